This is an optimization exercise on Yosys and OpenROAD, whose aim is small area, not a production implementation.
RTL that was checked went through simulation tests only; none was proved equivalent to the original.
The runs stand in the order in which they began. Some may have run side by side, so a run need not build on the results above it, and the first need not be the original design.
Not every run is shown, and edits may drop behaviour that the tests do not exercise.
Function not checked in runs 1 to 5, 8 and 14: the RTL went through the layout flow alone.
No activity file was given, so power comes from the tool's default toggle rates.

<file path="design/flow/design.v">
`timescale 1ns / 1ps
module execute(EXE_NPC, EXE_CSRFD, EXE_ALU1, EXE_ALU2, EXE_IR,
               EXE_V, EXE_RFD, MEM_NPC, MEM_ALU_RESULT, MEM_IR,
               MEM_SR2, MEM_SR1, MEM_V, MEM_CSRFD, MEM_RFD,clk, V_MEM_STALL, MEM_ECALL, EXE_ECALL, RESET,
               V_AGEX_BR_STALL, EXE_IR_OLD, V_AGEX_TRAP_STALL);
input clk;
input EXE_V;
input V_MEM_STALL;
input RESET;
input EXE_ECALL;
input [31:0] EXE_IR;
input [63:0] EXE_NPC, EXE_CSRFD, EXE_ALU1, EXE_ALU2;
input [63:0] EXE_RFD;
output reg MEM_ECALL;
output reg[31:0] MEM_IR;
output [31:0] EXE_IR_OLD;
output reg [63:0] MEM_NPC, MEM_ALU_RESULT, MEM_SR2, MEM_SR1,
              MEM_CSRFD, MEM_RFD;
output reg MEM_V;
output V_AGEX_BR_STALL;
output V_AGEX_TRAP_STALL;
wire [63:0] csrresult;
wire [63:0] alu_A, alu_B, EXE_PC, temp_div;
wire [63:0] tempsum, tempshiftright, tempshiftleft, tempsubab, tempblah;
assign tempsum = alu_A + alu_B;
assign tempshiftright = alu_A >> alu_B[4:0];
assign tempshiftleft = alu_A << alu_B[4:0];
assign tempsubab = alu_A - alu_B;
assign tempblah = ((alu_A[31]) ? {32'hFFFFFFFF, alu_A[31:0]} : {32'd0, alu_A[31:0]}) >>> alu_B[4:0];
wire [127:0] temp_mul_uu, temp_mul_ss, temp_mul_su;
assign EXE_PC = EXE_NPC - 'd4;
assign temp_mul_uu = $unsigned(alu_A) * $unsigned(alu_B);
assign temp_mul_ss = $signed(alu_A) * $signed(alu_B);
assign temp_mul_su = $signed(alu_A) * $unsigned(alu_B);
assign alu_A = ((EXE_IR[6:0] == 7'b0000011) || (EXE_IR[6:0] == 0010111) ||
                (EXE_IR[6:0] == 7'b0100011) || (EXE_IR[6:0] == 7'b1101111) ||
                (EXE_IR[6:0] == 7'b1100111))? EXE_PC : EXE_ALU1;
assign alu_B = EXE_ALU2;
assign V_AGEX_BR_STALL = (EXE_IR[6:0] == 7'b1100011 || EXE_IR[6:0] == 7'b1101111 || EXE_IR[6:0] == 7'b1100111) ? 1'd1 : 1'd0;
assign V_AGEX_TRAP_STALL = (EXE_IR[27:0] == 28'h0000073) ? 1'd1 : 1'd0;
assign EXE_IR_OLD = EXE_IR;
always @(posedge clk) begin
    if(RESET)begin
        MEM_NPC <= 0;
        MEM_ECALL <= 0;
        MEM_IR <= 0;
        MEM_SR1 <= 0;
        MEM_SR2 <= 0;
        MEM_CSRFD <= 0;
        MEM_RFD <= 0;
        MEM_V <= 0;
        MEM_ALU_RESULT <= 0;
    end
    else if(EXE_V && !V_MEM_STALL) begin
        MEM_NPC <= EXE_NPC;
        MEM_ECALL <= EXE_ECALL;
        MEM_IR <= EXE_IR;
        MEM_SR1 <= EXE_ALU1;
        MEM_SR2 <= EXE_ALU2;
        MEM_CSRFD <= EXE_CSRFD;
        MEM_RFD <= csrresult;
        MEM_V <= EXE_V;
    if (EXE_IR[6:0] == 7'b0110111) begin
        MEM_ALU_RESULT <= alu_B;
    end else if ((EXE_IR[6:0] == 7'b0010111) || (EXE_IR[6:0] == 7'b1101111) || (EXE_IR[6:0] == 7'b1100111) || (EXE_IR[6:0] == 7'b0000011) || (EXE_IR[6:0] == 7'b0100011)) begin
        MEM_ALU_RESULT <= alu_A + alu_B;
    end else if (EXE_IR[6:0] == 7'b0010011) begin
        case (EXE_IR[14:12])
            3'd0:begin
                MEM_ALU_RESULT <= alu_A + alu_B;
            end
            3'd1: begin
                MEM_ALU_RESULT <= alu_A << alu_B[5:0];
            end
            3'd2:begin
                MEM_ALU_RESULT <= ($signed(alu_A) < $signed(alu_B)) ? (1'd1) : 1'd0;
            end
            3'd3:begin
                MEM_ALU_RESULT <= ($unsigned(alu_A) < $unsigned(alu_B)) ? (1'd1) : 1'd0;
            end
            3'd4: begin
                MEM_ALU_RESULT <= alu_A ^ alu_B;
            end
            3'd5: begin
                if (EXE_IR[30]) begin
                    MEM_ALU_RESULT <= alu_A >>> alu_B[5:0]; 
                end else begin
                    MEM_ALU_RESULT <= alu_A >> alu_B[5:0]; 
                end
            end
            3'd6: begin
                MEM_ALU_RESULT <= alu_A | alu_B;
            end
            3'd7: begin
                MEM_ALU_RESULT <= alu_A & alu_B;
            end
        endcase
    end else if (EXE_IR[6:0] == 7'b0110011) begin
        case (EXE_IR[14:12])
            3'd0:begin
                if (EXE_IR[30] == 1'b1) begin
                    MEM_ALU_RESULT <= alu_A - alu_B;
                end else begin
                    MEM_ALU_RESULT <= alu_A + alu_B;
                end
            end
            3'd1: begin
                MEM_ALU_RESULT <= alu_A << alu_B[5:0];
            end
            3'd2:begin
                MEM_ALU_RESULT <= ($signed(alu_A) < $signed(alu_B)) ? (1'd1) : 1'd0;
            end
            3'd3:begin
                MEM_ALU_RESULT <= ($unsigned(alu_A) < $unsigned(alu_B)) ? (1'd1) : 1'd0;
            end
            3'd4: begin
                MEM_ALU_RESULT <= alu_A ^ alu_B;
            end
            3'd5: begin
                if (EXE_IR[30]) begin
                    MEM_ALU_RESULT <= alu_A >>> alu_B[5:0]; 
                end else begin
                    MEM_ALU_RESULT <= alu_A >> alu_B[5:0]; 
                end
            end
            3'd6: begin
                MEM_ALU_RESULT <= alu_A | alu_B;
            end
            3'd7: begin
                MEM_ALU_RESULT <= alu_A & alu_B;
            end
        endcase
    end else if (EXE_IR[6:0] == 7'b0011011) begin
        case (EXE_IR[14:12])
            3'd0: begin
                MEM_ALU_RESULT <= (tempsum[31]) ? {32'hFFFFFFFF, tempsum[31:0]} : {32'd0, tempsum[31:0]};
            end
            3'd1: begin
                MEM_ALU_RESULT <= {32'd0, tempshiftleft[31:0]};
            end
            3'd5: begin
                if (EXE_IR[30]) begin
                    MEM_ALU_RESULT <= {32'd0, tempblah[31:0]};
                end else begin
                    MEM_ALU_RESULT <= {32'd0, tempshiftright[31:0]};
                end
            end
        endcase
    end else if (EXE_IR[6:0] == 7'b0111011) begin
        case (EXE_IR[14:12])
            3'd0: begin
                if (EXE_IR[30] == 1'b1) begin
                MEM_ALU_RESULT <= (tempsubab[31]) ? {32'hFFFFFFFF, tempsubab[31:0]} : {32'd0, tempsubab[31:0]};    
                end else 
                MEM_ALU_RESULT <= (tempsum[31]) ? {32'hFFFFFFFF, tempsum[31:0]} : {32'd0, tempsum[31:0]};
            end
            3'd1: begin
               MEM_ALU_RESULT <= {32'd0, tempshiftleft[31:0]};
            end
            3'd5: begin
                if (EXE_IR[30]) begin
                    MEM_ALU_RESULT <= {32'd0, tempshiftleft[31:0]};
                end else begin
                    MEM_ALU_RESULT <= {32'd0, tempshiftright[31:0]};
                end
            end
        endcase
    end else if (EXE_IR[6:0] == 7'b0110011) begin
        case (EXE_IR[14:12])
            3'd0: begin
                MEM_ALU_RESULT <= temp_mul_uu[63:0];
            end
            3'd1: begin
                MEM_ALU_RESULT <= temp_mul_ss[127:64];
            end
            3'd2: begin
                MEM_ALU_RESULT <= temp_mul_su[127:64];
            end
            3'd3: begin
                MEM_ALU_RESULT <= temp_mul_uu[127:64];
            end
            3'd4: begin
                MEM_ALU_RESULT <= $signed(alu_A) / $signed(alu_B);
            end
            3'd5: begin
                MEM_ALU_RESULT <= $unsigned(alu_A) / $unsigned(alu_B);
            end
            3'd6: begin
                MEM_ALU_RESULT <= $signed(alu_A) % $signed(alu_B);
            end
            3'd6: begin
                MEM_ALU_RESULT <= $unsigned(alu_A) % $unsigned(alu_B);
            end
        endcase
    end else if (EXE_IR[6:0] == 7'b0111011) begin
        case(EXE_IR[14:12])
            3'd0: begin
                if (temp_div[63]) begin
                    MEM_ALU_RESULT <= {32'hFFFFFFFF, temp_mul_uu[31:0]};
                end else begin
                    MEM_ALU_RESULT <= {32'd0, temp_mul_uu[31:0]};
                end
            end
            3'd4: begin
                if (temp_div[63]) begin
                    MEM_ALU_RESULT <= {32'hFFFFFFFF, temp_mul_ss[31:0]};
                end else begin
                    MEM_ALU_RESULT <= {32'd0, temp_mul_ss[31:0]};
                end
            end
            3'd5: begin
                MEM_ALU_RESULT <= {32'd0, temp_mul_uu[31:0]};
            end
            3'd6: begin
                if (temp_div[31]) begin
                    MEM_ALU_RESULT <= {32'hFFFFFFFF, temp_mul_ss[31:0]};
                end else begin
                    MEM_ALU_RESULT <= {32'd0, temp_mul_ss[31:0]};
                end
            end
            3'd7: begin
                MEM_ALU_RESULT <= {32'd0, temp_mul_uu[31:0]};
            end
        endcase
    end
end
else begin
    MEM_NPC <= 0;
    MEM_ECALL <= 0;
    MEM_IR <= 0;
    MEM_SR1 <= 0;
    MEM_SR2 <= 0;
    MEM_CSRFD <= 0;
    MEM_RFD <= 0;
    MEM_V <= 0;
    MEM_ALU_RESULT <= 0;
end
end
assign csrresult = (EXE_IR[13:12] == 2'b01) ? EXE_RFD : (EXE_IR[13:12] == 2'b10) ? (EXE_ALU1 | EXE_RFD) : (EXE_IR[13:12] == 2'b10) ? (EXE_ALU1 & EXE_RFD) : 'd0;
endmodule
</file>
<file path="design/flow/run.sh">
#!/bin/bash
# synth_recipe.tcl (not shown) runs the flow's synth.tcl, then flattens the netlist and writes it again
# the make line also repeats each setting of config.mk as NAME=value (left out here)
make -C /OpenROAD-flow-scripts/flow DESIGN_CONFIG=/design/flow/config.mk WORK_HOME=/design/flow/orfs CLKGATE_MAP_FILE= SYNTH_SCRIPT=/design/flow/synth_recipe.tcl finish
</file>
<file path="design/flow/config.mk">
export PLATFORM = sky130hd
export DESIGN_NAME = execute
export DESIGN_NICKNAME = execute
export VERILOG_FILES = /design/flow/design.v
export SDC_FILE = /design/flow/constraint.sdc
export NUM_CORES = 4
export LEC_CHECK = 0
export CAP_MARGIN = 20
export CORE_MARGIN = 2
export CORE_UTILIZATION = 40
export SLEW_MARGIN = 20
</file>
<file path="design/flow/constraint.sdc">
create_clock -name core_clock -period 8.5 [get_ports {clk}]
set_input_delay 1.7000 -clock core_clock [delete_from_list [all_inputs] [get_ports {clk}]]
set_output_delay 1.7000 -clock core_clock [all_outputs]
set_load 0.01 [all_outputs]
</file>
==> results of run 1 <==
[critical path, stage by stage]
cell	delay, ns
clkdlybuf4s50_1	0.51
inv_1	0.17
ha_1	0.20
or4b_2	0.66
or4_1	0.62
nor3_1	0.29
xor2_1	0.22
a21bo_2	0.41
ha_1	0.38
a21oi_1	0.50
nand2_1	0.14
or4_1	0.55
a2bb2oi_1	0.48
xnor2_1	0.20
nand3_1	0.16
a21oi_1	0.12
buf_12	0.19
a21oi_1	0.13
o21ai_0	0.11
a2111oi_0	0.65
buf_4	0.22
a221oi_1	0.06
[cell type report]
class / count / area, sq um
clock inverter: 30 / 403
inverter: 209 / 797
fill: 9472 / 46300
clock buffer: 59 / 1310
multi-input combinational: 4304 / 28500
sequential: 418 / 8370
antenna: 18 / 45.0
timing repair buffer: 1147 / 10700
tap: 1287 / 1610
[where the power goes]
part	switching [uW]	total, uW	internal (uW)
clock network	1010	2360	1350
registers	18.4	2020	2000
logic	2060	3090	1030
[path summary, 6_finish.rpt]
kind | start | endpoint | slack [ns] | cells past startpoint
worst max register to register | MEM_ALU_RESULT[17] | MEM_ALU_RESULT[17] | 6.72 | 7
worst max-delay path | EXE_NPC[2] | MEM_ALU_RESULT[46] | 0.35 | 22
worst min-delay path | MEM_ALU_RESULT[59] | MEM_ALU_RESULT[59] | 0.57 | 2
worst min register to register | MEM_ALU_RESULT[59] | MEM_ALU_RESULT[59] | 0.57 | 2
[cells in the final DEF (no fill, tap or decap), types with 110 or more instances in the layout]
| master | n |
|---|---|
| and2_1 | 234 |
| xnor2_1 | 110 |
| clkdlybuf4s50_1 | 799 |
| inv_1 | 198 |
| nor3_1 | 127 |
| buf_4 | 336 |
| a21oi_1 | 477 |
| ha_1 | 208 |
| nand2_1 | 468 |
| dfxtp_1 | 418 |
| o21ai_0 | 377 |
| nor2_1 | 611 |
| mux2i_1 | 164 |
[synthesized netlist by cell type (all sizes together) (66+ instances only)]
library cell	count
nor2	622
ha	208
mux4	75
nand2	468
o211ai	82
mux2i	164
o21ai	382
and2	234
a31oi	66
clkbuf	359
a211oi	80
inv	204
dfxtp	418
xnor2	110
buf	94
nand3	95
nor3	129
a21oi	479
[metal layers]
layer	vias to the layer above	GRT usage, %	share of wire, %	wire, um
li1	21214	-	-	-
met1	25013	66.2	37	106000
met2	4859	72.7	38	110000
met3	1130	27.3	17	47000
met4	32	32.2	7.6	21600
met5	-	3.55	0.24	681
[state kept, by name (all words and copies together), names as in the netlist]
signal          cells
MEM_ALU_RESULT     64
MEM_CSRFD          64
MEM_NPC            64
MEM_RFD            64
MEM_SR1            64
MEM_SR2            64
MEM_IR             32
MEM_ECALL           1
MEM_V               1
[through the flow]
stage | cell area, sq um | setup TNS [ns] | instances | utilization (%) | power, uW
2_1_floorplan | 39400 | 0 | 5384 | - | 3540
3_3_place_gp | 49900 | 0 | 7364 | 51.0 | 4930
3_5_place_dp | 49900 | -0.0414 | 7364 | 51.0 | 4920
4_1_cts | 51700 | 0 | 7453 | 52.7 | 7250
5_1_grt | 51700 | 0 | 7459 | 52.8 | 7560
6_report | 51700 | 0 | 7472 | 52.8 | 7480
[cell families (layout without fill, tap and decap cells)]
| kind of cell | Yosys count | count (layout) | synth area share [%] |
|---|---|---|---|
| and+or+nand+nor | 1896 | 1896 | 22.9 |
| adders and majority gates | 210 | 210 | 6.71 |
| DFF | 418 | 418 | 21.3 |
| other | 0 | 18 | 0 |
| AOI/OAI and AO/OA | 1773 | 1773 | 29.5 |
| buffers and inverters | 662 | 1445 | 6.65 |
| xor gates and xnor gates | 130 | 130 | 2.89 |
| muxes | 295 | 295 | 10.1 |
==> run notes, run 1 <==
Status: complete, no violations
Core Area: 98000 sq um
Setup Buffers After CTS: 0
Cell taking the most area after synthesis: dfxtp_1
Die Wd: 318 um
Number of iterations in the first detailed-routing pass: 14
Avg Cell Area, Syn: 7.31 sq um
Sequential cell area fraction in the yosys report: 21.3%
Synth warn: 3
Synth Cell Area: 39400 sq um
Max-Cap Viols: 0
DR DRC count: 0
DPL Wire Length: 224000 um
Worst slack, placed: -0.0414 ns
Max Fclk: 0.123 GHz
WL/cell: 38.1 um
CP endpoint kind: register
Clk buf depth: 3
Max_slew headroom: 14.2%
RSZ-0062 raised after global routing: no
Drt initial violations: 10.3k
Worst-Margin Slew: 1.28 ns
Static Leak: 0.0203 uW
Row count: 115
CP Data Arrival Time: 8.68 ns
Post-route ant nets: 0
Final Hold Vio Count: 0
Setup-failing EPs final: 0
Antenna violations before repair: 31
Routability Congestion: 1.19
Post-cts sizing count: 0
Primary FF master, synth: dfxtp_1
Final net count: 6695
Pins Over Slew Limit: 0
Total track usage: 53.4%
Crit-path max FO: 19
CTS tree: built
Setup WS post-layout: 0.352 ns
Peak VDD IR: 0.000164 V
Port Buffers: 808
Worst hold slack: 0.571 ns
WS Path Type: in -> reg
Reg clk slew, reported paths: 0.07 ns
Fin Clk Skew: 0 ns
DR vias/cell: 6.99
Top-area cell type share of the netlist area: 21.3%
Syn Inst Count: 5384
Vias in the first global route: 47.5k
Initial Utilization: 40.2%
#FFs+latches synth: 418
CTS buffer count: 48
Clk sinks: 418
Vias post-DR: 52.2k
Power per Cell Area: 145 nW/um^2
Htree depth: 2
Hold Crit Class: reg -> reg
Ports: 809
EDFF count, synth: 0
Die area: 101000 sq um
Synth area leaders: dfxtp_1 21%, ha_1 6.6%, a21oi_1 6.1%, nor2_1 5.9%, o21ai_0 4.8%
P&R area growth vs syn: 31.4%
Async SR Flop Fraction: 0%
Layout cells sized above 1: 10.5%
Drt total wl: 285000 um
Die H: 318 um
Clock Tree Root: clkbuf_16
Final worst-path cycle share: 95.9%
WP data required: 9.04 ns
Clock latency (worst-skew pair): 0.69 ns
Gr ovfl total: 0
Hold Buf Count CTS: 0
First-pass GRT wire length: 385000 um
Min cycle time layout: 8.15 ns
Critical Path Start Type: input pin
Largest net degree at the start of global routing: 150
Post-synthesis cell type count: 87
==> run 2: changes to the inputs <==
==> design/flow/design.v (replaced) <==
module execute(EXE_NPC, EXE_CSRFD, EXE_ALU1, EXE_ALU2, EXE_IR,
               EXE_V, EXE_RFD, MEM_NPC, MEM_ALU_RESULT, MEM_IR,
               MEM_SR2, MEM_SR1, MEM_V, MEM_CSRFD, MEM_RFD, clk, V_MEM_STALL, MEM_ECALL, EXE_ECALL, RESET,
               V_AGEX_BR_STALL, EXE_IR_OLD, V_AGEX_TRAP_STALL);
input clk;
input EXE_V;
input V_MEM_STALL;
input RESET;
input EXE_ECALL;
input [31:0] EXE_IR;
input [63:0] EXE_NPC, EXE_CSRFD, EXE_ALU1, EXE_ALU2;
input [63:0] EXE_RFD;
output reg MEM_ECALL;
output reg [31:0] MEM_IR;
output [31:0] EXE_IR_OLD;
output reg [63:0] MEM_NPC, MEM_ALU_RESULT, MEM_SR2, MEM_SR1,
                  MEM_CSRFD, MEM_RFD;
output reg MEM_V;
output V_AGEX_BR_STALL;
output V_AGEX_TRAP_STALL;
wire [6:0] op = EXE_IR[6:0];
wire [2:0] f3 = EXE_IR[14:12];
wire b30 = EXE_IR[30];
assign V_AGEX_BR_STALL = (op == 7'b1100011) | (op == 7'b1101111) | (op == 7'b1100111);
assign V_AGEX_TRAP_STALL = (EXE_IR[27:0] == 28'h0000073);
assign EXE_IR_OLD = EXE_IR;
wire load = EXE_V & ~V_MEM_STALL & ~RESET;
wire isLUI  = (op == 7'b0110111);
wire isAUI  = (op == 7'b0010111);
wire isPC   = (op == 7'b0000011) | (op == 7'b0100011) | (op == 7'b1101111) | (op == 7'b1100111);
wire isOPI  = (op == 7'b0010011);
wire isOP   = (op == 7'b0110011);
wire isOPIW = (op == 7'b0011011);
wire isOPW  = (op == 7'b0111011);
wire rr = isOPI | isOP;
wire ww = isOPIW | isOPW;
wire f0 = (f3 == 3'd0);
wire f1 = (f3 == 3'd1);
wire f5 = (f3 == 3'd5);
wire selAdd64 = isLUI | isAUI | isPC | (rr & f0);
wire selAddW  = ww & f0;
wire selLt    = rr & (f3[2:1] == 2'b01);
wire selXorOr = rr & ((f3 == 3'd4) | (f3 == 3'd6));
wire selAndOr = rr & ((f3 == 3'd7) | (f3 == 3'd6));
wire selR64   = rr & f5;
wire selL64   = rr & f1;
wire selRW    = ww & f5 & ~(isOPW & b30);
wire selLW    = ww & (f1 | (isOPW & f5 & b30));
wire upd      = selAdd64 | selAddW | selLt | selXorOr | selAndOr |
                selR64 | selL64 | selRW | selLW;
wire sub    = ((isOP | isOPW) & f0 & b30) | selLt;
wire ltSign = ~f3[0];
wire left   = selL64 | selLW;
wire arith  = isOPIW & f5 & b30;
wire word   = ww;
reg [63:0] orp;
integer i, l;
always @* begin
    orp = EXE_NPC;
    for (l = 1; l <= 6; l = l + 1)
        for (i = 2 + (1 << l) - 1; i < 64; i = i + (1 << l))
            orp[i] = orp[i] | orp[i - (1 << (l - 1))];
    for (l = 5; l >= 1; l = l - 1)
        for (i = 2 + 3 * (1 << (l - 1)) - 1; i < 64; i = i + (1 << l))
            orp[i] = orp[i] | orp[i - (1 << (l - 1))];
end
wire [63:0] npcm4;
assign npcm4[1:0] = EXE_NPC[1:0];
assign npcm4[2] = ~EXE_NPC[2];
genvar k;
generate for (k = 3; k < 64; k = k + 1) begin : g_dec
    assign npcm4[k] = ~(EXE_NPC[k] ^ orp[k-1]);
end endgenerate
wire useA1 = ~isPC & ~isLUI;
wire [63:0] A = ({64{isPC}} & npcm4) | ({64{useA1}} & EXE_ALU1);
wire [63:0] B = EXE_ALU2;
wire [63:0] Bx = B ^ {64{sub}};
wire [63:0] p0 = A ^ Bx;
wire [63:0] g0 = A & Bx;
reg [63:0] G, P;
always @* begin
    G = g0;
    P = p0;
    G[0] = g0[0] | (p0[0] & sub);
    for (l = 1; l <= 6; l = l + 1)
        for (i = (1 << l) - 1; i < 64; i = i + (1 << l)) begin
            G[i] = G[i] | (P[i] & G[i - (1 << (l - 1))]);
            P[i] = P[i] & P[i - (1 << (l - 1))];
        end
    for (l = 5; l >= 1; l = l - 1)
        for (i = 3 * (1 << (l - 1)) - 1; i < 64; i = i + (1 << l)) begin
            G[i] = G[i] | (P[i] & G[i - (1 << (l - 1))]);
            P[i] = P[i] & P[i - (1 << (l - 1))];
        end
end
wire [63:0] carry = {G[62:0], sub};
wire [63:0] sum = p0 ^ carry;
wire cout = G[63];
wire ltu = ~cout;
wire lt = ltSign ? ((A[63] ^ B[63]) ? A[63] : ltu) : ltu;
wire [5:0] sh = {EXE_ALU2[5] & ~word, EXE_ALU2[4:0]};
wire [63:0] x;
generate for (k = 0; k < 64; k = k + 1) begin : g_sx
    if (k < 32) begin : lo
        assign x[k] = left ? A[63-k] : A[k];
    end else begin : hi
        assign x[k] = left ? A[63-k] : (arith ? A[31] : A[k]);
    end
end endgenerate
wire [63:0] r1 = sh[0] ? {1'b0,  x[63:1]}  : x;
wire [63:0] r2 = sh[1] ? {2'b0,  r1[63:2]} : r1;
wire [63:0] r3 = sh[2] ? {4'b0,  r2[63:4]} : r2;
wire [63:0] r4 = sh[3] ? {8'b0,  r3[63:8]} : r3;
wire [63:0] r5 = sh[4] ? {16'b0, r4[63:16]} : r4;
wire [63:0] R  = sh[5] ? {32'b0, r5[63:32]} : r5;
wire [63:0] Rrev;
generate for (k = 0; k < 64; k = k + 1) begin : g_rv
    assign Rrev[k] = R[63-k];
end endgenerate
wire gAdd64 = load & selAdd64;
wire gAddW  = load & selAddW;
wire gAddLo = gAdd64 | gAddW;
wire gLt    = load & selLt;
wire gXO    = load & selXorOr;
wire gAO    = load & selAndOr;
wire gR64   = load & selR64;
wire gL64   = load & selL64;
wire gRlo   = gR64 | (load & selRW);
wire gLlo   = gL64 | (load & selLW);
wire [63:0] res;
assign res[31:0] = ({32{gAddLo}} & sum[31:0]) | ({32{gXO}} & p0[31:0]) |
                   ({32{gAO}} & g0[31:0]) | ({32{gRlo}} & R[31:0]) |
                   ({32{gLlo}} & Rrev[31:0]) | {31'd0, gLt & lt};
assign res[63:32] = ({32{gAdd64}} & sum[63:32]) | ({32{gAddW & sum[31]}}) |
                    ({32{gXO}} & p0[63:32]) | ({32{gAO}} & g0[63:32]) |
                    ({32{gR64}} & R[63:32]) | ({32{gL64}} & Rrev[63:32]);
wire weAlu = ~load | upd;
wire c1 = load & (EXE_IR[13:12] == 2'b01);
wire c2 = load & (EXE_IR[13:12] == 2'b10);
wire [63:0] csr = ({64{c1 | c2}} & EXE_RFD) | ({64{c2}} & EXE_ALU1);
always @(posedge clk) begin
    MEM_NPC   <= {64{load}} & EXE_NPC;
    MEM_ECALL <= load & EXE_ECALL;
    MEM_IR    <= {32{load}} & EXE_IR;
    MEM_SR1   <= {64{load}} & EXE_ALU1;
    MEM_SR2   <= {64{load}} & EXE_ALU2;
    MEM_CSRFD <= {64{load}} & EXE_CSRFD;
    MEM_RFD   <= csr;
    MEM_V     <= load;
    if (weAlu)
        MEM_ALU_RESULT <= res;
end
endmodule
--- a/design/flow/config.mk
+++ b/design/flow/config.mk
@@ -5,7 +5,9 @@
 export SDC_FILE = /design/flow/constraint.sdc
 export NUM_CORES = 4
 export LEC_CHECK = 0
+export ABC_AREA = 1
 export CAP_MARGIN = 20
 export CORE_MARGIN = 2
-export CORE_UTILIZATION = 40
+export CORE_UTILIZATION = 60
+export CTS_BUF_LIST = sky130_fd_sc_hd__clkbuf_4
 export SLEW_MARGIN = 20
==> run 2 against run 1 <==
  * The run now fails in I/O pin placement (3_2_place_iop)
  * Area after synthesis decreased by 36%
  * Synthesized cell count is 34% lower
==> run notes, run 2 <==
#FFs+latches synth: 418
Top-area cell type share of the netlist area: 28.3%
Row count: 74
Post-synthesis cell type count: 55
Avg Cell Area, Syn: 7.10 sq um
Die H: 208 um
Die Wd: 208 um
Most common cell in the synthesized netlist: nand3_1
EDFF count, synth: 64
Post-synth top cells: 666 x nand3_1, 582 x nand2_1, 479 x inv_1
Primary FF master, synth: dfxtp_1
Synth Cell Area: 25000 sq um
Synth area leaders: dfxtp_1 28%, nand3_1 13%, nand2_1 8.7%, edfxtp_1 7.7%, inv_1 7.2%
Synth warn: 1
Exit stage: I/O pin placement (3_2_place_iop)
Status: did not finish
Async SR Flop Fraction: 0%
Sequential cell area fraction in the yosys report: 36.0%
Log Error: [ERROR PPL-0024] Number of IO pins (809) exceeds maximum number of available positions (748). Increase the die perimeter from 833.00um to 1100.24um.
Initial Utilization: 61.0%
Cell taking the most area after synthesis: dfxtp_1
Syn Inst Count: 3528
## run 2: changes by cell type after synthesis, sizes merged, moves of 75 or more
| cell | change |
|---|---|
| nor2 | -182 |
| nand3 | +577 |
| xnor2 | -85 |
| nand2 | +128 |
| a21oi | -412 |
| mux4 | -75 |
| inv | +287 |
| clkbuf | -246 |
| ha | -113 |
| and2 | -232 |
| o21ai | -251 |
| a211oi | -80 |
| nor3 | -108 |
| mux2i | -164 |
## run 2: logic make-up after synthesis
kind of cell	count (synthesis)	share of synthesized area [%]
adder cells (fa/ha/maj)	126	7.23
buffers and inverters	723	11.8
XOR/XNOR	118	4.13
flip-flops	418	36.0
AND/OR/NAND/NOR	1818	32.4
AO/OA/AOI/OAI	325	8.48
==> run 3: changes to the inputs <==
--- a/design/flow/config.mk
+++ b/design/flow/config.mk
@@ -7,7 +7,7 @@
 export LEC_CHECK = 0
 export ABC_AREA = 1
 export CAP_MARGIN = 20
-export CORE_MARGIN = 2
-export CORE_UTILIZATION = 60
+export CORE_AREA = 3 3 277 277
 export CTS_BUF_LIST = sky130_fd_sc_hd__clkbuf_4
+export DIE_AREA = 0 0 280 280
 export SLEW_MARGIN = 20
==> run 3 against run 2 <==
  * Now fails the layout checks on slew limit
  * Area after synthesis unchanged
  * Synthesized cell count stayed put
==> run notes, run 3 <==
RSZ-0062 raised after global routing: no
Critical Path Start Type: input pin
Row count: 99
P&R area growth vs syn: 40.8%
Async SR Flop Fraction: 0%
Final net count: 4762
Clk buf depth: 3
Power share of the sequential group: 39.6%
Failed Checks: slew limit
CP Data Arrival Time: 7.75 ns
Die Wd: 280 um
Pins Over Slew Limit: 42
Synth warn: 1
Cell taking the most area after synthesis: dfxtp_1
CP endpoint kind: register
Final Hold Vio Count: 0
Synth Cell Area: 25000 sq um
Peak VDD IR: 0.000103 V
Total track usage: 38.1%
Syn Inst Count: 3528
Antenna violations before repair: 23
Clock Tree Root: clkbuf_4
DR vias/cell: 5.33
Sw Share: 33.3%
Largest net degree at the start of global routing: 208
Post-cts sizing count: 0
Port Buffers: 808
Layout cells sized above 1: 7.63%
Sw power: 1750 uW
Clock power share: 36.5%
Most frequent cells in the layout: 804 x clkdlybuf4s50_1, 665 x nand3_1, 581 x nand2_1
Post-route ant nets: 0
Die area: 78400 sq um
Avg Cell Area, Syn: 7.10 sq um
Min cycle time layout: 7.09 ns
Max_slew headroom: -1.56%
Hold Buf Count CTS: 0
Worst-Margin Slew: 1.52 ns
Drt initial violations: 3416
Primary FF master, synth: dfxtp_1
Final worst-path cycle share: 83.4%
Htree depth: 3
FILL cells: 7600
Commonest non-fill, non-tap cell in the layout: clkdlybuf4s50_1
CTS buffer count: 118
Core Area: 73700 sq um
Die H: 280 um
Setup TNS: 0 ns
EDFF count, synth: 64
Hold Crit Class: in -> reg
CTS tree: built
Drt total wl: 154000 um
Internal power: 3520 uW
Synth area leaders: dfxtp_1 28%, nand3_1 13%, nand2_1 8.7%, edfxtp_1 7.7%, inv_1 7.2%
First-pass GRT wire length: 212000 um
WL/cell: 28.8 um
Power per Cell Area: 150 nW/um^2
Vias post-DR: 28.5k
Top-area cell type share of the netlist area: 28.3%
Gr ovfl total: 0
#FFs+latches synth: 418
Setup Buffers After CTS: 0
Clk sinks: 418
Slowest CP cell: o22ai_1
WP data required: 9.16 ns
Reg clk slew, reported paths: 0.07 ns
Max Fclk: 0.141 GHz
Placed cells: 5118
Setup-failing EPs final: 0
DPL Wire Length: 125000 um
Crit-path max FO: 4
Post-synthesis cell type count: 55
Max incr delay on CP: 0.58 ns
Most common cell in the synthesized netlist: nand3_1
Number of iterations in the first detailed-routing pass: 6
Post-synth top cells: 666 x nand3_1, 582 x nand2_1, 479 x inv_1
Combinational power share: 23.9%
Non-Filler Instances: 5352
WS Path Type: in -> reg
Initial Utilization: 34.0%
Max-Cap Viols: 0
Vias in the first global route: 27.9k
Status: complete, but fails checks
Ports: 809
DR DRC count: 0
Routability Congestion: 1.05
Static Leak: 0.0165 uW
Most common cell on crit path: nand2_1
Sequential cell area fraction in the yosys report: 36.0%
## run 3: final timing paths
path	start	to	slack [ns]	cells after the start
setup / recovery	EXE_NPC[2]	MEM_ALU_RESULT[58]	1.41	31
hold / removal	EXE_CSRFD[48]	MEM_CSRFD[48]	1.23	3
## run 3: final cells by class
class                   instances  area, sq um  area share (%)
diodes                         16         40.0           0.114
clock buffers                 168         1260            3.58
clock inverters                50          268           0.760
inverters                     496         1870            5.31
multi-input cells            2387        13100            37.2
flip-flops and latches        418         9010            25.6
well taps                     959         1200            3.40
repair buffers                858         8470            24.0
## run 3: power groups by stage
| stage | sequential, uW | clock [uW] | combinational, uW |
|---|---|---|---|
| final | 2090 | 1920 | 1260 |
| after global routing | 2090 | 2080 | 1340 |
| after CTS | 2090 | 1970 | 1230 |
| after detailed placement | 2130 | 0 | 1230 |
| after global placement | 2130 | 0 | 1230 |
| after floorplan | 2160 | 0 | 578 |
## run 3: worst max-delay path, delay by kind of cell
kind,cells,cell delay (ns)
adder cells (fa/ha/maj),4,1.25
buffers and inverters,3,0.61
AND/OR/NAND/NOR,17,2.42
XOR/XNOR,1,0.06
AO/OA/AOI/OAI,6,1.70
## run 3: through the flow
| step | util, % | total power [uW] | hold slack (ns) | instance area [sq um] | setup slack, ns |
|---|---|---|---|---|---|
| finish | 47.8 | 5270 | 1.23 | 35200 | 1.41 |
| floorplan | - | 2730 | 1.81 | 25000 | 2.05 |
| global route | 47.8 | 5510 | 1.20 | 35200 | 1.01 |
| CTS | 47.8 | 5290 | 1.16 | 35200 | 1.57 |
| global placement | 45.7 | 3360 | 2.22 | 33700 | 0.662 |
| detailed placement | 45.7 | 3360 | 2.23 | 33700 | 0.612 |
## run 3: cells by family (layout without fill, tap and decap cells)
kind of cell             after synthesis  in the layout  share of synthesized area, %
AND/OR/NAND/NOR                     1818           1818                          32.4
XOR/XNOR                             118            118                          4.13
other                                  0             16                             0
AO/OA/AOI/OAI                        325            325                          8.48
flip-flops                           418            418                          36.0
adder cells (fa/ha/maj)              126            126                          7.23
buffers and inverters                723           1572                          11.8
## run 3: metal layers
layer	track usage [%]	share of wire, %	vias up
met5	0	0.033	-
met4	27.8	8.7	6
met2	61.5	45	1778
met1	43.1	36	13316
li1	-	-	13045
met3	11.0	10	363
==> run 4: changes to the inputs <==
==> design/flow/flow/run.sh (new file) <==
#!/bin/bash
# The standard layout with three changes:
#  - synthesis maps with an area-oriented ABC script (flow/abc_area.script);
#    everything else in ORFS's scripts folder is used unchanged (copied);
#  - buffers that ABC inserted are removed at floorplan (REMOVE_ABC_BUFFERS);
#  - port buffers use sky130_fd_sc_hd__buf_1 instead of clkdlybuf4s50_1.
set -euo pipefail
cd "$(dirname "${BASH_SOURCE[0]}")/.."
rm -rf scripts_local
cp -r "$FLOW_HOME/scripts" scripts_local
cp flow/abc_area.script scripts_local/abc_area.script
cat >> config.mk <<'EOC'
export BUFFER_PORTS_ARGS = -buffer_cell sky130_fd_sc_hd__buf_1
export REMOVE_ABC_BUFFERS = 1
EOC
bash standard.sh SCRIPTS_DIR="$PWD/scripts_local" finish > standard_make.log 2>&1
==> design/flow/flow/abc_area.script (new file) <==
strash
&get -n
&st
&syn2
&dch
&nf -R 1000 -p
&st
&syn2
&dch
&nf -R 1000 -p
&st
&syn2
&dch
&nf -R 1000 -p
&st
&dch
&nf -R 1000 -p
&put
==> design/flow/standard.sh (new file) <==
#!/bin/bash
# synth_recipe.tcl (not shown) runs the flow's synth.tcl, then flattens the netlist and writes it again
# the make line also repeats each setting of config.mk as NAME=value (left out here)
make -C /OpenROAD-flow-scripts/flow DESIGN_CONFIG=/design/flow/config.mk WORK_HOME=/design/flow/orfs CLKGATE_MAP_FILE= SYNTH_SCRIPT=/design/flow/synth_recipe.tcl "${@:-finish}"
--- a/design/flow/config.mk
+++ b/design/flow/config.mk
@@ -8,6 +8,11 @@
 export ABC_AREA = 1
 export CAP_MARGIN = 20
 export CORE_AREA = 3 3 277 277
-export CTS_BUF_LIST = sky130_fd_sc_hd__clkbuf_4
+export CTS_BUF_LIST = sky130_fd_sc_hd__clkbuf_8
+export CTS_CLUSTER_DIAMETER = 60
+export CTS_CLUSTER_SIZE = 16
 export DIE_AREA = 0 0 280 280
+export GPL_TIMING_DRIVEN = 0
 export SLEW_MARGIN = 20
+export BUFFER_PORTS_ARGS = -buffer_cell sky130_fd_sc_hd__buf_1
+export REMOVE_ABC_BUFFERS = 1
removed: design/flow/run.sh
==> run 4 against run 3 <==
  * Non-clock buffer count grew 43
  * Largest cell class unchanged
  * Area after synthesis shrank 13%
  * Sequential power barely moved
  * The layout fails its checks (setup timing)
  * Synthesized cell count is 31% lower
  * Utilization is 8.3 points lower
==> run notes, run 4 <==
Clk buf depth: 3
Vias post-DR: 22.0k
Post-synthesis cell type count: 56
Final net count: 3822
Worst-case hold path end point: MEM_CSRFD[33]
Power per Cell Area: 157 nW/um^2
Top-area cell type share of the netlist area: 32.4%
Cell taking the most area after synthesis: dfxtp_1
WP data required: 8.87 ns
Worst slack, placed: -8.74 ns
CP endpoint kind: register
Hold Startpoint: EXE_CSRFD[33]
Primary FF master, synth: dfxtp_1
Antenna violations before repair: 12
Max Fclk: 0.0756 GHz
Ports: 809
DR vias/cell: 5.07
Status: complete, but fails checks
Row count: 99
Synth area leaders: dfxtp_1 32%, edfxtp_1 8.8%, and2_0 7.4%, ha_1 5.4%, o21ai_0 5.0%
Reg clk slew, reported paths: 0.10 ns
Most common cell on crit path: or3_4
Slowest CP cell: or3_4
Core Area: 73700 sq um
EDFF count, synth: 64
Setup-failing EPs final: 64
Die H: 280 um
Commonest non-fill, non-tap cell in the layout: buf_1
Crit-path max FO: 3
CTS buffer count: 45
DPL Wire Length: 82300 um
First-pass GRT wire length: 143000 um
Synth warn: 1
Initial Utilization: 29.7%
Min cycle time layout: 13.22 ns
Layout cells sized above 1: 9.91%
Setup TNS: -293.82 ns
CP Data Arrival Time: 13.59 ns
Final Hold Vio Count: 0
Number of iterations in the first detailed-routing pass: 6
Final worst-path cycle share: 156%
Post-route ant nets: 0
Failed Checks: setup timing
Syn Inst Count: 2423
Final non-filler cell area: 29100 sq um
Die area: 78400 sq um
Vias in the first global route: 21.4k
Gr ovfl total: 0
Setup WS post-layout: -4.72 ns
Async SR Flop Fraction: 0%
#FFs+latches synth: 418
Worst-Margin Slew: 1.07 ns
WHS Path Cells: 2
WL/cell: 23.5 um
Sequential cell area fraction in the yosys report: 41.2%
Most frequent cells in the layout: 802 x buf_1, 354 x dfxtp_1, 255 x and2_0
Critical Path Start Type: input pin
DR DRC count: 0
Post-synth top cells: 354 x dfxtp_1, 257 x and2_0, 246 x nor2_1
Routability Congestion: 0.938
Total power draw: 4580 uW
Total track usage: 24.6%
WS Path Type: in -> reg
Htree depth: 2
Placed Area: 26800 sq um
Clk sinks: 418
Drt initial violations: 1523
Most common cell in the synthesized netlist: dfxtp_1
Max-Cap Viols: 0
Pins Over Slew Limit: 0
Port Buffers: 808
Clock Tree Root: clkbuf_8
Avg Cell Area, Syn: 9.02 sq um
Die Wd: 280 um
Hold Crit Class: in -> reg
Peak VDD IR: 0.000123 V
Max incr delay on CP: 0.38 ns
CTS tree: built
Static Leak: 0.0112 uW
Largest net degree at the start of global routing: 107
Synth Cell Area: 21900 sq um
Drt total wl: 102000 um
RSZ-0062 raised after global routing: yes
P&R area growth vs syn: 33.1%
Max_slew headroom: 27.6%
## run 4: through the flow
step | cells | hold WS [ns] | util [%]
floorplan | 2391 | 1.82 | -
global placement | 4158 | 1.89 | 35.1
detailed placement | 4202 | 1.89 | 36.4
CTS | 4315 | 1.15 | 39.0
global route | 4331 | 1.17 | 39.5
finish | 4336 | 1.20 | 39.5
## run 4: final cells by class
type | instances | area (sq um)
Clock inverter | 30 | 329
Multi-Input combinational cell | 1834 | 13100
Inverter | 139 | 533
Tap cell | 959 | 1200
Timing Repair Buffer | 901 | 4300
Sequential cell | 418 | 9010
Clock buffer | 48 | 661
Fill cell | 7588 | 44600
Antenna cell | 7 | 17.5
## run 4: report_power, final
group	internal, uW	switching (uW)	leakage [uW]
combinational	358	650	0.00707
sequential	2060	15.8	0.00363
clock	614	877	0.000515
total	3030	1540	0.0112
## run 4: logic make-up (layout without fill, tap and decap cells)
kind of cell | after synthesis | in the layout | synth area share, %
AOI/OAI and AO/OA | 708 | 708 | 20.3
xor gates and xnor gates | 97 | 97 | 3.89
adders and majority gates | 126 | 126 | 8.27
buffers and inverters | 171 | 1118 | 3.48
DFF | 418 | 418 | 41.2
muxes | 107 | 107 | 5.00
other | 0 | 7 | 0
and+or+nand+nor | 796 | 796 | 17.8
## run 4: how the worst max path moves through the flow
stage          startpoint                  to  slack (ns)  cells after the start
5_1_grt        EXE_NPC[2]  MEM_ALU_RESULT[62]       -5.02                     50
6_report       EXE_NPC[2]  MEM_ALU_RESULT[62]       -4.72                     50
3_5_place_dp   EXE_NPC[2]  MEM_ALU_RESULT[63]       -8.74                     46
4_1_cts        EXE_NPC[2]   MEM_ALU_RESULT[1]       -4.81                     50
3_3_place_gp    EXE_IR[5]  MEM_ALU_RESULT[36]      -16.09                     27
2_1_floorplan  EXE_NPC[2]  MEM_ALU_RESULT[47]       -4.37                     43
## run 4: routing by layer
layer | wire length, um | vias up | global-route usage, %
li1 | - | 10480 | -
met1 | 40600 | 10474 | 29.7
met2 | 50400 | 876 | 43.6
met3 | 6980 | 161 | 4.83
met4 | 3840 | 6 | 8.70
met5 | 35 | - | 0
## run 4: what timing repair did
action | 4_1_cts | 5_1_grt
buffers inserted | 35 | 14
hold buffers | 0 | 0
pin swaps | 38 | 32
endpoints found under the setup margin | 64 | 64
resized for setup | 170 | 71
## run 4: critical path, delay by kind of cell
| kind | cells | cell delay (ns) |
|---|---|---|
| AO/OA/AOI/OAI | 7 | 1.12 |
| adder cells (fa/ha/maj) | 2 | 0.35 |
| AND/OR/NAND/NOR | 33 | 9.27 |
| multiplexers | 1 | 0.31 |
| buffers and inverters | 6 | 0.69 |
| XOR/XNOR | 1 | 0.08 |
==> run 5: changes to the inputs <==
--- a/design/flow/config.mk
+++ b/design/flow/config.mk
@@ -8,9 +8,9 @@
 export ABC_AREA = 1
 export CAP_MARGIN = 20
 export CORE_AREA = 3 3 277 277
-export CTS_BUF_LIST = sky130_fd_sc_hd__clkbuf_8
+export CTS_BUF_LIST = sky130_fd_sc_hd__clkbuf_4 sky130_fd_sc_hd__clkbuf_8
 export CTS_CLUSTER_DIAMETER = 60
-export CTS_CLUSTER_SIZE = 16
+export CTS_CLUSTER_SIZE = 12
 export DIE_AREA = 0 0 280 280
 export GPL_TIMING_DRIVEN = 0
 export SLEW_MARGIN = 20
==> run 5 against run 4 <==
  * Utilization increased by 0.54 points
  * Total power increased by 2.0%
  * Count of clock-buffer cells in the layout increased by 13
  * Final cell count increased by 0.32%
  * Still fails the layout checks on setup timing
  * Routed wire length increased by 0.53%
  * Critical endpoint is now MEM_ALU_RESULT[61]
  * Final area increased by 1.4%
  * Clock power increased by 4%
  * Worst setup slack got worse by 0.031 ns
  * Synthesized cell count unchanged
  * Critical path depth decreased by 2
==> run notes, run 5 <==
Max-Cap Viols: 0
Internal power: 3170 uW
Most common cell in the synthesized netlist: dfxtp_1
Combinational power share: 22.3%
Clock Tree Root: clkbuf_8
Vias post-DR: 22.2k
Max incr delay on CP: 0.38 ns
Most common cell on crit path: or3_4
WL/cell: 23.5 um
FF/Latch Area: 9010 sq um
Sw Share: 32.2%
Post-synthesis cell type count: 56
Syn Inst Count: 2423
WS Path Type: in -> reg
Clk sinks: 418
WP data required: 8.83 ns
FILL cells: 7539
Drt total wl: 102000 um
Critical Path Start Type: input pin
Setup WS post-layout: -4.76 ns
Primary FF master, synth: dfxtp_1
Setup-failing EPs final: 64
Clk buf depth: 3
DR DRC count: 0
Commonest non-fill, non-tap cell in the layout: buf_1
Total track usage: 24.8%
CTS tree: built
Synth warn: 1
Max_slew headroom: 27.4%
Slowest CP cell: or3_4
Final net count: 3841
Async SR Flop Fraction: 0%
Synth area leaders: dfxtp_1 32%, edfxtp_1 8.8%, and2_0 7.4%, ha_1 5.4%, o21ai_0 5.0%
Initial Utilization: 29.7%
CP endpoint kind: register
Max Fclk: 0.0754 GHz
Power share of the sequential group: 44.5%
Placed cells: 4202
Clock power share: 33.2%
Most frequent cells in the layout: 802 x buf_1, 354 x dfxtp_1, 255 x and2_0
Worst slack, placed: -8.74 ns
Antenna violations before repair: 12
Routability Congestion: 0.938
Crit-path max FO: 3
Sw power: 1500 uW
Power per Cell Area: 158 nW/um^2
Die area: 78400 sq um
Number of iterations in the first detailed-routing pass: 6
Placed Area: 26800 sq um
Pins Over Slew Limit: 0
Hold Startpoint: EXE_CSRFD[33]
Worst hold slack: 1.19 ns
Post-synth top cells: 354 x dfxtp_1, 257 x and2_0, 246 x nor2_1
Min cycle time layout: 13.26 ns
Sequential cell area fraction in the yosys report: 41.2%
Gr ovfl total: 0
Final non-filler cell area: 29500 sq um
Area of the multi-input gates: 13300 sq um
Drt initial violations: 1618
Status: complete, but fails checks
Port Buffers: 808
CP Data Arrival Time: 13.59 ns
Reg clk slew, reported paths: 0.08 ns
Hold Crit Class: in -> reg
Fin util: 40.0%
Post-route ant nets: 0
DR vias/cell: 5.11
Layout cells sized above 1: 11.2%
Peak VDD IR: 0.000117 V
Die H: 280 um
CTS buffer count: 50
Worst-case hold path end point: MEM_CSRFD[33]
EDFF count, synth: 64
Vias in the first global route: 21.6k
Largest net degree at the start of global routing: 107
Final worst-path cycle share: 156%
Die Wd: 280 um
Synth Cell Area: 21900 sq um
WHS Path Cells: 2
Htree depth: 2
P&R area growth vs syn: 34.9%
Static Leak: 0.0113 uW
Ports: 809
#FFs+latches synth: 418
Non-Filler Instances: 4350
Failed Checks: setup timing
RSZ-0062 raised after global routing: yes
Row count: 99
Top-area cell type share of the netlist area: 32.4%
Core Area: 73700 sq um
Final Hold Vio Count: 0
DPL Wire Length: 82300 um
Cell taking the most area after synthesis: dfxtp_1
First-pass GRT wire length: 144000 um
Avg Cell Area, Syn: 9.02 sq um
Worst-Margin Slew: 1.07 ns
-- run 5: final cells by class --
cell class | count | share of cell area (%)
Tap cell | 959 | 4.07
Inverter | 139 | 1.83
Multi-Input combinational cell | 1834 | 45.0
Antenna cell | 4 | 0.0339
Clock buffer | 61 | 2.70
Clock inverter | 20 | 0.814
Sequential cell | 418 | 30.5
Timing Repair Buffer | 915 | 15.1
-- run 5: per-layer routing --
layer | share of wire (%) | track usage (%)
met1 | 40 | 29.9
met2 | 49 | 43.5
met3 | 7.1 | 5.14
met4 | 3.8 | 9.02
met5 | 0.037 | 0
-- run 5: worst max-delay path by stage --
stage | cells after the start | startpoint | to | slack, ns
2_1_floorplan | 43 | EXE_NPC[2] | MEM_ALU_RESULT[47] | -4.37
3_3_place_gp | 27 | EXE_IR[5] | MEM_ALU_RESULT[36] | -16.09
3_5_place_dp | 46 | EXE_NPC[2] | MEM_ALU_RESULT[63] | -8.74
4_1_cts | 49 | EXE_NPC[2] | MEM_ALU_RESULT[40] | -4.85
5_1_grt | 49 | EXE_NPC[3] | MEM_ALU_RESULT[40] | -5.02
6_report | 48 | EXE_NPC[2] | MEM_ALU_RESULT[61] | -4.76
-- run 5: kinds of logic after synthesis --
family | after synthesis | synth area share [%]
mux | 107 | 5.00
flops | 418 | 41.2
xor+xnor | 97 | 3.89
buf+inv | 171 | 3.48
simple gates | 796 | 17.8
fa+ha+maj | 126 | 8.27
compound gates | 708 | 20.3
-- run 5: critical path, delay by kind of cell --
family | cells | cell delay (ns)
buf+inv | 6 | 0.75
xor+xnor | 1 | 0.08
simple gates | 31 | 9.16
mux | 1 | 0.12
compound gates | 7 | 1.35
fa+ha+maj | 2 | 0.35
-- run 5: power groups by stage --
stage	Sequential [uW]	Combinational (uW)	Clock [uW]
final	2080	1040	1550
after global routing	2080	1140	1670
after CTS	2080	1000	1590
after detailed placement	2120	902	0
after global placement	2120	890	0
after floorplan	2160	450	0
-- run 5: what timing repair did --
item | 4_1_cts | 5_1_grt
resized for setup | 232 | 61
hold buffers | 0 | 0
pin swaps | 59 | 47
setup buffers | 47 | 17
gates cloned | 0 | 0
endpoints found under the setup margin | 64 | 64
-- run 5: per-stage QoR --
stage	TNS [ns]	total power, uW
floorplan	-258.86	2610
global placement	-2451.91	3010
detailed placement	-521.09	3030
CTS	-302.64	4680
global route	-314.08	4890
finish	-296.66	4670
==> run 6: changes to the inputs <==
--- a/design/flow/design.v
+++ b/design/flow/design.v
@@ -57,12 +57,10 @@
 integer i, l;
 always @* begin
     orp = EXE_NPC;
-    for (l = 1; l <= 6; l = l + 1)
-        for (i = 2 + (1 << l) - 1; i < 64; i = i + (1 << l))
-            orp[i] = orp[i] | orp[i - (1 << (l - 1))];
-    for (l = 5; l >= 1; l = l - 1)
-        for (i = 2 + 3 * (1 << (l - 1)) - 1; i < 64; i = i + (1 << l))
-            orp[i] = orp[i] | orp[i - (1 << (l - 1))];
+    for (l = 0; l < 6; l = l + 1)
+        for (i = 2; i < 64; i = i + 1)
+            if (((i - 2) >> l) & 1)
+                orp[i] = orp[i] | orp[((((i - 2) >> l) << l) - 1) + 2];
 end
 wire [63:0] npcm4;
 assign npcm4[1:0] = EXE_NPC[1:0];
@@ -82,16 +80,12 @@
     G = g0;
     P = p0;
     G[0] = g0[0] | (p0[0] & sub);
-    for (l = 1; l <= 6; l = l + 1)
-        for (i = (1 << l) - 1; i < 64; i = i + (1 << l)) begin
-            G[i] = G[i] | (P[i] & G[i - (1 << (l - 1))]);
-            P[i] = P[i] & P[i - (1 << (l - 1))];
-        end
-    for (l = 5; l >= 1; l = l - 1)
-        for (i = 3 * (1 << (l - 1)) - 1; i < 64; i = i + (1 << l)) begin
-            G[i] = G[i] | (P[i] & G[i - (1 << (l - 1))]);
-            P[i] = P[i] & P[i - (1 << (l - 1))];
-        end
+    for (l = 0; l < 6; l = l + 1)
+        for (i = 0; i < 64; i = i + 1)
+            if ((i >> l) & 1) begin
+                G[i] = G[i] | (P[i] & G[((i >> l) << l) - 1]);
+                P[i] = P[i] & P[((i >> l) << l) - 1];
+            end
 end
 wire [63:0] carry = {G[62:0], sub};
 wire [63:0] sum = p0 ^ carry;
@@ -134,7 +128,7 @@
 assign res[63:32] = ({32{gAdd64}} & sum[63:32]) | ({32{gAddW & sum[31]}}) |
                     ({32{gXO}} & p0[63:32]) | ({32{gAO}} & g0[63:32]) |
                     ({32{gR64}} & R[63:32]) | ({32{gL64}} & Rrev[63:32]);
-wire weAlu = ~load | upd;
+wire hold = load & ~upd;
 wire c1 = load & (EXE_IR[13:12] == 2'b01);
 wire c2 = load & (EXE_IR[13:12] == 2'b10);
 wire [63:0] csr = ({64{c1 | c2}} & EXE_RFD) | ({64{c2}} & EXE_ALU1);
@@ -147,7 +141,6 @@
     MEM_CSRFD <= {64{load}} & EXE_CSRFD;
     MEM_RFD   <= csr;
     MEM_V     <= load;
-    if (weAlu)
-        MEM_ALU_RESULT <= res;
+    MEM_ALU_RESULT <= res | ({64{hold}} & MEM_ALU_RESULT);
 end
 endmodule
==> design/flow/flow/abc_area.script (replaced) <==
strash
&get -n
&st
&syn2
&dch
&nf -R 20 -p
&st
&syn2
&dch
&nf -R 20 -p
&st
&dch
&nf -R 20 -p
&put
--- a/design/flow/config.mk
+++ b/design/flow/config.mk
@@ -8,9 +8,9 @@
 export ABC_AREA = 1
 export CAP_MARGIN = 20
 export CORE_AREA = 3 3 277 277
-export CTS_BUF_LIST = sky130_fd_sc_hd__clkbuf_4 sky130_fd_sc_hd__clkbuf_8
+export CTS_BUF_LIST = sky130_fd_sc_hd__clkbuf_8
 export CTS_CLUSTER_DIAMETER = 60
-export CTS_CLUSTER_SIZE = 12
+export CTS_CLUSTER_SIZE = 16
 export DIE_AREA = 0 0 280 280
 export GPL_TIMING_DRIVEN = 0
 export SLEW_MARGIN = 20
==> run 6 against run 5 <==
  * Now clean on timing, DRC and antenna
  * Worst setup slack improved by 5.0 ns
  * Non-clock buffer count decreased by 37
  * Critical path type unchanged
  * Clock power increased by 7%
  * First-iteration DRC count increased by 71%
  * Sequential share of layout area decreased by 0.49 points
  * Largest cell class unchanged
  * Routed wire length increased by 15%
==> run notes, run 6 <==
Routability Congestion: 1.00
Commonest non-fill, non-tap cell in the layout: buf_1
Synth Cell Area: 21400 sq um
Fin Clk Skew: 0 ns
Reg2Reg Setup Slack: 7.17 ns
Die area: 78400 sq um
Most frequent cells in the layout: 801 x buf_1, 418 x dfxtp_1, 287 x and2_0
Final worst-path cycle share: 97.4%
WS Path Type: in -> reg
Max incr delay on CP: 0.60 ns
Final Hold Vio Count: 0
Slowest CP cell: o21ai_1
P&R area growth vs syn: 30.0%
Post-synth top cells: 418 x dfxtp_1, 290 x and2_0, 266 x nand2_1
Htree depth: 2
CP endpoint kind: register
Crit-path max FO: 4
Max-Cap Viols: 0
Total track usage: 28.1%
Synth area leaders: dfxtp_1 39%, and2_0 8.5%, o21ai_0 5.8%, a21oi_1 5.4%, nand2_1 4.7%
Largest net degree at the start of global routing: 120
Primary FF master, synth: dfxtp_1
Worst-case hold path end point: MEM_ALU_RESULT[28]
Final net count: 3864
Fin util: 37.8%
DPL Wire Length: 94000 um
Layout cells sized above 1: 6.32%
Clock latency (worst-skew pair): 0.66 ns
Max_slew headroom: 24.4%
Antenna violations before repair: 30
Top-area cell type share of the netlist area: 39.1%
Drt initial violations: 2763
FF-to-FF Start: MEM_ALU_RESULT[44]
Number of iterations in the first detailed-routing pass: 8
Worst-Margin Slew: 1.12 ns
WHS Path Cells: 2
Placed Area: 26300 sq um
Vias post-DR: 24.1k
Initial Utilization: 29.1%
Power per Cell Area: 167 nW/um^2
CP Data Arrival Time: 8.78 ns
CTS buffer count: 47
Setup-failing EPs final: 0
Critical Path Start: EXE_NPC[2]
Min cycle time layout: 8.28 ns
Drt total wl: 117000 um
Non-Filler Instances: 4436
Placed cells: 4319
Vias in the first global route: 22.2k
Avg Cell Area, Syn: 8.45 sq um
Final non-filler cell area: 27900 sq um
Die H: 280 um
Syn Inst Count: 2535
Synth warn: 1
Hold Crit Class: reg -> reg
Post-route ant nets: 0
Reg clk slew, reported paths: 0.10 ns
CTS tree: built
Setup TNS: 0 ns
Total power draw: 4660 uW
Clock Tree Root: clkbuf_8
DR vias/cell: 5.43
WP data required: 9.00 ns
Row count: 99
Most common cell in the synthesized netlist: dfxtp_1
Pins Over Slew Limit: 0
Post-synthesis cell type count: 61
Status: complete, no violations
Static Leak: 0.0104 uW
Clk buf depth: 3
Async SR Flop Fraction: 0%
EDFF count, synth: 0
WL/cell: 26.4 um
Ports: 809
Peak VDD IR: 0.000130 V
Gr ovfl total: 0
R2r worst-path depth: 4
Clk sinks: 418
Sequential cell area fraction in the yosys report: 39.1%
DR DRC count: 0
Critical Path Start Type: input pin
Max Fclk: 0.121 GHz
Capturing point of the worst reg2reg path: MEM_ALU_RESULT[44]
First-pass GRT wire length: 161000 um
Die Wd: 280 um
Core Area: 73700 sq um
#FFs+latches synth: 418
Hold Startpoint: MEM_ALU_RESULT[28]
Port Buffers: 808
Cell taking the most area after synthesis: dfxtp_1
[run 6: cell types whose count changed after synthesis, moves of 26 or more]
cell      previous run  this run
a222oi_1             1        30
and2_0             257       290
clkinv_1           139        54
dfxtp_1            354       418
edfxtp_1            64         0
fa_1                31         5
mux2i_1             89        62
nand2_1            176       266
nor2_1             246       220
nor3_1              24        51
o21ai_0            217       247
[run 6: logic make-up after synthesis]
group                      after synthesis  share of synthesized area, %
AOI/OAI and AO/OA                      792                          23.5
xor gates and xnor gates               110                          4.50
adders and majority gates               75                          4.56
buffers and inverters                   86                          2.07
and+or+nand+nor                        977                          22.7
muxes                                   77                          3.69
DFF                                    418                          39.1
[run 6: routing by layer]
| layer | vias up | routed length (um) | GRT usage [%] |
|---|---|---|---|
| met5 | - | 79 | 0 |
| met2 | 1446 | 50500 | 42.5 |
| li1 | 10993 | - | - |
| met4 | 14 | 4250 | 10.2 |
| met3 | 205 | 13500 | 8.13 |
| met1 | 11446 | 48900 | 38.1 |
[run 6: critical path: cells and delay by family]
| family | cells | cell delay [ns] |
|---|---|---|
| simple gates | 13 | 2.80 |
| compound gates | 11 | 2.99 |
| fa+ha+maj | 2 | 0.60 |
| buf+inv | 4 | 0.54 |
| xor+xnor | 1 | 0.16 |
[run 6: final cells by class]
cell class,instances,area (sq um)
Clock inverter,31,444
Sequential cell,418,8370
Clock buffer,50,688
Antenna cell,13,32.5
Multi-Input combinational cell,2033,13000
Inverter,54,208
Fill cell,7761,45900
Timing Repair Buffer,878,3940
Tap cell,959,1200
[run 6: repair_timing]
item / 4_1_cts / 5_1_grt
setup buffers: 8 / 13
cloned: 2 / 0
setup endpoints to repair: 64 / 38
pin swaps: 7 / 10
resized for setup: 29 / 35
hold buffers: 0 / 0
[run 6: how the worst max path moves through the flow]
stage | end | cells after the start | slack (ns)
final | MEM_ALU_RESULT[55] | 31 | 0.22
after global routing | MEM_ALU_RESULT[55] | 35 | -0.04
after CTS | MEM_ALU_RESULT[55] | 32 | 0.09
after detailed placement | MEM_ALU_RESULT[18] | 27 | -2.25
after global placement | MEM_ALU_RESULT[44] | 9 | -9.80
after floorplan | MEM_ALU_RESULT[0] | 26 | -2.01
[run 6: where the power goes]
part | internal [uW] | switching [uW] | total (uW)
clock network | 761 | 902 | 1660
logic | 307 | 666 | 974
registers | 2000 | 14.6 | 2020
total | 3070 | 1580 | 4660
[run 6: through the flow]
step	worst slack, ns	hold slack (ns)
detailed placement	-2.25	0.467
global route	-0.0405	0.555
CTS	0.0868	0.490
finish	0.222	0.492
global placement	-9.80	0.465
floorplan	-2.01	0.516
==> run 7: changes to the inputs <==
==> design/flow/flow/run.sh (replaced) <==
#!/bin/bash
# The standard layout with these changes:
#  - synthesis maps with an area-oriented ABC script (flow/abc_area.script);
#    everything else in ORFS's scripts folder is used unchanged (copied);
#  - buffers that ABC inserted are removed at floorplan (REMOVE_ABC_BUFFERS);
#  - port buffers use sky130_fd_sc_hd__buf_1 instead of clkdlybuf4s50_1;
set -euo pipefail
cd "$(dirname "${BASH_SOURCE[0]}")/.."
rm -rf scripts_local
cp -r "$FLOW_HOME/scripts" scripts_local
cp flow/abc_area.script scripts_local/abc_area.script
cat >> config.mk <<'EOC'
export BUFFER_PORTS_ARGS = -buffer_cell sky130_fd_sc_hd__buf_1
export REMOVE_ABC_BUFFERS = 1
export CTS_ARGS = -sink_clustering_enable -repair_clock_nets -dont_use_dummy_load -sink_clustering_size 16 -sink_clustering_max_diameter 60 -buf_list sky130_fd_sc_hd__clkbuf_8
EOC
bash standard.sh SCRIPTS_DIR="$PWD/scripts_local" finish > standard_make.log 2>&1
==> design/flow/flow/abc_area.script (replaced) <==
strash
&get -n
&st
&syn2
&dch
&nf -R 5 -p
&st
&syn2
&dch
&nf -R 5 -p
&st
&dch
&nf -R 5 -p
&put
--- a/design/flow/config.mk
+++ b/design/flow/config.mk
@@ -16,3 +16,4 @@
 export SLEW_MARGIN = 20
 export BUFFER_PORTS_ARGS = -buffer_cell sky130_fd_sc_hd__buf_1
 export REMOVE_ABC_BUFFERS = 1
+export CTS_ARGS = -sink_clustering_enable -repair_clock_nets -dont_use_dummy_load -sink_clustering_size 16 -sink_clustering_max_diameter 60 -buf_list sky130_fd_sc_hd__clkbuf_8
==> run 7 against run 6 <==
  * Total power is 8.9% lower
  * Critical endpoint is now MEM_ALU_RESULT[1]
  * Critical path type unchanged
  * Still clean on timing, DRC and antenna
  * Combinational power is 4% higher
  * Maximum frequency is 0.34% higher
  * Clock skew stayed put
  * First-iteration DRC count is 6.7% higher
  * Synthesized cell count is 0.55% lower
  * Utilization is 0.26 points lower
  * Via count is 0.66% lower
  * Highest routed layer unchanged
  * Global-route usage is 1.3 points higher
  * Worst setup slack better by 0.028 ns
  * Non-clock buffer count is 9 lower
  * Area after synthesis is 1.3% higher
==> run notes, run 7 <==
Status: complete, no violations
Synth warn: 1
Capturing point of the worst reg2reg path: MEM_ALU_RESULT[52]
Critical path endpoint: MEM_ALU_RESULT[1]
FF-to-FF Start: MEM_ALU_RESULT[52]
WL/cell: 28.0 um
Area of the multi-input gates: 13300 sq um
Fin Clk Skew: 0 ns
Min cycle time layout: 8.25 ns
Power per Cell Area: 153 nW/um^2
Combinational power share: 23.7%
Fin util: 37.5%
Peak VDD IR: 0.000106 V
Sequential cell area fraction in the yosys report: 38.6%
Largest net degree at the start of global routing: 108
Worst-Margin Slew: 1.22 ns
Max incr delay on CP: 0.56 ns
Sw power: 1430 uW
Antenna violations before repair: 18
Core Area: 73700 sq um
#FFs+latches synth: 418
Clock latency (worst-skew pair): 0.65 ns
DR vias/cell: 5.48
Die area: 78400 sq um
Met1 Use GR: 37.8%
Layout cells sized above 1: 5.05%
Avg Cell Area, Syn: 8.60 sq um
Setup TNS: 0 ns
Worst slack, placed: -2.39 ns
Clock Tree Root: clkbuf_8
Gr ovfl total: 0
P&R area growth vs syn: 27.5%
Primary FF master, synth: dfxtp_1
Slowest CP cell: or4b_1
Pins Over Slew Limit: 0
Reg clk slew, reported paths: 0.10 ns
Static Leak: 0.0103 uW
CTS buffer count: 47
Die H: 280 um
Final Hold Vio Count: 0
FF/Latch Area: 8370 sq um
FILL cells: 7809
First-pass GRT wire length: 166000 um
CTS tree: built
Max-Cap Viols: 0
Setup-failing EPs final: 0
DR DRC count: 0
Async SR Flop Fraction: 0%
Number of iterations in the first detailed-routing pass: 8
Cell taking the most area after synthesis: dfxtp_1
Critical Path Start: EXE_NPC[2]
Max_slew headroom: 18.7%
Final net count: 3840
Most common cell in the synthesized netlist: dfxtp_1
EDFF count, synth: 0
Clk buf depth: 3
Drt total wl: 123000 um
Hold Crit Class: reg -> reg
Syn Inst Count: 2521
Most common cell on crit path: o21ai_0
Ports: 809
Critical path depth: 30
Total track usage: 29.5%
GR Util met2: 47.3%
Power share of the sequential group: 47.6%
CP endpoint kind: register
Clock power share: 28.7%
Reg2Reg Setup Slack: 7.24 ns
Grt peak-use layer: met2
Synth area leaders: dfxtp_1 39%, and2_0 8.4%, a21oi_1 4.9%, o21ai_0 4.8%, nand2_1 4.3%
Top-area cell type share of the netlist area: 38.6%
Crit-path max FO: 7
Port Buffers: 808
Clk sinks: 418
WP data required: 9.08 ns
Row count: 99
CP top delay family: simple AND/OR/NAND/NOR gates
CP Data Arrival Time: 8.83 ns
Die Wd: 280 um
Setup WS post-layout: 0.250 ns
Post-synthesis cell type count: 65
Max Fclk: 0.121 GHz
Most frequent cells in the layout: 799 x buf_1, 418 x dfxtp_1, 290 x and2_0
R2r worst-path depth: 3
DPL Wire Length: 99500 um
Htree depth: 2
Sw Share: 33.7%
Synth Cell Area: 21700 sq um
Post-route ant nets: 0
Final worst-path cycle share: 97.1%
Critical Path Start Type: input pin
Crit path buffers/inverters: 8
Vias in the first global route: 22.2k
Vias post-DR: 23.9k
Drt initial violations: 2947
Fraction of met3 tracks used by global routing: 7.45%
Internal power: 2810 uW
Post-synth top cells: 418 x dfxtp_1, 291 x and2_0, 251 x nand2_1
Commonest non-fill, non-tap cell in the layout: buf_1
RSZ-0062 raised after global routing: yes
Routability Congestion: 1.00
WS Path Type: in -> reg
Initial Utilization: 29.4%
run 7: changes by cell type in the layout (fill, tap and decap cells not counted), sizes merged, moves of 11 or more:
cell,change
mux2,+11
inv,-17
mux2i,+18
nor2,-25
a21oi,-17
o21ai,-41
o211ai,+18
nand2,-15
run 7: cells by family (layout without fill, tap and decap cells):
logic type | Yosys count | count (layout) | synth area share (%)
other | 0 | 6 | 0
muxes | 106 | 106 | 5.04
DFF | 418 | 418 | 38.6
and+or+nand+nor | 939 | 940 | 21.8
buffers and inverters | 92 | 976 | 2.15
adders and majority gates | 75 | 75 | 4.50
xor gates and xnor gates | 106 | 106 | 4.28
AOI/OAI and AO/OA | 785 | 785 | 23.6
run 7: through the flow:
step / area (sq um) / total power (uW) / hold slack [ns] / instances
global route: 27700 / 4410 / 0.530 / 4367
CTS: 27400 / 4230 / 0.498 / 4353
floorplan: 21400 / 2550 / 0.521 / 2489
global placement: 25700 / 3000 / 0.468 / 4256
finish: 27700 / 4240 / 0.491 / 4371
detailed placement: 26600 / 3010 / 0.482 / 4299
run 7: worst min-delay path by stage:
stage,slack [ns],endpoint,start,cells past startpoint
6_report,0.49,MEM_ALU_RESULT[18],MEM_ALU_RESULT[18],2
5_1_grt,0.53,MEM_ALU_RESULT[18],MEM_ALU_RESULT[18],2
4_1_cts,0.50,MEM_ALU_RESULT[18],MEM_ALU_RESULT[18],2
3_5_place_dp,0.48,MEM_ALU_RESULT[18],MEM_ALU_RESULT[18],2
3_3_place_gp,0.47,MEM_ALU_RESULT[18],MEM_ALU_RESULT[18],2
2_1_floorplan,0.52,MEM_ALU_RESULT[15],MEM_ALU_RESULT[15],2
run 7: worst min-delay path, stage by stage (launching register included):
cell       delay, ns
dfxtp_1         0.32
a2111oi_0       0.08
o21ai_0         0.06
run 7: what timing repair did:
item	CTS	global route
gates resized for setup	30	27
hold buffers	0	0
setup endpoints to repair	64	42
setup buffers	6	11
gates cloned	1	0
pin swaps	3	7
run 7: per-layer routing:
layer  part of all wire (%)  vias to the layer above  routed length [um]
met4                    4.8                       14                5830
met1                     40                    11426               49500
li1                       -                    10931                   -
met3                    9.9                      238               12100
met2                     45                     1337               55100
met5                  0.061                        -                  75
run 7: final cells by class:
| class | instances | share of cell area, % |
|---|---|---|
| well taps | 959 | 4.34 |
| flip-flops and latches | 418 | 30.3 |
| clock buffers | 47 | 2.34 |
| multi-input cells | 2012 | 47.9 |
| diodes | 6 | 0.0543 |
| repair buffers | 869 | 14.3 |
| inverters | 60 | 0.841 |
run 7: power by group through the flow:
stage	combinational (uW)	sequential (uW)	clock, uW
after floorplan	464	2090	0
after detailed placement	945	2060	0
final	1010	2020	1220
after global placement	941	2060	0
after CTS	960	2020	1250
after global routing	1070	2020	1320
==> run 8: changes to the inputs <==
--- a/design/flow/design.v
+++ b/design/flow/design.v
@@ -96,9 +96,9 @@
 wire [63:0] x;
 generate for (k = 0; k < 64; k = k + 1) begin : g_sx
     if (k < 32) begin : lo
-        assign x[k] = left ? A[63-k] : A[k];
+        assign x[k] = left ? EXE_ALU1[63-k] : EXE_ALU1[k];
     end else begin : hi
-        assign x[k] = left ? A[63-k] : (arith ? A[31] : A[k]);
+        assign x[k] = left ? EXE_ALU1[63-k] : (arith ? EXE_ALU1[31] : EXE_ALU1[k]);
     end
 end endgenerate
 wire [63:0] r1 = sh[0] ? {1'b0,  x[63:1]}  : x;
==> design/flow/flow/abc_area.script (replaced) <==
strash
&get -n
&st
&syn2
&dch
&nf -R 20 -p
&st
&syn2
&dch
&nf -R 20 -p
&st
&dch
&nf -R 20 -p
&put
==> run 8 against run 7 <==
  * Now fails the layout checks on setup timing
  * Count of clock-buffer cells in the layout is 1 lower
  * Synthesized cell count is 0.87% lower
  * Sequential power hardly changed
  * Global-route usage is 4.3 points lower
  * Clock power hardly changed
  * Worst hold slack worse by 0.0078 ns
  * Non-clock buffer count is 37 higher
  * Clock skew stayed put
  * Total power is 2.5% lower
  * Maximum frequency is 3.8% lower
==> run notes, run 8 <==
Drt initial violations: 2200
Max_slew headroom: 22.0%
Slowest CP cell: or4_4
Fin util: 37.8%
Clk buf depth: 3
Max Fclk: 0.117 GHz
Vias post-DR: 22.9k
Gr ovfl total: 0
Final Hold Vio Count: 0
Number of iterations in the first detailed-routing pass: 9
Failed Checks: setup timing
Die Wd: 280 um
WHS Path Cells: 2
CP endpoint kind: register
Largest net degree at the start of global routing: 106
Synth area leaders: dfxtp_1 39%, and2_0 8.3%, nand2_1 5.9%, o21ai_0 4.9%, a21oi_1 4.4%
Reg clk slew, reported paths: 0.08 ns
Hold Crit Class: reg -> reg
Avg Cell Area, Syn: 8.55 sq um
Static Leak: 0.0108 uW
Final net count: 3854
Synth Cell Area: 21400 sq um
Clk sinks: 418
CP Data Arrival Time: 9.10 ns
Port Buffers: 808
Clock Tree Root: clkbuf_8
Vias in the first global route: 21.7k
Primary FF master, synth: dfxtp_1
Routability Congestion: 0.998
Synth warn: 1
Layout cells sized above 1: 6.90%
Die area: 78400 sq um
Ports: 809
EDFF count, synth: 0
Most common cell in the synthesized netlist: dfxtp_1
FILL cells: 7756
Commonest non-fill, non-tap cell in the layout: buf_1
Fin Clk Skew: 0 ns
Core Area: 73700 sq um
Post-route ant nets: 0
#FFs+latches synth: 418
R2r worst-path depth: 4
Setup-failing EPs final: 2
DR DRC count: 0
Hold Buf Count CTS: 0
Antenna violations before repair: 11
Max incr delay on CP: 0.54 ns
CTS tree: built
Initial Utilization: 29.0%
Max-Cap Viols: 0
Min cycle time layout: 8.57 ns
DPL Wire Length: 82900 um
Most common cell on crit path: or4_4
Crit-path max FO: 5
Die H: 280 um
Sequential cell area fraction in the yosys report: 39.1%
Status: complete, but fails checks
Worst slack, placed: -3.93 ns
Cell taking the most area after synthesis: dfxtp_1
Post-synth top cells: 418 x dfxtp_1, 335 x nand2_1, 284 x and2_0
Top-area cell type share of the netlist area: 39.1%
RSZ-0062 raised after global routing: yes
WS Path Type: in -> reg
Setup WS post-layout: -0.0722 ns
Critical Path Start Type: input pin
Syn Inst Count: 2499
Power per Cell Area: 148 nW/um^2
Htree depth: 2
Row count: 99
DR vias/cell: 5.23
Total track usage: 25.1%
P&R area growth vs syn: 30.3%
Async SR Flop Fraction: 0%
CTS buffer count: 46
Peak VDD IR: 0.000109 V
Pins Over Slew Limit: 0
WL/cell: 23.8 um
Post-synthesis cell type count: 62
WP data required: 9.03 ns
Drt total wl: 104000 um
Most frequent cells in the layout: 799 x buf_1, 418 x dfxtp_1, 331 x nand2_1
Clock latency (worst-skew pair): 0.63 ns
Worst-Margin Slew: 1.17 ns
Final worst-path cycle share: 101%
First-pass GRT wire length: 147000 um
## run 8: changes by cell type in the layout (fill, tap and decap cells not counted), sizes merged, moves of 18 or more
cell,before,now
a21oi,213,190
buf,868,905
clkinv,59,40
nand2,251,335
nand2b,10,28
o21a,33,15
## run 8: cell families after synthesis
kind of cell               after synthesis  share of synthesized area [%]
and+or+nand+nor                        999                           22.9
AOI/OAI and AO/OA                      714                           21.6
DFF                                    418                           39.1
muxes                                  112                           5.50
xor gates and xnor gates               105                           4.30
adders and majority gates               76                           4.66
buffers and inverters                   75                           1.88
## run 8: routing by layer
layer / vias to the layer above / wire, um / track usage (%)
li1: 10820 / - / -
met4: 6 / 3800 / 9.43
met3: 184 / 8110 / 5.28
met1: 10902 / 43200 / 31.6
met2: 1031 / 49300 / 42.3
met5: - / 29 / 0
## run 8: worst max-delay path, delay by kind of cell
kind,cells,cell delay [ns]
AND/OR/NAND/NOR,23,5.53
AO/OA/AOI/OAI,6,1.18
adder cells (fa/ha/maj),2,0.34
buffers and inverters,3,0.32
## run 8: worst paths after layout
check | startpoint | to | slack, ns
worst min-delay path | MEM_ALU_RESULT[57] | MEM_ALU_RESULT[57] | 0.48
worst min register to register | MEM_ALU_RESULT[57] | MEM_ALU_RESULT[57] | 0.48
worst max-delay path | EXE_NPC[2] | MEM_ALU_RESULT[62] | -0.07
worst max register to register | MEM_ALU_RESULT[20] | MEM_ALU_RESULT[20] | 7.13
## run 8: through the flow
| step | hold slack (ns) | area (sq um) | instances | power [uW] | TNS (ns) |
|---|---|---|---|---|---|
| finish | 0.483 | 27800 | 4386 | 4130 | -0.134 |
| global route | 0.505 | 27800 | 4383 | 4340 | -0.758 |
| CTS | 0.478 | 27600 | 4365 | 4150 | -1.65 |
| detailed placement | 0.463 | 26300 | 4267 | 2920 | -52.56 |
| global placement | 0.447 | 25400 | 4234 | 2910 | -1565.65 |
| floorplan | 0.503 | 21100 | 2467 | 2510 | -82.78 |
## run 8: cell type report
cell class	count	area (sq um)	area share (%)
antenna	8	20.0	0.0719
clock buffer	46	633	2.27
inverter	43	180	0.647
multi-input combinational	2006	13100	47.1
sequential	418	8370	30.1
tap	959	1200	4.31
timing repair buffer	906	4320	15.5
## run 8: where the power goes
group / switching (uW) / internal (uW) / leakage, uW
Sequential: 12.7 / 2010 / 0.00340
Combinational: 609 / 321 / 0.00706
Clock: 708 / 478 / 0.000331
## run 8: timing repair
action                     in CTS  in global routing
setup endpoints to repair      21                 17
resized for setup              72                 41
buffers inserted               57                 19
pin swaps                      54                 46
cloned                          0                  0
==> run 9: changes to the inputs <==
--- a/design/flow/design.v
+++ b/design/flow/design.v
@@ -96,9 +96,9 @@
 wire [63:0] x;
 generate for (k = 0; k < 64; k = k + 1) begin : g_sx
     if (k < 32) begin : lo
-        assign x[k] = left ? EXE_ALU1[63-k] : EXE_ALU1[k];
+        assign x[k] = left ? A[63-k] : A[k];
     end else begin : hi
-        assign x[k] = left ? EXE_ALU1[63-k] : (arith ? EXE_ALU1[31] : EXE_ALU1[k]);
+        assign x[k] = left ? A[63-k] : (arith ? A[31] : A[k]);
     end
 end endgenerate
 wire [63:0] r1 = sh[0] ? {1'b0,  x[63:1]}  : x;
--- a/design/flow/config.mk
+++ b/design/flow/config.mk
@@ -13,6 +13,7 @@
 export CTS_CLUSTER_SIZE = 16
 export DIE_AREA = 0 0 280 280
 export GPL_TIMING_DRIVEN = 0
+export SETUP_SLACK_MARGIN = 0.1
 export SLEW_MARGIN = 20
 export BUFFER_PORTS_ARGS = -buffer_cell sky130_fd_sc_hd__buf_1
 export REMOVE_ABC_BUFFERS = 1
==> run 9 against run 8 <==
  * Now clean on timing, DRC and antenna
  * Sequential share of layout area grew 0.51 points
  * Clock skew is the same
  * Total power grew 1.6%
  * Maximum frequency grew 3.7%
  * Non-clock buffer count shrank 27
  * Routed wire length grew 12%
==> run notes, run 9 <==
Hold Startpoint: MEM_ALU_RESULT[28]
WS Path Type: in -> reg
CTS tree: built
Placed Area: 26300 sq um
WL/cell: 26.6 um
CTS buffer count: 47
RSZ-0062 raised after global routing: yes
Synth Area in Adders: 4.56%
Synth area leaders: dfxtp_1 39%, and2_0 8.5%, o21ai_0 5.8%, a21oi_1 5.4%, nand2_1 4.7%
Post-synthesis cell type count: 61
Top-area cell type share of the netlist area: 39.1%
FF-to-FF Start: MEM_ALU_RESULT[52]
Clk sinks: 418
Primary FF master, synth: dfxtp_1
Final worst-path cycle share: 97.2%
CP Data Arrival Time: 8.73 ns
Static Leak: 0.0102 uW
DR DRC count: 0
CP endpoint kind: register
Sw power: 1400 uW
Capturing point of the worst reg2reg path: MEM_ALU_RESULT[52]
Combinational power share: 23.2%
Avg Cell Area, Syn: 8.45 sq um
EDFF count, synth: 0
Peak VDD IR: 0.000115 V
Most common cell in the synthesized netlist: dfxtp_1
Max-Cap Viols: 0
Clk buf depth: 3
Critical path depth: 32
Cell taking the most area after synthesis: dfxtp_1
R2r worst-path depth: 3
Critical Path Start Type: input pin
Post-synth top cells: 418 x dfxtp_1, 290 x and2_0, 266 x nand2_1
Setup TNS: 0 ns
Internal power: 2800 uW
Initial Utilization: 29.1%
Routability Congestion: 1.00
Die H: 280 um
Power share of the sequential group: 48.1%
Hold Buf Count CTS: 0
Htree depth: 2
Setup WS post-layout: 0.236 ns
Die Wd: 280 um
Max Fclk: 0.121 GHz
Reg clk slew, reported paths: 0.09 ns
Crit-path max FO: 5
Clock power share: 28.7%
Largest net degree at the start of global routing: 120
Commonest non-fill, non-tap cell in the layout: buf_1
Vias post-DR: 24.0k
Critical Path Start: EXE_NPC[2]
CP top delay family: simple AND/OR/NAND/NOR gates
Power per Cell Area: 153 nW/um^2
Slowest CP cell: or4b_4
#FFs+latches synth: 418
Async SR Flop Fraction: 0%
Max_slew headroom: 20.0%
Vias in the first global route: 22.2k
Worst slack, placed: -2.25 ns
Final non-filler cell area: 27400 sq um
Antenna violations before repair: 29
Final net count: 3865
Post-synthesis xor/xnor area fraction: 4.50%
Max incr delay on CP: 0.55 ns
Core Area: 73700 sq um
Multiplexer share of the synthesized area: 3.69%
Worst-Margin Slew: 1.19 ns
Post-route ant nets: 0
Most frequent cells in the layout: 801 x buf_1, 418 x dfxtp_1, 287 x and2_0
Min cycle time layout: 8.26 ns
Ports: 809
Gr ovfl total: 0
Largest family of logic cells by synthesized area: compound AO/OA/AOI/OAI gates
Status: complete, no violations
Drt total wl: 117000 um
Crit path buffers/inverters: 5
Number of iterations in the first detailed-routing pass: 7
Clock Tree Root: clkbuf_8
Die area: 78400 sq um
First-pass GRT wire length: 161000 um
Row count: 99
Critical path endpoint: MEM_ALU_RESULT[0]
Sequential cell area fraction in the yosys report: 39.1%
Hold Crit Class: reg -> reg
Total track usage: 28.1%
Reg2Reg Setup Slack: 7.17 ns
Port Buffers: 808
DR vias/cell: 5.44
Synth warn: 1
Sw Share: 33.3%
Drt initial violations: 2857
Compound-Gate Fraction of Synth Area: 23.5%
Setup-failing EPs final: 0
Pins Over Slew Limit: 0
Syn Inst Count: 2535
DPL Wire Length: 94000 um
Fin Clk Skew: 0 ns
Clock latency (worst-skew pair): 0.62 ns
Synth Area in Simple Gates: 22.7%
Final Hold Vio Count: 0
P&R area growth vs syn: 27.8%
WP data required: 8.96 ns
Synth Cell Area: 21400 sq um
Layout cells sized above 1: 5.60%
[run 9: worst min path at each step]
stage                          to  slack, ns  depth (start not counted)
2_1_floorplan  MEM_ALU_RESULT[28]       0.52                          2
3_3_place_gp   MEM_ALU_RESULT[28]       0.46                          2
3_5_place_dp   MEM_ALU_RESULT[28]       0.47                          2
4_1_cts        MEM_ALU_RESULT[28]       0.49                          2
5_1_grt        MEM_ALU_RESULT[29]       0.55                          2
6_report       MEM_ALU_RESULT[28]       0.49                          2
[run 9: worst reg2reg max path, delay by kind of cell, from the launching register on]
kind / cells / cell delay, ns
flip-flops: 1 / 0.37
AO/OA/AOI/OAI: 3 / 0.85
[run 9: kinds of logic after synthesis]
kind of cell	after synthesis
flops	418
buf+inv	86
simple gates	977
fa+ha+maj	75
xor+xnor	110
compound gates	792
mux	77
[run 9: through the flow]
step                      instances  power, uW  hold WS (ns)  utilization, %
after floorplan                2503       2540         0.516               -
after global placement         4270       2980         0.465            34.5
after detailed placement       4319       2980         0.467            35.7
after CTS                      4376       4200         0.487            36.8
after global routing           4393       4370         0.552            37.1
final                          4403       4200         0.490            37.1
[run 9: repair_timing]
action	in CTS	in global routing
setup buffers	8	14
cloned	2	0
setup endpoints to repair	64	49
resized for setup	31	38
pin swaps	7	11
endpoints found under the hold margin	0	0
[run 9: cell type report]
cell class | instances | area, sq um
inverters | 54 | 208
fillers | 7811 | 46300
repair buffers | 879 | 3950
diodes | 13 | 32.5
multi-input cells | 2033 | 13000
well taps | 959 | 1200
clock buffers | 47 | 647
flip-flops and latches | 418 | 8370
[run 9: routing by layer]
layer | track usage (%) | part of all wire, %
met1 | 38.2 | 42
met3 | 7.86 | 11
met5 | 0 | 0.068
met4 | 9.50 | 3.4
met2 | 42.9 | 43
[run 9: power by group through the flow]
stage | logic [uW] | clock network, uW | registers, uW
after floorplan | 451 | 0 | 2090
after global placement | 916 | 0 | 2060
after detailed placement | 920 | 0 | 2060
after CTS | 937 | 1240 | 2020
after global routing | 1040 | 1310 | 2020
final | 976 | 1210 | 2020
==> run 10: changes to the inputs <==
--- a/design/flow/flow/run.sh
+++ b/design/flow/flow/run.sh
@@ -12,6 +12,6 @@
 cat >> config.mk <<'EOC'
 export BUFFER_PORTS_ARGS = -buffer_cell sky130_fd_sc_hd__buf_1
 export REMOVE_ABC_BUFFERS = 1
-export CTS_ARGS = -sink_clustering_enable -repair_clock_nets -dont_use_dummy_load -sink_clustering_size 16 -sink_clustering_max_diameter 60 -buf_list sky130_fd_sc_hd__clkbuf_8
+export CTS_ARGS = -sink_clustering_enable -repair_clock_nets -dont_use_dummy_load -sink_clustering_size 16 -sink_clustering_max_diameter 100 -buf_list sky130_fd_sc_hd__clkbuf_8
 EOC
 bash standard.sh SCRIPTS_DIR="$PWD/scripts_local" finish > standard_make.log 2>&1
==> design/flow/config.mk (replaced) <==
export PLATFORM = sky130hd
export DESIGN_NAME = execute
export DESIGN_NICKNAME = execute
export VERILOG_FILES = /design/flow/design.v
export SDC_FILE = /design/flow/constraint.sdc
export NUM_CORES = 4
export LEC_CHECK = 0
export ABC_AREA = 1
export CAP_MARGIN = 20
export CORE_AREA = 3 3 277 277
export CTS_BUF_LIST = sky130_fd_sc_hd__clkbuf_8
export CTS_CLUSTER_DIAMETER = 100
export CTS_CLUSTER_SIZE = 16
export DIE_AREA = 0 0 280 280
export GPL_TIMING_DRIVEN = 0
export SETUP_SLACK_MARGIN = 0.25
export SLEW_MARGIN = 20
export BUFFER_PORTS_ARGS = -buffer_cell sky130_fd_sc_hd__buf_1
export REMOVE_ABC_BUFFERS = 1
export CTS_ARGS = -sink_clustering_enable -repair_clock_nets -dont_use_dummy_load -sink_clustering_size 16 -sink_clustering_max_diameter 100 -buf_list sky130_fd_sc_hd__clkbuf_8
==> run 10 against run 9 <==
  * Still clean on timing, DRC and antenna
  * Die area stayed put
  * Sequential power hardly changed
  * Total power is 2.9% lower
  * Worst setup slack better by 0.19 ns
  * Synthesized cell count stayed put
  * Highest routed layer unchanged
==> run notes, run 10 <==
Synth Cell Area: 21400 sq um
WP data required: 9.03 ns
DR DRC count: 0
Synth Area in Adders: 4.56%
Total track usage: 28.2%
CTS tree: built
Slowest CP cell: or4b_4
Core Area: 73700 sq um
Critical Path Start Type: input pin
Compound-Gate Fraction of Synth Area: 23.5%
Die area: 78400 sq um
Htree depth: 2
RSZ-0062 raised after global routing: yes
Final net count: 3854
Multiplexer share of the synthesized area: 3.69%
Top-area cell type share of the netlist area: 39.1%
CP endpoint kind: register
P&R area growth vs syn: 28.0%
Synth Area in Simple Gates: 22.7%
Final Hold Vio Count: 0
Status: complete, no violations
Min cycle time layout: 8.07 ns
Routability Congestion: 1.00
Power share of the sequential group: 49.5%
Die H: 280 um
EDFF count, synth: 0
Peak VDD IR: 0.000101 V
Post-synth top cells: 418 x dfxtp_1, 290 x and2_0, 266 x nand2_1
Max incr delay on CP: 0.54 ns
Pins Over Slew Limit: 0
Power per Cell Area: 149 nW/um^2
Clock Tree Root: clkbuf_8
Drt total wl: 118000 um
Internal power: 2690 uW
Primary FF master, synth: dfxtp_1
Fin util: 37.2%
Final worst-path cycle share: 95.0%
Drt initial violations: 2751
#FFs+latches synth: 418
WS Path Type: in -> reg
Crit-path max FO: 6
Layout cells sized above 1: 6.46%
Synth warn: 1
Most frequent cells in the layout: 801 x buf_1, 418 x dfxtp_1, 286 x and2_0
Max Fclk: 0.124 GHz
DPL Wire Length: 94000 um
Antenna violations before repair: 28
Combinational power share: 24.3%
Row count: 99
Die Wd: 280 um
Worst-Margin Slew: 1.16 ns
Initial Utilization: 29.1%
Clk buf depth: 3
First-pass GRT wire length: 161000 um
Largest net degree at the start of global routing: 120
Post-synthesis cell type count: 61
Sequential cell area fraction in the yosys report: 39.1%
Setup TNS: 0 ns
DR vias/cell: 5.43
Gr ovfl total: 0
Vias post-DR: 23.9k
Number of iterations in the first detailed-routing pass: 6
Reg clk slew, reported paths: 0.11 ns
Worst hold slack: 0.506 ns
Setup-failing EPs final: 0
Commonest non-fill, non-tap cell in the layout: buf_1
Largest family of logic cells by synthesized area: compound AO/OA/AOI/OAI gates
Async SR Flop Fraction: 0%
Avg Cell Area, Syn: 8.45 sq um
Clock latency (worst-skew pair): 0.61 ns
Sw Share: 34.1%
Synth area leaders: dfxtp_1 39%, and2_0 8.5%, o21ai_0 5.8%, a21oi_1 5.4%, nand2_1 4.7%
Max-Cap Viols: 0
Hold Crit Class: reg -> reg
CP Data Arrival Time: 8.60 ns
Clk sinks: 418
Syn Inst Count: 2535
Cell taking the most area after synthesis: dfxtp_1
WL/cell: 26.8 um
Max_slew headroom: 21.7%
Ports: 809
Port Buffers: 808
CTS buffer count: 35
Fin Clk Skew: 0 ns
Sw power: 1390 uW
Clock power share: 26.2%
Vias in the first global route: 22.0k
Most common cell in the synthesized netlist: dfxtp_1
Post-synthesis xor/xnor area fraction: 4.50%
Post-route ant nets: 0
Static Leak: 0.0101 uW
[run 10: cell counts after synthesis]
Identical to the previous run, type by type.
[run 10: routing by layer]
metal / vias up / track usage [%] / share of wire (%)
li1: 10942 / - / -
met5: - / 0 / 0.059
met1: 11307 / 37.8 / 41
met3: 198 / 8.81 / 12
met4: 12 / 8.94 / 3.4
met2: 1404 / 43.0 / 43
[run 10: cells by family (layout without fill, tap and decap cells)]
group | count (synthesis) | count (layout)
fa+ha+maj | 75 | 75
mux | 77 | 77
other cells | 0 | 13
simple gates | 977 | 979
flops | 418 | 418
buf+inv | 86 | 969
xor+xnor | 110 | 110
compound gates | 792 | 792
[run 10: worst paths after layout]
kind	slack [ns]	depth (start not counted)	startpoint	to
min	0.51	2	MEM_ALU_RESULT[28]	MEM_ALU_RESULT[28]
max reg2reg	7.15	4	MEM_ALU_RESULT[44]	MEM_ALU_RESULT[44]
max	0.43	33	EXE_NPC[2]	MEM_ALU_RESULT[0]
min reg2reg	0.51	2	MEM_ALU_RESULT[28]	MEM_ALU_RESULT[28]
[run 10: worst max-delay path: cells and delay by family]
family,cells,cell delay (ns)
fa+ha+maj,2,0.60
buf+inv,5,0.71
compound gates,13,3.09
simple gates,12,2.39
xor+xnor,1,0.08
[run 10: cell type report]
cell class                      instances  area (sq um)
Inverter                               54           208
Antenna cell                           13          32.5
Timing Repair Buffer                  880          3960
Clock buffer                           35           482
Fill cell                            7809         46300
Multi-Input combinational cell       2033         13200
Sequential cell                       418          8370
Tap cell                              959          1200
[run 10: timing repair]
item                       in CTS  in global routing
resized for setup              35                 91
setup buffers                  12                 11
hold buffers                    0                  0
gates cloned                    2                  0
hold endpoints to repair        0                  0
pin swaps                      11                 19
setup endpoints to repair      64                 53
[run 10: through the flow]
step	power (uW)	cells	cell area [sq um]	setup WS (ns)
final	4080	4392	27400	0.428
after global routing	4250	4382	27400	0.206
after CTS	4060	4368	27000	0.257
after detailed placement	2980	4319	26300	-2.25
after global placement	2980	4270	25400	-9.80
after floorplan	2540	2503	21200	-2.01
[run 10: power by group through the flow]
stage / Sequential, uW / Combinational (uW) / Clock, uW
finish: 2020 / 991 / 1070
global route: 2020 / 1060 / 1170
CTS: 2020 / 939 / 1110
detailed placement: 2060 / 920 / 0
global placement: 2060 / 916 / 0
floorplan: 2090 / 451 / 0
==> run 11: changes to the inputs <==
--- a/design/flow/flow/run.sh
+++ b/design/flow/flow/run.sh
@@ -12,6 +12,6 @@
 cat >> config.mk <<'EOC'
 export BUFFER_PORTS_ARGS = -buffer_cell sky130_fd_sc_hd__buf_1
 export REMOVE_ABC_BUFFERS = 1
-export CTS_ARGS = -sink_clustering_enable -repair_clock_nets -dont_use_dummy_load -sink_clustering_size 16 -sink_clustering_max_diameter 100 -buf_list sky130_fd_sc_hd__clkbuf_8
+export CTS_ARGS = -sink_clustering_enable -repair_clock_nets -dont_use_dummy_load -sink_clustering_size 16 -sink_clustering_max_diameter 60 -buf_list sky130_fd_sc_hd__clkbuf_8
 EOC
 bash standard.sh SCRIPTS_DIR="$PWD/scripts_local" finish > standard_make.log 2>&1
==> design/flow/config.mk (replaced) <==
export PLATFORM = sky130hd
export DESIGN_NAME = execute
export DESIGN_NICKNAME = execute
export VERILOG_FILES = /design/flow/design.v
export SDC_FILE = /design/flow/constraint.sdc
export NUM_CORES = 4
export LEC_CHECK = 0
export ABC_AREA = 1
export CAP_MARGIN = 20
export CORE_AREA = 3 3 277 277
export CTS_BUF_LIST = sky130_fd_sc_hd__clkbuf_8
export CTS_CLUSTER_DIAMETER = 60
export CTS_CLUSTER_SIZE = 16
export DIE_AREA = 0 0 280 280
export GPL_TIMING_DRIVEN = 0
export SETUP_SLACK_MARGIN = 0.25
export SLEW_MARGIN = 20
export BUFFER_PORTS_ARGS = -buffer_cell sky130_fd_sc_hd__buf_1
export REMOVE_ABC_BUFFERS = 1
export CTS_ARGS = -sink_clustering_enable -repair_clock_nets -dont_use_dummy_load -sink_clustering_size 16 -sink_clustering_max_diameter 60 -buf_list sky130_fd_sc_hd__clkbuf_8
==> run 11 against run 10 <==
  * Still clean on timing, DRC and antenna
  * Count of clock-buffer cells in the layout is 12 higher
  * Clock power is 12% higher
  * Sequential share of layout area hardly changed
  * Highest routed layer unchanged
==> run notes, run 11 <==
Most common cell in the synthesized netlist: dfxtp_1
Crit-path max FO: 4
Avg Cell Area, Syn: 8.45 sq um
Power share of the sequential group: 48.1%
#FFs+latches synth: 418
WHS Path Cells: 2
Sw Share: 33.3%
Max_slew headroom: 20.5%
Routability Congestion: 1.00
Peak VDD IR: 0.000114 V
First-pass GRT wire length: 161000 um
Reg2Reg Setup Slack: 7.17 ns
Vias in the first global route: 22.2k
Worst-Margin Slew: 1.18 ns
Gr ovfl total: 0
Ports: 809
Clk sinks: 418
CP top delay family: compound AO/OA/AOI/OAI gates
Layout cells sized above 1: 5.77%
Critical Path Start: EXE_NPC[2]
Status: complete, no violations
Core Area: 73700 sq um
Clock Tree Root: clkbuf_8
FF-to-FF Start: MEM_ALU_RESULT[44]
Antenna violations before repair: 29
Clock power share: 28.6%
Total track usage: 28.1%
Htree depth: 2
Total power draw: 4200 uW
Final non-filler cell area: 27400 sq um
Min cycle time layout: 8.13 ns
CTS tree: built
WL/cell: 26.6 um
Placed Area: 26300 sq um
WP data required: 9.04 ns
FILL cells: 7815
Most common cell on crit path: buf_4
P&R area growth vs syn: 28.0%
Syn Inst Count: 2535
CP Data Arrival Time: 8.67 ns
DR vias/cell: 5.44
Drt initial violations: 2840
Initial Utilization: 29.1%
Reg clk slew, reported paths: 0.09 ns
RSZ-0062 raised after global routing: yes
Post-synthesis cell type count: 61
Final worst-path cycle share: 95.6%
Static Leak: 0.0102 uW
Port Buffers: 808
Hold Crit Class: reg -> reg
Synth area leaders: dfxtp_1 39%, and2_0 8.5%, o21ai_0 5.8%, a21oi_1 5.4%, nand2_1 4.7%
Pins Over Slew Limit: 0
Max Fclk: 0.123 GHz
Synth Cell Area: 21400 sq um
CP endpoint kind: register
Setup-failing EPs final: 0
Crit path buffers/inverters: 5
Worst-case hold path end point: MEM_ALU_RESULT[28]
Die Wd: 280 um
Capturing point of the worst reg2reg path: MEM_ALU_RESULT[44]
Max-Cap Viols: 0
Primary FF master, synth: dfxtp_1
Async SR Flop Fraction: 0%
Most frequent cells in the layout: 801 x buf_1, 418 x dfxtp_1, 286 x and2_0
WS Path Type: in -> reg
Hold Startpoint: MEM_ALU_RESULT[28]
Combinational power share: 23.3%
Die area: 78400 sq um
EDFF count, synth: 0
Number of iterations in the first detailed-routing pass: 6
Fin Clk Skew: 0 ns
DR DRC count: 0
Synth warn: 1
Top-area cell type share of the netlist area: 39.1%
Drt total wl: 117000 um
Sw power: 1400 uW
Max incr delay on CP: 0.55 ns
Die H: 280 um
Critical Path Start Type: input pin
R2r worst-path depth: 4
Vias post-DR: 24.0k
CTS buffer count: 47
Clock latency (worst-skew pair): 0.62 ns
Sequential cell area fraction in the yosys report: 39.1%
Row count: 99
Largest net degree at the start of global routing: 120
Slowest CP cell: or4b_4
Clk buf depth: 3
Final Hold Vio Count: 0
Cell taking the most area after synthesis: dfxtp_1
DPL Wire Length: 94000 um
Commonest non-fill, non-tap cell in the layout: buf_1
Post-route ant nets: 0
Final net count: 3866
Power per Cell Area: 153 nW/um^2
Post-synth top cells: 418 x dfxtp_1, 290 x and2_0, 266 x nand2_1
Internal power: 2800 uW
## run 11: cell count changes in the layout (fill, tap and decap cells not counted), moves of 3 or more
| cell | previous run | this run |
|---|---|---|
| a21oi_2 | 15 | 9 |
| nor3_1 | 43 | 46 |
| o21ai_0 | 214 | 220 |
| a21oi_1 | 212 | 220 |
| o21ai_2 | 15 | 9 |
| ha_1 | 65 | 68 |
| nor3_2 | 8 | 5 |
| diode_2 | 13 | 17 |
| clkbuf_8 | 35 | 47 |
## run 11: worst register-to-register path: stages, from the launching register on
cell and delay [ns]:
dfxtp_1 0.31, a222oi_1 0.29, o311ai_0 0.24, a21oi_1 0.18
o21ai_0 0.14
## run 11: worst max path at each step
stage	endpoint	slack [ns]	depth (start not counted)
4_1_cts	MEM_ALU_RESULT[0]	0.17	31
6_report	MEM_ALU_RESULT[63]	0.37	32
2_1_floorplan	MEM_ALU_RESULT[0]	-2.01	26
3_3_place_gp	MEM_ALU_RESULT[44]	-9.80	9
3_5_place_dp	MEM_ALU_RESULT[18]	-2.25	27
5_1_grt	MEM_ALU_RESULT[63]	0.13	35
## run 11: layer usage
layer | vias up | part of all wire, % | global-route usage (%)
li1 | 10966 | - | -
met1 | 11381 | 41 | 38.1
met2 | 1416 | 43 | 42.7
met3 | 197 | 12 | 8.18
met4 | 14 | 3.7 | 9.78
met5 | - | 0.068 | 0
## run 11: repair_timing
item                       4_1_cts  5_1_grt
pin swaps                        8       13
setup endpoints to repair       64       48
gates resized for setup         34       47
setup buffers                   12       11
cloned                           2        0
hold buffers                     0        0
## run 11: cell families after synthesis
| logic type | share of synthesized area (%) |
|---|---|
| and+or+nand+nor | 22.7 |
| AOI/OAI and AO/OA | 23.5 |
| DFF | 39.1 |
| xor gates and xnor gates | 4.50 |
| buffers and inverters | 2.07 |
| muxes | 3.69 |
| adders and majority gates | 4.56 |
## run 11: cell type report
cell class | count | area [sq um] | share of cell area [%]
diodes | 17 | 42.5 | 0.155
clock buffers | 47 | 647 | 2.36
inverters | 54 | 208 | 0.757
multi-input cells | 2033 | 13000 | 47.4
flip-flops and latches | 418 | 8370 | 30.5
well taps | 959 | 1200 | 4.37
repair buffers | 880 | 3960 | 14.4
## run 11: through the flow
stage	hold slack (ns)	setup slack [ns]	instances	util, %	TNS, ns
finish	0.494	0.370	4408	37.2	0
global route	0.552	0.129	4394	37.2	0
CTS	0.487	0.166	4380	36.9	0
detailed placement	0.467	-2.25	4319	35.7	-106.47
global placement	0.465	-9.80	4270	34.5	-1741.28
floorplan	0.516	-2.01	2503	-	-85.90
## run 11: power groups by stage
stage	combinational [uW]	sequential (uW)	clock, uW
final	981	2020	1200
after floorplan	451	2090	0
after detailed placement	920	2060	0
after global placement	916	2060	0
after CTS	939	2020	1240
after global routing	1040	2020	1310
==> run 12: changes to the inputs <==
--- a/design/flow/flow/run.sh
+++ b/design/flow/flow/run.sh
@@ -12,6 +12,6 @@
 cat >> config.mk <<'EOC'
 export BUFFER_PORTS_ARGS = -buffer_cell sky130_fd_sc_hd__buf_1
 export REMOVE_ABC_BUFFERS = 1
-export CTS_ARGS = -sink_clustering_enable -repair_clock_nets -dont_use_dummy_load -sink_clustering_size 16 -sink_clustering_max_diameter 60 -buf_list sky130_fd_sc_hd__clkbuf_8
+export CTS_ARGS = -sink_clustering_enable -repair_clock_nets -dont_use_dummy_load -sink_clustering_size 16 -sink_clustering_max_diameter 100 -buf_list sky130_fd_sc_hd__clkbuf_8
 EOC
 bash standard.sh SCRIPTS_DIR="$PWD/scripts_local" finish > standard_make.log 2>&1
==> design/flow/config.mk (replaced) <==
export PLATFORM = sky130hd
export DESIGN_NAME = execute
export DESIGN_NICKNAME = execute
export VERILOG_FILES = /design/flow/design.v
export SDC_FILE = /design/flow/constraint.sdc
export NUM_CORES = 4
export LEC_CHECK = 0
export ABC_AREA = 1
export CAP_MARGIN = 20
export CORE_AREA = 3 3 277 277
export CTS_BUF_LIST = sky130_fd_sc_hd__clkbuf_8
export CTS_CLUSTER_DIAMETER = 100
export CTS_CLUSTER_SIZE = 16
export DIE_AREA = 0 0 280 280
export GPL_TIMING_DRIVEN = 0
export SETUP_SLACK_MARGIN = 0.12
export SLEW_MARGIN = 20
export BUFFER_PORTS_ARGS = -buffer_cell sky130_fd_sc_hd__buf_1
export REMOVE_ABC_BUFFERS = 1
export CTS_ARGS = -sink_clustering_enable -repair_clock_nets -dont_use_dummy_load -sink_clustering_size 16 -sink_clustering_max_diameter 100 -buf_list sky130_fd_sc_hd__clkbuf_8
==> run 12 against run 11 <==
  * Global-route usage is essentially flat
  * Synthesized cell count is the same
  * Sequential power is essentially flat
  * Total power shrank 3.3%
  * Still clean
==> run notes, run 12 <==
DR vias/cell: 5.43
Worst-Margin Slew: 1.11 ns
Clk buf depth: 3
Placed Area: 26300 sq um
EDFF count, synth: 0
Most frequent cells in the layout: 801 x buf_1, 418 x dfxtp_1, 287 x and2_0
Max incr delay on CP: 0.55 ns
Hold Crit Class: reg -> reg
Max_slew headroom: 25.1%
Drt initial violations: 2605
Die H: 280 um
Antenna violations before repair: 28
CTS tree: built
Htree depth: 2
Non-Filler Instances: 4390
Initial Utilization: 29.1%
P&R area growth vs syn: 27.1%
Compound-Gate Fraction of Synth Area: 23.5%
Row count: 99
Avg Cell Area, Syn: 8.45 sq um
Synth Area in Simple Gates: 22.7%
Slowest CP cell: or4b_4
Final worst-path cycle share: 96.6%
Pins Over Slew Limit: 0
Port Buffers: 808
Most common cell in the synthesized netlist: dfxtp_1
Layout cells sized above 1: 5.44%
Largest family of logic cells by synthesized area: compound AO/OA/AOI/OAI gates
Commonest non-fill, non-tap cell in the layout: buf_1
RSZ-0062 raised after global routing: yes
Clock latency (worst-skew pair): 0.61 ns
Cell taking the most area after synthesis: dfxtp_1
Final non-filler cell area: 27200 sq um
Post-synth top cells: 418 x dfxtp_1, 290 x and2_0, 266 x nand2_1
Primary FF master, synth: dfxtp_1
Synth area leaders: dfxtp_1 39%, and2_0 8.5%, o21ai_0 5.8%, a21oi_1 5.4%, nand2_1 4.7%
CTS buffer count: 35
Static Leak: 0.0101 uW
Synth warn: 1
WL/cell: 26.7 um
Syn Inst Count: 2535
Hold Buf Count CTS: 0
Critical Path Start Type: input pin
CP endpoint kind: register
Vias in the first global route: 22.0k
Status: complete, no violations
Sequential cell area fraction in the yosys report: 39.1%
Top-area cell type share of the netlist area: 39.1%
Setup WS post-layout: 0.286 ns
Final Hold Vio Count: 0
Die Wd: 280 um
Setup-failing EPs final: 0
Clock Tree Root: clkbuf_8
Gr ovfl total: 0
First-pass GRT wire length: 161000 um
WS Path Type: in -> reg
Die area: 78400 sq um
DR DRC count: 0
Clk sinks: 418
Drt total wl: 117000 um
Number of iterations in the first detailed-routing pass: 8
Total track usage: 28.1%
Ports: 809
Power per Cell Area: 149 nW/um^2
CP Data Arrival Time: 8.73 ns
Fin Clk Skew: 0 ns
DPL Wire Length: 94000 um
Post-route ant nets: 0
Vias post-DR: 23.8k
Async SR Flop Fraction: 0%
Final net count: 3853
Reg clk slew, reported paths: 0.11 ns
Largest net degree at the start of global routing: 120
WP data required: 9.02 ns
Core Area: 73700 sq um
Max-Cap Viols: 0
Synth Cell Area: 21400 sq um
Multiplexer share of the synthesized area: 3.69%
Peak VDD IR: 0.000101 V
Crit-path max FO: 6
Routability Congestion: 1.00
Post-synthesis cell type count: 61
Post-synthesis xor/xnor area fraction: 4.50%
Synth Area in Adders: 4.56%
Worst slack, placed: -2.25 ns
Max Fclk: 0.122 GHz
Min cycle time layout: 8.21 ns
Placed cells: 4319
#FFs+latches synth: 418
==> run 12: cell counts after synthesis <==
No cell type changed its count.
==> run 12: per-layer routing <==
metal | wire length [um] | global-route usage (%) | vias to the layer above
met1 | 49100 | 37.8 | 11298
li1 | - | - | 10930
met2 | 50900 | 42.9 | 1398
met3 | 13100 | 8.70 | 193
met5 | 69 | 0 | -
met4 | 4010 | 9.11 | 12
==> run 12: where the power goes <==
part	switching, uW	internal, uW	total [uW]
Clock	697	371	1070
Combinational	668	310	978
Sequential	14.7	2000	2020
Total	1380	2690	4070
==> run 12: through the flow <==
stage                     power, uW  hold WS [ns]  util [%]  setup TNS, ns
after floorplan                2540         0.516         -         -85.90
after global placement         2980         0.465      34.5       -1741.28
after detailed placement       2980         0.467      35.7        -106.47
after CTS                      4060         0.493      36.6              0
after global routing           4240         0.558      36.9              0
final                          4070         0.500      37.0              0
==> run 12: timing repair <==
item	4_1_cts	5_1_grt
buffers inserted	8	14
resized for setup	33	44
pin swaps	8	11
cloned	2	0
setup endpoints to repair	64	39
==> run 12: worst paths after layout <==
| path | to | cells past startpoint | slack (ns) | from |
|---|---|---|---|---|
| min | MEM_ALU_RESULT[28] | 2 | 0.50 | MEM_ALU_RESULT[28] |
| min reg2reg | MEM_ALU_RESULT[28] | 2 | 0.50 | MEM_ALU_RESULT[28] |
| max reg2reg | MEM_ALU_RESULT[44] | 4 | 7.18 | MEM_ALU_RESULT[44] |
| max | MEM_ALU_RESULT[62] | 29 | 0.29 | EXE_NPC[2] |
==> run 12: layout make-up <==
class,count,area [sq um]
antenna,12,30.0
timing repair buffer,879,3950
inverter,54,208
clock buffer,35,482
tap,959,1200
fill,7824,46500
multi-input combinational,2033,13000
sequential,418,8370
==> run 12: worst max-delay path: cells and delay by family <==
family / cells / cell delay (ns)
buffers and inverters: 6 / 0.98
adder cells (fa/ha/maj): 1 / 0.20
multiplexers: 2 / 0.73
AND/OR/NAND/NOR: 10 / 2.69
AO/OA/AOI/OAI: 10 / 2.40
==> run 12: logic make-up (layout without fill, tap and decap cells) <==
| family | count (synthesis) | after routing |
|---|---|---|
| buffers and inverters | 86 | 968 |
| multiplexers | 77 | 77 |
| flip-flops | 418 | 418 |
| AND/OR/NAND/NOR | 977 | 979 |
| adder cells (fa/ha/maj) | 75 | 75 |
| AO/OA/AOI/OAI | 792 | 792 |
| other | 0 | 12 |
| XOR/XNOR | 110 | 110 |
==> run 13: changes to the inputs <==
--- a/design/flow/config.mk
+++ b/design/flow/config.mk
@@ -6,7 +6,7 @@
 export NUM_CORES = 4
 export LEC_CHECK = 0
 export ABC_AREA = 1
-export CAP_MARGIN = 20
+export CAP_MARGIN = 10
 export CORE_AREA = 3 3 277 277
 export CTS_BUF_LIST = sky130_fd_sc_hd__clkbuf_8
 export CTS_CLUSTER_DIAMETER = 100
@@ -14,7 +14,7 @@
 export DIE_AREA = 0 0 280 280
 export GPL_TIMING_DRIVEN = 0
 export SETUP_SLACK_MARGIN = 0.12
-export SLEW_MARGIN = 20
+export SLEW_MARGIN = 10
 export BUFFER_PORTS_ARGS = -buffer_cell sky130_fd_sc_hd__buf_1
 export REMOVE_ABC_BUFFERS = 1
 export CTS_ARGS = -sink_clustering_enable -repair_clock_nets -dont_use_dummy_load -sink_clustering_size 16 -sink_clustering_max_diameter 100 -buf_list sky130_fd_sc_hd__clkbuf_8
==> run 13 against run 12 <==
  * Total power is 0.43% higher
  * Sequential cell count unchanged
  * Global-route usage decreased by 0.37 points
  * First-iteration DRC count up 9.6%
  * Area after synthesis is the same
  * Maximum frequency shrank 1.2%
  * Utilization decreased by 0.12 points
  * Still clean on timing, DRC and antenna
  * Clock power about the same
==> run notes, run 13 <==
WL/cell: 26.6 um
Worst-Margin Slew: 1.32 ns
Avg Cell Area, Syn: 8.45 sq um
#FFs+latches synth: 418
Primary FF master, synth: dfxtp_1
CP Data Arrival Time: 8.85 ns
Routability Congestion: 1.00
Static Leak: 0.0101 uW
Top-area cell type share of the netlist area: 39.1%
Final worst-path cycle share: 97.8%
DR DRC count: 0
Placed cells: 4315
Synth Cell Area: 21400 sq um
Power per Cell Area: 150 nW/um^2
Initial Utilization: 29.1%
WHS Path Cells: 2
Row count: 99
Htree depth: 2
Cell taking the most area after synthesis: dfxtp_1
Synth Area in Simple Gates: 22.7%
Post-synthesis xor/xnor area fraction: 4.50%
Ports: 809
Most common cell in the synthesized netlist: dfxtp_1
Max_slew headroom: 12.0%
Die Wd: 280 um
Clk sinks: 418
Synth area leaders: dfxtp_1 39%, and2_0 8.5%, o21ai_0 5.8%, a21oi_1 5.4%, nand2_1 4.7%
RSZ-0062 raised after global routing: no
Multiplexer share of the synthesized area: 3.69%
Post-synth top cells: 418 x dfxtp_1, 290 x and2_0, 266 x nand2_1
Drt total wl: 117000 um
Post-synthesis cell type count: 61
Clock Tree Root: clkbuf_8
Gr ovfl total: 0
P&R area growth vs syn: 26.7%
CTS buffer count: 36
Antenna violations before repair: 26
Reg2Reg Setup Slack: 7.19 ns
Reg clk slew, reported paths: 0.12 ns
Syn Inst Count: 2535
Hold Crit Class: reg -> reg
Final non-filler cell area: 27100 sq um
CP endpoint kind: register
WP data required: 9.03 ns
Non-Filler Instances: 4381
Max Fclk: 0.120 GHz
DPL Wire Length: 93800 um
Largest net degree at the start of global routing: 120
Die H: 280 um
Largest family of logic cells by synthesized area: compound AO/OA/AOI/OAI gates
Vias in the first global route: 21.6k
Compound-Gate Fraction of Synth Area: 23.5%
Hold Buf Count CTS: 0
Critical Path Start Type: input pin
Synth Area in Adders: 4.56%
FILL cells: 7799
Clock latency (worst-skew pair): 0.65 ns
Final Hold Vio Count: 0
Pins Over Slew Limit: 0
Port Buffers: 808
Final net count: 3846
FF-to-FF Start: MEM_ALU_RESULT[15]
Total power draw: 4080 uW
Layout cells sized above 1: 4.89%
Status: complete, no violations
Setup WS post-layout: 0.186 ns
Hold Startpoint: MEM_ALU_RESULT[28]
Number of iterations in the first detailed-routing pass: 8
Placed Area: 26200 sq um
Async SR Flop Fraction: 0%
DR vias/cell: 5.42
Setup-failing EPs final: 0
Vias post-DR: 23.8k
Setup TNS: 0 ns
Core Area: 73700 sq um
WS Path Type: in -> reg
Die area: 78400 sq um
CTS tree: built
Max-Cap Viols: 0
Peak VDD IR: 0.000113 V
First-pass GRT wire length: 158000 um
Worst slack, placed: -2.65 ns
Clk buf depth: 3
Fin Clk Skew: 0 ns
Crit-path max FO: 6
Sequential cell area fraction in the yosys report: 39.1%
EDFF count, synth: 0
R2r worst-path depth: 2
Synth warn: 1
Commonest non-fill, non-tap cell in the layout: buf_1
Total track usage: 27.8%
Most frequent cells in the layout: 801 x buf_1, 418 x dfxtp_1, 288 x and2_0
Min cycle time layout: 8.31 ns
Critical Path Start: EXE_NPC[2]
Drt initial violations: 2854
Post-route ant nets: 0
-- run 13: cell types whose count changed in the layout (fill, tap and decap cells not counted), moves of 3 or more --
cell	delta
buf_16	-3
o21ai_0	+3
a21oi_1	+3
buf_2	-7
buf_8	+3
a21oi_2	-3
o21ai_2	-3
-- run 13: where the power goes --
part	leakage [uW]	switching (uW)	internal, uW
logic	0.00641	667	308
clock network	0.000259	708	380
registers	0.00340	14.5	2000
-- run 13: final timing paths --
path / to
max: MEM_ALU_RESULT[44]
min: MEM_ALU_RESULT[28]
max reg2reg: MEM_ALU_RESULT[15]
min reg2reg: MEM_ALU_RESULT[28]
-- run 13: routing by layer --
metal | track usage (%) | vias to the layer above | routed length [um] | share of wire, %
met4 | 9.20 | 12 | 4090 | 3.5
met5 | 0 | - | 78 | 0.067
met3 | 7.90 | 185 | 12500 | 11
met1 | 37.9 | 11317 | 49700 | 43
met2 | 42.1 | 1344 | 50200 | 43
li1 | - | 10903 | - | -
-- run 13: layout make-up --
type                    count  area, sq um  area share [%]
repair buffers            873         3890            14.3
diodes                     10         25.0          0.0922
well taps                 959         1200            4.42
flip-flops and latches    418         8370            30.8
inverters                  54          208           0.765
multi-input cells        2031        13000            47.7
clock buffers              36          495            1.83
-- run 13: cells by family (layout without fill, tap and decap cells) --
group	Yosys count	in the layout
and+or+nand+nor	977	977
AOI/OAI and AO/OA	792	792
DFF	418	418
xor gates and xnor gates	110	110
buffers and inverters	86	963
muxes	77	77
adders and majority gates	75	75
other	0	10
-- run 13: stage by stage --
step	hold slack, ns	utilization, %
5_1_grt	0.558	36.8
3_5_place_dp	0.469	35.6
3_3_place_gp	0.465	34.5
2_1_floorplan	0.516	-
4_1_cts	0.495	36.5
6_report	0.493	36.8
-- run 13: critical path, stage by stage --
cell	delay (ns)
buf_1	0.11
clkinv_1	0.07
ha_1	0.20
or3b_4	0.40
or4b_4	0.55
nor4b_4	0.26
buf_4	0.18
nor4b_4	0.34
nand4_1	0.15
buf_4	0.21
buf_4	0.13
nor4_4	0.13
buf_4	0.20
nand3_1	0.20
or4_1	0.51
xor2_1	0.17
o21ai_1	0.55
nor2_1	0.11
nor2_1	0.11
a21oi_1	0.05
o21ai_0	0.39
mux2i_1	0.28
o21ai_0	0.45
mux2i_1	0.25
o311ai_0	0.87
a21oi_1	0.14
o21ai_0	0.15
-- run 13: repair_timing --
item / in CTS / in global routing
pin swaps: 7 / 9
endpoints found under the setup margin: 64 / 40
setup buffers: 11 / 8
resized for setup: 36 / 32
hold endpoints to repair: 0 / 0
==> run 14: changes to the inputs <==
--- a/design/flow/design.v
+++ b/design/flow/design.v
@@ -101,12 +101,24 @@
         assign x[k] = left ? A[63-k] : (arith ? A[31] : A[k]);
     end
 end endgenerate
-wire [63:0] r1 = sh[0] ? {1'b0,  x[63:1]}  : x;
-wire [63:0] r2 = sh[1] ? {2'b0,  r1[63:2]} : r1;
-wire [63:0] r3 = sh[2] ? {4'b0,  r2[63:4]} : r2;
-wire [63:0] r4 = sh[3] ? {8'b0,  r3[63:8]} : r3;
-wire [63:0] r5 = sh[4] ? {16'b0, r4[63:16]} : r4;
-wire [63:0] R  = sh[5] ? {32'b0, r5[63:32]} : r5;
+wire [3:0] d0 = 4'b0001 << sh[1:0];
+wire [3:0] d1 = 4'b0001 << sh[3:2];
+wire [3:0] d2 = 4'b0001 << sh[5:4];
+wire [66:0] xe = {3'b0, x};
+wire [63:0] q1;
+generate for (k = 0; k < 64; k = k + 1) begin : g_q1
+    assign q1[k] = (d0[0] & xe[k]) | (d0[1] & xe[k+1]) | (d0[2] & xe[k+2]) | (d0[3] & xe[k+3]);
+end endgenerate
+wire [111:0] q1e = {48'b0, q1};
+wire [63:0] q2;
+generate for (k = 0; k < 64; k = k + 1) begin : g_q2
+    assign q2[k] = (d1[0] & q1e[k]) | (d1[1] & q1e[k+4]) | (d1[2] & q1e[k+8]) | (d1[3] & q1e[k+12]);
+end endgenerate
+wire [111:0] q2e = {48'b0, q2};
+wire [63:0] R;
+generate for (k = 0; k < 64; k = k + 1) begin : g_q3
+    assign R[k] = (d2[0] & q2e[k]) | (d2[1] & q2e[k+16]) | (d2[2] & q2e[k+32]) | (d2[3] & q2e[k+48]);
+end endgenerate
 wire [63:0] Rrev;
 generate for (k = 0; k < 64; k = k + 1) begin : g_rv
     assign Rrev[k] = R[63-k];
==> run 14 against run 13 <==
  * Sequential power is essentially flat
  * Worst hold slack gained 0.014 ns
  * Routed wire length shrank 1.0%
  * Register-to-register slack gained 0.16 ns
  * Worst setup slack gained 0.085 ns
  * Clock power is essentially flat
  * Utilization grew 0.25 points
  * Sequential cell count is the same
  * Area after synthesis shrank 1.0%
  * Largest cell class unchanged
==> run notes, run 14 <==
Status: complete, no violations
Power share of the sequential group: 49.8%
Critical Path Start Type: input pin
Clk sinks: 418
Power per Cell Area: 148 nW/um^2
Setup-failing EPs final: 0
Clock power share: 26.2%
Total track usage: 27.6%
Worst hold slack: 0.507 ns
Vias post-DR: 23.3k
Post-synth top cells: 418 x dfxtp_1, 297 x and2_0, 252 x o21ai_0
CP endpoint kind: register
Crit path buffers/inverters: 4
Worst-Margin Slew: 1.38 ns
Gr ovfl total: 0
Fin Clk Skew: 0 ns
Vias in the first global route: 22.0k
Post-synthesis cell type count: 62
Port Buffers: 808
Placed cells: 4288
Avg Cell Area, Syn: 8.44 sq um
Max-Cap Viols: 0
Setup WS post-layout: 0.271 ns
Post-route ant nets: 0
Max incr delay on CP: 1.06 ns
Final worst-path cycle share: 96.8%
Ports: 809
WS Path Type: in -> reg
WL/cell: 26.4 um
DR vias/cell: 5.33
Most frequent cells in the layout: 796 x buf_1, 418 x dfxtp_1, 294 x and2_0
Drt initial violations: 2135
Synth Cell Area: 21200 sq um
Async SR Flop Fraction: 0%
Reg clk slew, reported paths: 0.11 ns
Sequential cell area fraction in the yosys report: 39.5%
RSZ-0062 raised after global routing: yes
Pins Over Slew Limit: 0
CTS tree: built
Synth area leaders: dfxtp_1 39%, and2_0 8.8%, o21ai_0 5.9%, a21oi_1 5.9%, ha_1 4.1%
CP top delay family: compound AO/OA/AOI/OAI gates
CTS buffer count: 35
Final Hold Vio Count: 0
P&R area growth vs syn: 28.9%
Setup TNS: 0 ns
Layout cells sized above 1: 6.51%
Row count: 99
Drt total wl: 115000 um
Commonest non-fill, non-tap cell in the layout: buf_1
Worst slack, placed: -3.36 ns
Combinational power share: 24.0%
Hold Crit Class: reg -> reg
Top-area cell type share of the netlist area: 39.5%
Hold Buf Count CTS: 0
Clock latency (worst-skew pair): 0.55 ns
Most common cell in the synthesized netlist: dfxtp_1
Max Fclk: 0.122 GHz
Peak VDD IR: 0.0000989 V
Primary FF master, synth: dfxtp_1
EDFF count, synth: 0
Max_slew headroom: 6.92%
Largest net degree at the start of global routing: 133
Die area: 78400 sq um
WP data required: 8.96 ns
DR DRC count: 0
Antenna violations before repair: 17
Routability Congestion: 1.03
Internal power: 2690 uW
Die Wd: 280 um
#FFs+latches synth: 418
Syn Inst Count: 2511
Crit-path max FO: 5
First-pass GRT wire length: 158000 um
Initial Utilization: 28.8%
Core Area: 73700 sq um
Htree depth: 2
DPL Wire Length: 92400 um
Slowest CP cell: o21ai_0
Non-Filler Instances: 4366
Cell taking the most area after synthesis: dfxtp_1
Final net count: 3831
CP Data Arrival Time: 8.69 ns
Synth warn: 1
Clock Tree Root: clkbuf_8
Die H: 280 um
Sw Share: 33.7%
Min cycle time layout: 8.23 ns
Static Leak: 0.0103 uW
Clk buf depth: 3
Number of iterations in the first detailed-routing pass: 5
Sw power: 1360 uW
Total power draw: 4050 uW
[run 14: metal layers]
metal | global-route usage, % | vias up | routed length (um)
li1 | - | 10824 | -
met2 | 43.1 | 1082 | 51600
met3 | 6.23 | 186 | 9260
met4 | 10.9 | 8 | 4870
met1 | 36.8 | 11163 | 49600
met5 | 0 | - | 54
[run 14: path summary, 6_finish.rpt]
| path | startpoint | endpoint | slack (ns) | cells after the start |
|---|---|---|---|---|
| setup reg to reg | MEM_ALU_RESULT[3] | MEM_ALU_RESULT[3] | 7.35 | 4 |
| hold reg to reg | MEM_ALU_RESULT[4] | MEM_ALU_RESULT[4] | 0.51 | 2 |
| setup / recovery | EXE_NPC[2] | MEM_ALU_RESULT[63] | 0.27 | 32 |
| hold / removal | MEM_ALU_RESULT[4] | MEM_ALU_RESULT[4] | 0.51 | 2 |
[run 14: layout make-up]
type | count | area (sq um)
Antenna cell | 11 | 27.5
Clock buffer | 35 | 482
Fill cell | 7878 | 46400
Inverter | 55 | 213
Multi-Input combinational cell | 2007 | 13100
Sequential cell | 418 | 8370
Tap cell | 959 | 1200
Timing Repair Buffer | 881 | 3970
[run 14: tightest hold or removal path, delay by kind of cell, from the launching register on]
kind | cells | cell delay, ns
flops | 1 | 0.35
compound gates | 2 | 0.14
[run 14: stage by stage]
stage	cell area, sq um	utilization [%]
global route	27300	37.1
detailed placement	26000	35.3
floorplan	21000	-
finish	27300	37.1
CTS	26900	36.5
global placement	25200	34.2
[run 14: power by group through the flow]
| stage | combinational [uW] | sequential [uW] | clock, uW |
|---|---|---|---|
| floorplan | 437 | 2090 | 0 |
| finish | 972 | 2020 | 1060 |
| detailed placement | 898 | 2060 | 0 |
| CTS | 922 | 2020 | 1100 |
| global route | 1040 | 2020 | 1160 |
| global placement | 896 | 2060 | 0 |
[run 14: kinds of logic (layout without fill, tap and decap cells)]
| group | Yosys count | count (layout) | synth area share, % |
|---|---|---|---|
| AO/OA/AOI/OAI | 824 | 824 | 24.2 |
| XOR/XNOR | 101 | 101 | 4.17 |
| flip-flops | 418 | 418 | 39.5 |
| buffers and inverters | 87 | 971 | 2.11 |
| AND/OR/NAND/NOR | 931 | 932 | 21.8 |
| other | 0 | 11 | 0 |
| multiplexers | 74 | 74 | 3.56 |
| adder cells (fa/ha/maj) | 76 | 76 | 4.70 |
[run 14: what timing repair did]
action,CTS,global route
hold endpoints to repair,0,0
gates cloned,0,1
setup endpoints to repair,64,58
buffers inserted,19,12
pin swaps,12,25
resized for setup,67,78
==> run 15: changes to the inputs <==
--- a/design/flow/design.v
+++ b/design/flow/design.v
@@ -101,24 +101,12 @@
         assign x[k] = left ? A[63-k] : (arith ? A[31] : A[k]);
     end
 end endgenerate
-wire [3:0] d0 = 4'b0001 << sh[1:0];
-wire [3:0] d1 = 4'b0001 << sh[3:2];
-wire [3:0] d2 = 4'b0001 << sh[5:4];
-wire [66:0] xe = {3'b0, x};
-wire [63:0] q1;
-generate for (k = 0; k < 64; k = k + 1) begin : g_q1
-    assign q1[k] = (d0[0] & xe[k]) | (d0[1] & xe[k+1]) | (d0[2] & xe[k+2]) | (d0[3] & xe[k+3]);
-end endgenerate
-wire [111:0] q1e = {48'b0, q1};
-wire [63:0] q2;
-generate for (k = 0; k < 64; k = k + 1) begin : g_q2
-    assign q2[k] = (d1[0] & q1e[k]) | (d1[1] & q1e[k+4]) | (d1[2] & q1e[k+8]) | (d1[3] & q1e[k+12]);
-end endgenerate
-wire [111:0] q2e = {48'b0, q2};
-wire [63:0] R;
-generate for (k = 0; k < 64; k = k + 1) begin : g_q3
-    assign R[k] = (d2[0] & q2e[k]) | (d2[1] & q2e[k+16]) | (d2[2] & q2e[k+32]) | (d2[3] & q2e[k+48]);
-end endgenerate
+wire [63:0] r1 = sh[0] ? {1'b0,  x[63:1]}  : x;
+wire [63:0] r2 = sh[1] ? {2'b0,  r1[63:2]} : r1;
+wire [63:0] r3 = sh[2] ? {4'b0,  r2[63:4]} : r2;
+wire [63:0] r4 = sh[3] ? {8'b0,  r3[63:8]} : r3;
+wire [63:0] r5 = sh[4] ? {16'b0, r4[63:16]} : r4;
+wire [63:0] R  = sh[5] ? {32'b0, r5[63:32]} : r5;
 wire [63:0] Rrev;
 generate for (k = 0; k < 64; k = k + 1) begin : g_rv
     assign Rrev[k] = R[63-k];
--- a/design/flow/config.mk
+++ b/design/flow/config.mk
@@ -12,7 +12,7 @@
 export CTS_CLUSTER_DIAMETER = 100
 export CTS_CLUSTER_SIZE = 16
 export DIE_AREA = 0 0 280 280
-export GPL_TIMING_DRIVEN = 0
+export GPL_TIMING_DRIVEN = 1
 export SETUP_SLACK_MARGIN = 0.12
 export SLEW_MARGIN = 10
 export BUFFER_PORTS_ARGS = -buffer_cell sky130_fd_sc_hd__buf_1
==> run 15 against run 14 <==
  * Via count rose by 5.4%
  * Clock power barely moved
  * Worst setup slack improved by 0.30 ns
  * Routed wire length rose by 3.1%
  * Critical path depth did not move
==> run notes, run 15 <==
CTS buffer count: 35
Die H: 280 um
Ports: 809
Worst slack, placed: -0.417 ns
Post-synth top cells: 418 x dfxtp_1, 290 x and2_0, 266 x nand2_1
CTS tree: built
Final net count: 4051
DR DRC count: 0
Top-area cell type share of the netlist area: 39.1%
Final Hold Vio Count: 0
Vias in the first global route: 22.9k
Final worst-path cycle share: 93.3%
Min cycle time layout: 7.93 ns
Post-route ant nets: 0
Most frequent cells in the layout: 803 x buf_1, 418 x dfxtp_1, 289 x and2_0
Clk buf depth: 3
Peak VDD IR: 0.000110 V
Max-Cap Viols: 0
Most common cell in the synthesized netlist: dfxtp_1
Max incr delay on CP: 0.53 ns
Htree depth: 2
Routability Congestion: 1.06
WL/cell: 25.9 um
WP data required: 9.03 ns
Status: complete, no violations
Layout cells sized above 1: 9.29%
Core Area: 73700 sq um
Commonest non-fill, non-tap cell in the layout: buf_1
WS Path Type: in -> reg
Reg clk slew, reported paths: 0.11 ns
Slowest CP cell: or4b_4
Worst-Margin Slew: 1.10 ns
Row count: 99
Post-synthesis cell type count: 61
RSZ-0062 raised after global routing: no
First-pass GRT wire length: 164000 um
Largest net degree at the start of global routing: 200
EDFF count, synth: 0
Sequential cell area fraction in the yosys report: 39.1%
Drt initial violations: 2962
Port Buffers: 808
Setup WS post-layout: 0.568 ns
Power per Cell Area: 149 nW/um^2
Most common cell on crit path: buf_4
Gr ovfl total: 0
DPL Wire Length: 95100 um
CP endpoint kind: register
Synth Cell Area: 21400 sq um
Fin Clk Skew: 0 ns
Pins Over Slew Limit: 0
Critical Path Start Type: input pin
Synth warn: 1
Static Leak: 0.0108 uW
Async SR Flop Fraction: 0%
Clk sinks: 418
Initial Utilization: 29.1%
Clock Tree Root: clkbuf_8
Die area: 78400 sq um
Max_slew headroom: 26.3%
Total power draw: 4190 uW
Hold Crit Class: reg -> reg
CP Data Arrival Time: 8.47 ns
Total track usage: 28.5%
Number of iterations in the first detailed-routing pass: 6
FILL cells: 7860
P&R area growth vs syn: 31.2%
Syn Inst Count: 2535
Die Wd: 280 um
Avg Cell Area, Syn: 8.45 sq um
Vias post-DR: 24.5k
Cell taking the most area after synthesis: dfxtp_1
DR vias/cell: 5.35
Crit-path max FO: 4
Primary FF master, synth: dfxtp_1
Drt total wl: 119000 um
Synth area leaders: dfxtp_1 39%, and2_0 8.5%, o21ai_0 5.8%, a21oi_1 5.4%, nand2_1 4.7%
#FFs+latches synth: 418
Max Fclk: 0.126 GHz
Clock latency (worst-skew pair): 0.62 ns
Setup-failing EPs final: 0
Antenna violations before repair: 21
==> run 15: changes by cell type after synthesis, sizes merged, moves of 8 or more <==
| cell | delta |
|---|---|
| nand4 | -8 |
| o22ai | -17 |
| a21oi | -19 |
| o22a | -9 |
| nand2 | +38 |
| nand2b | -8 |
| xnor2 | +67 |
| nor2b | +14 |
| a22oi | -36 |
| a222oi | +29 |
| o21a | +18 |
| nor3 | +13 |
| nor2 | -11 |
| xor2 | -58 |
==> run 15: path summary, 6_finish.rpt <==
check                startpoint            endpoint  slack [ns]  depth (start not counted)
min          MEM_ALU_RESULT[28]  MEM_ALU_RESULT[28]        0.50                          2
max                  EXE_NPC[2]  MEM_ALU_RESULT[63]        0.57                         32
max reg2reg  MEM_ALU_RESULT[58]  MEM_ALU_RESULT[58]        7.21                          4
min reg2reg  MEM_ALU_RESULT[28]  MEM_ALU_RESULT[28]        0.50                          2
==> run 15: critical path: cells and delay by family <==
family | cells | cell delay (ns)
buffers and inverters | 5 | 0.65
xor gates and xnor gates | 1 | 0.17
AOI/OAI and AO/OA | 13 | 2.92
adders and majority gates | 2 | 0.49
and+or+nand+nor | 11 | 2.54
==> run 15: routing by layer <==
| metal | vias to the layer above | wire length [um] | global-route usage (%) |
|---|---|---|---|
| met5 | - | 51 | 0 |
| met4 | 8 | 3880 | 8.88 |
| met3 | 199 | 14200 | 9.04 |
| met2 | 1416 | 50500 | 42.6 |
| met1 | 11594 | 50300 | 39.1 |
| li1 | 11306 | - | - |
==> run 15: cells by family after synthesis <==
kind of cell             Yosys count  share of synthesized area, %
adder cells (fa/ha/maj)           75                          4.56
AND/OR/NAND/NOR                  977                          22.7
multiplexers                      77                          3.69
flip-flops                       418                          39.1
buffers and inverters             86                          2.07
XOR/XNOR                         110                          4.50
AO/OA/AOI/OAI                    792                          23.5
==> run 15: report_power, final <==
part	switching, uW	total [uW]	internal [uW]
combinational	692	1090	399
sequential	14.6	2020	2000
clock	705	1080	371
total	1410	4190	2780
==> run 15: layout make-up <==
type / instances / area [sq um] / share of cell area (%)
Antenna cell: 9 / 22.5 / 0.0802
Tap cell: 959 / 1200 / 4.27
Inverter: 54 / 210 / 0.748
Multi-Input combinational cell: 2031 / 12700 / 45.3
Clock buffer: 35 / 482 / 1.71
Timing Repair Buffer: 1079 / 5080 / 18.1
Sequential cell: 418 / 8370 / 29.8
==> run 15: timing repair <==
action,4_1_cts,5_1_grt
gates resized for setup,0,14
setup endpoints to repair,0,19
endpoints found under the hold margin,0,0
hold buffers,0,0
buffers inserted,0,1
==> run 15: per-stage QoR <==
| step | instance area, sq um | hold slack, ns | cells | utilization [%] | setup TNS, ns |
|---|---|---|---|---|---|
| 2_1_floorplan | 21200 | 0.516 | 2503 | - | -85.90 |
| 3_3_place_gp | 27500 | 0.468 | 4540 | 37.3 | -1.07 |
| 3_5_place_dp | 27500 | 0.477 | 4540 | 37.3 | -2.71 |
| 4_1_cts | 28000 | 0.502 | 4575 | 38.0 | 0 |
| 5_1_grt | 28100 | 0.518 | 4577 | 38.1 | 0 |
| 6_report | 28100 | 0.498 | 4585 | 38.1 | 0 |
==> run 16: changes to the inputs <==
--- a/design/flow/flow/run.sh
+++ b/design/flow/flow/run.sh
@@ -12,6 +12,6 @@
 cat >> config.mk <<'EOC'
 export BUFFER_PORTS_ARGS = -buffer_cell sky130_fd_sc_hd__buf_1
 export REMOVE_ABC_BUFFERS = 1
-export CTS_ARGS = -sink_clustering_enable -repair_clock_nets -dont_use_dummy_load -sink_clustering_size 16 -sink_clustering_max_diameter 100 -buf_list sky130_fd_sc_hd__clkbuf_8
+export CTS_ARGS = -sink_clustering_enable -repair_clock_nets -dont_use_dummy_load -sink_clustering_size 12 -sink_clustering_max_diameter 100 -buf_list sky130_fd_sc_hd__clkbuf_4 sky130_fd_sc_hd__clkbuf_8
 EOC
 bash standard.sh SCRIPTS_DIR="$PWD/scripts_local" finish > standard_make.log 2>&1
==> design/flow/config.mk (replaced) <==
export PLATFORM = sky130hd
export DESIGN_NAME = execute
export DESIGN_NICKNAME = execute
export VERILOG_FILES = /design/flow/design.v
export SDC_FILE = /design/flow/constraint.sdc
export NUM_CORES = 4
export LEC_CHECK = 0
export ABC_AREA = 1
export CAP_MARGIN = 10
export CORE_AREA = 3 3 277 277
export CTS_BUF_LIST = sky130_fd_sc_hd__clkbuf_4 sky130_fd_sc_hd__clkbuf_8
export CTS_CLUSTER_DIAMETER = 100
export CTS_CLUSTER_SIZE = 12
export DIE_AREA = 0 0 280 280
export GPL_TIMING_DRIVEN = 0
export SETUP_SLACK_MARGIN = 0.12
export SLEW_MARGIN = 10
export BUFFER_PORTS_ARGS = -buffer_cell sky130_fd_sc_hd__buf_1
export REMOVE_ABC_BUFFERS = 1
export CTS_ARGS = -sink_clustering_enable -repair_clock_nets -dont_use_dummy_load -sink_clustering_size 12 -sink_clustering_max_diameter 100 -buf_list sky130_fd_sc_hd__clkbuf_4 sky130_fd_sc_hd__clkbuf_8
==> run 16 against run 15 <==
  * The run now fails in clock tree synthesis (4_1_cts)
  * Synthesized cell count unchanged
  * Area after synthesis unchanged
==> run notes, run 16 <==
Avg Cell Area, Syn: 8.45 sq um
Post-synthesis cell type count: 61
Log Error: [ERROR STA-0564] clock_tree_synthesis positional arguments not supported.
Primary FF master, synth: dfxtp_1
Post-synth top cells: 418 x dfxtp_1, 290 x and2_0, 266 x nand2_1
Status: did not finish
Exit stage: clock tree synthesis (4_1_cts)
Synth Cell Area: 21400 sq um
Top-area cell type share of the netlist area: 39.1%
Sequential cell area fraction in the yosys report: 39.1%
Most common cell in the synthesized netlist: dfxtp_1
Async SR Flop Fraction: 0%
Die Wd: 280 um
Row count: 99
Synth area leaders: dfxtp_1 39%, and2_0 8.5%, o21ai_0 5.8%, a21oi_1 5.4%, nand2_1 4.7%
Placed cells: 4315
#FFs+latches synth: 418
Ports: 809
Port Buffers: 808
Initial Utilization: 29.1%
EDFF count, synth: 0
Routability Congestion: 1.00
Die H: 280 um
Syn Inst Count: 2535
Synth warn: 1
Cell taking the most area after synthesis: dfxtp_1
DPL Wire Length: 93800 um
[run 16: cell counts after synthesis]
Identical to the previous run, type by type.
[run 16: power groups by stage]
stage | combinational, uW | clock, uW | sequential (uW)
3_5_place_dp | 917 | 0 | 2060
3_3_place_gp | 916 | 0 | 2060
2_1_floorplan | 451 | 0 | 2090
[run 16: worst min-delay path by stage]
stage | start | endpoint | slack [ns] | cells after the start
floorplan | MEM_ALU_RESULT[28] | MEM_ALU_RESULT[28] | 0.52 | 2
global placement | MEM_ALU_RESULT[28] | MEM_ALU_RESULT[28] | 0.46 | 2
detailed placement | MEM_ALU_RESULT[28] | MEM_ALU_RESULT[28] | 0.47 | 2
[run 16: cells by family after synthesis]
| kind of cell | after synthesis | synth area share [%] |
|---|---|---|
| AOI/OAI and AO/OA | 792 | 23.5 |
| xor gates and xnor gates | 110 | 4.50 |
| adders and majority gates | 75 | 4.56 |
| buffers and inverters | 86 | 2.07 |
| DFF | 418 | 39.1 |
| muxes | 77 | 3.69 |
| and+or+nand+nor | 977 | 22.7 |
[run 16: per-stage QoR]
step | setup WS (ns) | cell area, sq um
3_5_place_dp | -2.65 | 26200
2_1_floorplan | -2.01 | 21200
3_3_place_gp | -9.80 | 25400
==> run 17: changes to the inputs <==
--- a/design/flow/flow/run.sh
+++ b/design/flow/flow/run.sh
@@ -12,6 +12,6 @@
 cat >> config.mk <<'EOC'
 export BUFFER_PORTS_ARGS = -buffer_cell sky130_fd_sc_hd__buf_1
 export REMOVE_ABC_BUFFERS = 1
-export CTS_ARGS = -sink_clustering_enable -repair_clock_nets -dont_use_dummy_load -sink_clustering_size 12 -sink_clustering_max_diameter 100 -buf_list sky130_fd_sc_hd__clkbuf_4 sky130_fd_sc_hd__clkbuf_8
+export CTS_ARGS = -sink_clustering_enable -repair_clock_nets -dont_use_dummy_load -sink_clustering_size 12 -sink_clustering_max_diameter 100 -buf_list {sky130_fd_sc_hd__clkbuf_4 sky130_fd_sc_hd__clkbuf_8}
 EOC
 bash standard.sh SCRIPTS_DIR="$PWD/scripts_local" finish > standard_make.log 2>&1
--- a/design/flow/config.mk
+++ b/design/flow/config.mk
@@ -17,4 +17,4 @@
 export SLEW_MARGIN = 10
 export BUFFER_PORTS_ARGS = -buffer_cell sky130_fd_sc_hd__buf_1
 export REMOVE_ABC_BUFFERS = 1
-export CTS_ARGS = -sink_clustering_enable -repair_clock_nets -dont_use_dummy_load -sink_clustering_size 12 -sink_clustering_max_diameter 100 -buf_list sky130_fd_sc_hd__clkbuf_4 sky130_fd_sc_hd__clkbuf_8
+export CTS_ARGS = -sink_clustering_enable -repair_clock_nets -dont_use_dummy_load -sink_clustering_size 12 -sink_clustering_max_diameter 100 -buf_list {sky130_fd_sc_hd__clkbuf_4 sky130_fd_sc_hd__clkbuf_8}
==> run 17 against run 16 <==
  * The run now finishes clean
  * Synthesized cell count stayed put
  * Area after synthesis stayed put
==> run notes, run 17 <==
Crit-path max FO: 6
Final non-filler cell area: 27200 sq um
Placed Area: 26200 sq um
CTS buffer count: 43
Most common cell in the synthesized netlist: dfxtp_1
Slowest CP cell: or4b_4
Synth area leaders: dfxtp_1 39%, and2_0 8.5%, o21ai_0 5.8%, a21oi_1 5.4%, nand2_1 4.7%
WL/cell: 26.5 um
Sequential cell area fraction in the yosys report: 39.1%
CP endpoint kind: register
Hold Startpoint: MEM_ALU_RESULT[28]
Top-area cell type share of the netlist area: 39.1%
Largest net degree at the start of global routing: 120
RSZ-0062 raised after global routing: no
Cell taking the most area after synthesis: dfxtp_1
Final worst-path cycle share: 97.1%
Clk sinks: 418
Routability Congestion: 1.00
Setup TNS: 0 ns
Worst hold slack: 0.491 ns
Max incr delay on CP: 0.55 ns
EDFF count, synth: 0
Final Hold Vio Count: 0
Port Buffers: 808
Fin util: 37.0%
Antenna violations before repair: 27
Peak VDD IR: 0.000102 V
Clock Tree Root: clkbuf_8
Static Leak: 0.0101 uW
FF/Latch Area: 8370 sq um
Max-Cap Viols: 0
#FFs+latches synth: 418
Ports: 809
Area of the multi-input gates: 13000 sq um
Layout cells sized above 1: 5.15%
DR vias/cell: 5.42
Total track usage: 27.8%
Die H: 280 um
Vias in the first global route: 21.8k
WP data required: 9.06 ns
Drt total wl: 116000 um
Final net count: 3853
Avg Cell Area, Syn: 8.45 sq um
CP Data Arrival Time: 8.81 ns
Post-route ant nets: 0
Die area: 78400 sq um
Drt initial violations: 2652
DPL Wire Length: 93800 um
Pins Over Slew Limit: 0
Core Area: 73700 sq um
Setup-failing EPs final: 0
Syn Inst Count: 2535
Fin Clk Skew: 0 ns
Status: complete, no violations
WS Path Type: in -> reg
Row count: 99
Clk buf depth: 3
Synth Cell Area: 21400 sq um
Min cycle time layout: 8.25 ns
Reg clk slew, reported paths: 0.10 ns
Die Wd: 280 um
Most common cell on crit path: buf_4
Commonest non-fill, non-tap cell in the layout: buf_1
Vias post-DR: 23.8k
Post-synthesis cell type count: 61
Number of iterations in the first detailed-routing pass: 8
Hold Crit Class: reg -> reg
Primary FF master, synth: dfxtp_1
Htree depth: 2
First-pass GRT wire length: 158000 um
Critical Path Start Type: input pin
DR DRC count: 0
Most frequent cells in the layout: 799 x buf_1, 418 x dfxtp_1, 288 x and2_0
CTS tree: built
P&R area growth vs syn: 27.2%
Critical Path Start: EXE_NPC[2]
FILL cells: 7802
Clock latency (worst-skew pair): 0.64 ns
Post-synth top cells: 418 x dfxtp_1, 290 x and2_0, 266 x nand2_1
FF-to-FF Start: MEM_ALU_RESULT[52]
Async SR Flop Fraction: 0%
Synth warn: 1
Max Fclk: 0.121 GHz
Worst-Margin Slew: 1.32 ns
Initial Utilization: 29.1%
Max_slew headroom: 12.0%
Power per Cell Area: 153 nW/um^2
Gr ovfl total: 0
-- run 17: cell counts after synthesis --
Identical to the previous run, type by type.
-- run 17: area by class of cell --
class	count	share of cell area, %
Multi-Input combinational cell	2031	47.5
Tap cell	959	4.40
Antenna cell	14	0.129
Clock buffer	43	2.17
Timing Repair Buffer	873	14.3
Inverter	54	0.762
Sequential cell	418	30.7
-- run 17: what timing repair did --
item / in CTS / in global routing
resized for setup: 35 / 33
endpoints found under the setup margin: 64 / 40
pin swaps: 7 / 11
buffers inserted: 11 / 8
hold buffers: 0 / 0
-- run 17: logic make-up (layout without fill, tap and decap cells) --
kind of cell,Yosys count,after routing,synth area share (%)
and+or+nand+nor,977,977,22.7
buffers and inverters,86,970,2.07
muxes,77,77,3.69
other,0,14,0
xor gates and xnor gates,110,110,4.50
AOI/OAI and AO/OA,792,792,23.5
adders and majority gates,75,75,4.56
DFF,418,418,39.1
-- run 17: critical path: cells and delay by family --
| family | cells | cell delay (ns) |
|---|---|---|
| compound gates | 13 | 2.95 |
| xor+xnor | 1 | 0.17 |
| fa+ha+maj | 2 | 0.46 |
| buf+inv | 6 | 0.89 |
| simple gates | 12 | 2.64 |
-- run 17: through the flow --
stage / instances / power, uW / worst slack (ns)
3_5_place_dp: 4315 / 2980 / -2.65
5_1_grt: 4381 / 4320 / 0.0908
6_report: 4392 / 4170 / 0.250
2_1_floorplan: 2503 / 2540 / -2.01
4_1_cts: 4369 / 4160 / 0.149
3_3_place_gp: 4270 / 2980 / -9.80
-- run 17: final timing paths --
path / endpoint / slack (ns) / cells after the start
setup / recovery: MEM_ALU_RESULT[0] / 0.25 / 34
hold / removal: MEM_ALU_RESULT[28] / 0.49 / 2
setup reg to reg: MEM_ALU_RESULT[52] / 7.19 / 3
hold reg to reg: MEM_ALU_RESULT[28] / 0.49 / 2
-- run 17: layer usage --
| layer | track usage (%) | wire length (um) | part of all wire [%] | vias to the layer above |
|---|---|---|---|---|
| li1 | - | - | - | 10917 |
| met3 | 8.28 | 12900 | 11 | 208 |
| met2 | 42.1 | 49900 | 43 | 1377 |
| met5 | 0 | 78 | 0.067 | - |
| met4 | 9.45 | 4300 | 3.7 | 12 |
| met1 | 37.6 | 49300 | 42 | 11276 |
-- run 17: report_power, final --
group	internal (uW)	switching, uW
sequential	2000	14.4
combinational	308	667
clock	451	724
total	2760	1410
==> run 18: changes to the inputs <==
--- a/design/flow/flow/run.sh
+++ b/design/flow/flow/run.sh
@@ -12,6 +12,6 @@
 cat >> config.mk <<'EOC'
 export BUFFER_PORTS_ARGS = -buffer_cell sky130_fd_sc_hd__buf_1
 export REMOVE_ABC_BUFFERS = 1
-export CTS_ARGS = -sink_clustering_enable -repair_clock_nets -dont_use_dummy_load -sink_clustering_size 12 -sink_clustering_max_diameter 100 -buf_list {sky130_fd_sc_hd__clkbuf_4 sky130_fd_sc_hd__clkbuf_8}
+export CTS_ARGS = -sink_clustering_enable -repair_clock_nets -dont_use_dummy_load -sink_clustering_size 9 -sink_clustering_max_diameter 70 -buf_list sky130_fd_sc_hd__clkbuf_8 -root_buf sky130_fd_sc_hd__clkbuf_8 -sink_clustering_buffer sky130_fd_sc_hd__clkbuf_4
 EOC
 bash standard.sh SCRIPTS_DIR="$PWD/scripts_local" finish > standard_make.log 2>&1
==> design/flow/config.mk (replaced) <==
export PLATFORM = sky130hd
export DESIGN_NAME = execute
export DESIGN_NICKNAME = execute
export VERILOG_FILES = /design/flow/design.v
export SDC_FILE = /design/flow/constraint.sdc
export NUM_CORES = 4
export LEC_CHECK = 0
export ABC_AREA = 1
export CAP_MARGIN = 10
export CORE_AREA = 3 3 277 277
export CTS_BUF_LIST = sky130_fd_sc_hd__clkbuf_4 sky130_fd_sc_hd__clkbuf_8
export CTS_CLUSTER_DIAMETER = 70
export CTS_CLUSTER_SIZE = 9
export DIE_AREA = 0 0 280 280
export GPL_TIMING_DRIVEN = 0
export SETUP_SLACK_MARGIN = 0.12
export SLEW_MARGIN = 10
export BUFFER_PORTS_ARGS = -buffer_cell sky130_fd_sc_hd__buf_1
export REMOVE_ABC_BUFFERS = 1
export CTS_ARGS = -sink_clustering_enable -repair_clock_nets -dont_use_dummy_load -sink_clustering_size 9 -sink_clustering_max_diameter 70 -buf_list sky130_fd_sc_hd__clkbuf_8 -root_buf sky130_fd_sc_hd__clkbuf_8 -sink_clustering_buffer sky130_fd_sc_hd__clkbuf_4
==> run 18 against run 17 <==
  * Combinational power hardly changed
  * Sequential share of layout area grew 0.15 points
  * Final cell count grew 0.32%
  * Routed wire length decreased by 0.12%
  * Register-to-register slack worse by 0.02 ns
  * Worst setup slack got worse by 0.034 ns
  * Synthesized cell count stayed put
  * Worst hold slack improved by 0.0031 ns
  * Largest power group unchanged
==> run notes, run 18 <==
Status: complete, no violations
Max Fclk: 0.121 GHz
Clk sinks: 418
CTS tree: built
Compound-Gate Fraction of Synth Area: 23.5%
Reg clk slew, reported paths: 0.12 ns
Drt total wl: 116000 um
Min cycle time layout: 8.28 ns
Die area: 78400 sq um
Largest family of logic cells by synthesized area: compound AO/OA/AOI/OAI gates
WS Path Type: in -> reg
Final non-filler cell area: 27100 sq um
Max_slew headroom: 12.6%
Final Hold Vio Count: 0
Gr ovfl total: 0
FILL cells: 7826
Post-synthesis xor/xnor area fraction: 4.50%
Slowest CP cell: or4b_4
Initial Utilization: 29.1%
Final worst-path cycle share: 97.5%
Post-synth top cells: 418 x dfxtp_1, 290 x and2_0, 266 x nand2_1
Fin util: 36.8%
Synth area leaders: dfxtp_1 39%, and2_0 8.5%, o21ai_0 5.8%, a21oi_1 5.4%, nand2_1 4.7%
Placed cells: 4315
Critical Path Start: EXE_NPC[2]
Syn Inst Count: 2535
Synth Area in Adders: 4.56%
Critical Path Start Type: input pin
WHS Path Cells: 2
Top-area cell type share of the netlist area: 39.1%
P&R area growth vs syn: 26.6%
Power per Cell Area: 149 nW/um^2
Synth Area in Simple Gates: 22.7%
Crit-path max FO: 4
DPL Wire Length: 93800 um
Static Leak: 0.0101 uW
DR vias/cell: 5.40
Most frequent cells in the layout: 799 x buf_1, 418 x dfxtp_1, 288 x and2_0
First-pass GRT wire length: 158000 um
Post-route ant nets: 0
WL/cell: 26.4 um
Synth Cell Area: 21400 sq um
Fin Clk Skew: 0 ns
Area of the multi-input gates: 13000 sq um
Reg2Reg Setup Slack: 7.17 ns
Cell taking the most area after synthesis: dfxtp_1
Primary FF master, synth: dfxtp_1
Total track usage: 27.8%
Port Buffers: 808
Vias in the first global route: 21.8k
R2r worst-path depth: 3
Placed Area: 26200 sq um
Number of iterations in the first detailed-routing pass: 8
CP Data Arrival Time: 8.81 ns
CP endpoint kind: register
WP data required: 9.02 ns
RSZ-0062 raised after global routing: no
Hold Buf Count CTS: 0
Worst-case hold path end point: MEM_ALU_RESULT[28]
Hold Startpoint: MEM_ALU_RESULT[28]
Peak VDD IR: 0.000102 V
Most common cell in the synthesized netlist: dfxtp_1
Largest net degree at the start of global routing: 120
Synth warn: 1
FF/Latch Area: 8370 sq um
Capturing point of the worst reg2reg path: MEM_ALU_RESULT[52]
EDFF count, synth: 0
Avg Cell Area, Syn: 8.45 sq um
CTS buffer count: 58
Multiplexer share of the synthesized area: 3.69%
Htree depth: 2
Clk buf depth: 3
Row count: 99
Ports: 809
Clock latency (worst-skew pair): 0.61 ns
Die Wd: 280 um
Non-Filler Instances: 4406
Pins Over Slew Limit: 0
Max incr delay on CP: 0.55 ns
Worst-Margin Slew: 1.31 ns
DR DRC count: 0
Core Area: 73700 sq um
Routability Congestion: 1.00
Clock Tree Root: clkbuf_8
Final net count: 3866
Max-Cap Viols: 0
Post-synthesis cell type count: 61
Die H: 280 um
Commonest non-fill, non-tap cell in the layout: buf_1
Most common cell on crit path: buf_4
Setup-failing EPs final: 0
Hold Crit Class: reg -> reg
Layout cells sized above 1: 5.51%
#FFs+latches synth: 418
Sequential cell area fraction in the yosys report: 39.1%
FF-to-FF Start: MEM_ALU_RESULT[52]
Vias post-DR: 23.8k
Async SR Flop Fraction: 0%
Antenna violations before repair: 28
Drt initial violations: 2767
run 18: how the worst max path moves through the flow:
stage	endpoint	cells after the start	slack, ns
after floorplan	MEM_ALU_RESULT[0]	26	-2.01
after global placement	MEM_ALU_RESULT[44]	9	-9.80
after detailed placement	MEM_ALU_RESULT[18]	27	-2.65
after CTS	MEM_ALU_RESULT[0]	30	0.16
after global routing	MEM_ALU_RESULT[18]	31	0.08
final	MEM_ALU_RESULT[0]	34	0.22
run 18: timing repair:
action                     in CTS  in global routing
setup endpoints to repair      64                 40
pin swaps                       7                 11
resized for setup              35                 32
cloned                          0                  0
setup buffers                  11                  6
run 18: metrics by stage:
step | worst slack (ns) | power (uW) | setup TNS [ns] | hold WS (ns)
after floorplan | -2.01 | 2540 | -85.90 | 0.516
after global placement | -9.80 | 2980 | -1741.28 | 0.465
after detailed placement | -2.65 | 2980 | -133.98 | 0.469
after CTS | 0.161 | 4040 | 0 | 0.497
after global routing | 0.0822 | 4210 | 0 | 0.560
final | 0.216 | 4040 | 0 | 0.494
run 18: area by class of cell:
cell class                 count  share of cell area, %
multi-input combinational   2031                   47.8
sequential                   418                   30.9
timing repair buffer         871                   14.3
tap                          959                   4.43
clock buffer                  58                   1.72
inverter                      54                  0.766
antenna                       15                  0.138
run 18: logic make-up (layout without fill, tap and decap cells):
logic type | count (synthesis) | count (layout)
buf+inv | 86 | 983
fa+ha+maj | 75 | 75
mux | 77 | 77
simple gates | 977 | 977
xor+xnor | 110 | 110
other cells | 0 | 15
compound gates | 792 | 792
flops | 418 | 418
run 18: critical path, delay by kind of cell:
kind	cells	cell delay (ns)
buffers and inverters	6	0.89
AO/OA/AOI/OAI	12	2.77
XOR/XNOR	1	0.09
AND/OR/NAND/NOR	13	2.82
adder cells (fa/ha/maj)	2	0.50
run 18: where the power goes:
| part | internal (uW) | switching (uW) |
|---|---|---|
| combinational | 306 | 665 |
| sequential | 2010 | 14.3 |
| clock | 340 | 706 |
run 18: layer usage:
metal  GRT usage, %  part of all wire, %  vias to the layer above  wire (um)
met3           8.06                   12                      201      13500
met1           37.6                   42                    11174      48600
met5              0                0.052                        -         60
met4           9.83                  3.7                       10       4360
met2           42.0                   43                     1444      49800
li1               -                    -                    10951          -
==> run 19: changes to the inputs <==
--- a/design/flow/flow/run.sh
+++ b/design/flow/flow/run.sh
@@ -12,6 +12,6 @@
 cat >> config.mk <<'EOC'
 export BUFFER_PORTS_ARGS = -buffer_cell sky130_fd_sc_hd__buf_1
 export REMOVE_ABC_BUFFERS = 1
-export CTS_ARGS = -sink_clustering_enable -repair_clock_nets -dont_use_dummy_load -sink_clustering_size 9 -sink_clustering_max_diameter 70 -buf_list sky130_fd_sc_hd__clkbuf_8 -root_buf sky130_fd_sc_hd__clkbuf_8 -sink_clustering_buffer sky130_fd_sc_hd__clkbuf_4
+export CTS_ARGS = -sink_clustering_enable -repair_clock_nets -dont_use_dummy_load -sink_clustering_size 8 -sink_clustering_max_diameter 60 -buf_list sky130_fd_sc_hd__clkbuf_4
 EOC
 bash standard.sh SCRIPTS_DIR="$PWD/scripts_local" finish > standard_make.log 2>&1
==> design/flow/config.mk (replaced) <==
export PLATFORM = sky130hd
export DESIGN_NAME = execute
export DESIGN_NICKNAME = execute
export VERILOG_FILES = /design/flow/design.v
export SDC_FILE = /design/flow/constraint.sdc
export NUM_CORES = 4
export LEC_CHECK = 0
export ABC_AREA = 1
export CAP_MARGIN = 10
export CORE_AREA = 3 3 277 277
export CTS_BUF_LIST = sky130_fd_sc_hd__clkbuf_4
export CTS_CLUSTER_DIAMETER = 60
export CTS_CLUSTER_SIZE = 8
export DIE_AREA = 0 0 280 280
export GPL_TIMING_DRIVEN = 0
export SETUP_SLACK_MARGIN = 0.2
export SLEW_MARGIN = 10
export BUFFER_PORTS_ARGS = -buffer_cell sky130_fd_sc_hd__buf_1
export REMOVE_ABC_BUFFERS = 1
export CTS_ARGS = -sink_clustering_enable -repair_clock_nets -dont_use_dummy_load -sink_clustering_size 8 -sink_clustering_max_diameter 60 -buf_list sky130_fd_sc_hd__clkbuf_4
==> run 19 against run 18 <==
  * Routed wire length up 0.47%
  * Via count is 0.88% higher
  * Non-clock buffer count rose by 5
  * Count of clock-buffer cells in the layout is 11 higher
  * Die area is the same
  * Critical path depth down 8
  * Combinational power about the same
  * Worst setup slack better by 0.15 ns
  * Register-to-register slack about the same
  * Highest routed layer unchanged
==> run notes, run 19 <==
Status: complete, no violations
Fin util: 36.9%
Clk sinks: 418
Primary FF master, synth: dfxtp_1
Port Buffers: 808
P&R area growth vs syn: 26.9%
Max-Cap Viols: 0
DR DRC count: 0
Fin Clk Skew: 0 ns
Synth warn: 1
Top-area cell type share of the netlist area: 39.1%
Min cycle time layout: 8.14 ns
EDFF count, synth: 0
Die area: 78400 sq um
Drt total wl: 117000 um
Critical path depth: 26
Die H: 280 um
Vias post-DR: 24.0k
Htree depth: 3
Crit path buffers/inverters: 5
Vias in the first global route: 21.9k
WL/cell: 26.4 um
Drt initial violations: 2845
Syn Inst Count: 2535
WHS Path Cells: 2
Largest net degree at the start of global routing: 120
Peak VDD IR: 0.0000815 V
Post-synthesis cell type count: 61
Async SR Flop Fraction: 0%
WS Path Type: in -> reg
Antenna violations before repair: 28
Max Fclk: 0.123 GHz
CTS buffer count: 69
Total track usage: 28.0%
Final net count: 3882
Commonest non-fill, non-tap cell in the layout: buf_1
Pins Over Slew Limit: 0
#FFs+latches synth: 418
Final worst-path cycle share: 95.7%
CP Data Arrival Time: 8.84 ns
Clk buf depth: 3
CP endpoint kind: register
DPL Wire Length: 93800 um
Post-synth top cells: 418 x dfxtp_1, 290 x and2_0, 266 x nand2_1
Most common cell in the synthesized netlist: dfxtp_1
Setup-failing EPs final: 0
DR vias/cell: 5.42
Core Area: 73700 sq um
Slowest CP cell: o311ai_0
Initial Utilization: 29.1%
CP top delay family: simple AND/OR/NAND/NOR gates
Clock Tree Root: clkbuf_4
R2r worst-path depth: 4
WP data required: 9.20 ns
Critical Path Start Type: input pin
Max incr delay on CP: 0.81 ns
Hold Crit Class: reg -> reg
Synth Cell Area: 21400 sq um
Worst-Margin Slew: 1.32 ns
FILL cells: 7823
Layout cells sized above 1: 5.68%
Crit-path max FO: 6
Gr ovfl total: 0
Clock latency (worst-skew pair): 0.81 ns
Ports: 809
Total power draw: 4100 uW
Post-route ant nets: 0
RSZ-0062 raised after global routing: yes
Sequential cell area fraction in the yosys report: 39.1%
Synth area leaders: dfxtp_1 39%, and2_0 8.5%, o21ai_0 5.8%, a21oi_1 5.4%, nand2_1 4.7%
Row count: 99
Power per Cell Area: 151 nW/um^2
Static Leak: 0.0101 uW
Most frequent cells in the layout: 799 x buf_1, 418 x dfxtp_1, 288 x and2_0
Avg Cell Area, Syn: 8.45 sq um
Routability Congestion: 1.00
Number of iterations in the first detailed-routing pass: 8
Die Wd: 280 um
Final Hold Vio Count: 0
CTS tree: built
Reg clk slew, reported paths: 0.11 ns
Cell taking the most area after synthesis: dfxtp_1
Max_slew headroom: 11.6%
First-pass GRT wire length: 159000 um
Worst hold slack: 0.495 ns
==> run 19: cell counts after synthesis <==
No cell type changed its count.
==> run 19: cell families after synthesis <==
family,share of synthesized area [%]
DFF,39.1
and+or+nand+nor,22.7
AOI/OAI and AO/OA,23.5
adders and majority gates,4.56
buffers and inverters,2.07
xor gates and xnor gates,4.50
muxes,3.69
==> run 19: final cells by class <==
class | count | area, sq um | share of cell area (%)
antenna | 15 | 37.5 | 0.138
multi-input combinational | 2031 | 12900 | 47.5
inverter | 54 | 208 | 0.764
tap | 959 | 1200 | 4.41
timing repair buffer | 876 | 3930 | 14.4
clock buffer | 69 | 518 | 1.91
sequential | 418 | 8370 | 30.8
==> run 19: worst reg2reg max path: stages, from the launching register on <==
cell      delay, ns
dfxtp_1        0.32
a222oi_1       0.31
o311ai_0       0.23
a21oi_1        0.16
o21ai_0        0.14
==> run 19: routing by layer <==
metal  up-vias  wire [um]  track usage [%]  part of all wire (%)
li1      10998          -                -                     -
met1     11347      49900             38.0                    43
met2      1393      49900             42.1                    43
met3       237      12300             8.18                    11
met4        14       4650             10.0                   4.0
met5         -        101                0                 0.086
==> run 19: worst paths after layout <==
kind	from	end	slack, ns
max	EXE_NPC[2]	MEM_ALU_RESULT[44]	0.36
min	MEM_ALU_RESULT[28]	MEM_ALU_RESULT[28]	0.50
max reg2reg	MEM_ALU_RESULT[44]	MEM_ALU_RESULT[44]	7.18
min reg2reg	MEM_ALU_RESULT[28]	MEM_ALU_RESULT[28]	0.50
==> run 19: power by group <==
group          leakage [uW]  switching, uW  total, uW  internal (uW)
combinational       0.00643            666        975            309
clock              0.000318            738       1110            371
sequential          0.00340           14.5       2020           2000
total                0.0101           1420       4100           2690
==> run 19: repair_timing <==
item | CTS | global route
resized for setup | 33 | 28
endpoints found under the setup margin | 64 | 49
hold buffers | 0 | 0
setup buffers | 8 | 14
pin swaps | 5 | 8
==> run 19: stage by stage <==
stage / setup WS [ns] / TNS (ns) / instance area, sq um / cells
after floorplan: -2.01 / -85.90 / 21200 / 2503
after global placement: -9.80 / -1741.28 / 25400 / 4270
after detailed placement: -2.65 / -133.98 / 26200 / 4315
after CTS: 0.194 / 0 / 26900 / 4392
after global routing: 0.160 / 0 / 27200 / 4411
final: 0.362 / 0 / 27200 / 4422
==> run 20: changes to the inputs <==
--- a/design/flow/flow/run.sh
+++ b/design/flow/flow/run.sh
@@ -12,6 +12,6 @@
 cat >> config.mk <<'EOC'
 export BUFFER_PORTS_ARGS = -buffer_cell sky130_fd_sc_hd__buf_1
 export REMOVE_ABC_BUFFERS = 1
-export CTS_ARGS = -sink_clustering_enable -repair_clock_nets -dont_use_dummy_load -sink_clustering_size 8 -sink_clustering_max_diameter 60 -buf_list sky130_fd_sc_hd__clkbuf_4
+export CTS_ARGS = -sink_clustering_enable -repair_clock_nets -dont_use_dummy_load -sink_clustering_size 16 -sink_clustering_max_diameter 100 -buf_list sky130_fd_sc_hd__clkbuf_8
 EOC
 bash standard.sh SCRIPTS_DIR="$PWD/scripts_local" finish > standard_make.log 2>&1
==> design/flow/flow/abc_area.script (replaced) <==
strash
&get -n
&st
&syn2
&dch
&nf -R 20 -p -F 8 -A 4
&st
&syn2
&dch
&nf -R 20 -p -F 8 -A 4
&st
&dch
&nf -R 20 -p -F 8 -A 4
&put
==> design/flow/config.mk (replaced) <==
export PLATFORM = sky130hd
export DESIGN_NAME = execute
export DESIGN_NICKNAME = execute
export VERILOG_FILES = /design/flow/design.v
export SDC_FILE = /design/flow/constraint.sdc
export NUM_CORES = 4
export LEC_CHECK = 0
export ABC_AREA = 1
export CAP_MARGIN = 10
export CORE_AREA = 3 3 277 277
export CTS_BUF_LIST = sky130_fd_sc_hd__clkbuf_8
export CTS_CLUSTER_DIAMETER = 100
export CTS_CLUSTER_SIZE = 16
export DIE_AREA = 0 0 280 280
export GPL_TIMING_DRIVEN = 0
export SETUP_SLACK_MARGIN = 0.12
export SLEW_MARGIN = 10
export BUFFER_PORTS_ARGS = -buffer_cell sky130_fd_sc_hd__buf_1
export REMOVE_ABC_BUFFERS = 1
export CTS_ARGS = -sink_clustering_enable -repair_clock_nets -dont_use_dummy_load -sink_clustering_size 16 -sink_clustering_max_diameter 100 -buf_list sky130_fd_sc_hd__clkbuf_8
==> run 20 against run 19 <==
  * First-iteration DRC count decreased by 16%
  * Utilization rose by 0.17 points
  * Sequential power about the same
  * Routed wire length fell by 1.8%
  * Clock skew unchanged
  * Worst hold slack better by 0.0050 ns
  * Area after synthesis decreased by 0.19%
  * Count of clock-buffer cells in the layout decreased by 33
  * Combinational power is 0.4% lower
  * Sequential share of layout area down 0.14 points
  * Sequential cell count is the same
  * Largest cell class unchanged
==> run notes, run 20 <==
Status: complete, no violations
RSZ-0062 raised after global routing: no
R2r worst-path depth: 4
Syn Inst Count: 2519
WP data required: 9.03 ns
Worst hold slack: 0.500 ns
Placed cells: 4313
Avg Cell Area, Syn: 8.49 sq um
Clock Tree Root: clkbuf_8
First-pass GRT wire length: 157000 um
CP endpoint kind: register
EDFF count, synth: 0
DR DRC count: 0
Synth Area in Simple Gates: 22.2%
Largest net degree at the start of global routing: 60
Hold Startpoint: MEM_ALU_RESULT[18]
Area of the multi-input gates: 13000 sq um
Vias in the first global route: 21.8k
Worst slack, placed: -2.81 ns
Die Wd: 280 um
CP Data Arrival Time: 8.83 ns
Crit-path max FO: 6
Power per Cell Area: 149 nW/um^2
Clk buf depth: 3
Synth Area in Adders: 4.56%
Row count: 99
Post-synthesis cell type count: 64
Synth Cell Area: 21400 sq um
Static Leak: 0.0101 uW
WL/cell: 26.2 um
Max-Cap Viols: 0
CTS buffer count: 36
Gr ovfl total: 0
Drt total wl: 115000 um
Most common cell on crit path: buf_4
Most frequent cells in the layout: 799 x buf_1, 418 x dfxtp_1, 296 x and2_0
FILL cells: 7819
CTS tree: built
Final net count: 3849
Min cycle time layout: 8.29 ns
Fin Clk Skew: 0 ns
Compound-Gate Fraction of Synth Area: 23.8%
Largest family of logic cells by synthesized area: compound AO/OA/AOI/OAI gates
Clock latency (worst-skew pair): 0.62 ns
Worst-case hold path end point: MEM_ALU_RESULT[18]
Setup-failing EPs final: 0
Clk sinks: 418
Fin util: 37.1%
Post-route ant nets: 0
Pins Over Slew Limit: 0
Final Hold Vio Count: 0
Hold Crit Class: reg -> reg
Peak VDD IR: 0.000120 V
Worst-Margin Slew: 1.30 ns
Reg clk slew, reported paths: 0.11 ns
Synth warn: 1
Non-Filler Instances: 4385
FF-to-FF Start: MEM_ALU_RESULT[56]
Critical Path Start Type: input pin
Max Fclk: 0.121 GHz
Core Area: 73700 sq um
Critical Path Start: EXE_NPC[3]
WHS Path Cells: 2
DR vias/cell: 5.40
Sequential cell area fraction in the yosys report: 39.1%
Ports: 809
Multiplexer share of the synthesized area: 3.65%
FF/Latch Area: 8370 sq um
Max_slew headroom: 12.4%
Final worst-path cycle share: 97.5%
Routability Congestion: 1.03
Max incr delay on CP: 0.72 ns
Slowest CP cell: o21ai_0
Placed Area: 26300 sq um
Die area: 78400 sq um
Async SR Flop Fraction: 0%
WS Path Type: in -> reg
Vias post-DR: 23.7k
Htree depth: 2
Capturing point of the worst reg2reg path: MEM_ALU_RESULT[56]
DPL Wire Length: 93500 um
Synth area leaders: dfxtp_1 39%, and2_0 8.7%, o21ai_0 5.9%, a21oi_1 5.7%, nand2_1 4.3%
CP top delay family: compound AO/OA/AOI/OAI gates
Number of iterations in the first detailed-routing pass: 6
Reg2Reg Setup Slack: 7.17 ns
Die H: 280 um
Hold Buf Count CTS: 0
Setup WS post-layout: 0.209 ns
Layout cells sized above 1: 5.74%
Commonest non-fill, non-tap cell in the layout: buf_1
Total track usage: 27.5%
Antenna violations before repair: 22
Most common cell in the synthesized netlist: dfxtp_1
Primary FF master, synth: dfxtp_1
Port Buffers: 808
Post-synthesis xor/xnor area fraction: 4.47%
P&R area growth vs syn: 27.7%
Cell taking the most area after synthesis: dfxtp_1
Drt initial violations: 2386
Final non-filler cell area: 27300 sq um
Crit path buffers/inverters: 8
#FFs+latches synth: 418
Initial Utilization: 29.0%
Top-area cell type share of the netlist area: 39.1%
Post-synth top cells: 418 x dfxtp_1, 298 x and2_0, 254 x o21ai_0
## run 20: cell types whose count changed in the layout (fill, tap and decap cells not counted), sizes merged, moves of 5 or more
cell    before  now
a21oi      230  242
nand2      266  243
clkbuf      72   38
buf        873  890
o21ai      247  254
and2       290  298
nor3        51   45
nand2b       8   13
o21a        31   22
nor2       220  207
## run 20: through the flow
| stage | total power (uW) | setup TNS [ns] |
|---|---|---|
| finish | 4070 | 0 |
| global placement | 2970 | -8026.58 |
| global route | 4240 | 0 |
| CTS | 4080 | 0 |
| floorplan | 2540 | -2744.04 |
| detailed placement | 2980 | -132.55 |
## run 20: tightest hold or removal path, stage by stage, from the launching register on
cell and delay, ns:
dfxtp_1 0.34, a2111oi_0 0.08, o21ai_0 0.06
## run 20: worst max path at each step
stage	depth (start not counted)	to
6_report	30	MEM_ALU_RESULT[1]
3_5_place_dp	26	MEM_ALU_RESULT[18]
3_3_place_gp	8	MEM_ALU_RESULT[33]
5_1_grt	30	MEM_ALU_RESULT[62]
2_1_floorplan	7	MEM_ALU_RESULT[56]
4_1_cts	32	MEM_ALU_RESULT[55]
## run 20: kinds of logic (layout without fill, tap and decap cells)
family                   Yosys count  after routing
buffers and inverters             90            986
XOR/XNOR                         109            109
multiplexers                      76             76
adder cells (fa/ha/maj)           75             75
AND/OR/NAND/NOR                  945            945
flip-flops                       418            418
AO/OA/AOI/OAI                    806            806
other                              0             11
## run 20: power breakdown
group          switching [uW]  internal [uW]
logic                     658            313
clock network             699            381
registers                14.0           2000
total                    1370           2700
## run 20: timing repair
| action | 4_1_cts | 5_1_grt |
|---|---|---|
| pin swaps | 5 | 12 |
| endpoints found under the setup margin | 64 | 44 |
| resized for setup | 38 | 48 |
| buffers inserted | 10 | 15 |
| hold endpoints to repair | 0 | 0 |
## run 20: layout make-up
type / instances / share of cell area (%)
Sequential cell: 418 / 30.6
Tap cell: 959 / 4.39
Clock buffer: 36 / 1.81
Timing Repair Buffer: 892 / 14.8
Inverter: 58 / 0.797
Antenna cell: 11 / 0.101
Multi-Input combinational cell: 2011 / 47.5
## run 20: layer usage
| layer | vias up | global-route usage (%) | part of all wire, % |
|---|---|---|---|
| met4 | 6 | 9.89 | 4.0 |
| met2 | 1369 | 40.9 | 42 |
| met3 | 207 | 9.26 | 12 |
| met5 | - | 0 | 0.036 |
| li1 | 10891 | - | - |
| met1 | 11216 | 37.1 | 42 |
==> run 21: changes to the inputs <==
==> design/flow/flow/abc_area.script (replaced) <==
strash
&get -n
&st
&syn2
&dch
&nf -R 20
&st
&syn2
&dch
&nf -R 20
&st
&dch
&nf -R 20
&put
==> run 21 against run 20 <==
  * First-iteration DRC count rose by 5.2%
  * Area after synthesis is 0.22% higher
  * Largest power group unchanged
  * Highest routed layer unchanged
  * Routed wire length is 1.5% lower
  * Sequential power is essentially flat
  * Still clean
==> run notes, run 21 <==
Status: complete, no violations
Gr ovfl total: 0
Ports: 809
Clk sinks: 418
Post-route ant nets: 0
Peak VDD IR: 0.000102 V
CP Data Arrival Time: 8.57 ns
Vias post-DR: 23.3k
Async SR Flop Fraction: 0%
Fin util: 37.3%
Sw power: 1370 uW
DR DRC count: 0
Worst-Margin Slew: 1.33 ns
Reg clk slew, reported paths: 0.09 ns
Slowest CP cell: a21oi_1
Crit-path max FO: 7
Hold Buf Count CTS: 0
EDFF count, synth: 0
Syn Inst Count: 2546
Pins Over Slew Limit: 0
Avg Cell Area, Syn: 8.42 sq um
Final worst-path cycle share: 95.9%
CTS tree: built
Critical Path Start Type: input pin
Die area: 78400 sq um
Synth area leaders: dfxtp_1 39%, and2_0 8.4%, a21oi_1 5.8%, o21ai_0 5.3%, nand2_1 4.5%
Total track usage: 27.1%
Setup-failing EPs final: 0
Core Area: 73700 sq um
DR vias/cell: 5.29
Sequential cell area fraction in the yosys report: 39.1%
WP data required: 8.92 ns
Clock latency (worst-skew pair): 0.63 ns
Power share of the sequential group: 49.7%
Combinational power share: 24.6%
Post-synthesis cell type count: 62
Power per Cell Area: 148 nW/um^2
P&R area growth vs syn: 28.3%
Setup TNS: 0 ns
Drt total wl: 113000 um
Hold Crit Class: reg -> reg
Top-area cell type share of the netlist area: 39.1%
Die Wd: 280 um
RSZ-0062 raised after global routing: yes
Sw Share: 33.8%
Clock power share: 25.6%
Htree depth: 2
Internal power: 2690 uW
DPL Wire Length: 92000 um
Most common cell on crit path: o21ai_0
First-pass GRT wire length: 156000 um
Post-synth top cells: 418 x dfxtp_1, 289 x and2_0, 258 x nand2_1
WS Path Type: in -> reg
Static Leak: 0.0102 uW
Fin Clk Skew: 0 ns
Port Buffers: 808
Largest net degree at the start of global routing: 145
Die H: 280 um
Min cycle time layout: 8.15 ns
Vias in the first global route: 21.7k
Most common cell in the synthesized netlist: dfxtp_1
WHS Path Cells: 2
Layout cells sized above 1: 6.24%
FILL cells: 7823
Max-Cap Viols: 0
Final net count: 3866
Initial Utilization: 29.1%
Max incr delay on CP: 0.75 ns
Commonest non-fill, non-tap cell in the layout: buf_1
Max_slew headroom: 11.0%
Primary FF master, synth: dfxtp_1
Cell taking the most area after synthesis: dfxtp_1
CTS buffer count: 34
Drt initial violations: 2510
WL/cell: 25.7 um
Clock Tree Root: clkbuf_8
Antenna violations before repair: 11
Synth warn: 1
#FFs+latches synth: 418
Row count: 99
Clk buf depth: 3
Routability Congestion: 1.02
Max Fclk: 0.123 GHz
Final Hold Vio Count: 0
CP endpoint kind: register
Number of iterations in the first detailed-routing pass: 9
Most frequent cells in the layout: 798 x buf_1, 418 x dfxtp_1, 288 x and2_0
Synth Cell Area: 21400 sq um
R2r worst-path depth: 3
==> run 21: timing repair <==
action | CTS | global route
pin swaps | 5 | 28
setup buffers | 10 | 19
setup endpoints to repair | 64 | 56
resized for setup | 60 | 72
hold endpoints to repair | 0 | 0
==> run 21: worst paths after layout <==
| check | from | end | slack [ns] |
|---|---|---|---|
| min reg2reg | MEM_ALU_RESULT[28] | MEM_ALU_RESULT[28] | 0.50 |
| max reg2reg | MEM_ALU_RESULT[52] | MEM_ALU_RESULT[52] | 7.12 |
| min | MEM_ALU_RESULT[28] | MEM_ALU_RESULT[28] | 0.50 |
| max | EXE_NPC[2] | MEM_ALU_RESULT[58] | 0.35 |
==> run 21: cell families after synthesis <==
group	after synthesis	share of synthesized area, %
AOI/OAI and AO/OA	796	23.7
xor gates and xnor gates	112	4.58
adders and majority gates	75	4.55
buffers and inverters	85	2.05
DFF	418	39.1
muxes	72	3.43
and+or+nand+nor	988	22.6
==> run 21: cell type report <==
cell class	count	area, sq um	share of cell area, %
multi-input cells	2043	13200	48.0
flip-flops and latches	418	8370	30.4
repair buffers	884	4050	14.7
well taps	959	1200	4.37
clock buffers	34	468	1.70
inverters	53	211	0.769
diodes	3	7.51	0.0273
==> run 21: routing by layer <==
layer | global-route usage, % | share of wire, %
met1 | 33.4 | 40
met2 | 44.8 | 47
met3 | 5.45 | 7.7
met4 | 13.5 | 5.5
met5 | 0 | 0.035
==> run 21: critical path: cells and delay by family <==
kind            cells  cell delay, ns
xor+xnor            1            0.13
compound gates      9            2.75
simple gates       11            3.01
fa+ha+maj           1            0.12
buf+inv             5            0.82
==> run 21: through the flow <==
step	cells	hold WS [ns]	area (sq um)	power (uW)	setup WS (ns)
floorplan	2514	0.516	21200	2540	-2.25
global placement	4281	0.466	25400	2980	-9.06
detailed placement	4328	0.479	26300	2990	-2.95
CTS	4372	0.495	27100	4050	0.122
global route	4392	0.521	27500	4230	0.0475
finish	4394	0.501	27500	4060	0.347
==> run 21: power by group through the flow <==
stage          clock, uW  sequential (uW)  combinational, uW
3_3_place_gp           0             2060                922
2_1_floorplan          0             2090                456
6_report            1040             2020               1000
5_1_grt             1130             2020               1070
3_5_place_dp           0             2060                930
4_1_cts             1080             2020                951
==> run 22: changes to the inputs <==
--- a/design/flow/flow/run.sh
+++ b/design/flow/flow/run.sh
@@ -12,6 +12,6 @@
 cat >> config.mk <<'EOC'
 export BUFFER_PORTS_ARGS = -buffer_cell sky130_fd_sc_hd__buf_1
 export REMOVE_ABC_BUFFERS = 1
-export CTS_ARGS = -sink_clustering_enable -repair_clock_nets -dont_use_dummy_load -sink_clustering_size 16 -sink_clustering_max_diameter 100 -buf_list sky130_fd_sc_hd__clkbuf_8
+export CTS_ARGS = -sink_clustering_enable -repair_clock_nets -dont_use_dummy_load -sink_clustering_size 8 -sink_clustering_max_diameter 60 -buf_list sky130_fd_sc_hd__clkbuf_8 -root_buf sky130_fd_sc_hd__clkbuf_8 -sink_clustering_buffer sky130_fd_sc_hd__clkbuf_4
 EOC
 bash standard.sh SCRIPTS_DIR="$PWD/scripts_local" finish > standard_make.log 2>&1
==> design/flow/flow/abc_area.script (replaced) <==
strash
&get -n
&st
&syn2
&dch
&nf -R 20 -p
&st
&syn2
&dch
&nf -R 20 -p
&st
&dch
&nf -R 20 -p
&put
==> design/flow/config.mk (replaced) <==
export PLATFORM = sky130hd
export DESIGN_NAME = execute
export DESIGN_NICKNAME = execute
export VERILOG_FILES = /design/flow/design.v
export SDC_FILE = /design/flow/constraint.sdc
export NUM_CORES = 4
export LEC_CHECK = 0
export ABC_AREA = 1
export CAP_MARGIN = 10
export CORE_AREA = 3 3 277 277
export CTS_BUF_LIST = sky130_fd_sc_hd__clkbuf_4 sky130_fd_sc_hd__clkbuf_8
export CTS_CLUSTER_DIAMETER = 60
export CTS_CLUSTER_SIZE = 8
export DIE_AREA = 0 0 280 280
export GPL_TIMING_DRIVEN = 0
export SETUP_SLACK_MARGIN = 0.12
export SLEW_MARGIN = 10
export BUFFER_PORTS_ARGS = -buffer_cell sky130_fd_sc_hd__buf_1
export REMOVE_ABC_BUFFERS = 1
export CTS_ARGS = -sink_clustering_enable -repair_clock_nets -dont_use_dummy_load -sink_clustering_size 8 -sink_clustering_max_diameter 60 -buf_list sky130_fd_sc_hd__clkbuf_8 -root_buf sky130_fd_sc_hd__clkbuf_8 -sink_clustering_buffer sky130_fd_sc_hd__clkbuf_4
==> run 22 against run 21 <==
  * Routed wire length increased by 3.5%
  * Non-clock buffer count decreased by 9
  * Sequential cell count unchanged
  * First-iteration DRC count is 16% higher
  * Via count rose by 3.1%
==> run notes, run 22 <==
#FFs+latches synth: 418
Clock latency (worst-skew pair): 0.62 ns
Critical Path Start Type: input pin
Total track usage: 28.0%
Max_slew headroom: 10.0%
Top-area cell type share of the netlist area: 39.1%
Vias in the first global route: 22.0k
Synth Cell Area: 21400 sq um
Row count: 99
Die area: 78400 sq um
Slowest CP cell: o311ai_0
Final non-filler cell area: 27300 sq um
Commonest non-fill, non-tap cell in the layout: buf_1
Final net count: 3881
Ports: 809
Max incr delay on CP: 0.81 ns
Drt total wl: 117000 um
Syn Inst Count: 2535
Crit-path max FO: 6
Gr ovfl total: 0
Vias post-DR: 24.0k
Initial Utilization: 29.1%
RSZ-0062 raised after global routing: yes
Post-route ant nets: 0
Setup-failing EPs final: 0
Reg clk slew, reported paths: 0.11 ns
DR DRC count: 0
Port Buffers: 808
Core Area: 73700 sq um
CTS buffer count: 69
WS Path Type: in -> reg
Routability Congestion: 1.00
Worst slack, placed: -2.65 ns
FILL cells: 7816
Post-synth top cells: 418 x dfxtp_1, 290 x and2_0, 266 x nand2_1
Hold Buf Count CTS: 0
Most common cell in the synthesized netlist: dfxtp_1
Sequential cell area fraction in the yosys report: 39.1%
Status: complete, no violations
Htree depth: 3
Worst hold slack: 0.494 ns
Min cycle time layout: 8.26 ns
Setup WS post-layout: 0.237 ns
Fin Clk Skew: 0 ns
Primary FF master, synth: dfxtp_1
CP top delay family: simple AND/OR/NAND/NOR gates
Final Hold Vio Count: 0
Power per Cell Area: 153 nW/um^2
Async SR Flop Fraction: 0%
Worst-Margin Slew: 1.35 ns
Clock Tree Root: clkbuf_8
Synth warn: 1
Antenna violations before repair: 27
Placed Area: 26200 sq um
Avg Cell Area, Syn: 8.45 sq um
Pins Over Slew Limit: 0
Drt initial violations: 2911
Max Fclk: 0.121 GHz
CTS tree: built
WL/cell: 26.4 um
Clk buf depth: 3
Hold Crit Class: reg -> reg
Cell taking the most area after synthesis: dfxtp_1
Post-synthesis cell type count: 61
Most frequent cells in the layout: 799 x buf_1, 418 x dfxtp_1, 288 x and2_0
Max-Cap Viols: 0
DPL Wire Length: 93800 um
Static Leak: 0.0102 uW
Synth area leaders: dfxtp_1 39%, and2_0 8.5%, o21ai_0 5.8%, a21oi_1 5.4%, nand2_1 4.7%
Crit path buffers/inverters: 6
WP data required: 9.03 ns
Layout cells sized above 1: 6.06%
Total power draw: 4170 uW
CP Data Arrival Time: 8.79 ns
Peak VDD IR: 0.0000821 V
Largest net degree at the start of global routing: 120
Final worst-path cycle share: 97.2%
EDFF count, synth: 0
Number of iterations in the first detailed-routing pass: 8
DR vias/cell: 5.42
Clk sinks: 418
Most common cell on crit path: buf_4
P&R area growth vs syn: 27.4%
First-pass GRT wire length: 159000 um
Die H: 280 um
CP endpoint kind: register
Die Wd: 280 um
[run 22: cell count changes after synthesis, moves of 4 or more]
cell | before | now
nor2b_1 | 22 | 26
and3_1 | 9 | 3
nand2_1 | 258 | 266
nand3_1 | 31 | 35
o21ai_0 | 225 | 247
a211o_1 | 7 | 3
a21oi_1 | 248 | 230
nor2_1 | 253 | 220
mux2_1 | 11 | 15
or3_1 | 10 | 14
[run 22: path summary, 6_finish.rpt]
path         depth (start not counted)                  to          startpoint  slack (ns)
max                                 27  MEM_ALU_RESULT[44]          EXE_NPC[2]        0.24
min                                  2  MEM_ALU_RESULT[28]  MEM_ALU_RESULT[28]        0.49
max reg2reg                          3  MEM_ALU_RESULT[52]  MEM_ALU_RESULT[52]        7.21
min reg2reg                          2  MEM_ALU_RESULT[28]  MEM_ALU_RESULT[28]        0.49
[run 22: worst reg2reg max path: cells and delay by family (launching register included)]
family,cells,cell delay [ns]
AO/OA/AOI/OAI,3,0.83
flip-flops,1,0.36
[run 22: power breakdown]
group | internal, uW | leakage, uW | switching (uW)
combinational | 311 | 0.00642 | 669
clock | 422 | 0.000341 | 744
sequential | 2000 | 0.00340 | 14.5
total | 2740 | 0.0102 | 1430
[run 22: cells by family after synthesis]
group,Yosys count,share of synthesized area (%)
AND/OR/NAND/NOR,977,22.7
AO/OA/AOI/OAI,792,23.5
flip-flops,418,39.1
XOR/XNOR,110,4.50
buffers and inverters,86,2.07
multiplexers,77,3.69
adder cells (fa/ha/maj),75,4.56
[run 22: area by class of cell]
class / instances / area, sq um / area share (%)
flip-flops and latches: 418 / 8370 / 30.7
multi-input cells: 2031 / 13000 / 47.6
well taps: 959 / 1200 / 4.40
repair buffers: 875 / 3920 / 14.4
clock buffers: 69 / 574 / 2.10
diodes: 16 / 40.0 / 0.147
inverters: 54 / 208 / 0.761
[run 22: repair_timing]
| action | in CTS | in global routing |
|---|---|---|
| pin swaps | 7 | 8 |
| setup endpoints to repair | 64 | 38 |
| setup buffers | 10 | 11 |
| gates resized for setup | 35 | 43 |
[run 22: metal layers]
layer / global-route usage [%] / vias to the layer above / wire (um)
li1: - / 10997 / -
met1: 37.9 / 11343 / 49300
met2: 41.9 / 1416 / 50000
met3: 8.34 / 207 / 12900
met4: 10.4 / 12 / 4550
met5: 0 / - / 87
[run 22: stage by stage]
stage	cells	utilization (%)	setup TNS, ns
after CTS	4394	36.7	0
after detailed placement	4315	35.6	-133.98
after global placement	4270	34.5	-1741.28
after floorplan	2503	-	-85.90
final	4422	37.0	0
after global routing	4408	37.0	0

==> what the ideal ports hide <==
The results above use ideal ports. As a check the final layouts listed here were re-extracted and re-timed, cells and wires unchanged. Step 1 sets driving cells, clkbuf_16 on the clock port and buf_2 on the other inputs (assumed; they add their load-dependent delay and slew). Step 2, shift: input delay + t, output delay - t, t = (earliest + latest rising clock arrival at the registers) / 2. This alone moves slack from input paths to output paths. Slacks: ideal / step 1 / step 2; pairs: ideal / step 1.
run | shift t [ns] | slack for setup (ns) | worst hold slack (ns) | worst register clock-pin slew, ns
run 1 | 0.742 | 0.352 / 0.395 / -0.347 | 0.571 / 0.571 / 0.571 | 0.08 / 0.08
run 3 | 1.006 | 1.408 / 1.425 / 0.419 | 1.232 / 1.198 / 2.204 | 0.08 / 0.08
run 4 | 0.720 | -4.725 / -4.708 / -5.428 | 1.197 / 1.167 / 1.887 | 0.10 / 0.10
run 5 | 0.725 | -4.755 / -4.742 / -5.467 | 1.186 / 1.159 / 1.884 | 0.09 / 0.09
run 6 | 0.714 | 0.222 / 0.247 / -0.466 | 0.492 / 0.492 / 0.492 | 0.11 / 0.11
run 7 | 0.700 | 0.250 / 0.257 / -0.443 | 0.491 / 0.491 / 0.491 | 0.11 / 0.11
run 8 | 0.694 | -0.072 / -0.071 / -0.765 | 0.483 / 0.483 / 0.483 | 0.11 / 0.11
run 9 | 0.693 | 0.236 / 0.265 / -0.428 | 0.490 / 0.490 / 0.490 | 0.11 / 0.11
run 10 | 0.681 | 0.428 / 0.460 / -0.221 | 0.506 / 0.506 / 0.506 | 0.11 / 0.11
run 11 | 0.687 | 0.370 / 0.397 / -0.290 | 0.494 / 0.494 / 0.494 | 0.11 / 0.11
run 12 | 0.681 | 0.286 / 0.319 / -0.362 | 0.500 / 0.500 / 0.500 | 0.12 / 0.12
run 13 | 0.693 | 0.186 / 0.211 / -0.482 | 0.493 / 0.493 / 0.493 | 0.12 / 0.12
run 14 | 0.655 | 0.271 / 0.299 / -0.356 | 0.507 / 0.507 / 0.507 | 0.12 / 0.12
run 15 | 0.673 | 0.568 / 0.605 / -0.068 | 0.498 / 0.498 / 0.498 | 0.11 / 0.11
run 17 | 0.684 | 0.250 / 0.276 / -0.409 | 0.491 / 0.491 / 0.491 | 0.10 / 0.10
run 18 | 0.695 | 0.216 / 0.240 / -0.455 | 0.494 / 0.494 / 0.494 | 0.12 / 0.12
run 19 | 0.879 | 0.362 / 0.387 / -0.493 | 0.495 / 0.495 / 0.495 | 0.11 / 0.11
run 20 | 0.685 | 0.209 / 0.225 / -0.460 | 0.500 / 0.500 / 0.500 | 0.11 / 0.11
run 21 | 0.672 | 0.347 / 0.358 / -0.314 | 0.501 / 0.501 / 0.501 | 0.11 / 0.11
run 22 | 0.704 | 0.237 / 0.265 / -0.439 | 0.494 / 0.494 / 0.494 | 0.11 / 0.11
Met with ideal ports but missed after step 2: setup timing in 16 of these runs. The setup slack of run 3, which loses most, moves by +0.017 ns with the drivers and by -0.989 ns with both steps.
